This is an optimization exercise on Yosys and OpenROAD, whose aim is small area, a short achievable clock period and few clock cycles, not a production implementation. Where RTL was checked, it was by simulation tests only, not by an equivalence proof against the original. Order is by start time. A run may have started before the one above it ended, and the first run may already hold edits. Some runs may be left out. An edit can pass the tests and still lose a function that they never use. Only the layout flow was run in runs 3 to 6, 10 and 11; the RTL was not checked for function there. No activity file was given, so power comes from the tool's default toggle rates.

==> design.v <==
module rv32i_core (
  input         clk,
  input         rst_n,
  output [31:0] imem_addr,
  input  [31:0] imem_rdata,
  output reg        dmem_valid,
  output reg        dmem_we,
  output reg [31:0] dmem_addr,
  output reg [31:0] dmem_wdata,
  output reg [3:0]  dmem_wstrb,
  input      [31:0] dmem_rdata,
  output reg        halted
);
  localparam [2:0] ST_RESET  = 3'd0;
  localparam [2:0] ST_FETCH  = 3'd1;
  localparam [2:0] ST_DECODE = 3'd2;
  localparam [2:0] ST_EXEC   = 3'd3;
  localparam [2:0] ST_MEM    = 3'd4;
  localparam [2:0] ST_WB     = 3'd5;
  reg [2:0] state;
  reg [31:0] pc;
  reg [31:0] instr;
  reg [31:0] pc_plus4;
  reg [31:0] regs[0:31];
  reg [6:0]  opcode;
  reg [2:0]  funct3;
  reg [6:0]  funct7;
  reg [4:0]  rd, rs1, rs2;
  reg [31:0] rs1_val, rs2_val;
  reg [31:0] imm_i, imm_s, imm_b, imm_u, imm_j;
  reg [31:0] alu_res;
  reg [31:0] wb_data;
  reg        wb_en;
  reg [4:0]  wb_rd;
  reg [4:0]  shamt;
  reg        branch_take;
  reg [31:0] eff_addr_load;
  reg [1:0]  eff_addr_load_lsb;
  reg [31:0] eff_addr_store;
  reg [1:0]  eff_addr_store_lsb;
  reg [31:0] load_shifted;
  reg [31:0] load_wb_data;
  reg        mem_is_load;
  reg [31:0] mem_addr;
  reg [31:0] mem_store_wdata;
  reg [3:0]  mem_store_wstrb;
  reg [2:0]  mem_funct3;
  reg [1:0]  mem_addr_lsb;
  reg [31:0] mem_load_word;
  integer i;
  function [31:0] signext;
    input [31:0] x;
    input integer bits;
    reg [31:0] mask;
    begin
      mask = 32'h1 << (bits - 1);
      signext = (x ^ mask) - mask;
    end
  endfunction
  always @* begin
    opcode = instr[6:0];
    rd     = instr[11:7];
    funct3 = instr[14:12];
    rs1    = instr[19:15];
    rs2    = instr[24:20];
    funct7 = instr[31:25];
    imm_i = signext({20'b0, instr[31:20]}, 12);
    imm_s = signext({20'b0, instr[31:25], instr[11:7]}, 12);
    imm_b = signext({19'b0, instr[31], instr[7], instr[30:25], instr[11:8], 1'b0}, 13);
    imm_u = {instr[31:12], 12'b0};
    imm_j = signext({11'b0, instr[31], instr[19:12], instr[20], instr[30:21], 1'b0}, 21);
  end
  always @* begin
    rs1_val = (rs1 == 5'd0) ? 32'b0 : regs[rs1];
    rs2_val = (rs2 == 5'd0) ? 32'b0 : regs[rs2];
  end
  always @* begin
    shamt = instr[24:20];
    eff_addr_load = rs1_val + imm_i;
    eff_addr_load_lsb = rs1_val[1:0] + imm_i[1:0];
    eff_addr_store = rs1_val + imm_s;
    eff_addr_store_lsb = rs1_val[1:0] + imm_s[1:0];
    branch_take = 1'b0;
    if (opcode == 7'b1100011) begin
      case (funct3)
        3'b000: branch_take = (rs1_val == rs2_val);  
        3'b001: branch_take = (rs1_val != rs2_val);  
        3'b100: branch_take = ($signed(rs1_val) <  $signed(rs2_val));  
        3'b101: branch_take = ($signed(rs1_val) >= $signed(rs2_val));  
        3'b110: branch_take = (rs1_val <  rs2_val);  
        3'b111: branch_take = (rs1_val >= rs2_val);  
        default: branch_take = 1'b0;
      endcase
    end
    load_shifted = mem_load_word >> (mem_addr_lsb * 8);
    load_wb_data = 32'b0;
    case (mem_funct3)
      3'b000: load_wb_data = signext({24'b0, load_shifted[7:0]}, 8);    
      3'b001: load_wb_data = signext({16'b0, load_shifted[15:0]}, 16);  
      3'b010: load_wb_data = load_shifted;                               
      3'b100: load_wb_data = {24'b0, load_shifted[7:0]};                 
      3'b101: load_wb_data = {16'b0, load_shifted[15:0]};                
      default: load_wb_data = 32'b0;
    endcase
  end
  assign imem_addr = pc;
  always @* begin
    dmem_valid = 1'b0;
    dmem_we    = 1'b0;
    dmem_addr  = 32'b0;
    dmem_wdata = 32'b0;
    dmem_wstrb = 4'b0000;
    if (state == ST_MEM) begin
      dmem_valid = 1'b1;
      dmem_we    = !mem_is_load;
      dmem_addr  = mem_addr;
      dmem_wdata = mem_store_wdata;
      dmem_wstrb = mem_store_wstrb;
    end
  end
  always @(posedge clk or negedge rst_n) begin
    if (!rst_n) begin
      state   <= ST_RESET;
      pc      <= 32'b0;
      instr   <= 32'h00000013;
      pc_plus4 <= 32'b0;
      halted  <= 1'b0;
      wb_en   <= 1'b0;
      wb_rd   <= 5'd0;
      wb_data <= 32'b0;
      mem_is_load <= 1'b1;
      mem_addr <= 32'b0;
      mem_store_wdata <= 32'b0;
      mem_store_wstrb <= 4'b0000;
      mem_funct3 <= 3'b000;
      mem_addr_lsb <= 2'b00;
      mem_load_word <= 32'b0;
      for (i = 0; i < 32; i = i + 1) regs[i] <= 32'b0;
    end else begin
      regs[0] <= 32'b0;
      if (!halted) begin
        wb_en <= 1'b0;
        case (state)
          ST_RESET: begin
            pc <= 32'b0;
            state <= ST_FETCH;
          end
          ST_FETCH: begin
            instr <= imem_rdata;
            pc_plus4 <= pc + 32'd4;
            state <= ST_DECODE;
          end
          ST_DECODE: begin
            state <= ST_EXEC;
          end
          ST_EXEC: begin
            wb_rd <= rd;
            case (opcode)
              7'b0110111: begin  
                wb_en   <= (rd != 5'd0);
                wb_data <= imm_u;
                state   <= ST_WB;
              end
              7'b0010111: begin  
                wb_en   <= (rd != 5'd0);
                wb_data <= pc + imm_u;
                state   <= ST_WB;
              end
              7'b1101111: begin  
                if (rd != 5'd0) regs[rd] <= pc_plus4;
                pc <= pc + imm_j;
                state <= ST_FETCH;
              end
              7'b1100111: begin  
                if (rd != 5'd0) regs[rd] <= pc_plus4;
                pc <= (rs1_val + imm_i) & 32'hFFFF_FFFE;
                state <= ST_FETCH;
              end
              7'b1100011: begin  
                pc <= branch_take ? (pc + imm_b) : pc_plus4;
                state <= ST_FETCH;
              end
              7'b0000011: begin  
                mem_is_load <= 1'b1;
                mem_addr  <= eff_addr_load;
                mem_store_wstrb <= 4'b0000;
                mem_funct3 <= funct3;
                mem_addr_lsb <= eff_addr_load_lsb;
                state <= ST_MEM;
              end
              7'b0100011: begin  
                mem_is_load <= 1'b0;
                mem_addr  <= eff_addr_store;
                mem_store_wdata <= rs2_val << {eff_addr_store_lsb, 3'b000};
                case (funct3)
                  3'b000: mem_store_wstrb <= (4'b0001 << eff_addr_store_lsb);  
                  3'b001: mem_store_wstrb <= eff_addr_store_lsb[1] ? 4'b1100 : 4'b0011;  
                  3'b010: mem_store_wstrb <= 4'b1111;  
                  default: mem_store_wstrb <= 4'b0000;
                endcase
                state <= ST_MEM;
              end
              7'b0010011: begin  
                case (funct3)
                  3'b000: alu_res = rs1_val + imm_i;  
                  3'b010: alu_res = ($signed(rs1_val) < $signed(imm_i)) ? 32'd1 : 32'd0;  
                  3'b011: alu_res = (rs1_val < imm_i) ? 32'd1 : 32'd0;  
                  3'b100: alu_res = rs1_val ^ imm_i;  
                  3'b110: alu_res = rs1_val | imm_i;  
                  3'b111: alu_res = rs1_val & imm_i;  
                  3'b001: alu_res = rs1_val << shamt;  
                  3'b101: begin
                    if (funct7 == 7'b0100000) alu_res = $signed(rs1_val) >>> shamt;  
                    else                      alu_res = rs1_val >> shamt;           
                  end
                  default: alu_res = 32'b0;
                endcase
                wb_en   <= (rd != 5'd0);
                wb_data <= alu_res;
                state   <= ST_WB;
              end
              7'b0110011: begin  
                case (funct3)
                  3'b000: alu_res = (funct7 == 7'b0100000) ? (rs1_val - rs2_val) : (rs1_val + rs2_val);  
                  3'b001: alu_res = rs1_val << rs2_val[4:0];  
                  3'b010: alu_res = ($signed(rs1_val) < $signed(rs2_val)) ? 32'd1 : 32'd0;  
                  3'b011: alu_res = (rs1_val < rs2_val) ? 32'd1 : 32'd0;  
                  3'b100: alu_res = rs1_val ^ rs2_val;  
                  3'b101: begin
                    if (funct7 == 7'b0100000) alu_res = $signed(rs1_val) >>> rs2_val[4:0];  
                    else                      alu_res = rs1_val >> rs2_val[4:0];           
                  end
                  3'b110: alu_res = rs1_val | rs2_val;  
                  3'b111: alu_res = rs1_val & rs2_val;  
                  default: alu_res = 32'b0;
                endcase
                wb_en   <= (rd != 5'd0);
                wb_data <= alu_res;
                state   <= ST_WB;
              end
              7'b1110011: begin
                halted <= 1'b1;
                state  <= ST_FETCH;
              end
              default: begin
                halted <= 1'b1;
                state  <= ST_FETCH;
              end
            endcase
          end
          ST_MEM: begin
            if (mem_is_load) begin
              mem_load_word <= dmem_rdata;
              state <= ST_WB;
            end else begin
              pc <= pc_plus4;
              state <= ST_FETCH;
            end
          end
          ST_WB: begin
            if (opcode == 7'b0000011) begin
              if (wb_rd != 5'd0) regs[wb_rd] <= load_wb_data;
            end else if (wb_en && (wb_rd != 5'd0)) begin
              regs[wb_rd] <= wb_data;
            end
            pc <= pc_plus4;
            state <= ST_FETCH;
          end
          default: begin
            state <= ST_FETCH;
          end
        endcase
      end
    end
  end
endmodule
==> run.sh <==
#!/bin/bash
# synth_recipe.tcl (not shown) runs the flow's synth.tcl, then flattens the netlist and writes it again
# the make line also repeats each setting of config.mk as NAME=value (left out here)
make -C /OpenROAD-flow-scripts/flow DESIGN_CONFIG=/design/flow/config.mk WORK_HOME=/design/flow/orfs CLKGATE_MAP_FILE= SYNTH_SCRIPT=/design/flow/synth_recipe.tcl finish
==> config.mk <==
export PLATFORM = sky130hd
export DESIGN_NAME = rv32i_core
export DESIGN_NICKNAME = rv32i_core
export VERILOG_FILES = /design/flow/design.v
export SDC_FILE = /design/flow/constraint.sdc
export NUM_CORES = 4
export LEC_CHECK = 0
export CAP_MARGIN = 20
export CORE_MARGIN = 2
export CORE_UTILIZATION = 25
export PLACE_DENSITY = 0.4
export SLEW_MARGIN = 20
==> constraint.sdc <==
create_clock -name core_clock -period 10.0 [get_ports {clk}]
set_input_delay 2.0000 -clock core_clock [delete_from_list [all_inputs] [get_ports {clk}]]
set_output_delay 2.0000 -clock core_clock [all_outputs]
set_load 0.01 [all_outputs]
==> impl_metrics.csv, run 1 <==
group,metric,value,unit
place,dp_slack,1.32,ns
sta,slew_viol_final,0,
setup_path,cp_max_fo,56,
clock_network,clkTransAtPathRegs,0.06,ns
setup_path,r2r-end,"pc[5]$_DFFE_PN0P_",
die,rows,215,
die,die_w,591,µm
logic_synthesis,postSynth.asyncResetShare,100,%
logic_synthesis,synth_area,86200,µm²
logic_synthesis,ys_ff_latch,1236,
logic_synthesis,avgSynthCellArea,9.28,µm²
pwr,power.leakage,44.7,nW
route,avgRoutedWirePerCell,45.0,µm
run_status,status,"complete, no violations",
route,vias,90000,
pwr,ir_worst_vdd,0.000165,V
sta,rsz0062_at_grt,"no",
route,route.detailed.drc,0,
sta,worst_slack,0.995,ns
logic_synthesis,synth_edf_count,0,
route,via_per_inst,6.44,
global_route,grt_antenna_before_repair,64,
logic_synthesis,synthTopCellsByArea,"dfrtp_1 (36%), mux2_2 (14%), a21oi_1 (4.0%)",
die,io-pin-count,169,
die,coreArea,343000,µm²
clock_network,cts_buffer_depth,4,
die,die_area,349000,µm²
setup_path,startpoint,"instr[20]$_DFFE_PN0P_",
setup_path,r2r_start,"instr[20]$_DFFE_PN0P_",
global_route,grt.overflow.total,0,
die,fp.dieH,591,µm
final_layout,drive_gt1_share,23.0,%
setup_path,crit_required,10.76,ns
sta,post-route-period-util,90.1,%
setup_path,arrival,9.76,ns
logic_synthesis,synth_top_area_share,35.8,%
route,routed_wl,629,mm
logic_synthesis,ys.flop_type,"dfrtp_1",
setup_path,end_kind,"flip-flop",
clock_network,clock_latency,0.94,ns
global_route,grt_usage,34.8,%
place,place_congestion,1.03,
logic_synthesis,yosysWarnings,2,
sta,fin_tns_setup,0,ns
setup_path,r2r_slack,0.99,ns
global_route,grt_pass1_wl,829,mm
flow_run,maxCapViolations,0,
clock_network,hold_buffers,0,
clock_network,cts_tree,"built",
clock_network,post_cts_buffers,0,
logic_synthesis,synth.yosys.seq_area_share,35.9,%
final_layout,syn2layout_area_growth,16.8,%
route,ant_nets,0,
setup_path,startpoint_type,"flip-flop",
sta,setup_violations,0,
logic_synthesis,syn_nets,9617,
die,start_util,25.1,%
final_layout,nets,9573,
place,dp_hpwl,447,mm
global_route,grt_max_degree,161,
global_route,grt_pass1_vias,85700,
clock_network,cts_root_buf,"clkbuf_16",
place,io_buffers,168,
route,drtPass1Iterations,9,
setup_path,crit_end,"pc[5]$_DFFE_PN0P_",
clock_network,cts_buffers,162,
sta,relSlewSlack,6.49,%
setup_path,worst-r2r-cell-count,23,
logic_synthesis,synth.distinct_cells,99,
clock_network,cts_resized,0,
hold_path,hold_path_class,"reg2reg",
logic_synthesis,netlist_instances,9289,
sta,hold_viol,0,
route,drt-initial-drc-count,13100,
sta,skew,0.100,ns
sta,min_period,9.01,ns
sta,tightest_slew,1.39,ns
clock_network,cts.sinks,1236,
sta,max_clock_freq,0.111,GHz
pwr,p_per_area,302,nW/µm²
clock_network,htreeDepth,4,
logic_synthesis,yosysTopAreaCell,"dfrtp_1",
setup_path,worstSetupPathType,"reg2reg",
-- critical path: stages, from the launching register on --
cell and delay (ns):
dfrtp_4 0.97, nand2b_1 0.81, nor2_4 0.88, buf_4 0.50, a22o_1 0.20, a221oi_1 0.05, nand4_1 0.17, nor3_1 0.13
nor2_1 0.90, inv_1 0.17, ha_1 0.51, a21o_1 0.22, a21oi_1 0.25, o21ai_0 0.11, o21ai_0 0.28, and2_1 0.23
o211ai_1 0.10, a221o_1 0.39, o31ai_4 0.58, buf_12 0.26, buf_4 0.36, nor2_1 0.09, a2111oi_0 0.40, o221ai_1 0.16
-- power by group --
| part | switching [W] | leakage (nW) | total, W | internal, W |
|---|---|---|---|---|
| combinational | 0.0139 | 25.0 | 0.0182 | 0.00421 |
| clock | 0.00261 | 2.64 | 0.00622 | 0.00362 |
| sequential | 0.000855 | 17.1 | 0.00607 | 0.00522 |
-- through the flow --
step	util (%)	total power, W	hold slack (ns)	instance area [µm²]	cells
3_5_place_dp	27.7	0.0234	0.463	95100	13600
3_3_place_gp	27.7	0.0235	0.458	95100	13600
6_report	29.4	0.0305	0.468	101000	14000
5_1_grt	29.3	0.0307	0.495	101000	13900
4_1_cts	29.3	0.0296	0.474	101000	13900
2_1_floorplan	-	0.0138	0.442	86200	9289
-- worst min path at each step --
stage                                   startpoint                        to  cells past startpoint
after global routing      mem_addr[23]$_DFFE_PN0P_  mem_addr[23]$_DFFE_PN0P_                      2
after detailed placement  mem_addr[31]$_DFFE_PN0P_  mem_addr[31]$_DFFE_PN0P_                      2
after floorplan            mem_addr[0]$_DFFE_PN0P_   mem_addr[0]$_DFFE_PN0P_                      2
after CTS                 mem_addr[31]$_DFFE_PN0P_  mem_addr[31]$_DFFE_PN0P_                      2
final                     mem_addr[31]$_DFFE_PN0P_  mem_addr[31]$_DFFE_PN0P_                      2
after global placement    mem_addr[23]$_DFFE_PN0P_  mem_addr[23]$_DFFE_PN0P_                      2
-- area by class of cell --
| class | instances | area [µm²] |
|---|---|---|
| multi-input cells | 6979 | 52000 |
| fillers | 36100 | 242000 |
| inverters | 198 | 744 |
| clock inverters | 65 | 837 |
| flip-flops and latches | 1236 | 31000 |
| diodes | 48 | 120 |
| repair buffers | 668 | 5750 |
| well taps | 4557 | 5700 |
| clock buffers | 221 | 4580 |
-- per-layer routing --
| layer | vias up | global-route usage [%] | routed length (µm) |
|---|---|---|---|
| li1 | 35000 | - | - |
| met1 | 46300 | 43.9 | 249000 |
| met2 | 6611 | 52.2 | 268000 |
| met3 | 1970 | 7.81 | 56900 |
| met4 | 32 | 25.2 | 54900 |
| met5 | - | 0 | 208 |
-- cells in the final DEF, fill, tap and decap left out, types with 38 or more instances in the layout --
master,n
nor2_1,414
clkdlybuf4s50_1,167
buf_4,476
and2_1,88
a22oi_1,268
nor2b_1,38
inv_1,177
o21bai_1,38
a2111oi_0,115
o21ai_0,407
nand2_1,619
a21oi_1,688
diode_2,48
nor3_1,82
mux2i_1,186
a22o_1,153
xnor2_1,120
nor4_1,66
xor2_1,58
a221oi_1,177
dfrtp_1,1218
a211oi_1,86
and3_1,437
nand3_1,301
nor3_2,56
o22ai_1,60
mux2_2,1084
nand2b_1,43
a31oi_1,51
clkbuf_16,164
o221ai_1,40
nand4_1,154
ha_1,254
a21o_1,69
o211ai_1,62
-- sequential cells by signal, summed over array words and instances (netlist names), 5 cells and up --
register	cells
mem_addr	32
pc	32
wb_data	32
mem_store_wdata	32
instr	32
pc_plus4	32
mem_load_word	32
regs	992
wb_rd	5
-- kinds of logic (layout without fill, tap and decap cells) --
family / after synthesis / after routing / share of synthesized area, %
AOI/OAI and AO/OA: 2684 / 2684 / 21.4
and+or+nand+nor: 2560 / 2560 / 15.1
muxes: 1293 / 1293 / 16.9
DFF: 1236 / 1236 / 35.9
buffers and inverters: 1074 / 1152 / 4.98
adders and majority gates: 262 / 262 / 3.87
xor gates and xnor gates: 180 / 180 / 1.83
other: 0 / 48 / 0
-- Yosys cell counts (32+ instances only) --
library cell,count
dfrtp_1,1232
mux2_2,1084
a21oi_1,696
clkbuf_1,690
nand2_1,622
nor2_1,462
o21ai_0,442
and3_1,439
nand3_1,303
a22oi_1,268
ha_1,255
mux2i_1,186
inv_1,182
a221oi_1,178
a22o_1,154
nand4_1,154
nor3_1,141
xnor2_1,122
a2111oi_0,116
buf_2,110
and2_1,89
a211oi_1,88
a21o_1,69
nor4_1,68
o211ai_1,62
o22ai_1,60
xor2_1,58
buf_1,55
a31oi_1,53
nor2b_1,46
nand2b_1,43
o221ai_1,40
o21bai_1,38
nand3b_1,34
o31ai_1,33
a32oi_1,32
Testbench counts, summed over its fixed seeds: cycles 267,373.
==> run 2, diff against run 1 <==
==> design.v (replaced) <==
module rv32i_core (
  input         clk,
  input         rst_n,
  output [31:0] imem_addr,
  input  [31:0] imem_rdata,
  output        dmem_valid,
  output        dmem_we,
  output [31:0] dmem_addr,
  output [31:0] dmem_wdata,
  output [3:0]  dmem_wstrb,
  input  [31:0] dmem_rdata,
  output        halted
);
  reg [31:0] rf [1:31];
  reg        x_v;         
  reg        halt_r;      
  reg [31:0] x_pc;
  reg [31:0] x_a;         
  reg [31:0] x_rs2;
  reg [31:0] x_imm;
  reg [4:0]  x_rd;
  reg        x_wen;       
  reg        x_useimm;    
  reg        x_sub;       
  reg        x_sra;
  reg [2:0]  x_f3;
  reg        x_br, x_jal, x_jalr, x_ld, x_st, x_halt;
  reg        x_rsum, x_rsll, x_rslt, x_rsltu, x_rxor, x_rsr, x_ror, x_rand, x_rld, x_rlink;
  wire [31:0] opb = x_useimm ? x_imm : x_rs2;
  wire [31:0] opb_x = x_sub ? ~opb : opb;
  wire [32:0] sum33 = {1'b0, x_a} + {1'b0, opb_x} + {32'b0, x_sub};
  wire [31:0] sum = sum33[31:0];
  wire        ltu = ~sum33[32];
  wire        lt  = (x_a[31] ^ opb[31]) ? x_a[31] : sum[31];
  wire        eq  = (x_a == x_rs2);
  wire        taken = (x_f3[2] ? (x_f3[1] ? ltu : lt) : eq) ^ x_f3[0];
  wire [4:0]  shamt = opb[4:0];
  reg  [31:0] sh_in, sh_rev;
  integer k;
  always @* begin
    for (k = 0; k < 32; k = k + 1) sh_in[k] = x_rsll ? x_a[31-k] : x_a[k];
  end
  wire        sh_fill = x_sra & x_a[31] & ~x_rsll;
  wire [31:0] sh_r = $signed({sh_fill, sh_in}) >>> shamt;
  always @* begin
    for (k = 0; k < 32; k = k + 1) sh_rev[k] = sh_r[31-k];
  end
  wire [31:0] pc4 = x_pc + 32'd4;
  wire [31:0] pc_tgt = x_pc + x_imm;
  wire [1:0]  ba = sum[1:0];
  wire [31:0] ld_sh = dmem_rdata >> {ba, 3'b000};
  reg  [31:0] ld_val;
  always @* begin
    case (x_f3[1:0])
      2'b00:   ld_val = {{24{ld_sh[7]  & ~x_f3[2]}}, ld_sh[7:0]};
      2'b01:   ld_val = {{16{ld_sh[15] & ~x_f3[2]}}, ld_sh[15:0]};
      default: ld_val = ld_sh;
    endcase
  end
  wire [31:0] wdata =
      ({32{x_rsum}}  & sum)
    | ({32{x_rsll}}  & sh_rev)
    | ({32{x_rslt}}  & {31'b0, lt})
    | ({32{x_rsltu}} & {31'b0, ltu})
    | ({32{x_rxor}}  & (x_a ^ opb))
    | ({32{x_rsr}}   & sh_r)
    | ({32{x_ror}}   & (x_a | opb))
    | ({32{x_rand}}  & (x_a & opb))
    | ({32{x_rld}}   & ld_val)
    | ({32{x_rlink}} & pc4);
  wire        x_we = x_v & x_wen;
  wire        redirect = x_v & (x_jal | x_jalr | (x_br & taken));
  assign imem_addr = redirect ? (x_jalr ? {sum[31:1], 1'b0} : pc_tgt) : pc4;
  assign dmem_valid = x_v & (x_ld | x_st);
  assign dmem_we    = x_st;
  assign dmem_addr  = sum;
  assign dmem_wdata = (x_f3[1:0] == 2'b00) ? {4{x_rs2[7:0]}} :
                      (x_f3[1:0] == 2'b01) ? {2{x_rs2[15:0]}} : x_rs2;
  assign dmem_wstrb = (x_f3[1:0] == 2'b00) ? (4'b0001 << ba) :
                      (x_f3[1:0] == 2'b01) ? (ba[1] ? 4'b1100 : 4'b0011) : 4'b1111;
  wire        halt_now = x_v & x_halt;
  assign halted = halt_r | halt_now;
  wire [31:0] in = imem_rdata;
  wire [6:0]  op = in[6:0];
  wire [2:0]  f3 = in[14:12];
  wire [4:0]  rs1 = in[19:15];
  wire [4:0]  rs2 = in[24:20];
  wire d_lui   = (op == 7'b0110111);
  wire d_auipc = (op == 7'b0010111);
  wire d_jal   = (op == 7'b1101111);
  wire d_jalr  = (op == 7'b1100111);
  wire d_br    = (op == 7'b1100011);
  wire d_ld    = (op == 7'b0000011);
  wire d_st    = (op == 7'b0100011);
  wire d_opi   = (op == 7'b0010011);
  wire d_op    = (op == 7'b0110011);
  wire d_known = d_lui | d_auipc | d_jal | d_jalr | d_br | d_ld | d_st | d_opi | d_op;
  wire d_alu   = d_op | d_opi;
  wire [31:0] imm_i = {{20{in[31]}}, in[31:20]};
  wire [31:0] imm_s = {{20{in[31]}}, in[31:25], in[11:7]};
  wire [31:0] imm_b = {{20{in[31]}}, in[7], in[30:25], in[11:8], 1'b0};
  wire [31:0] imm_u = {in[31:12], 12'b0};
  wire [31:0] imm_j = {{12{in[31]}}, in[19:12], in[20], in[30:21], 1'b0};
  wire [31:0] d_imm = d_st ? imm_s : d_br ? imm_b : (d_lui | d_auipc) ? imm_u : d_jal ? imm_j : imm_i;
  reg [31:0] rd1, rd2;
  integer r;
  always @* begin
    rd1 = 32'b0;
    rd2 = 32'b0;
    for (r = 1; r < 32; r = r + 1) begin
      rd1 = rd1 | ({32{rs1 == r}} & rf[r]);
      rd2 = rd2 | ({32{rs2 == r}} & rf[r]);
    end
  end
  wire fw1 = x_we & (x_rd == rs1);
  wire fw2 = x_we & (x_rd == rs2);
  wire [31:0] v1 = fw1 ? wdata : rd1;
  wire [31:0] v2 = fw2 ? wdata : rd2;
  wire halt_next = halt_r | halt_now;
  always @(posedge clk or negedge rst_n) begin
    if (!rst_n) begin
      x_v    <= 1'b0;
      halt_r <= 1'b0;
      x_pc   <= 32'hFFFF_FFFC;
    end else begin
      x_v    <= ~halt_next;
      halt_r <= halt_next;
      x_pc   <= imem_addr;
    end
  end
  always @(posedge clk) begin
    x_a      <= d_lui ? 32'b0 : d_auipc ? imem_addr : v1;
    x_rs2    <= v2;
    x_imm    <= d_imm;
    x_rd     <= in[11:7];
    x_wen    <= (in[11:7] != 5'd0) & (d_lui | d_auipc | d_jal | d_jalr | d_ld | d_alu);
    x_useimm <= ~(d_op | d_br);
    x_sub    <= d_br | (d_op & (f3 == 3'b000) & in[30]) | (d_alu & (f3[2:1] == 2'b01));
    x_sra    <= in[30];
    x_f3     <= f3;
    x_br     <= d_br;
    x_jal    <= d_jal;
    x_jalr   <= d_jalr;
    x_ld     <= d_ld;
    x_st     <= d_st;
    x_halt   <= ~d_known;
    x_rsum   <= d_lui | d_auipc | (d_alu & (f3 == 3'b000));
    x_rsll   <= d_alu & (f3 == 3'b001);
    x_rslt   <= d_alu & (f3 == 3'b010);
    x_rsltu  <= d_alu & (f3 == 3'b011);
    x_rxor   <= d_alu & (f3 == 3'b100);
    x_rsr    <= d_alu & (f3 == 3'b101);
    x_ror    <= d_alu & (f3 == 3'b110);
    x_rand   <= d_alu & (f3 == 3'b111);
    x_rld    <= d_ld;
    x_rlink  <= d_jal | d_jalr;
  end
  integer w;
  always @(posedge clk) begin
    for (w = 1; w < 32; w = w + 1)
      if (x_we && x_rd == w) rf[w] <= wdata;
  end
endmodule
==> run 2 against run 1 <==
  * Still clean
  * Final cell count fell by 43%
  * Global-route usage fell by 4.3 points
  * Via count decreased by 43%
  * Largest cell class is now sequential cells
  * Largest power group is now sequential cells
==> impl_metrics.csv, run 2 <==
group,metric,value,unit
final_layout,largest_register_ffs,992,
sta,max_clock_freq,0.112,GHz
place,io_buffers,168,
global_route,grt_max_degree,44,
final_layout,instances_no_fill,7978,
route,vias,51600,
global_route,top_usage_layer,"met2",
place,placed_area,64000,µm²
setup_path,cp_max_fo,26,
pwr,p_per_area,189,nW/µm²
clock_network,cts_tree,"built",
pwr,p_comb_share,18.4,%
sta,min_period,8.93,ns
logic_synthesis,syn_nets,4832,
final_layout,largest-register,"rf",
clock_network,clkTransAtPathRegs,0.06,ns
pwr,switchingPower,0.00404,W
global_route,grt.overflow.total,0,
final_layout,layout_common_cells,"edfxtp_1 (992), a22oi_1 (435), a221oi_1 (246)",
pwr,seqPwrFrac,41.8,%
logic_synthesis,synth.most_common_cell,"edfxtp_1",
logic_synthesis,synth.distinct_cells,82,
logic_synthesis,synth.yosys.seq_area_share,57.9,%
logic_synthesis,avgSynthCellArea,12.3,µm²
route,ant_nets,0,
global_route,grt_pass1_vias,48600,
logic_synthesis,synthTopCellsByCount,"edfxtp_1 (992), a22oi_1 (435), clkbuf_1 (271)",
route,via_per_inst,6.47,
sta,slew_viol_final,0,
pwr,internal_power,0.00896,W
sta,setup_violations,0,
die,coreArea,227000,µm²
clock_network,cts.sinks,1149,
route,routed_wl,366,mm
final_layout,syn2layout_area_growth,20.0,%
place,place_congestion,0.960,
setup_path,startpoint_type,"flip-flop",
clock_network,post_cts_buffers,0,
sta,hold_viol,0,
final_layout,drive_gt1_share,14.0,%
sta,skew,0.0501,ns
die,io-pin-count,169,
logic_synthesis,yosysTopAreaCell,"edfxtp_1",
die,fp.dieH,482,µm
die,rows,175,
clock_network,cts_resized,0,
global_route,grtUsageMet3,8.71,%
global_route,grt_pass1_wl,474,mm
clock_network,cts_buffer_depth,3,
sta,relSlewSlack,11.0,%
flow_run,maxCapViolations,0,
logic_synthesis,yosysWarnings,2,
sta,fin_tns_setup,0,ns
logic_synthesis,ys.flop_type,"edfxtp_1",
setup_path,worstSetupPathType,"reg2out",
logic_synthesis,synth_area,57200,µm²
run_status,status,"complete, no violations",
sta,tightest_slew,1.33,ns
die,die_area,233000,µm²
setup_path,end_kind,"output pin",
global_route,grt_util_met1,39.2,%
clock_network,cts_root_buf,"clkbuf_16",
route,drt-initial-drc-count,9914,
place,placed_cells,7710,
sta,post-route-period-util,89.3,%
final_layout,nets,5041,
logic_synthesis,ys_ff_latch,1149,
clock_network,cts_buffers,139,
die,start_util,25.1,%
route,route.detailed.drc,0,
pwr,ir_worst_vdd,0.000189,V
pwr,power.leakage,22.8,nW
pwr,clkPwrFrac,39.8,%
clock_network,hold_buffers,0,
place,dp_hpwl,233,mm
die,die_w,482,µm
final_layout,fill_cells,22800,
logic_synthesis,synthTopCellsByArea,"edfxtp_1 (52%), a22oi_1 (5.7%), dfxtp_1 (4.3%)",
setup_path,arrival,6.93,ns
sta,rsz0062_at_grt,"no",
logic_synthesis,netlist_instances,4637,
global_route,grt_usage,30.4,%
logic_synthesis,synth_top_area_share,52.1,%
logic_synthesis,synth_edf_count,992,
hold_path,hold_path_class,"reg2reg",
final_layout,fin_area,68600,µm²
route,avgRoutedWirePerCell,45.9,µm
setup_path,crit_required,8.00,ns
final_layout,layout_commonest_cell,"edfxtp_1",
global_route,grt_antenna_before_repair,23,
clock_network,htreeDepth,4,
logic_synthesis,postSynth.asyncResetShare,2.96,%
route,drtPass1Iterations,10,
pwr,p_sw_share,31.1,%
global_route,grtUsageMet2,45.8,%
clock_network,clock_latency,0.84,ns
[run 2: cell count changes after synthesis, sizes merged, moves of 323 or more]
| cell | before | now |
|---|---|---|
| dfrtp | 1232 | 4 |
| mux2 | 1085 | 40 |
| edfxtp | 0 | 992 |
| a21oi | 698 | 195 |
| and3 | 439 | 9 |
| nand2 | 622 | 193 |
| clkbuf | 693 | 271 |
| o21ai | 452 | 129 |
[run 2: critical path, stage by stage (launching register included)]
cell	delay, ns
dfxtp_2	0.97
mux2i_4	0.34
buf_4	0.38
xnor2_1	0.11
ha_1	0.38
nor2b_1	0.17
o31a_1	0.30
o41ai_1	0.32
o211ai_1	0.29
a31o_2	0.34
a21oi_1	0.23
nor4_1	0.11
o31ai_4	0.84
buf_4	0.36
mux2i_1	0.34
clkdlybuf4s50_1	0.60
[run 2: cells by family (layout without fill, tap and decap cells)]
| kind of cell | Yosys count | after routing | share of synthesized area, % |
|---|---|---|---|
| AOI/OAI and AO/OA | 1580 | 1580 | 21.0 |
| DFF | 1149 | 1149 | 57.9 |
| and+or+nand+nor | 947 | 947 | 8.02 |
| buffers and inverters | 449 | 774 | 3.07 |
| muxes | 227 | 227 | 4.72 |
| xor gates and xnor gates | 156 | 156 | 2.40 |
| adders and majority gates | 129 | 129 | 2.85 |
| other | 0 | 7 | 0 |
[run 2: worst paths after layout]
check,slack [ns],start,to,cells after the start
min,0.49,halt_r$_DFF_PN0_,halt_r$_DFF_PN0_,1
max reg2reg,3.26,x_useimm$_DFF_P_,x_a[28]$_SDFF_PP0_,14
max,1.07,x_useimm$_DFF_P_,imem_addr[24],15
min in group asynchronous,1.33,rst_n,x_v$_DFF_PN0_,1
min reg2reg,0.49,halt_r$_DFF_PN0_,halt_r$_DFF_PN0_,1
max in group asynchronous,8.09,rst_n,x_pc[1]$_DFF_PN0_,1
[run 2: power groups by stage]
| stage | Combinational (W) | Clock [W] | Sequential (W) |
|---|---|---|---|
| 6_report | 0.00239 | 0.00517 | 0.00544 |
| 3_3_place_gp | 0.00233 | 0 | 0.00553 |
| 5_1_grt | 0.00248 | 0.00538 | 0.00544 |
| 2_1_floorplan | 0.00114 | 0 | 0.00543 |
| 4_1_cts | 0.00232 | 0.00520 | 0.00543 |
| 3_5_place_dp | 0.00231 | 0 | 0.00553 |
[run 2: area by class of cell]
cell class              count  area (µm²)  area share [%]
flip-flops and latches   1149       33100            48.3
clock buffers             173        3730            5.44
clock inverters            84         820            1.19
inverters                 107         404           0.589
diodes                      7        17.5          0.0255
multi-input cells        3039       23200            33.8
well taps                3009        3760            5.49
repair buffers            410        3580            5.21
[run 2: through the flow]
stage	power [W]	utilization [%]	hold WS [ns]	setup WS (ns)
floorplan	0.00657	-	0.499	3.42
global placement	0.00786	28.1	0.475	1.87
detailed placement	0.00784	28.1	0.475	1.92
CTS	0.0130	30.1	0.490	1.05
global route	0.0133	30.2	0.528	0.827
finish	0.0130	30.2	0.495	1.07
[run 2: metal layers]
metal | vias up | share of wire (%)
met1 | 26600 | 39
met2 | 4529 | 43
met4 | 22 | 6.7
li1 | 19400 | -
met3 | 1143 | 12
met5 | - | 0.039
Testbench counts for the RTL of run 2, summed over its fixed seeds: cycles 69,486.
==> run 3, diff against run 2 <==
==> design.v (replaced) <==
module rv32i_core (
  input         clk,
  input         rst_n,
  output [31:0] imem_addr,
  input  [31:0] imem_rdata,
  output        dmem_valid,
  output        dmem_we,
  output [31:0] dmem_addr,
  output [31:0] dmem_wdata,
  output [3:0]  dmem_wstrb,
  input  [31:0] dmem_rdata,
  output        halted
);
  reg [31:0] rf [1:31];
  reg [31:0] fpc;         
  reg        halt_r;      
  reg        x_wen;       
  reg        x_br, x_ld, x_st, x_halt;
  reg [31:0] x_a;         
  reg [31:0] x_b;         
  reg [31:0] x_c;         
  reg        x_cin;       
  reg        x_pred;      
  reg        x_late;      
  reg [4:0]  x_rd;
  reg        x_sra;
  reg [2:0]  x_f3;
  reg        x_rsum, x_rsll, x_rslt, x_rxor, x_rsr, x_ror, x_rand, x_rld, x_rc;
  wire [31:0] sum;
  wire        cout;
  add32 u_alu_add (.a(x_a), .b(x_b), .cin(x_cin), .s(sum), .cout(cout));
  wire        ltu = ~cout;                  
  wire        eq  = &(x_a ^ x_b);                
  wire        taken = (x_f3[2] ? ltu : eq) ^ x_f3[0];
  wire        mispredict = x_br & (taken ^ x_pred);
  wire [4:0]  shamt = x_b[4:0];
  reg  [31:0] sh_in, sh_rev;
  integer k;
  always @* begin
    for (k = 0; k < 32; k = k + 1) sh_in[k] = x_rsll ? x_a[31-k] : x_a[k];
  end
  wire        sh_fill = x_sra & x_a[31] & ~x_rsll;
  wire [31:0] sh_r = $signed({sh_fill, sh_in}) >>> shamt;
  always @* begin
    for (k = 0; k < 32; k = k + 1) sh_rev[k] = sh_r[31-k];
  end
  wire [1:0]  ba = x_a[1:0];
  wire [31:0] ld_sh = dmem_rdata >> {ba, 3'b000};
  reg  [31:0] ld_val;
  always @* begin
    case (x_f3[1:0])
      2'b00:   ld_val = {{24{ld_sh[7]  & ~x_f3[2]}}, ld_sh[7:0]};
      2'b01:   ld_val = {{16{ld_sh[15] & ~x_f3[2]}}, ld_sh[15:0]};
      default: ld_val = ld_sh;
    endcase
  end
  wire [31:0] wdata =
      ({32{x_rsum}}  & sum)
    | ({32{x_rsll}}  & sh_rev)
    | ({32{x_rslt}}  & {31'b0, ltu})
    | ({32{x_rxor}}  & (x_a ^ x_b))
    | ({32{x_rsr}}   & sh_r)
    | ({32{x_ror}}   & (x_a | x_b))
    | ({32{x_rand}}  & (x_a & x_b))
    | ({32{x_rld}}   & ld_val)
    | ({32{x_rc}}    & x_c);
  assign imem_addr  = fpc;
  assign dmem_valid = x_ld | x_st;
  assign dmem_we    = x_st;
  assign dmem_addr  = x_a;
  assign dmem_wdata = (x_f3[1:0] == 2'b00) ? {4{x_c[7:0]}} :
                      (x_f3[1:0] == 2'b01) ? {2{x_c[15:0]}} : x_c;
  assign dmem_wstrb = (x_f3[1:0] == 2'b00) ? (4'b0001 << ba) :
                      (x_f3[1:0] == 2'b01) ? (ba[1] ? 4'b1100 : 4'b0011) : 4'b1111;
  assign halted = halt_r | x_halt;
  wire [31:0] in = imem_rdata;
  wire [6:0]  op = in[6:0];
  wire [2:0]  f3 = in[14:12];
  wire [4:0]  rs1 = in[19:15];
  wire [4:0]  rs2 = in[24:20];
  wire d_lui   = (op == 7'b0110111);
  wire d_auipc = (op == 7'b0010111);
  wire d_jal   = (op == 7'b1101111);
  wire d_jalr  = (op == 7'b1100111);
  wire d_br    = (op == 7'b1100011);
  wire d_ld    = (op == 7'b0000011);
  wire d_st    = (op == 7'b0100011);
  wire d_opi   = (op == 7'b0010011);
  wire d_op    = (op == 7'b0110011);
  wire d_known = d_lui | d_auipc | d_jal | d_jalr | d_br | d_ld | d_st | d_opi | d_op;
  wire d_alu   = d_op | d_opi;
  wire [31:0] imm_i = {{20{in[31]}}, in[31:20]};
  wire [31:0] imm_s = {{20{in[31]}}, in[31:25], in[11:7]};
  wire [31:0] imm_b = {{20{in[31]}}, in[7], in[30:25], in[11:8], 1'b0};
  wire [31:0] imm_u = {in[31:12], 12'b0};
  wire [31:0] imm_j = {{12{in[31]}}, in[19:12], in[20], in[30:21], 1'b0};
  reg [31:0] rd1, rd2;
  integer r;
  always @* begin
    rd1 = 32'b0;
    rd2 = 32'b0;
    for (r = 1; r < 32; r = r + 1) begin
      rd1 = rd1 | ({32{rs1 == r}} & rf[r]);
      rd2 = rd2 | ({32{rs2 == r}} & rf[r]);
    end
  end
  wire hit1 = x_wen & (x_rd == rs1);
  wire hit2 = x_wen & (x_rd == rs2);
  wire [31:0] v1 = hit1 ? wdata : rd1;
  wire [31:0] v2 = hit2 ? wdata : rd2;
  wire [31:0] base = hit1 ? x_c : rd1;
  wire [31:0] addr;
  add32 u_addr_add (.a(base), .b(d_st ? imm_s : imm_i), .cin(1'b0), .s(addr), .cout());
  wire        d_usebase = d_ld | d_st | d_jalr;
  wire        stall = d_usebase & hit1 & x_late;
  wire [31:0] fpc4 = fpc + 32'd4;
  wire [31:0] tgt;
  add32 u_tgt_add (.a(fpc), .b(d_jal ? imm_j : d_br ? imm_b : imm_u), .cin(1'b0), .s(tgt), .cout());
  wire        d_pred = d_br & in[31];            
  wire halt_next = halt_r | x_halt;
  wire go = ~halt_next & ~mispredict & ~stall;
  wire [31:0] fpc_next = mispredict ? x_c :
                         stall      ? fpc :
                         d_jalr     ? {addr[31:1], 1'b0} :
                         (d_jal | d_pred) ? tgt : fpc4;
  wire d_sub  = d_br | (d_op & (f3 == 3'b000) & in[30]) | (d_alu & (f3[2:1] == 2'b01));
  wire d_sgn  = (d_br & ~f3[1]) | (d_alu & (f3 == 3'b010));    
  wire [31:0] a_n = (d_ld | d_st) ? addr : {v1[31] ^ d_sgn, v1[30:0]};
  wire [31:0] b_n = (d_op | d_br) ? v2 : imm_i;
  wire [31:0] b_x = b_n ^ {d_sub ^ d_sgn, {31{d_sub}}};
  wire [31:0] c_n = d_st ? v2 :
                    (d_jal | d_jalr | d_pred) ? fpc4 :
                    d_lui ? imm_u : tgt;
  always @(posedge clk or negedge rst_n) begin
    if (!rst_n) begin
      fpc    <= 32'b0;
      halt_r <= 1'b0;
      x_wen  <= 1'b0;
      x_br   <= 1'b0;
      x_ld   <= 1'b0;
      x_st   <= 1'b0;
      x_halt <= 1'b0;
    end else begin
      fpc    <= fpc_next;
      halt_r <= halt_next;
      x_wen  <= go & (in[11:7] != 5'd0) & (d_lui | d_auipc | d_jal | d_jalr | d_ld | d_alu);
      x_br   <= go & d_br;
      x_ld   <= go & d_ld;
      x_st   <= go & d_st;
      x_halt <= go & ~d_known;
    end
  end
  always @(posedge clk) begin
    x_a      <= a_n;
    x_b      <= b_x;
    x_c      <= c_n;
    x_cin    <= d_sub;
    x_pred   <= d_pred;
    x_late   <= d_alu | d_ld;
    x_rd     <= in[11:7];
    x_sra    <= in[30];
    x_f3     <= f3;
    x_rsum   <= d_alu & (f3 == 3'b000);
    x_rsll   <= d_alu & (f3 == 3'b001);
    x_rslt   <= d_alu & (f3[2:1] == 2'b01);
    x_rxor   <= d_alu & (f3 == 3'b100);
    x_rsr    <= d_alu & (f3 == 3'b101);
    x_ror    <= d_alu & (f3 == 3'b110);
    x_rand   <= d_alu & (f3 == 3'b111);
    x_rld    <= d_ld;
    x_rc     <= d_lui | d_auipc | d_jal | d_jalr;
  end
  integer w;
  always @(posedge clk) begin
    for (w = 1; w < 32; w = w + 1)
      if (x_wen && x_rd == w) rf[w] <= wdata;
  end
endmodule
module add32 (
  input  [31:0] a,
  input  [31:0] b,
  input         cin,
  output [31:0] s,
  output        cout
);
  wire [31:0] p0 = a ^ b;
  wire [31:0] g0 = a & b;
  wire [31:0] g [0:5];
  wire [31:0] p [0:5];
  assign g[0] = {g0[31:1], g0[0] | (p0[0] & cin)};
  assign p[0] = p0;
  genvar l, i;
  generate
    for (l = 0; l < 5; l = l + 1) begin : lvl
      for (i = 0; i < 32; i = i + 1) begin : bt
        if (i >= (1 << l)) begin : op
          assign g[l+1][i] = g[l][i] | (p[l][i] & g[l][i - (1 << l)]);
          assign p[l+1][i] = p[l][i] & p[l][i - (1 << l)];
        end else begin : pass
          assign g[l+1][i] = g[l][i];
          assign p[l+1][i] = p[l][i];
        end
      end
    end
  endgenerate
  wire [32:0] c = {g[5], cin};
  assign s = p0 ^ c[31:0];
  assign cout = c[32];
endmodule
--- a/config.mk
+++ b/config.mk
@@ -9,4 +9,5 @@
 export CORE_MARGIN = 2
 export CORE_UTILIZATION = 25
 export PLACE_DENSITY = 0.4
+export SETUP_SLACK_MARGIN = 5
 export SLEW_MARGIN = 20
==> run 3 against run 2 <==
  * Critical endpoint is now fpc[28]$_DFFE_PN0P_
  * Largest power group unchanged
  * Highest routed layer unchanged
  * Utilization is 2.5 points higher
  * Cell area up 15%
  * Synthesized cell count rose by 17%
==> impl_metrics.csv, run 3 <==
group,metric,value,unit
run_status,status,"complete, no violations",
logic_synthesis,synth.most_common_cell,"edfxtp_1",
die,die_area,246000,µm²
pwr,ir_worst_vdd,0.000126,V
flow_run,maxCapViolations,0,
hold_path,hold_path_class,"reg2reg",
logic_synthesis,synthAdderAreaFrac,2.73,%
logic_synthesis,ys.flop_type,"edfxtp_1",
final_layout,nets,6140,
global_route,grt_pass1_vias,55600,
sta,hold_viol,0,
logic_synthesis,yosysTopAreaCell,"edfxtp_1",
route,route.detailed.drc,0,
route,drtPass1Iterations,10,
die,rows,180,
logic_synthesis,synth_compound_gate_area_share,22.2,%
route,routed_wl,395,mm
setup_path,crit_required,10.69,ns
clock_network,htreeDepth,4,
final_layout,syn2layout_area_growth,29.7,%
sta,post-route-period-util,57.7,%
pwr,power.leakage,27.7,nW
sta,max_clock_freq,0.173,GHz
setup_path,crit_slowest_cell,"a2111o_1",
sta,rsz0062_at_grt,"yes",
die,io-pin-count,169,
die,fp.dieH,496,µm
final_layout,drive_gt1_share,23.4,%
logic_synthesis,netlist_instances,5435,
sta,min_period,5.77,ns
pwr,p_per_area,188,nW/µm²
logic_synthesis,yosys.area_share.xor_xnor,2.04,%
place,dp_hpwl,249,mm
route,vias,59000,
sta,fin_tns_setup,0,ns
global_route,grt_usage,31.0,%
route,top_layer,"met5",
final_layout,layout_commonest_cell,"edfxtp_1",
sta,relSlewSlack,19.6,%
logic_synthesis,yosysWarnings,3,
logic_synthesis,synthTopCellsByCount,"edfxtp_1 (992), a22oi_1 (821), nand2_1 (536)",
sta,tightest_slew,1.21,ns
route,wl_met2,169,mm
route,ant_nets,0,
setup_path,startpoint,"imem_rdata[16]",
logic_synthesis,synthSimpleGateAreaFrac,11.4,%
logic_synthesis,ys_ff_latch,1147,
clock_network,cts_buffer_depth,3,
clock_network,clkTransAtPathRegs,0.06,ns
logic_synthesis,syn_nets,5631,
sta,slew_viol_final,0,
logic_synthesis,synth.yosys.seq_area_share,54.6,%
logic_synthesis,synthTopCellsByArea,"edfxtp_1 (49%), a22oi_1 (10%), dfxtp_1 (3.9%)",
final_layout,largest-register,"rf",
setup_path,max_stage_delay,0.54,ns
global_route,grt_pass1_wl,517,mm
route,met1_length,148,mm
setup_path,r2r_start,"x_rsll$_DFF_P_",
clock_network,clock_latency,0.84,ns
die,start_util,25.2,%
sta,setup_violations,0,
die,coreArea,241000,µm²
clock_network,cts.sinks,1147,
route,met3_length,46.7,mm
place,place_congestion,0.952,
sta,whs,0.470,ns
logic_synthesis,synth.distinct_cells,88,
logic_synthesis,postSynth.asyncResetShare,3.31,%
final_layout,layout_common_cells,"edfxtp_1 (992), a22oi_1 (789), nand2_1 (518)",
die,die_w,496,µm
setup_path,end_kind,"flip-flop",
setup_path,worstSetupPathType,"in2reg",
logic_synthesis,avgSynthCellArea,11.2,µm²
route,drt-initial-drc-count,10800,
place,placed_area,67800,µm²
hold_path,hold_path.startpoint,"halt_r$_DFF_PN0_",
logic_synthesis,synth_top_family_by_area,"compound AO/OA/AOI/OAI gates",
global_route,grt.overflow.total,0,
final_layout,largest_register_ffs,992,
route,avgRoutedWirePerCell,42.7,µm
clock_network,cts_buffers,134,
logic_synthesis,synth_top_area_share,49.1,%
sta,skew,0.0703,ns
clock_network,cts_tree,"built",
setup_path,cp_max_fo,10,
logic_synthesis,muxShareOfSynthArea,3.73,%
global_route,grt_max_degree,64,
final_layout,fill_cells,24000,
route,via_per_inst,6.39,
logic_synthesis,synth_area,60600,µm²
setup_path,arrival,6.46,ns
final_layout,fin_area,78600,µm²
clock_network,cts_root_buf,"clkbuf_16",
global_route,grt_antenna_before_repair,36,
place,io_buffers,168,
setup_path,startpoint_type,"input pin",
logic_synthesis,synth_edf_count,992,
-- run 3: changes by cell type after synthesis, sizes merged, moves of 54 or more --
cell	delta
mux2i	-104
nand2	+343
and3	+69
nand4	-67
a22oi	+386
a22o	-191
o21ai	+114
a221oi	-190
nor4	+54
-- run 3: cell type report --
type / instances / area (µm²) / area share, %
Clock inverter: 71 / 850 / 1.08
Antenna cell: 6 / 15.0 / 0.0191
Inverter: 118 / 447 / 0.568
Timing Repair Buffer: 771 / 7850 / 9.98
Clock buffer: 166 / 3550 / 4.51
Multi-Input combinational cell: 3772 / 28900 / 36.7
Tap cell: 3185 / 3990 / 5.07
Sequential cell: 1147 / 33100 / 42.1
-- run 3: metal layers --
layer	vias to the layer above	track usage, %
li1	22600	-
met3	1413	9.00
met1	29700	39.0
met4	30	18.8
met2	5208	46.7
met5	-	0
-- run 3: repair_timing --
item / 4_1_cts / 5_1_grt
resized for setup: 523 / 216
hold buffers: 0 / 0
gates cloned: 9 / 1
endpoints found under the setup margin: 171 / 198
setup buffers: 270 / 71
pin swaps: 163 / 96
endpoints found under the hold margin: 0 / 0
-- run 3: cell families (layout without fill, tap and decap cells) --
| group | after synthesis | in the layout |
|---|---|---|
| AO/OA/AOI/OAI | 1879 | 1879 |
| AND/OR/NAND/NOR | 1466 | 1469 |
| flip-flops | 1147 | 1147 |
| buffers and inverters | 519 | 1126 |
| multiplexers | 153 | 153 |
| XOR/XNOR | 141 | 141 |
| adder cells (fa/ha/maj) | 130 | 130 |
| other | 0 | 6 |
-- run 3: metrics by stage --
step	total power (W)	setup WS, ns	std cells	utilization, %
after global placement	0.00913	1.73	8640	28.1
after global routing	0.0152	4.18	9231	32.7
after CTS	0.0145	4.39	9157	32.0
after floorplan	0.00738	4.27	5435	-
after detailed placement	0.00911	1.72	8641	28.1
final	0.0148	4.23	9236	32.7
-- run 3: path summary, 6_finish.rpt --
| kind | endpoint | slack (ns) | depth (start not counted) |
|---|---|---|---|
| min in group asynchronous | fpc[0]$_DFFE_PN0P_ | 1.23 | 1 |
| worst min-delay path | halt_r$_DFF_PN0_ | 0.47 | 1 |
| worst max-delay path | fpc[28]$_DFFE_PN0P_ | 4.23 | 25 |
| worst min register to register | halt_r$_DFF_PN0_ | 0.47 | 1 |
| max in group asynchronous | fpc[6]$_DFFE_PN0P_ | 8.32 | 1 |
| worst max register to register | x_b[0]$_DFF_P_ | 4.97 | 10 |
-- run 3: power breakdown --
part | switching [W] | leakage (nW) | total [W] | internal, W
registers | 0.000614 | 10.4 | 0.00594 | 0.00533
clock network | 0.00222 | 2.12 | 0.00503 | 0.00282
logic | 0.00225 | 15.2 | 0.00381 | 0.00156
-- run 3: worst max-delay path: cells and delay by family --
kind / cells / cell delay, ns
and+or+nand+nor: 9 / 1.24
buffers and inverters: 6 / 0.99
adders and majority gates: 2 / 0.43
AOI/OAI and AO/OA: 8 / 1.74
==> run 4, diff against run 3 <==
--- a/design.v
+++ b/design.v
@@ -13,6 +13,10 @@
 );
   reg [31:0] rf [1:31];
   reg [31:0] fpc;         
+  reg        d_v;         
+  reg [31:0] d_ir;
+  reg [31:0] d_pc;
+  reg        d_pred;      
   reg        halt_r;      
   reg        x_wen;       
   reg        x_br, x_ld, x_st, x_halt;
@@ -29,7 +33,7 @@
   wire [31:0] sum;
   wire        cout;
   add32 u_alu_add (.a(x_a), .b(x_b), .cin(x_cin), .s(sum), .cout(cout));
-  wire        ltu = ~cout;                  
+  wire        ltu = ~cout;                       
   wire        eq  = &(x_a ^ x_b);                
   wire        taken = (x_f3[2] ? ltu : eq) ^ x_f3[0];
   wire        mispredict = x_br & (taken ^ x_pred);
@@ -73,7 +77,7 @@
   assign dmem_wstrb = (x_f3[1:0] == 2'b00) ? (4'b0001 << ba) :
                       (x_f3[1:0] == 2'b01) ? (ba[1] ? 4'b1100 : 4'b0011) : 4'b1111;
   assign halted = halt_r | x_halt;
-  wire [31:0] in = imem_rdata;
+  wire [31:0] in = d_ir;
   wire [6:0]  op = in[6:0];
   wire [2:0]  f3 = in[14:12];
   wire [4:0]  rs1 = in[19:15];
@@ -112,28 +116,39 @@
   wire [31:0] addr;
   add32 u_addr_add (.a(base), .b(d_st ? imm_s : imm_i), .cin(1'b0), .s(addr), .cout());
   wire        d_usebase = d_ld | d_st | d_jalr;
-  wire        stall = d_usebase & hit1 & x_late;
-  wire [31:0] fpc4 = fpc + 32'd4;
-  wire [31:0] tgt;
-  add32 u_tgt_add (.a(fpc), .b(d_jal ? imm_j : d_br ? imm_b : imm_u), .cin(1'b0), .s(tgt), .cout());
-  wire        d_pred = d_br & in[31];            
+  wire        stall = d_v & d_usebase & hit1 & x_late;
+  wire [31:0] dpc4 = d_pc + 32'd4;
+  wire [31:0] dtgt;
+  add32 u_tgt_add (.a(d_pc), .b(d_br ? imm_b : imm_u), .cin(1'b0), .s(dtgt), .cout());
   wire halt_next = halt_r | x_halt;
-  wire go = ~halt_next & ~mispredict & ~stall;
-  wire [31:0] fpc_next = mispredict ? x_c :
-                         stall      ? fpc :
-                         d_jalr     ? {addr[31:1], 1'b0} :
-                         (d_jal | d_pred) ? tgt : fpc4;
+  wire go = d_v & ~halt_next & ~mispredict & ~stall;
+  wire redirect_d = go & d_jalr;
   wire d_sub  = d_br | (d_op & (f3 == 3'b000) & in[30]) | (d_alu & (f3[2:1] == 2'b01));
   wire d_sgn  = (d_br & ~f3[1]) | (d_alu & (f3 == 3'b010));    
   wire [31:0] a_n = (d_ld | d_st) ? addr : {v1[31] ^ d_sgn, v1[30:0]};
   wire [31:0] b_n = (d_op | d_br) ? v2 : imm_i;
   wire [31:0] b_x = b_n ^ {d_sub ^ d_sgn, {31{d_sub}}};
   wire [31:0] c_n = d_st ? v2 :
-                    (d_jal | d_jalr | d_pred) ? fpc4 :
-                    d_lui ? imm_u : tgt;
+                    (d_jal | d_jalr | d_pred) ? dpc4 :
+                    d_lui ? imm_u : dtgt;
+  wire [31:0] fin = imem_rdata;
+  wire f_jal  = (fin[6:0] == 7'b1101111);
+  wire f_pred = (fin[6:0] == 7'b1100011) & fin[31];
+  wire [31:0] f_immj = {{12{fin[31]}}, fin[19:12], fin[20], fin[30:21], 1'b0};
+  wire [31:0] f_immb = {{20{fin[31]}}, fin[7], fin[30:25], fin[11:8], 1'b0};
+  wire [31:0] ftgt_j, ftgt_b;
+  add32 u_ftgtj_add (.a(fpc), .b(f_immj), .cin(1'b0), .s(ftgt_j), .cout());
+  add32 u_ftgtb_add (.a(fpc), .b(f_immb), .cin(1'b0), .s(ftgt_b), .cout());
+  wire [31:0] fpc4 = fpc + 32'd4;
+  wire replay = stall & ~mispredict & ~halt_next;
+  wire [31:0] fpc_next = mispredict ? x_c :
+                         replay     ? d_pc :
+                         redirect_d ? {addr[31:1], 1'b0} :
+                         f_jal ? ftgt_j : f_pred ? ftgt_b : fpc4;
   always @(posedge clk or negedge rst_n) begin
     if (!rst_n) begin
       fpc    <= 32'b0;
+      d_v    <= 1'b0;
       halt_r <= 1'b0;
       x_wen  <= 1'b0;
       x_br   <= 1'b0;
@@ -142,6 +157,7 @@
       x_halt <= 1'b0;
     end else begin
       fpc    <= fpc_next;
+      d_v    <= ~(mispredict | replay | redirect_d | halt_next);
       halt_r <= halt_next;
       x_wen  <= go & (in[11:7] != 5'd0) & (d_lui | d_auipc | d_jal | d_jalr | d_ld | d_alu);
       x_br   <= go & d_br;
@@ -149,6 +165,11 @@
       x_st   <= go & d_st;
       x_halt <= go & ~d_known;
     end
+  end
+  always @(posedge clk) begin
+    d_ir   <= fin;
+    d_pc   <= fpc;
+    d_pred <= f_pred;
   end
   always @(posedge clk) begin
     x_a      <= a_n;
==> run 4 against run 3 <==
  * Final cell count grew 5.6%
  * Setup slack improved by 0.57 ns
  * Largest power group unchanged
  * Critical endpoint is now x_b[3]$_DFF_P_
  * Power rose by 1.5%
==> impl_metrics.csv, run 4 <==
group,metric,value,unit
pwr,p_per_area,190,nW/µm²
sta,tightest_slew,1.20,ns
sta,whs,0.405,ns
setup_path,arrival,5.83,ns
sta,max_clock_freq,0.192,GHz
place,dp_hpwl,250,mm
route,via_per_inst,6.30,
run_status,status,"complete, no violations",
clock_network,clkTransAtPathRegs,0.06,ns
global_route,grt_util_met1,37.6,%
global_route,grt_pass1_vias,57500,
place,place_congestion,0.931,
clock_network,cts_buffer_depth,3,
pwr,power.leakage,28.0,nW
setup_path,worstPathCellList,"buf_4, nor3b_1, and2_2, buf_4, a22oi_1, nand2_1, nor4_1, nand3_1, o21ai_1, o21ai_0, xor2_1",
clock_network,cts.sinks,1213,
die,coreArea,260000,µm²
logic_synthesis,ys_ff_latch,1213,
sta,setup_violations,0,
die,io-pin-count,169,
sta,post-route-period-util,52.0,%
final_layout,fill_cells,26500,
clock_network,cts_root_buf,"clkbuf_16",
route,drtPass1Iterations,10,
logic_synthesis,synthTopCellsByArea,"edfxtp_1 (46%), a22oi_1 (9.8%), dfxtp_1 (5.6%)",
logic_synthesis,synth_top_area_share,45.6,%
global_route,grtUsageMet3,7.29,%
sta,hold_viol,0,
flow_run,maxCapViolations,0,
setup_path,path_buf_inv,2,
sta,rsz0062_at_grt,"yes",
final_layout,largest_register_ffs,992,
final_layout,largest-register,"rf",
route,avgRoutedWirePerCell,40.8,µm
die,die_w,515,µm
clock_network,htreeDepth,4,
logic_synthesis,synth_edf_count,992,
setup_path,max_stage_delay,1.00,ns
final_layout,layout_commonest_cell,"edfxtp_1",
route,routed_wl,398,mm
global_route,grt_pass1_wl,524,mm
logic_synthesis,yosysWarnings,3,
die,die_area,265000,µm²
global_route,grt_usage,28.8,%
logic_synthesis,ys.flop_type,"edfxtp_1",
sta,min_period,5.20,ns
logic_synthesis,yosysTopAreaCell,"edfxtp_1",
route,route.detailed.drc,0,
logic_synthesis,syn_nets,6247,
logic_synthesis,synth.most_common_cell,"edfxtp_1",
setup_path,crit_path_frequent_cell,"buf_4",
sta,fin_tns_setup,0,ns
pwr,ir_worst_vdd,0.000202,V
final_layout,syn2layout_area_growth,20.8,%
hold_path,hold_path_class,"reg2reg",
logic_synthesis,avgSynthCellArea,10.9,µm²
place,io_buffers,168,
die,rows,187,
route,vias,61400,
logic_synthesis,netlist_instances,6005,
global_route,grt_antenna_before_repair,32,
setup_path,crit_slowest_cell,"and2_2",
global_route,top_usage_layer,"met2",
final_layout,drive_gt1_share,14.3,%
sta,relSlewSlack,19.5,%
logic_synthesis,synthTopCellsByCount,"edfxtp_1 (992), a22oi_1 (851), nand2_1 (637)",
logic_synthesis,postSynth.asyncResetShare,3.22,%
setup_path,cpLargestDelayFamily,"simple AND/OR/NAND/NOR gates",
global_route,grt.overflow.total,0,
clock_network,cts_tree,"built",
setup_path,worstSetupPathType,"reg2reg",
sta,slew_viol_final,0,
sta,skew,0.0660,ns
final_layout,layout_common_cells,"edfxtp_1 (992), a22oi_1 (845), nand2_1 (636)",
setup_path,cp_max_fo,18,
logic_synthesis,synth.yosys.seq_area_share,52.7,%
global_route,grtUsageMet2,44.0,%
global_route,grt_max_degree,64,
die,start_util,25.1,%
setup_path,end_kind,"flip-flop",
setup_path,startpoint_type,"flip-flop",
logic_synthesis,synth.distinct_cells,92,
route,drt-initial-drc-count,11000,
clock_network,cts_buffers,140,
logic_synthesis,synth_area,65300,µm²
die,fp.dieH,515,µm
setup_path,crit_required,10.63,ns
setup_path,r2r_slack,4.80,ns
final_layout,nets,6477,
clock_network,clock_latency,0.84,ns
route,ant_nets,0,
-- run 4: layer usage --
metal / up-vias / part of all wire, %
met5: - / 0.021
met4: 14 / 6.2
met3: 1180 / 11
met2: 4903 / 43
met1: 31100 / 39
li1: 24200 / -
-- run 4: worst paths after layout --
check	startpoint	endpoint	cells past startpoint
min in group asynchronous	rst_n	x_br$_DFF_PN0_	2
worst min-delay path	d_pred$_DFF_P_	x_pred$_DFF_P_	0
worst max-delay path	d_ir[21]$_DFF_P_	x_b[3]$_DFF_P_	11
max in group asynchronous	rst_n	fpc[22]$_DFF_PN0_	2
worst max register to register	d_ir[21]$_DFF_P_	x_b[3]$_DFF_P_	11
worst min register to register	d_pred$_DFF_P_	x_pred$_DFF_P_	0
-- run 4: what timing repair did --
item | CTS | global route
buffers inserted | 59 | 39
gates resized for setup | 112 | 132
cloned | 3 | 3
endpoints found under the setup margin | 137 | 117
pin swaps | 25 | 30
hold buffers | 0 | 0
-- run 4: report_power, final --
group	total [W]	switching [W]	internal [W]
Sequential	0.00622	0.000624	0.00560
Combinational	0.00344	0.00213	0.00131
Clock	0.00534	0.00234	0.00300
-- run 4: cells by family (layout without fill, tap and decap cells) --
group                      count (synthesis)  count (layout)  synth area share, %
other                                      0              10                    0
muxes                                    159             159                 3.61
DFF                                     1213            1213                 52.7
buffers and inverters                    539             876                 3.26
xor gates and xnor gates                 172             172                 2.31
adders and majority gates                176             176                 3.44
and+or+nand+nor                         1704            1705                 12.2
AOI/OAI and AO/OA                       2042            2042                 22.4
-- run 4: cell type report --
cell class	count	area [µm²]	share of cell area, %
multi-input combinational	4254	30200	38.4
sequential	1213	34400	43.7
clock buffer	176	3740	4.74
clock inverter	74	893	1.13
inverter	128	489	0.620
tap	3402	4260	5.40
antenna	10	25.0	0.0317
timing repair buffer	496	4770	6.04
timing repair inverter	2	12.5	0.0159
-- run 4: through the flow --
stage / area (µm²) / setup slack (ns) / instances / total power (W) / util [%]
2_1_floorplan: 65300 / 5.03 / 6005 / 0.00783 / -
3_3_place_gp: 72100 / 3.50 / 9387 / 0.00955 / 27.8
3_5_place_dp: 72200 / 3.62 / 9391 / 0.00954 / 27.8
4_1_cts: 77800 / 5.00 / 9703 / 0.0149 / 30.0
5_1_grt: 78800 / 4.86 / 9749 / 0.0154 / 30.4
6_report: 78900 / 4.80 / 9755 / 0.0150 / 30.4
==> run 5, diff against run 4 <==
==> flow/run.sh (new file) <==
#!/bin/bash
set -euo pipefail
bash standard.sh SETUP_SLACK_MARGIN=6 finish > standard_flow.log 2>&1
==> standard.sh (new file) <==
#!/bin/bash
# synth_recipe.tcl (not shown) runs the flow's synth.tcl, then flattens the netlist and writes it again
# the make line also repeats each setting of config.mk as NAME=value (left out here)
make -C /OpenROAD-flow-scripts/flow DESIGN_CONFIG=/design/flow/config.mk WORK_HOME=/design/flow/orfs CLKGATE_MAP_FILE= SYNTH_SCRIPT=/design/flow/synth_recipe.tcl "${@:-finish}"
--- a/config.mk
+++ b/config.mk
@@ -9,5 +9,4 @@
 export CORE_MARGIN = 2
 export CORE_UTILIZATION = 25
 export PLACE_DENSITY = 0.4
-export SETUP_SLACK_MARGIN = 5
 export SLEW_MARGIN = 20
removed: run.sh
==> run 5 against run 4 <==
  * Flip-flop and latch count stayed put
  * Sequential share of layout area is 2.9 points lower
  * Cell area is 7.7% higher
  * Non-clock buffer count is 234 higher
  * First-iteration DRC count is 0.57% lower
  * Combinational power is 19% higher
  * Die area stayed put
  * Wire length is 4.2% higher
  * Sequential power hardly changed
  * Global-route usage is 1.2 points higher
  * Area after synthesis stayed put
  * Critical path type unchanged
  * Largest power group unchanged
==> impl_metrics.csv, run 5 <==
group,metric,value,unit
final_layout,layout_common_cells,"edfxtp_1 (992), a22oi_1 (819), nand2_1 (630)",
route,route.detailed.drc,0,
logic_synthesis,ys_ff_latch,1213,
clock_network,cts_buffer_depth,3,
hold_path,hold_path_class,"reg2reg",
setup_path,crit_required,10.70,ns
flow_run,maxCapViolations,0,
logic_synthesis,synth_edf_count,992,
logic_synthesis,yosysWarnings,3,
clock_network,clkTransAtPathRegs,0.06,ns
pwr,ir_worst_vdd,0.000192,V
logic_synthesis,synth_area,65300,µm²
sta,worst_slack,5.26,ns
sta,hold_viol,0,
route,top_layer,"met5",
sta,fin_tns_setup,0,ns
logic_synthesis,synth_compound_gate_area_share,22.4,%
logic_synthesis,synthTopCellsByArea,"edfxtp_1 (46%), a22oi_1 (9.8%), dfxtp_1 (5.6%)",
place,dp_slack,3.73,ns
logic_synthesis,synthAdderAreaFrac,3.44,%
place,dp_hpwl,251,mm
clock_network,cts.sinks,1213,
sta,setup_violations,0,
final_layout,nets,6718,
setup_path,r2r_slack,5.26,ns
pwr,seqPwrFrac,39.6,%
final_layout,largest_register_ffs,992,
sta,slew_viol_final,0,
logic_synthesis,avgSynthCellArea,10.9,µm²
setup_path,worstSetupPathType,"reg2reg",
pwr,power.total,0.0157,W
route,met1_length,158,mm
place,placed_area,72500,µm²
final_layout,fin_area,84900,µm²
sta,max_clock_freq,0.211,GHz
sta,rsz0062_at_grt,"yes",
pwr,internal_power,0.0103,W
route,drtPass1Iterations,10,
pwr,switchingPower,0.00542,W
global_route,grt_usage,30.0,%
clock_network,hold_buffers,0,
logic_synthesis,synthTopCellsByCount,"edfxtp_1 (992), a22oi_1 (851), nand2_1 (637)",
die,die_w,515,µm
sta,tightest_slew,1.24,ns
clock_network,clock_latency,0.84,ns
place,io_buffers,168,
final_layout,layout_commonest_cell,"edfxtp_1",
final_layout,largest-register,"rf",
final_layout,syn2layout_area_growth,30.1,%
setup_path,end_kind,"flip-flop",
die,rows,187,
clock_network,cts_buffers,144,
setup_path,cp_max_fo,13,
route,wl_met2,174,mm
die,fp.dieH,515,µm
die,start_util,25.1,%
logic_synthesis,synth.yosys.seq_area_share,52.7,%
logic_synthesis,synthSimpleGateAreaFrac,12.2,%
route,ant_nets,0,
clock_network,htreeDepth,4,
logic_synthesis,yosysTopAreaCell,"edfxtp_1",
setup_path,startpoint_type,"flip-flop",
logic_synthesis,synth_top_area_share,45.6,%
run_status,status,"complete, no violations",
global_route,grt.overflow.total,0,
die,io-pin-count,169,
route,avgRoutedWirePerCell,41.4,µm
pwr,clkPwrFrac,34.4,%
final_layout,post-route-util,32.7,%
route,drt-initial-drc-count,11000,
global_route,grt_pass1_wl,543,mm
pwr,p_per_area,185,nW/µm²
place,place_congestion,0.958,
global_route,grt_max_degree,62,
die,coreArea,260000,µm²
route,routed_wl,415,mm
logic_synthesis,netlist_instances,6005,
route,vias,63600,
pwr,power.leakage,30.5,nW
logic_synthesis,synth_top_family_by_area,"compound AO/OA/AOI/OAI gates",
logic_synthesis,syn_nets,6247,
route,via_per_inst,6.35,
clock_network,cts_root_buf,"clkbuf_16",
setup_path,arrival,5.44,ns
sta,relSlewSlack,17.3,%
clock_network,cts_tree,"built",
sta,post-route-period-util,47.4,%
global_route,grt_pass1_vias,59100,
logic_synthesis,muxShareOfSynthArea,3.61,%
logic_synthesis,synth.most_common_cell,"edfxtp_1",
die,die_area,265000,µm²
logic_synthesis,yosys.area_share.xor_xnor,2.31,%
logic_synthesis,ys.flop_type,"edfxtp_1",
pwr,p_sw_share,34.5,%
final_layout,drive_gt1_share,23.4,%
sta,skew,0.0666,ns
logic_synthesis,synth.distinct_cells,92,
route,met3_length,51.6,mm
sta,min_period,4.74,ns
global_route,grt_antenna_before_repair,34,
logic_synthesis,postSynth.asyncResetShare,3.22,%
pwr,p_comb_share,26.0,%
[run 5: cells by family (layout without fill, tap and decap cells)]
group           after synthesis  after routing
simple gates               1704           1708
flops                      1213           1213
fa+ha+maj                   176            176
mux                         159            159
other cells                   0             13
buf+inv                     539           1119
compound gates             2042           2044
xor+xnor                    172            172
[run 5: through the flow]
| step | hold WS [ns] | instances |
|---|---|---|
| 3_5_place_dp | 0.420 | 9392 |
| 6_report | 0.412 | 10000 |
| 2_1_floorplan | 0.329 | 6005 |
| 5_1_grt | 0.408 | 9995 |
| 4_1_cts | 0.402 | 9913 |
| 3_3_place_gp | 0.423 | 9386 |
[run 5: final cells by class]
class	count	area [µm²]
tap	3402	4260
inverter	128	503
timing repair buffer	730	8080
clock inverter	75	896
antenna	13	32.5
clock buffer	186	3880
multi-input combinational	4259	32600
fill	26100	175000
sequential	1213	34600
[run 5: critical path, cell delays in order, from the launching register on]
cell and delay [ns]:
dfxtp_4 0.38, buf_6 0.15, or3b_4 0.43, nor2_4 0.21, buf_4 0.42, a22oi_1 0.12, nand2_1 0.09, nor4_1 0.05
and3_4 0.18, nand3_4 0.16, o21a_1 0.19, ha_4 0.22, buf_4 0.13, and4_1 0.18, a21o_1 0.20, o21ai_2 0.19
nand4_1 0.27, a211oi_2 0.24, buf_4 0.17, o31ai_2 0.07, xnor2_1 0.17, and2_1 0.18, o31ai_1 0.20
[run 5: layer usage]
metal	global-route usage, %	vias to the layer above
met5	0	-
met4	17.6	8
met3	9.26	1318
met2	44.4	5214
met1	38.4	32300
li1	-	24700
[run 5: power by group through the flow]
stage | Sequential [W] | Clock [W] | Combinational [W]
finish | 0.00623 | 0.00541 | 0.00408
CTS | 0.00619 | 0.00545 | 0.00375
floorplan | 0.00592 | 0 | 0.00198
global placement | 0.00629 | 0 | 0.00334
global route | 0.00620 | 0.00565 | 0.00429
detailed placement | 0.00628 | 0 | 0.00333
[run 5: worst paths after layout]
kind	startpoint	to	depth (start not counted)
max reg2reg	d_ir[18]$_DFF_P_	fpc[28]$_DFF_PN0_	22
max in group asynchronous	rst_n	fpc[14]$_DFF_PN0_	1
min	d_pred$_DFF_P_	x_pred$_DFF_P_	0
max	d_ir[18]$_DFF_P_	fpc[28]$_DFF_PN0_	22
min reg2reg	d_pred$_DFF_P_	x_pred$_DFF_P_	0
min in group asynchronous	rst_n	d_v$_DFF_PN0_	1
[run 5: what timing repair did]
action,in CTS,in global routing
resized for setup,790,313
gates cloned,26,2
setup buffers,234,78
setup endpoints to repair,904,270
pin swaps,110,130
==> run 6, diff against run 5 <==
--- a/design.v
+++ b/design.v
@@ -13,10 +13,13 @@
 );
   reg [31:0] rf [1:31];
   reg [31:0] fpc;         
+  reg [1:0]  bht [0:15];  
   reg        d_v;         
   reg [31:0] d_ir;
   reg [31:0] d_pc;
   reg        d_pred;      
+  reg [31:1] d_s1;        
+  reg        d_h1, d_h2;  
   reg        halt_r;      
   reg        x_wen;       
   reg        x_br, x_ld, x_st, x_halt;
@@ -25,9 +28,12 @@
   reg [31:0] x_c;         
   reg        x_cin;       
   reg        x_pred;      
+  reg        x_back;      
+  reg [3:0]  x_bi;        
   reg        x_late;      
   reg [4:0]  x_rd;
-  reg        x_sra;
+  reg        x_sra;       
+  reg [4:0]  x_sh;        
   reg [2:0]  x_f3;
   reg        x_rsum, x_rsll, x_rslt, x_rxor, x_rsr, x_ror, x_rand, x_rld, x_rc;
   wire [31:0] sum;
@@ -37,14 +43,10 @@
   wire        eq  = &(x_a ^ x_b);                
   wire        taken = (x_f3[2] ? ltu : eq) ^ x_f3[0];
   wire        mispredict = x_br & (taken ^ x_pred);
-  wire [4:0]  shamt = x_b[4:0];
-  reg  [31:0] sh_in, sh_rev;
+  wire        sh_fill = x_sra & x_a[31];
+  wire [31:0] sh_r = $signed({sh_fill, x_a}) >>> x_sh;
+  reg  [31:0] sh_rev;
   integer k;
-  always @* begin
-    for (k = 0; k < 32; k = k + 1) sh_in[k] = x_rsll ? x_a[31-k] : x_a[k];
-  end
-  wire        sh_fill = x_sra & x_a[31] & ~x_rsll;
-  wire [31:0] sh_r = $signed({sh_fill, sh_in}) >>> shamt;
   always @* begin
     for (k = 0; k < 32; k = k + 1) sh_rev[k] = sh_r[31-k];
   end
@@ -104,12 +106,12 @@
     rd1 = 32'b0;
     rd2 = 32'b0;
     for (r = 1; r < 32; r = r + 1) begin
-      rd1 = rd1 | ({32{rs1 == r}} & rf[r]);
+      rd1 = rd1 | ({32{d_s1[r]}} & rf[r]);
       rd2 = rd2 | ({32{rs2 == r}} & rf[r]);
     end
   end
-  wire hit1 = x_wen & (x_rd == rs1);
-  wire hit2 = x_wen & (x_rd == rs2);
+  wire hit1 = x_wen & d_h1;
+  wire hit2 = x_wen & d_h2;
   wire [31:0] v1 = hit1 ? wdata : rd1;
   wire [31:0] v2 = hit2 ? wdata : rd2;
   wire [31:0] base = hit1 ? x_c : rd1;
@@ -125,7 +127,12 @@
   wire redirect_d = go & d_jalr;
   wire d_sub  = d_br | (d_op & (f3 == 3'b000) & in[30]) | (d_alu & (f3[2:1] == 2'b01));
   wire d_sgn  = (d_br & ~f3[1]) | (d_alu & (f3 == 3'b010));    
-  wire [31:0] a_n = (d_ld | d_st) ? addr : {v1[31] ^ d_sgn, v1[30:0]};
+  reg  [31:0] v1_rev;
+  always @* begin
+    for (r = 0; r < 32; r = r + 1) v1_rev[r] = v1[31-r];
+  end
+  wire d_sll = d_alu & (f3 == 3'b001);
+  wire [31:0] a_n = (d_ld | d_st) ? addr : d_sll ? v1_rev : {v1[31] ^ d_sgn, v1[30:0]};
   wire [31:0] b_n = (d_op | d_br) ? v2 : imm_i;
   wire [31:0] b_x = b_n ^ {d_sub ^ d_sgn, {31{d_sub}}};
   wire [31:0] c_n = d_st ? v2 :
@@ -133,12 +140,19 @@
                     d_lui ? imm_u : dtgt;
   wire [31:0] fin = imem_rdata;
   wire f_jal  = (fin[6:0] == 7'b1101111);
-  wire f_pred = (fin[6:0] == 7'b1100011) & fin[31];
-  wire [31:0] f_immj = {{12{fin[31]}}, fin[19:12], fin[20], fin[30:21], 1'b0};
-  wire [31:0] f_immb = {{20{fin[31]}}, fin[7], fin[30:25], fin[11:8], 1'b0};
-  wire [31:0] ftgt_j, ftgt_b;
-  add32 u_ftgtj_add (.a(fpc), .b(f_immj), .cin(1'b0), .s(ftgt_j), .cout());
-  add32 u_ftgtb_add (.a(fpc), .b(f_immb), .cin(1'b0), .s(ftgt_b), .cout());
+  wire f_agree = bht[fpc[5:2]][1];
+  wire f_pred = (fin[6:0] == 7'b1100011) & (fin[31] ~^ f_agree);
+  wire        f_s = fin[31];
+  wire [12:0] lo_b = {1'b0, fpc[11:0]} + {1'b0, fin[7], fin[30:25], fin[11:8], 1'b0};
+  wire [20:0] lo_j = {1'b0, fpc[19:0]} + {1'b0, fin[19:12], fin[20], fin[30:21], 1'b0};
+  wire [19:0] hb_inc = fpc[31:12] + 20'd1;
+  wire [19:0] hb_dec = fpc[31:12] - 20'd1;
+  wire [11:0] hj_inc = fpc[31:20] + 12'd1;
+  wire [11:0] hj_dec = fpc[31:20] - 12'd1;
+  wire [19:0] hb = (lo_b[12] == f_s) ? fpc[31:12] : lo_b[12] ? hb_inc : hb_dec;
+  wire [11:0] hj = (lo_j[20] == f_s) ? fpc[31:20] : lo_j[20] ? hj_inc : hj_dec;
+  wire [31:0] ftgt_b = {hb, lo_b[11:0]};
+  wire [31:0] ftgt_j = {hj, lo_j[19:0]};
   wire [31:0] fpc4 = fpc + 32'd4;
   wire replay = stall & ~mispredict & ~halt_next;
   wire [31:0] fpc_next = mispredict ? x_c :
@@ -170,6 +184,9 @@
     d_ir   <= fin;
     d_pc   <= fpc;
     d_pred <= f_pred;
+    for (r = 1; r < 32; r = r + 1) d_s1[r] <= (fin[19:15] == r);
+    d_h1   <= (fin[19:15] == in[11:7]);
+    d_h2   <= (fin[24:20] == in[11:7]);
   end
   always @(posedge clk) begin
     x_a      <= a_n;
@@ -177,12 +194,15 @@
     x_c      <= c_n;
     x_cin    <= d_sub;
     x_pred   <= d_pred;
+    x_back   <= in[31];
+    x_bi     <= d_pc[5:2];
     x_late   <= d_alu | d_ld;
     x_rd     <= in[11:7];
-    x_sra    <= in[30];
+    x_sra    <= in[30] & ~d_sll;
+    x_sh     <= d_op ? v2[4:0] : in[24:20];
     x_f3     <= f3;
     x_rsum   <= d_alu & (f3 == 3'b000);
-    x_rsll   <= d_alu & (f3 == 3'b001);
+    x_rsll   <= d_sll;
     x_rslt   <= d_alu & (f3[2:1] == 2'b01);
     x_rxor   <= d_alu & (f3 == 3'b100);
     x_rsr    <= d_alu & (f3 == 3'b101);
@@ -190,6 +210,16 @@
     x_rand   <= d_alu & (f3 == 3'b111);
     x_rld    <= d_ld;
     x_rc     <= d_lui | d_auipc | d_jal | d_jalr;
+  end
+  wire        agreed = taken ~^ x_back;
+  integer e;
+  always @(posedge clk or negedge rst_n) begin
+    if (!rst_n) begin
+      for (e = 0; e < 16; e = e + 1) bht[e] <= 2'b10;
+    end else if (x_br) begin
+      if (agreed) bht[x_bi] <= (bht[x_bi] == 2'b11) ? 2'b11 : bht[x_bi] + 2'b01;
+      else        bht[x_bi] <= (bht[x_bi] == 2'b00) ? 2'b00 : bht[x_bi] - 2'b01;
+    end
   end
   integer w;
   always @(posedge clk) begin
==> run.sh (new file) <==
#!/bin/bash
# synth_recipe.tcl (not shown) runs the flow's synth.tcl, then flattens the netlist and writes it again
# the make line also repeats each setting of config.mk as NAME=value (left out here)
make -C /OpenROAD-flow-scripts/flow DESIGN_CONFIG=/design/flow/config.mk WORK_HOME=/design/flow/orfs CLKGATE_MAP_FILE= SYNTH_SCRIPT=/design/flow/synth_recipe.tcl finish
--- a/config.mk
+++ b/config.mk
@@ -9,4 +9,5 @@
 export CORE_MARGIN = 2
 export CORE_UTILIZATION = 25
 export PLACE_DENSITY = 0.4
+export SETUP_SLACK_MARGIN = 5
 export SLEW_MARGIN = 20
removed: flow/run.sh
removed: standard.sh
==> run 6 against run 5 <==
  * Still clean on timing, DRC and antenna
  * Non-clock buffer count fell by 262
  * Fmax down 7.3%
  * Synthesized cell count shrank 2.1%
  * Flip-flop and latch count rose by 75
  * Via count down 3.9%
  * Worst hold slack better by 0.022 ns
  * Utilization down 2.4 points
  * Highest routed layer unchanged
==> impl_metrics.csv, run 6 <==
group,metric,value,unit
pwr,p_per_area,225,nW/µm²
hold_path,hold_path_class,"reg2reg",
setup_path,crit_required,10.68,ns
die,fp.dieH,522,µm
logic_synthesis,netlist_instances,5878,
route,ant_nets,0,
clock_network,hold_buffers,0,
clock_network,clock_latency,0.84,ns
global_route,grt.overflow.total,0,
route,via_per_inst,6.25,
pwr,power.leakage,28.0,nW
global_route,grt_usage,28.5,%
place,io_buffers,168,
logic_synthesis,avgSynthCellArea,11.4,µm²
setup_path,end_kind,"flip-flop",
setup_path,startpoint_type,"flip-flop",
logic_synthesis,ys.flop_type,"edfxtp_1",
setup_path,worstSetupPathType,"reg2reg",
global_route,grt_max_degree,47,
logic_synthesis,synth_area,67000,µm²
setup_path,r2r-end,"fpc[31]$_DFFE_PN0P_",
logic_synthesis,synth_top_area_share,44.4,%
route,drtPass1Iterations,6,
logic_synthesis,synth_top_family_by_area,"compound AO/OA/AOI/OAI gates",
setup_path,crit_slowest_cell,"dfxtp_2",
final_layout,drive_gt1_share,16.1,%
setup_path,arrival,5.80,ns
sta,setup_violations,0,
route,routed_wl,403,mm
sta,worst_slack,4.88,ns
sta,post-route-period-util,51.2,%
global_route,grt_pass1_wl,532,mm
route,route.detailed.drc,0,
sta,relSlewSlack,18.9,%
clock_network,cts.sinks,1288,
setup_path,cpLargestDelayFamily,"compound AO/OA/AOI/OAI gates",
sta,rsz0062_at_grt,"yes",
global_route,grt_antenna_before_repair,27,
die,io-pin-count,169,
final_layout,largest_register_ffs,992,
die,coreArea,267000,µm²
pwr,power.total,0.0182,W
global_route,grt_pass1_vias,58200,
final_layout,nets,6348,
logic_synthesis,synth.yosys.seq_area_share,53.8,%
logic_synthesis,synth.most_common_cell,"edfxtp_1",
clock_network,cts_buffers,152,
logic_synthesis,yosysTopAreaCell,"edfxtp_1",
clock_network,clkTransAtPathRegs,0.06,ns
logic_synthesis,synth_compound_gate_area_share,23.0,%
sta,slew_viol_final,0,
logic_synthesis,synthTopCellsByArea,"edfxtp_1 (44%), dfxtp_1 (6.7%), a221oi_1 (4.9%)",
sta,skew,0.0596,ns
logic_synthesis,yosysWarnings,4,
logic_synthesis,synth.distinct_cells,103,
sta,tightest_slew,1.22,ns
final_layout,layout_commonest_cell,"edfxtp_1",
setup_path,path_buf_inv,2,
die,start_util,25.1,%
logic_synthesis,synth_edf_count,992,
die,die_area,272000,µm²
final_layout,post-route-util,30.3,%
sta,max_clock_freq,0.195,GHz
logic_synthesis,synthSimpleGateAreaFrac,10.0,%
logic_synthesis,syn_nets,6134,
route,vias,61100,
route,avgRoutedWirePerCell,41.2,µm
die,rows,190,
hold_path,worstHoldEndpoint,"x_pred$_DFF_P_",
place,dp_hpwl,250,mm
flow_run,maxCapViolations,0,
place,place_congestion,0.945,
setup_path,worstPathCellList,"buf_4, a221oi_1, nand3_1, or4_4, o21a_1, ha_1, a21o_1, a21o_1, a2111oi_4, o211ai_1, a21oi_2, nor2_2, a221oi_2, xor2_2, buf_4, o221ai_1, a31oi_1",
logic_synthesis,synthAdderAreaFrac,3.67,%
logic_synthesis,yosys.area_share.xor_xnor,2.68,%
die,die_w,522,µm
final_layout,largest-register,"rf",
sta,min_period,5.12,ns
final_layout,syn2layout_area_growth,20.8,%
clock_network,cts_tree,"built",
route,drt-initial-drc-count,9700,
logic_synthesis,postSynth.asyncResetShare,5.51,%
clock_network,cts_buffer_depth,3,
setup_path,worst-r2r-cell-count,17,
place,dp_slack,3.10,ns
setup_path,max_stage_delay,0.62,ns
run_status,status,"complete, no violations",
hold_path,hold_path.startpoint,"d_pred$_DFF_P_",
clock_network,cts_root_buf,"clkbuf_16",
logic_synthesis,muxShareOfSynthArea,3.41,%
sta,hold_viol,0,
setup_path,r2r_slack,4.88,ns
logic_synthesis,synthTopCellsByCount,"edfxtp_1 (992), nand2_1 (419), a221oi_1 (372)",
logic_synthesis,ys_ff_latch,1288,
clock_network,htreeDepth,4,
final_layout,layout_common_cells,"edfxtp_1 (992), nand2_1 (415), a22oi_1 (369)",
setup_path,cp_max_fo,18,
setup_path,r2r_start,"d_s1[19]$_DFF_P_",
hold_path,worstHoldPathCells,0,
pwr,ir_worst_vdd,0.000218,V
sta,fin_tns_setup,0,ns
run 6: changes by cell type after synthesis, sizes merged, moves of 43 or more:
cell	before	now
nand2	637	420
a22oi	851	370
a222oi	65	0
dfxtp	182	225
a22o	35	311
nand4	63	117
a221oi	60	377
nor4	80	18
run 6: cells by family (layout without fill, tap and decap cells):
group                    after synthesis  after routing
buffers and inverters                545            880
XOR/XNOR                             205            205
adder cells (fa/ha/maj)              192            192
AO/OA/AOI/OAI                       2072           2073
other                                  0              5
AND/OR/NAND/NOR                     1411           1413
multiplexers                         165            165
flip-flops                          1288           1288
run 6: how the worst max path moves through the flow:
| stage | depth (start not counted) | slack, ns | endpoint | startpoint |
|---|---|---|---|---|
| 2_1_floorplan | 17 | 4.45 | fpc[28]$_DFFE_PN0P_ | imem_rdata[25] |
| 3_5_place_dp | 18 | 3.10 | fpc[31]$_DFFE_PN0P_ | imem_rdata[26] |
| 5_1_grt | 20 | 4.77 | fpc[28]$_DFFE_PN0P_ | imem_rdata[26] |
| 3_3_place_gp | 17 | 3.00 | fpc[28]$_DFFE_PN0P_ | imem_rdata[27] |
| 4_1_cts | 17 | 4.92 | fpc[28]$_DFFE_PN0P_ | imem_rdata[28] |
| 6_report | 17 | 4.88 | fpc[31]$_DFFE_PN0P_ | d_s1[19]$_DFF_P_ |
run 6: through the flow:
stage	hold slack [ns]	std cells	area, µm²
6_report	0.434	9773	81000
5_1_grt	0.447	9768	81000
4_1_cts	0.426	9741	80200
3_5_place_dp	0.419	9421	74100
3_3_place_gp	0.414	9421	74100
2_1_floorplan	0.329	5878	67400
run 6: cell type report:
class / instances / area (µm²)
antenna: 5 / 12.5
clock buffer: 191 / 4060
clock inverter: 87 / 1050
fill: 27200 / 186000
inverter: 131 / 526
multi-input combinational: 4048 / 30600
sequential: 1288 / 36200
tap: 3552 / 4440
timing repair buffer: 468 / 4120
timing repair inverter: 3 / 16.3
run 6: per-layer routing:
metal,vias up,GRT usage (%),share of wire (%)
met5,-,0.527,0.080
met4,18,17.5,7.4
met3,1296,7.51,11
met2,4654,43.9,43
met1,31100,35.5,38
li1,24000,-,-
run 6: repair_timing:
action / CTS / global route
setup endpoints to repair: 103 / 129
endpoints found under the hold margin: 0 / 0
gates cloned: 4 / 2
gates resized for setup: 217 / 121
pin swaps: 44 / 38
buffers inserted: 38 / 25
run 6: power breakdown:
part	switching, W	internal, W	leakage [nW]
Clock	0.00249	0.00332	2.48
Sequential	0.000884	0.00597	11.9
Combinational	0.00323	0.00234	13.6
Total	0.00660	0.0116	28.0
==> run 7, diff against run 6 <==
--- a/design.v
+++ b/design.v
@@ -13,11 +13,12 @@
 );
   reg [31:0] rf [1:31];
   reg [31:0] fpc;         
-  reg [1:0]  bht [0:15];  
+  reg [15:0] bht;         
   reg        d_v;         
   reg [31:0] d_ir;
   reg [31:0] d_pc;
   reg        d_pred;      
+  reg        d_fused;     
   reg [31:1] d_s1;        
   reg        d_h1, d_h2;  
   reg        halt_r;      
@@ -124,7 +125,7 @@
   add32 u_tgt_add (.a(d_pc), .b(d_br ? imm_b : imm_u), .cin(1'b0), .s(dtgt), .cout());
   wire halt_next = halt_r | x_halt;
   wire go = d_v & ~halt_next & ~mispredict & ~stall;
-  wire redirect_d = go & d_jalr;
+  wire redirect_d = go & d_jalr & ~d_fused;
   wire d_sub  = d_br | (d_op & (f3 == 3'b000) & in[30]) | (d_alu & (f3[2:1] == 2'b01));
   wire d_sgn  = (d_br & ~f3[1]) | (d_alu & (f3 == 3'b010));    
   reg  [31:0] v1_rev;
@@ -140,7 +141,9 @@
                     d_lui ? imm_u : dtgt;
   wire [31:0] fin = imem_rdata;
   wire f_jal  = (fin[6:0] == 7'b1101111);
-  wire f_agree = bht[fpc[5:2]][1];
+  wire f_agree = bht[fpc[5:2]];
+  wire f_fuse = (fin[6:0] == 7'b1100111) & d_v & d_auipc & (in[11:7] != 5'd0) & (fin[19:15] == in[11:7]);
+  wire [31:0] fjt = dtgt + {{20{fin[31]}}, fin[31:20]};
   wire f_pred = (fin[6:0] == 7'b1100011) & (fin[31] ~^ f_agree);
   wire        f_s = fin[31];
   wire [12:0] lo_b = {1'b0, fpc[11:0]} + {1'b0, fin[7], fin[30:25], fin[11:8], 1'b0};
@@ -158,6 +161,7 @@
   wire [31:0] fpc_next = mispredict ? x_c :
                          replay     ? d_pc :
                          redirect_d ? {addr[31:1], 1'b0} :
+                         f_fuse ? {fjt[31:1], 1'b0} :
                          f_jal ? ftgt_j : f_pred ? ftgt_b : fpc4;
   always @(posedge clk or negedge rst_n) begin
     if (!rst_n) begin
@@ -184,6 +188,7 @@
     d_ir   <= fin;
     d_pc   <= fpc;
     d_pred <= f_pred;
+    d_fused <= f_fuse;
     for (r = 1; r < 32; r = r + 1) d_s1[r] <= (fin[19:15] == r);
     d_h1   <= (fin[19:15] == in[11:7]);
     d_h2   <= (fin[24:20] == in[11:7]);
@@ -212,14 +217,9 @@
     x_rc     <= d_lui | d_auipc | d_jal | d_jalr;
   end
   wire        agreed = taken ~^ x_back;
-  integer e;
   always @(posedge clk or negedge rst_n) begin
-    if (!rst_n) begin
-      for (e = 0; e < 16; e = e + 1) bht[e] <= 2'b10;
-    end else if (x_br) begin
-      if (agreed) bht[x_bi] <= (bht[x_bi] == 2'b11) ? 2'b11 : bht[x_bi] + 2'b01;
-      else        bht[x_bi] <= (bht[x_bi] == 2'b00) ? 2'b00 : bht[x_bi] - 2'b01;
-    end
+    if (!rst_n)    bht <= 16'hFFFF;
+    else if (x_br) bht[x_bi] <= agreed;
   end
   integer w;
   always @(posedge clk) begin
==> run 7 against run 6 <==
  * Still clean on timing, DRC and antenna
  * Sequential share of layout area fell by 1.4 points
  * Fmax fell by 4.8%
  * Wire length rose by 0.88%
  * Power rose by 7.5%
  * Utilization rose by 0.62 points
  * Clock power fell by 2%
  * Non-clock buffer count rose by 52
  * Final cell count rose by 1.7%
  * Combinational power rose by 28%
  * Largest power group is now combinational cells
  * Highest routed layer unchanged
==> impl_metrics.csv, run 7 <==
group,metric,value,unit
setup_path,startpoint,"imem_rdata[27]",
pwr,clkPwrFrac,29.1,%
run_status,status,"complete, no violations",
place,dp_hpwl,257,mm
setup_path,r2r_start,"d_s1[25]$_DFF_P_",
logic_synthesis,synth_edf_count,992,
flow_run,maxCapViolations,0,
global_route,grt_antenna_before_repair,28,
pwr,p_sw_share,38.0,%
logic_synthesis,avgSynthCellArea,11.3,µm²
final_layout,nets,6545,
place,io_buffers,168,
logic_synthesis,yosysWarnings,3,
final_layout,largest_register_ffs,992,
logic_synthesis,synthSimpleGateAreaFrac,9.82,%
logic_synthesis,ys_ff_latch,1273,
clock_network,cts_buffer_depth,3,
sta,min_period,5.38,ns
setup_path,max_stage_delay,0.32,ns
sta,setup_violations,0,
pwr,ir_worst_vdd,0.000134,V
route,vias,61800,
route,via_per_inst,6.22,
sta,hold_viol,0,
hold_path,hold_path_class,"reg2reg",
global_route,grt_pass1_vias,58800,
logic_synthesis,synth.most_common_cell,"edfxtp_1",
die,start_util,25.1,%
setup_path,r2r-end,"fpc[31]$_DFFE_PN0P_",
final_layout,seqCellArea,35800,µm²
setup_path,crit_slowest_cell,"a32o_2",
sta,tightest_slew,1.31,ns
setup_path,cp_max_fo,7,
logic_synthesis,muxShareOfSynthArea,3.00,%
clock_network,cts_root_buf,"clkbuf_16",
setup_path,worst-r2r-cell-count,16,
hold_path,worstHoldPathCells,0,
sta,post-route-period-util,53.8,%
setup_path,worstSetupPathType,"in2reg",
clock_network,htreeDepth,4,
sta,skew,0.0564,ns
logic_synthesis,ys.flop_type,"edfxtp_1",
setup_path,startpoint_type,"input pin",
logic_synthesis,synthTopCellsByCount,"edfxtp_1 (992), nand2_1 (430), a221oi_1 (372)",
logic_synthesis,synth.yosys.seq_area_share,53.0,%
sta,relSlewSlack,12.7,%
sta,rsz0062_at_grt,"yes",
global_route,grt_usage,28.7,%
die,rows,190,
logic_synthesis,synth_compound_gate_area_share,23.6,%
logic_synthesis,synthAdderAreaFrac,4.22,%
logic_synthesis,synthTopCellsByArea,"edfxtp_1 (44%), dfxtp_1 (6.7%), a221oi_1 (4.8%)",
route,avgRoutedWirePerCell,40.9,µm
route,drtPass1Iterations,7,
logic_synthesis,syn_nets,6268,
setup_path,crit_required,10.71,ns
global_route,grt.overflow.total,0,
die,fp.dieH,523,µm
clock_network,cts_buffers,146,
pwr,p_per_area,237,nW/µm²
final_layout,layout_common_cells,"edfxtp_1 (992), nand2_1 (424), a221oi_1 (362)",
final_layout,post-route-util,30.9,%
die,io-pin-count,169,
route,drt-initial-drc-count,9347,
place,place_congestion,0.946,
clock_network,clock_latency,0.84,ns
setup_path,r2r_slack,4.74,ns
setup_path,arrival,6.09,ns
final_layout,multiInputGateArea,32100,µm²
final_layout,fill_cells,27100,
hold_path,hold_path.startpoint,"fpc[0]$_DFFE_PN0P_",
pwr,p_comb_share,36.4,%
clock_network,clkTransAtPathRegs,0.06,ns
final_layout,syn2layout_area_growth,22.8,%
logic_synthesis,yosys.area_share.xor_xnor,3.17,%
sta,max_clock_freq,0.186,GHz
hold_path,worstHoldEndpoint,"d_pc[0]$_DFF_P_",
logic_synthesis,synth_top_family_by_area,"compound AO/OA/AOI/OAI gates",
clock_network,cts.sinks,1273,
die,coreArea,268000,µm²
global_route,grt_max_degree,57,
die,die_area,274000,µm²
route,routed_wl,406,mm
sta,fin_tns_setup,0,ns
global_route,grt_pass1_wl,537,mm
logic_synthesis,postSynth.asyncResetShare,4.32,%
pwr,seqPwrFrac,34.5,%
route,ant_nets,0,
route,route.detailed.drc,0,
setup_path,worstPathCellList,"buf_8, ha_4, a2111oi_4, o21ai_2, a32o_2, a31o_4, a31o_4, a31oi_4, buf_12, ha_4, a211oi_4, o21ai_2, o31a_1, a211o_1, a21o_1, a21oi_2, xnor2_1, xnor2_1, a211oi_1, o21ai_1, a22o_1",
logic_synthesis,synth.distinct_cells,93,
logic_synthesis,synth_top_area_share,44.2,%
logic_synthesis,yosysTopAreaCell,"edfxtp_1",
logic_synthesis,netlist_instances,5980,
pwr,internal_power,0.0122,W
setup_path,end_kind,"flip-flop",
pwr,switchingPower,0.00744,W
final_layout,drive_gt1_share,18.0,%
die,die_w,523,µm
final_layout,largest-register,"rf",
logic_synthesis,synth_area,67400,µm²
clock_network,cts_tree,"built",
pwr,power.leakage,28.8,nW
sta,slew_viol_final,0,
final_layout,layout_commonest_cell,"edfxtp_1",
==> run 7: per-layer routing <==
| layer | vias to the layer above | share of wire [%] | track usage, % |
|---|---|---|---|
| met1 | 31500 | 38 | 35.6 |
| met2 | 4584 | 43 | 44.1 |
| li1 | 24400 | - | - |
| met3 | 1223 | 11 | 8.43 |
| met4 | 26 | 7.3 | 16.9 |
| met5 | - | 0.12 | 0.849 |
==> run 7: worst max path at each step <==
stage,to,slack (ns),depth (start not counted)
floorplan,fpc[31]$_DFFE_PN0P_,3.96,20
global placement,fpc[31]$_DFFE_PN0P_,2.72,20
detailed placement,fpc[31]$_DFFE_PN0P_,2.82,20
CTS,fpc[31]$_DFFE_PN0P_,4.59,21
global route,fpc[31]$_DFFE_PN0P_,4.50,21
finish,fpc[31]$_DFFE_PN0P_,4.62,21
==> run 7: timing repair <==
action | 4_1_cts | 5_1_grt
cloned | 8 | 0
endpoints found under the setup margin | 210 | 155
setup buffers | 87 | 40
hold buffers | 0 | 0
hold endpoints to repair | 0 | 0
pin swaps | 78 | 79
resized for setup | 374 | 184
==> run 7: critical path, delay by kind of cell <==
kind,cells,cell delay [ns]
fa+ha+maj,2,0.45
xor+xnor,2,0.24
buf+inv,2,0.26
compound gates,15,3.15
==> run 7: area by class of cell <==
cell class                 count  share of cell area, %
sequential                  1273                   43.3
multi-input combinational   4158                   38.8
timing repair buffer         520                   5.72
tap                         3552                   5.37
clock buffer                 183                   4.77
clock inverter                84                   1.28
inverter                     152                  0.732
timing repair inverter         6                 0.0438
antenna                       13                 0.0393
==> run 7: power by group through the flow <==
stage / Clock (W) / Sequential, W / Combinational (W)
global route: 0.00594 / 0.00674 / 0.00755
finish: 0.00571 / 0.00676 / 0.00713
floorplan: 0 / 0.00634 / 0.00370
CTS: 0.00576 / 0.00673 / 0.00659
global placement: 0 / 0.00684 / 0.00590
detailed placement: 0 / 0.00683 / 0.00589
==> run 7: through the flow <==
stage	setup slack (ns)	cell area [µm²]	hold WS [ns]	total power (W)	cells
after floorplan	3.96	67600	0.329	0.0100	5980
after global placement	2.72	74400	0.430	0.0127	9523
after detailed placement	2.82	74500	0.417	0.0127	9526
after CTS	4.59	81600	0.426	0.0191	9888
after global routing	4.50	82700	0.432	0.0202	9929
final	4.62	82800	0.437	0.0196	9941
==> run 7: cells by family after synthesis <==
group,after synthesis
AOI/OAI and AO/OA,2167
xor gates and xnor gates,242
adders and majority gates,222
buffers and inverters,551
DFF,1273
muxes,146
and+or+nand+nor,1379
Testbench counts for the RTL of run 7, summed over its fixed seeds: cycles 73,590.
==> run 8, diff against run 7 <==
--- a/config.mk
+++ b/config.mk
@@ -7,7 +7,8 @@
 export LEC_CHECK = 0
 export CAP_MARGIN = 20
 export CORE_MARGIN = 2
-export CORE_UTILIZATION = 25
-export PLACE_DENSITY = 0.4
+export CORE_UTILIZATION = 35
+export CTS_BUF_LIST = sky130_fd_sc_hd__clkbuf_8
+export PLACE_DENSITY = 0.5
 export SETUP_SLACK_MARGIN = 5
 export SLEW_MARGIN = 20
==> run 8 against run 7 <==
  * Sequential share of layout area increased by 1.2 points
  * Register-to-register slack about the same
  * Sequential power barely moved
  * Area after synthesis is the same
  * Non-clock buffer count is 31 lower
  * Worst hold slack improved by 0.017 ns
  * Critical path depth unchanged
  * Setup slack improved by 0.11 ns
  * Synthesized cell count did not move
  * Final cell count decreased by 9.3%
  * Clock-buffer cell count grew 57
  * Critical endpoint unchanged
  * Largest cell class unchanged
==> impl_metrics.csv, run 8 <==
group,metric,value,unit
run_status,status,"complete, no violations",
logic_synthesis,yosysTopAreaCell,"edfxtp_1",
route,drtPass1Iterations,9,
sta,hold_viol,0,
sta,rsz0062_at_grt,"yes",
final_layout,drive_gt1_share,18.3,%
sta,relSlewSlack,12.0,%
setup_path,crit_required,10.91,ns
global_route,grt.overflow.total,0,
logic_synthesis,ys.flop_type,"edfxtp_1",
route,ant_nets,0,
sta,worst_slack,4.73,ns
pwr,ir_worst_vdd,0.000172,V
die,coreArea,192000,µm²
logic_synthesis,postSynth.asyncResetShare,4.32,%
logic_synthesis,synthTopCellsByArea,"edfxtp_1 (44%), dfxtp_1 (6.7%), a221oi_1 (4.8%)",
die,die_w,443,µm
sta,max_clock_freq,0.190,GHz
place,placed_cells,8481,
die,fp.dieH,443,µm
setup_path,worstPathCellList,"buf_6, ha_4, a2111oi_4, o21ai_2, a32o_2, a31o_4, a31o_4, a31oi_4, buf_12, ha_4, a211oi_4, o21ai_2, o31a_1, a211o_1, a21o_1, a21oi_2, xnor2_1, xnor2_1, a211oi_1, o21ai_1, a22o_1",
setup_path,cp_max_fo,5,
place,io_buffers,168,
setup_path,worstSetupPathType,"in2reg",
route,route.detailed.drc,0,
die,rows,161,
route,vias,62800,
final_layout,largest_register_ffs,992,
pwr,p_per_area,231,nW/µm²
logic_synthesis,synth_edf_count,992,
route,avgRoutedWirePerCell,41.5,µm
route,drt-initial-drc-count,11800,
sta,setup_violations,0,
flow_run,maxCapViolations,0,
logic_synthesis,syn_nets,6268,
global_route,grt_usage,36.6,%
die,start_util,35.1,%
clock_network,clkTransAtPathRegs,0.06,ns
final_layout,seqCellArea,35800,µm²
sta,fin_tns_setup,0,ns
logic_synthesis,ys_ff_latch,1273,
hold_path,hold_path_class,"reg2reg",
logic_synthesis,netlist_instances,5980,
clock_network,htreeDepth,4,
route,routed_wl,374,mm
final_layout,fin_area,80600,µm²
die,io-pin-count,169,
sta,skew,0.0830,ns
sta,min_period,5.27,ns
final_layout,nets,6580,
final_layout,instances_no_fill,9019,
final_layout,multiInputGateArea,32000,µm²
clock_network,cts.sinks,1273,
logic_synthesis,synth.most_common_cell,"edfxtp_1",
sta,post-route-period-util,52.7,%
setup_path,end_kind,"flip-flop",
final_layout,layout_commonest_cell,"edfxtp_1",
sta,tightest_slew,1.31,ns
setup_path,cpLargestDelayFamily,"compound AO/OA/AOI/OAI gates",
place,dp_hpwl,234,mm
final_layout,post-route-util,42.0,%
setup_path,arrival,6.18,ns
sta,slew_viol_final,0,
clock_network,cts_buffers,217,
logic_synthesis,synth.yosys.seq_area_share,53.0,%
setup_path,startpoint_type,"input pin",
logic_synthesis,synth_area,67400,µm²
clock_network,cts_buffer_depth,3,
route,via_per_inst,6.97,
setup_path,max_stage_delay,0.34,ns
global_route,grt_max_degree,57,
setup_path,path_buf_inv,2,
place,place_congestion,0.998,
final_layout,largest-register,"rf",
place,dp_slack,2.73,ns
global_route,grt_pass1_wl,497,mm
final_layout,layout_common_cells,"edfxtp_1 (992), nand2_1 (423), a221oi_1 (361)",
clock_network,hold_buffers,0,
logic_synthesis,yosysWarnings,3,
logic_synthesis,avgSynthCellArea,11.3,µm²
global_route,grt_antenna_before_repair,21,
logic_synthesis,synthTopCellsByCount,"edfxtp_1 (992), nand2_1 (430), a221oi_1 (372)",
clock_network,cts_tree,"built",
final_layout,syn2layout_area_growth,19.6,%
logic_synthesis,synth.distinct_cells,93,
clock_network,clock_latency,1.08,ns
clock_network,cts_root_buf,"clkbuf_8",
setup_path,crit_slowest_cell,"a2111oi_4",
die,die_area,196000,µm²
place,placed_area,73000,µm²
final_layout,fill_cells,18100,
pwr,power.leakage,28.8,nW
logic_synthesis,synth_top_area_share,44.2,%
global_route,grt_pass1_vias,58600,
[run 8: cell count changes in the layout (fill, tap and decap cells not counted), sizes merged]
cell / delta
inv: +76
clkbuf: +60
buf: -35
clkinv: +10
clkinvlp: -7
dlymetal6s2s: +6
bufinv: -4
diode: +4
dlygate4sd2: -4
clkdlybuf4s15: -2
and3: -1
bufbuf: +1
[run 8: path summary, 6_finish.rpt]
path / startpoint / cells past startpoint / slack [ns] / to
hold / removal: d_pred$_DFF_P_ / 0 / 0.45 / x_pred$_DFF_P_
min in group asynchronous: rst_n / 2 / 1.15 / x_wen$_DFF_PN0_
setup reg to reg: d_s1[18]$_DFF_P_ / 17 / 4.73 / fpc[25]$_DFFE_PN0P_
setup / recovery: imem_rdata[26] / 21 / 4.73 / fpc[31]$_DFFE_PN0P_
max in group asynchronous: rst_n / 2 / 8.19 / x_ld$_DFF_PN0_
hold reg to reg: d_pred$_DFF_P_ / 0 / 0.45 / x_pred$_DFF_P_
[run 8: final cells by class]
cell class	instances	area share (%)
clock buffer	240	4.10
inverter	152	0.728
timing repair buffer	489	5.54
multi-input combinational	4157	39.7
timing repair inverter	2	0.0109
tap	2526	3.92
sequential	1273	44.5
antenna	17	0.0528
clock inverter	163	1.45
[run 8: through the flow]
step	hold WS [ns]	power [W]
global route	0.448	0.0192
floorplan	0.329	0.0100
finish	0.454	0.0186
detailed placement	0.415	0.0125
CTS	0.431	0.0178
global placement	0.419	0.0125
[run 8: timing repair]
action	CTS	global route
resized for setup	285	241
endpoints found under the setup margin	82	94
pin swaps	81	106
buffers inserted	59	55
gates cloned	4	0
[run 8: cell families after synthesis]
| family | share of synthesized area [%] |
|---|---|
| adders and majority gates | 4.22 |
| xor gates and xnor gates | 3.17 |
| AOI/OAI and AO/OA | 23.6 |
| and+or+nand+nor | 9.82 |
| DFF | 53.0 |
| buffers and inverters | 3.18 |
| muxes | 3.00 |
[run 8: power breakdown]
group	switching, W	leakage, nW	internal (W)
Sequential	0.000818	11.6	0.00591
Combinational	0.00399	14.7	0.00294
Clock	0.00243	2.54	0.00253
Total	0.00724	28.8	0.0114
[run 8: layer usage]
metal	share of wire (%)	vias up	wire, µm	global-route usage, %
li1	-	24600	-	-
met5	0.15	-	562	1.66
met3	14	1673	52400	13.6
met1	36	30800	134000	44.9
met2	41	5749	155000	53.2
met4	8.6	19	32100	25.0
[run 8: worst register-to-register path: cells and delay by family (launching register included)]
kind | cells | cell delay (ns)
compound gates | 6 | 1.63
simple gates | 8 | 1.16
flops | 1 | 0.84
buf+inv | 1 | 0.69
xor+xnor | 1 | 0.45
fa+ha+maj | 1 | 0.33
==> run 9, diff against run 8 <==
==> config.mk (replaced) <==
export PLATFORM = sky130hd
export DESIGN_NAME = rv32i_core
export DESIGN_NICKNAME = rv32i_core
export VERILOG_FILES = /design/flow/design.v
export SDC_FILE = /design/flow/constraint.sdc
export NUM_CORES = 4
export LEC_CHECK = 0
export ABC_AREA = 1
export CAP_MARGIN = 20
export CORE_MARGIN = 2
export CORE_UTILIZATION = 25
export PLACE_DENSITY = 0.4
export SETUP_SLACK_MARGIN = 5
export SLEW_MARGIN = 20
==> run 9 against run 8 <==
  * Via count grew 16%
  * Largest cell class unchanged
  * Clock power grew 22%
  * Critical path depth shrank 5
  * Area after synthesis grew 7.1%
  * Highest routed layer unchanged
  * Setup slack gained 0.022 ns
==> impl_metrics.csv, run 9 <==
group,metric,value,unit
run_status,status,"complete, no violations",
final_layout,layout_commonest_cell,"nand2_1",
logic_synthesis,yosysTopAreaCell,"edfxtp_1",
setup_path,worstPathCellList,"inv_2, nand2_1, nor2_1, nand2_1, buf_4, inv_2, buf_4, nand2_1, o211ai_1, nor4_2, nand4_1, nand2_1, nand2_1, nand2_1, nand2_1, nand2_1",
sta,setup_violations,0,
sta,hold_viol,0,
route,routed_wl,465,mm
sta,rsz0062_at_grt,"yes",
logic_synthesis,synth_area,72100,µm²
sta,relSlewSlack,14.7,%
sta,max_clock_freq,0.191,GHz
setup_path,crit_path_frequent_cell,"nand2_1",
final_layout,largest_register_ffs,992,
logic_synthesis,synthTopCellsByArea,"edfxtp_1 (41%), nand2_1 (13%), dfxtp_1 (6.3%)",
die,die_w,541,µm
route,route.detailed.drc,0,
global_route,grt_pass1_vias,67800,
global_route,grt_usage,30.4,%
global_route,grt.overflow.total,0,
sta,skew,0.106,ns
place,placed_cells,12400,
logic_synthesis,netlist_instances,8497,
clock_network,cts_root_buf,"clkbuf_16",
route,vias,73100,
route,ant_nets,0,
final_layout,fill_cells,30300,
logic_synthesis,synth.most_common_cell,"nand2_1",
global_route,grt_antenna_before_repair,53,
logic_synthesis,postSynth.asyncResetShare,4.32,%
place,place_congestion,0.978,
hold_path,worstHoldEndpoint,"d_pc[0]$_DFF_P_",
setup_path,startpoint_type,"flip-flop",
clock_network,cts.sinks,1273,
clock_network,cts_tree,"built",
logic_synthesis,synth.distinct_cells,70,
sta,min_period,5.24,ns
flow_run,maxCapViolations,0,
clock_network,clock_latency,0.86,ns
sta,post-route-period-util,52.4,%
final_layout,largest-register,"rf",
place,dp_hpwl,324,mm
setup_path,worst-r2r-cell-count,16,
setup_path,path_buf_inv,4,
logic_synthesis,synthTopCellsByCount,"nand2_1 (2,536), edfxtp_1 (992), inv_1 (817)",
logic_synthesis,synth_top_area_share,41.3,%
final_layout,instances_no_fill,12900,
setup_path,crit_required,10.78,ns
route,drtPass1Iterations,10,
die,die_area,293000,µm²
logic_synthesis,synth.yosys.seq_area_share,49.5,%
clock_network,htreeDepth,4,
final_layout,drive_gt1_share,15.4,%
sta,tightest_slew,1.25,ns
final_layout,layout_common_cells,"nand2_1 (2,455), edfxtp_1 (992), inv_1 (775)",
setup_path,worstSetupPathType,"reg2reg",
die,fp.dieH,541,µm
place,io_buffers,168,
pwr,ir_worst_vdd,0.000145,V
setup_path,r2r_slack,4.76,ns
final_layout,nets,9218,
setup_path,cpLargestDelayFamily,"simple AND/OR/NAND/NOR gates",
setup_path,end_kind,"flip-flop",
route,via_per_inst,5.69,
final_layout,post-route-util,31.1,%
die,io-pin-count,169,
logic_synthesis,yosysWarnings,3,
route,drt-initial-drc-count,10800,
logic_synthesis,avgSynthCellArea,8.49,µm²
logic_synthesis,ys.flop_type,"edfxtp_1",
die,rows,197,
hold_path,hold_path.startpoint,"fpc[0]$_DFFE_PN0P_",
sta,fin_tns_setup,0,ns
setup_path,max_stage_delay,0.84,ns
die,coreArea,288000,µm²
clock_network,cts_buffer_depth,4,
pwr,p_per_area,234,nW/µm²
global_route,grt_pass1_wl,609,mm
setup_path,cp_max_fo,14,
global_route,grt_max_degree,70,
logic_synthesis,ys_ff_latch,1273,
logic_synthesis,synth_edf_count,992,
clock_network,clkTransAtPathRegs,0.06,ns
setup_path,r2r-end,"x_b[20]$_DFF_P_",
clock_network,cts_buffers,162,
route,avgRoutedWirePerCell,36.2,µm
logic_synthesis,syn_nets,8785,
pwr,power.leakage,34.8,nW
setup_path,arrival,6.02,ns
setup_path,r2r_start,"d_ir[20]$_DFF_P_",
final_layout,syn2layout_area_growth,24.0,%
die,start_util,25.1,%
sta,slew_viol_final,0,
hold_path,hold_path_class,"reg2reg",
hold_path,worstHoldPathCells,0,
setup_path,crit_slowest_cell,"nand4_1",
## run 9: kinds of logic after synthesis
family / count (synthesis) / share of synthesized area, %
AOI/OAI and AO/OA: 1677 / 14.9
xor gates and xnor gates: 139 / 1.69
adders and majority gates: 222 / 3.94
buffers and inverters: 1203 / 6.63
DFF: 1273 / 49.5
muxes: 13 / 0.180
and+or+nand+nor: 3970 / 23.2
## run 9: worst max path at each step
stage	startpoint	end	slack, ns	depth (start not counted)
4_1_cts	d_s1[23]$_DFF_P_	fpc[31]$_DFFE_PN0P_	4.86	22
3_3_place_gp	imem_rdata[27]	fpc[27]$_DFFE_PN0P_	2.98	26
2_1_floorplan	imem_rdata[30]	fpc[29]$_DFFE_PN0P_	5.01	25
6_report	d_ir[20]$_DFF_P_	x_b[20]$_DFF_P_	4.76	16
5_1_grt	d_ir[5]$_DFF_P_	fpc[24]$_DFFE_PN0P_	4.86	32
3_5_place_dp	imem_rdata[27]	fpc[24]$_DFFE_PN0P_	3.04	25
## run 9: report_power, final
group / internal [W] / total, W / switching [W]
sequential: 0.00591 / 0.00671 / 0.000798
combinational: 0.00286 / 0.00818 / 0.00532
clock: 0.00354 / 0.00603 / 0.00249
## run 9: cell type report
class	instances	area (µm²)	area share, %
Clock inverter	72	807	0.902
Inverter	853	3320	3.71
Sequential cell	1273	35800	40.0
Tap cell	3781	4730	5.29
Antenna cell	22	55.1	0.0615
Timing Repair Buffer	610	5380	6.01
Multi-Input combinational cell	6024	34900	39.0
Timing Repair inverter	6	40.0	0.0447
Clock buffer	214	4450	4.98
## run 9: worst register-to-register path: stages, from the launching register on
cell      delay [ns]
dfxtp_2         0.67
inv_2           0.20
nand2_1         0.27
nor2_1          0.10
nand2_1         0.36
buf_4           0.35
inv_2           0.44
buf_4           0.45
nand2_1         0.14
o211ai_1        0.14
nor4_2          0.61
nand4_1         0.85
nand2_1         0.36
nand2_1         0.10
nand2_1         0.07
nand2_1         0.05
nand2_1         0.08
## run 9: timing repair
item	in CTS	in global routing
pin swaps	56	149
gates cloned	3	7
setup endpoints to repair	95	49
gates resized for setup	402	408
setup buffers	83	94
hold buffers	0	0
## run 9: through the flow
stage               hold slack, ns  cell area (µm²)  total power [W]  setup WS, ns
floorplan                    0.331            72100          0.00999          5.01
global placement             0.422            79300           0.0133          2.98
detailed placement           0.419            79400           0.0132          3.04
CTS                          0.436            87100           0.0200          4.86
global route                 0.415            89400           0.0216          4.86
finish                       0.427            89500           0.0209          4.76
## run 9: metal layers
metal	global-route usage, %	wire length [µm]	vias up
met5	0	169	-
met4	14.9	27200	20
met3	6.79	46600	1055
met2	47.4	204000	4741
met1	39.6	187000	36700
li1	-	-	30600
==> run 10, diff against run 9 <==
--- a/design.v
+++ b/design.v
@@ -18,7 +18,6 @@
   reg [31:0] d_ir;
   reg [31:0] d_pc;
   reg        d_pred;      
-  reg        d_fused;     
   reg [31:1] d_s1;        
   reg        d_h1, d_h2;  
   reg        halt_r;      
@@ -125,7 +124,7 @@
   add32 u_tgt_add (.a(d_pc), .b(d_br ? imm_b : imm_u), .cin(1'b0), .s(dtgt), .cout());
   wire halt_next = halt_r | x_halt;
   wire go = d_v & ~halt_next & ~mispredict & ~stall;
-  wire redirect_d = go & d_jalr & ~d_fused;
+  wire redirect_d = go & d_jalr;
   wire d_sub  = d_br | (d_op & (f3 == 3'b000) & in[30]) | (d_alu & (f3[2:1] == 2'b01));
   wire d_sgn  = (d_br & ~f3[1]) | (d_alu & (f3 == 3'b010));    
   reg  [31:0] v1_rev;
@@ -142,16 +141,16 @@
   wire [31:0] fin = imem_rdata;
   wire f_jal  = (fin[6:0] == 7'b1101111);
   wire f_agree = bht[fpc[5:2]];
-  wire f_fuse = (fin[6:0] == 7'b1100111) & d_v & d_auipc & (in[11:7] != 5'd0) & (fin[19:15] == in[11:7]);
-  wire [31:0] fjt = dtgt + {{20{fin[31]}}, fin[31:20]};
   wire f_pred = (fin[6:0] == 7'b1100011) & (fin[31] ~^ f_agree);
   wire        f_s = fin[31];
-  wire [12:0] lo_b = {1'b0, fpc[11:0]} + {1'b0, fin[7], fin[30:25], fin[11:8], 1'b0};
-  wire [20:0] lo_j = {1'b0, fpc[19:0]} + {1'b0, fin[19:12], fin[20], fin[30:21], 1'b0};
-  wire [19:0] hb_inc = fpc[31:12] + 20'd1;
-  wire [19:0] hb_dec = fpc[31:12] - 20'd1;
-  wire [11:0] hj_inc = fpc[31:20] + 12'd1;
-  wire [11:0] hj_dec = fpc[31:20] - 12'd1;
+  wire [12:0] lo_b;
+  wire [20:0] lo_j;
+  wire [19:0] hb_inc, hb_dec;
+  wire [11:0] hj_inc, hj_dec;
+  addks #(.W(12)) u_lob (.a(fpc[11:0]), .b({fin[7], fin[30:25], fin[11:8], 1'b0}), .s(lo_b[11:0]), .cout(lo_b[12]));
+  addks #(.W(20)) u_loj (.a(fpc[19:0]), .b({fin[19:12], fin[20], fin[30:21], 1'b0}), .s(lo_j[19:0]), .cout(lo_j[20]));
+  incdec #(.W(20)) u_hb (.a(fpc[31:12]), .inc(hb_inc), .dec(hb_dec));
+  incdec #(.W(12)) u_hj (.a(fpc[31:20]), .inc(hj_inc), .dec(hj_dec));
   wire [19:0] hb = (lo_b[12] == f_s) ? fpc[31:12] : lo_b[12] ? hb_inc : hb_dec;
   wire [11:0] hj = (lo_j[20] == f_s) ? fpc[31:20] : lo_j[20] ? hj_inc : hj_dec;
   wire [31:0] ftgt_b = {hb, lo_b[11:0]};
@@ -161,7 +160,6 @@
   wire [31:0] fpc_next = mispredict ? x_c :
                          replay     ? d_pc :
                          redirect_d ? {addr[31:1], 1'b0} :
-                         f_fuse ? {fjt[31:1], 1'b0} :
                          f_jal ? ftgt_j : f_pred ? ftgt_b : fpc4;
   always @(posedge clk or negedge rst_n) begin
     if (!rst_n) begin
@@ -188,7 +186,6 @@
     d_ir   <= fin;
     d_pc   <= fpc;
     d_pred <= f_pred;
-    d_fused <= f_fuse;
     for (r = 1; r < 32; r = r + 1) d_s1[r] <= (fin[19:15] == r);
     d_h1   <= (fin[19:15] == in[11:7]);
     d_h2   <= (fin[24:20] == in[11:7]);
@@ -258,3 +255,50 @@
   assign s = p0 ^ c[31:0];
   assign cout = c[32];
 endmodule
+module addks #(parameter W = 12) (
+  input  [W-1:0] a,
+  input  [W-1:0] b,
+  output [W-1:0] s,
+  output         cout
+);
+  localparam L = $clog2(W);
+  wire [W-1:0] p0 = a ^ b;
+  wire [W-1:0] g [0:L];
+  wire [W-1:0] p [0:L];
+  assign g[0] = a & b;
+  assign p[0] = p0;
+  genvar l, i;
+  generate
+    for (l = 0; l < L; l = l + 1) begin : lvl
+      for (i = 0; i < W; i = i + 1) begin : bt
+        if (i >= (1 << l)) begin : op
+          assign g[l+1][i] = g[l][i] | (p[l][i] & g[l][i - (1 << l)]);
+          assign p[l+1][i] = p[l][i] & p[l][i - (1 << l)];
+        end else begin : pass
+          assign g[l+1][i] = g[l][i];
+          assign p[l+1][i] = p[l][i];
+        end
+      end
+    end
+  endgenerate
+  assign s = p0 ^ {g[L][W-2:0], 1'b0};
+  assign cout = g[L][W-1];
+endmodule
+module incdec #(parameter W = 12) (
+  input  [W-1:0] a,
+  output [W-1:0] inc,
+  output [W-1:0] dec
+);
+  genvar i;
+  generate
+    for (i = 0; i < W; i = i + 1) begin : bt
+      if (i == 0) begin : lsb
+        assign inc[i] = ~a[i];
+        assign dec[i] = ~a[i];
+      end else begin : msb
+        assign inc[i] = a[i] ^ (&a[i-1:0]);
+        assign dec[i] = a[i] ^ ~(|a[i-1:0]);
+      end
+    end
+  endgenerate
+endmodule
==> config.mk (replaced) <==
export PLATFORM = sky130hd
export DESIGN_NAME = rv32i_core
export DESIGN_NICKNAME = rv32i_core
export VERILOG_FILES = /design/flow/design.v
export SDC_FILE = /design/flow/constraint.sdc
export NUM_CORES = 4
export LEC_CHECK = 0
export CAP_MARGIN = 20
export CORE_MARGIN = 2
export CORE_UTILIZATION = 35
export CTS_BUF_LIST = sky130_fd_sc_hd__clkbuf_16
export CTS_CLUSTER_DIAMETER = 120
export CTS_CLUSTER_SIZE = 24
export PLACE_DENSITY = 0.5
export SETUP_SLACK_MARGIN = 5
export SLEW_MARGIN = 20
==> run 10 against run 9 <==
  * Critical path depth decreased by 5
  * Combinational power decreased by 57%
  * Worst hold slack improved by 0.0035 ns
  * Sequential power decreased by 2%
  * Synthesized cell count decreased by 34%
  * Area after synthesis decreased by 10%
  * Cell area decreased by 18%
  * Setup slack improved by 0.20 ns
  * Clock-buffer cell count decreased by 153
  * First-iteration DRC count increased by 5.2%
  * Clock power decreased by 51%
  * Critical endpoint is now x_b[0]$_DFF_P_
  * Largest cell class unchanged
  * Largest power group is now sequential cells
  * Highest routed layer unchanged
==> impl_metrics.csv, run 10 <==
group,metric,value,unit
run_status,status,"complete, no violations",
logic_synthesis,syn_nets,5866,
setup_path,max_stage_delay,0.83,ns
setup_path,worstPathCellList,"clkdlybuf4s50_1, mux2i_1, nand2_1, nand3_1, o2111ai_1, a221oi_1, nand2_1, buf_4, o22ai_1, o21ai_0, xor2_1",
setup_path,startpoint_type,"input pin",
logic_synthesis,synth.yosys.seq_area_share,55.0,%
final_layout,syn2layout_area_growth,13.0,%
hold_path,hold_path_class,"reg2reg",
logic_synthesis,yosysTopAreaCell,"edfxtp_1",
logic_synthesis,ys.flop_type,"edfxtp_1",
setup_path,crit_path_frequent_cell,"nand2_1",
sta,worst_slack,4.96,ns
sta,hold_viol,0,
clock_network,clock_latency,0.79,ns
global_route,grt_pass1_vias,54500,
final_layout,nets,5938,
sta,relSlewSlack,13.8,%
place,place_congestion,0.995,
clock_network,hold_buffers,0,
sta,tightest_slew,1.28,ns
logic_synthesis,synth.most_common_cell,"edfxtp_1",
setup_path,r2r_slack,4.98,ns
route,via_per_inst,7.18,
pwr,clkPwrFrac,22.7,%
final_layout,largest-register,"rf",
setup_path,worstSetupPathType,"in2reg",
sta,slew_viol_final,0,
setup_path,crit_required,10.60,ns
sta,fin_tns_setup,0,ns
final_layout,layout_commonest_cell,"edfxtp_1",
pwr,p_sw_share,36.4,%
setup_path,path_buf_inv,2,
sta,rsz0062_at_grt,"yes",
global_route,grt_usage,35.9,%
sta,setup_violations,0,
sta,min_period,5.04,ns
route,ant_nets,0,
final_layout,layout_common_cells,"edfxtp_1 (992), a221oi_1 (381), nand2_1 (358)",
logic_synthesis,synthTopCellsByCount,"edfxtp_1 (992), a221oi_1 (388), nand2_1 (362)",
clock_network,htreeDepth,2,
pwr,p_comb_share,26.9,%
setup_path,end_kind,"flip-flop",
route,avgRoutedWirePerCell,43.3,µm
setup_path,cpLargestDelayFamily,"compound AO/OA/AOI/OAI gates",
setup_path,cp_max_fo,33,
final_layout,drive_gt1_share,12.0,%
global_route,grt_antenna_before_repair,25,
clock_network,cts_buffers,61,
die,io-pin-count,169,
clock_network,cts_buffer_depth,3,
logic_synthesis,synth_edf_count,992,
route,drtPass1Iterations,11,
final_layout,largest_register_ffs,992,
route,met1_length,127,mm
route,met3_length,51.8,mm
route,routed_wl,357,mm
pwr,p_per_area,178,nW/µm²
final_layout,instances_no_fill,8239,
route,vias,59100,
clock_network,cts_root_buf,"clkbuf_16",
route,top_layer,"met5",
pwr,internal_power,0.00832,W
global_route,grt.overflow.total,0,
place,dp_slack,3.77,ns
final_layout,fill_cells,17600,
sta,max_clock_freq,0.198,GHz
global_route,grt_pass1_wl,473,mm
die,fp.dieH,435,µm
logic_synthesis,yosysWarnings,5,
clock_network,cts.sinks,1272,
die,die_w,435,µm
die,coreArea,185000,µm²
pwr,power.leakage,25.3,nW
setup_path,cp_num_cells,11,
hold_path,worstHoldPathCells,0,
logic_synthesis,synth_top_area_share,45.9,%
clock_network,clkTransAtPathRegs,0.10,ns
pwr,ir_worst_vdd,0.000135,V
setup_path,crit_slowest_cell,"o22ai_1",
route,wl_met2,148,mm
pwr,switchingPower,0.00477,W
place,io_buffers,168,
logic_synthesis,synthTopCellsByArea,"edfxtp_1 (46%), dfxtp_1 (6.9%), a221oi_1 (5.2%)",
logic_synthesis,netlist_instances,5639,
flow_run,maxCapViolations,0,
sta,skew,0.0522,ns
route,route.detailed.drc,0,
logic_synthesis,postSynth.asyncResetShare,4.32,%
logic_synthesis,synth.distinct_cells,94,
pwr,seqPwrFrac,50.3,%
logic_synthesis,synth_area,64900,µm²
place,dp_hpwl,216,mm
setup_path,arrival,5.64,ns
place,placed_cells,8079,
die,rows,158,
route,drt-initial-drc-count,11300,
die,start_util,35.1,%
logic_synthesis,avgSynthCellArea,11.5,µm²
global_route,grt_max_degree,63,
clock_network,cts_tree,"built",
die,die_area,189000,µm²
sta,post-route-period-util,50.4,%
setup_path,worst-r2r-cell-count,17,
logic_synthesis,ys_ff_latch,1272,
==> run 10: layer usage <==
layer | global-route usage (%) | vias to the layer above
li1 | - | 22700
met1 | 44.5 | 29200
met2 | 52.3 | 5669
met3 | 13.5 | 1568
met4 | 23.4 | 28
met5 | 0.454 | -
==> run 10: through the flow <==
stage	area (µm²)	hold WS [ns]	utilization, %	power (W)
after global routing	73400	0.419	39.7	0.0134
final	73400	0.431	39.7	0.0131
after detailed placement	70200	0.408	38.0	0.00992
after CTS	72600	0.427	39.3	0.0129
after floorplan	64900	0.346	-	0.00815
after global placement	70200	0.407	38.0	0.00993
==> run 10: final cells by class <==
class / instances / area, µm² / area share, %
Inverter: 131 / 514 / 0.701
Clock buffer: 61 / 1530 / 2.08
Antenna cell: 11 / 27.5 / 0.0375
Timing Repair inverter: 5 / 30.0 / 0.0409
Timing Repair Buffer: 415 / 3800 / 5.18
Multi-Input combinational cell: 3825 / 28400 / 38.6
Tap cell: 2480 / 3100 / 4.23
Sequential cell: 1272 / 35800 / 48.7
Clock inverter: 39 / 253 / 0.344
==> run 10: cell families (layout without fill, tap and decap cells) <==
family	Yosys count	in the layout	share of synthesized area [%]
adders and majority gates	161	161	3.17
DFF	1272	1272	55.0
muxes	154	154	3.17
AOI/OAI and AO/OA	2058	2060	23.4
xor gates and xnor gates	188	188	2.56
and+or+nand+nor	1262	1262	9.38
other	0	11	0
buffers and inverters	544	651	3.33
==> run 10: final timing paths <==
| kind | startpoint | endpoint |
|---|---|---|
| max | dmem_rdata[24] | x_b[0]$_DFF_P_ |
| max reg2reg | d_s1[25]$_DFF_P_ | fpc[31]$_DFFE_PN0P_ |
| min in group asynchronous | rst_n | fpc[9]$_DFF_PN0_ |
| min | d_pred$_DFF_P_ | x_pred$_DFF_P_ |
| max in group asynchronous | rst_n | x_wen$_DFF_PN0_ |
| min reg2reg | d_pred$_DFF_P_ | x_pred$_DFF_P_ |
==> run 10: what timing repair did <==
action,in CTS,in global routing
pin swaps,6,19
cloned,5,3
gates resized for setup,107,106
endpoints found under the hold margin,0,0
endpoints found under the setup margin,122,129
setup buffers,12,28
==> run 10: power groups by stage <==
stage          logic [W]  clock network [W]  registers (W)
6_report         0.00353            0.00297        0.00659
5_1_grt          0.00368            0.00313        0.00658
4_1_cts          0.00334            0.00296        0.00655
3_5_place_dp     0.00324                  0        0.00667
3_3_place_gp     0.00325                  0        0.00668
2_1_floorplan    0.00192                  0        0.00623
==> run 10: worst reg2reg max path: cells and delay by family, from the launching register on <==
family	cells	cell delay, ns
buffers and inverters	2	0.70
flip-flops	1	0.33
adder cells (fa/ha/maj)	1	0.50
AND/OR/NAND/NOR	6	1.44
XOR/XNOR	1	0.23
AO/OA/AOI/OAI	7	1.72
==> run 11, diff against run 10 <==
--- a/design.v
+++ b/design.v
@@ -25,8 +25,8 @@
   reg        x_br, x_ld, x_st, x_halt;
   reg [31:0] x_a;         
   reg [31:0] x_b;         
+  reg [1:0]  x_ba;        
   reg [31:0] x_c;         
-  reg        x_cin;       
   reg        x_pred;      
   reg        x_back;      
   reg [3:0]  x_bi;        
@@ -35,11 +35,11 @@
   reg        x_sra;       
   reg [4:0]  x_sh;        
   reg [2:0]  x_f3;
-  reg        x_rsum, x_rsll, x_rslt, x_rxor, x_rsr, x_ror, x_rand, x_rld, x_rc;
+  reg        x_rsum, x_rsub, x_rsll, x_rslt, x_rxor, x_rsr, x_ror, x_rand, x_rld, x_rc;
   wire [31:0] sum;
   wire        cout;
-  add32 u_alu_add (.a(x_a), .b(x_b), .cin(x_cin), .s(sum), .cout(cout));
-  wire        ltu = ~cout;                       
+  add32 u_alu_add (.a(x_a), .b(x_b), .cin(1'b0), .s(sum), .cout(cout));
+  wire        ltu = cout;                        
   wire        eq  = &(x_a ^ x_b);                
   wire        taken = (x_f3[2] ? ltu : eq) ^ x_f3[0];
   wire        mispredict = x_br & (taken ^ x_pred);
@@ -50,7 +50,7 @@
   always @* begin
     for (k = 0; k < 32; k = k + 1) sh_rev[k] = sh_r[31-k];
   end
-  wire [1:0]  ba = x_a[1:0];
+  wire [1:0]  ba = x_ba;
   wire [31:0] ld_sh = dmem_rdata >> {ba, 3'b000};
   reg  [31:0] ld_val;
   always @* begin
@@ -62,6 +62,7 @@
   end
   wire [31:0] wdata =
       ({32{x_rsum}}  & sum)
+    | ({32{x_rsub}}  & ~sum)
     | ({32{x_rsll}}  & sh_rev)
     | ({32{x_rslt}}  & {31'b0, ltu})
     | ({32{x_rxor}}  & (x_a ^ x_b))
@@ -132,9 +133,9 @@
     for (r = 0; r < 32; r = r + 1) v1_rev[r] = v1[31-r];
   end
   wire d_sll = d_alu & (f3 == 3'b001);
-  wire [31:0] a_n = (d_ld | d_st) ? addr : d_sll ? v1_rev : {v1[31] ^ d_sgn, v1[30:0]};
+  wire [31:0] a_n = (d_ld | d_st) ? addr : d_sll ? v1_rev : (v1 ^ {d_sub ^ d_sgn, {31{d_sub}}});
   wire [31:0] b_n = (d_op | d_br) ? v2 : imm_i;
-  wire [31:0] b_x = b_n ^ {d_sub ^ d_sgn, {31{d_sub}}};
+  wire [31:0] b_x = {b_n[31] ^ d_sgn, b_n[30:0]};
   wire [31:0] c_n = d_st ? v2 :
                     (d_jal | d_jalr | d_pred) ? dpc4 :
                     d_lui ? imm_u : dtgt;
@@ -192,9 +193,9 @@
   end
   always @(posedge clk) begin
     x_a      <= a_n;
+    x_ba     <= addr[1:0];
     x_b      <= b_x;
     x_c      <= c_n;
-    x_cin    <= d_sub;
     x_pred   <= d_pred;
     x_back   <= in[31];
     x_bi     <= d_pc[5:2];
@@ -203,7 +204,8 @@
     x_sra    <= in[30] & ~d_sll;
     x_sh     <= d_op ? v2[4:0] : in[24:20];
     x_f3     <= f3;
-    x_rsum   <= d_alu & (f3 == 3'b000);
+    x_rsum   <= d_alu & (f3 == 3'b000) & ~d_sub;
+    x_rsub   <= d_alu & (f3 == 3'b000) & d_sub;
     x_rsll   <= d_sll;
     x_rslt   <= d_alu & (f3[2:1] == 2'b01);
     x_rxor   <= d_alu & (f3 == 3'b100);
--- a/config.mk
+++ b/config.mk
@@ -8,9 +8,7 @@
 export CAP_MARGIN = 20
 export CORE_MARGIN = 2
 export CORE_UTILIZATION = 35
-export CTS_BUF_LIST = sky130_fd_sc_hd__clkbuf_16
-export CTS_CLUSTER_DIAMETER = 120
-export CTS_CLUSTER_SIZE = 24
+export CTS_BUF_LIST = sky130_fd_sc_hd__clkbuf_8
 export PLACE_DENSITY = 0.5
 export SETUP_SLACK_MARGIN = 5
 export SLEW_MARGIN = 20
==> run 11 against run 10 <==
  * Worst hold slack worse by 0.0088 ns
  * Non-clock buffer count fell by 9
  * Highest routed layer unchanged
  * Clock-buffer cell count grew 168
  * Die area is 2.0% higher
  * Synthesized cell count rose by 2.9%
  * Power up 19%
  * Critical path depth fell by 8
  * Clock power is 69% higher
  * Fmax rose by 1.4%
  * Utilization increased by 1.4 points
  * Global-route usage is 1.1 points higher
  * Area after synthesis up 2.0%
==> impl_metrics.csv, run 11 <==
group,metric,value,unit
run_status,status,"complete, no violations",
clock_network,hold_buffers,0,
final_layout,drive_gt1_share,14.8,%
global_route,grt_antenna_before_repair,27,
logic_synthesis,synth_edf_count,992,
logic_synthesis,synth.most_common_cell,"edfxtp_1",
logic_synthesis,synthAdderAreaFrac,3.08,%
die,die_area,193000,µm²
setup_path,r2r_slack,5.05,ns
setup_path,cp_num_cells,3,
sta,skew,0.0745,ns
logic_synthesis,synth.yosys.seq_area_share,53.9,%
die,die_w,439,µm
global_route,grt_pass1_wl,493,mm
logic_synthesis,synth_compound_gate_area_share,23.6,%
logic_synthesis,syn_nets,6028,
pwr,power.leakage,26.9,nW
setup_path,cp_max_fo,6,
sta,tightest_slew,1.25,ns
setup_path,startpoint,"x_c[11]$_DFF_P_",
logic_synthesis,yosysWarnings,5,
route,ant_nets,0,
sta,fin_tns_setup,0,ns
setup_path,crit_required,8.00,ns
final_layout,largest_register_ffs,992,
final_layout,multiInputGateArea,29400,µm²
logic_synthesis,synthSimpleGateAreaFrac,10.1,%
die,rows,159,
final_layout,layout_commonest_cell,"edfxtp_1",
sta,post-route-period-util,49.7,%
route,route.detailed.drc,0,
place,dp_hpwl,223,mm
setup_path,worstSetupPathType,"reg2out",
final_layout,seqCellArea,35800,µm²
global_route,grt_usage,37.1,%
place,io_buffers,168,
logic_synthesis,ys_ff_latch,1274,
logic_synthesis,muxShareOfSynthArea,3.68,%
setup_path,startpoint_type,"flip-flop",
setup_path,crit_end,"dmem_wdata[27]",
setup_path,end_kind,"output pin",
pwr,p_per_area,202,nW/µm²
final_layout,post-route-util,41.1,%
logic_synthesis,postSynth.asyncResetShare,4.32,%
route,drtPass1Iterations,13,
route,drt-initial-drc-count,11600,
hold_path,hold_path_class,"reg2reg",
sta,relSlewSlack,16.5,%
logic_synthesis,synth_top_family_by_area,"compound AO/OA/AOI/OAI gates",
clock_network,cts_root_buf,"clkbuf_8",
final_layout,fill_cells,17900,
clock_network,clkTransAtPathRegs,0.07,ns
final_layout,layout_common_cells,"edfxtp_1 (992), a221oi_1 (390), nand2_1 (375)",
setup_path,worst-r2r-cell-count,17,
place,placed_area,71500,µm²
clock_network,cts_tree,"built",
setup_path,cpLargestDelayFamily,"flip-flops",
logic_synthesis,synth_area,66200,µm²
global_route,grt_pass1_vias,57700,
final_layout,fin_area,77200,µm²
setup_path,max_stage_delay,1.00,ns
logic_synthesis,synthTopCellsByCount,"edfxtp_1 (992), a221oi_1 (396), nand2_1 (381)",
sta,setup_violations,0,
logic_synthesis,synthTopCellsByArea,"edfxtp_1 (45%), dfxtp_1 (6.9%), a221oi_1 (5.2%)",
sta,max_clock_freq,0.201,GHz
sta,min_period,4.97,ns
setup_path,r2r-end,"fpc[23]$_DFFE_PN0P_",
setup_path,arrival,2.97,ns
sta,rsz0062_at_grt,"yes",
clock_network,cts.sinks,1274,
pwr,ir_worst_vdd,0.000151,V
logic_synthesis,synth_top_area_share,45.0,%
final_layout,instances_no_fill,8690,
place,place_congestion,0.980,
global_route,grt.overflow.total,0,
setup_path,r2r_start,"d_s1[4]$_DFF_P_",
route,routed_wl,370,mm
setup_path,worstPathCellList,"mux2i_1, o21ai_0, clkdlybuf4s50_1",
logic_synthesis,yosys.area_share.xor_xnor,2.18,%
flow_run,maxCapViolations,0,
logic_synthesis,ys.flop_type,"edfxtp_1",
die,io-pin-count,169,
sta,slew_viol_final,0,
global_route,grt_max_degree,56,
final_layout,syn2layout_area_growth,16.5,%
die,start_util,35.2,%
logic_synthesis,synth.distinct_cells,102,
logic_synthesis,avgSynthCellArea,11.4,µm²
final_layout,largest-register,"rf",
clock_network,cts_buffer_depth,3,
place,placed_cells,8246,
hold_path,hold_path.startpoint,"d_pred$_DFF_P_",
route,avgRoutedWirePerCell,42.6,µm
clock_network,cts_buffers,213,
die,fp.dieH,439,µm
logic_synthesis,yosysTopAreaCell,"edfxtp_1",
clock_network,htreeDepth,4,
setup_path,path_buf_inv,1,
logic_synthesis,netlist_instances,5802,
route,vias,61400,
route,via_per_inst,7.06,
final_layout,nets,6228,
die,coreArea,188000,µm²
setup_path,crit_slowest_cell,"dfxtp_1",
clock_network,clock_latency,1.05,ns
sta,hold_viol,0,
sta,whs,0.422,ns
## run 11: worst min-delay path by stage
stage	cells after the start	slack [ns]	end
2_1_floorplan	0	0.33	x_f3[0]$_DFF_P_
3_3_place_gp	0	0.40	d_pc[0]$_DFF_P_
3_5_place_dp	0	0.41	d_pc[0]$_DFF_P_
4_1_cts	0	0.41	x_pred$_DFF_P_
5_1_grt	0	0.43	x_pred$_DFF_P_
6_report	0	0.42	x_pred$_DFF_P_
## run 11: area by class of cell
class,instances,share of cell area [%]
Antenna cell,13,0.0421
Multi-Input combinational cell,3953,38.1
Tap cell,2495,4.04
Sequential cell,1274,46.4
Timing Repair inverter,2,0.0162
Clock inverter,166,1.70
Inverter,152,0.754
Clock buffer,229,4.08
Timing Repair Buffer,406,4.88
## run 11: stage by stage
stage / setup WS [ns] / power [W]
3_5_place_dp: 3.15 / 0.0103
5_1_grt: 4.99 / 0.0160
3_3_place_gp: 3.14 / 0.0104
4_1_cts: 4.89 / 0.0153
6_report: 5.03 / 0.0156
2_1_floorplan: 5.14 / 0.00844
## run 11: where the power goes
group          internal (W)  leakage [nW]  switching (W)
clock network       0.00261          2.47        0.00241
registers           0.00594          11.6       0.000807
logic               0.00146          12.9        0.00234
total                0.0100          26.9        0.00556
## run 11: timing repair
item / in CTS / in global routing
pin swaps: 7 / 19
setup buffers: 12 / 21
gates resized for setup: 111 / 116
cloned: 2 / 0
endpoints found under the setup margin: 154 / 136
## run 11: per-layer routing
layer  vias up  global-route usage, %  routed length, µm
met3      1580                   13.4              52300
met5         -                   1.09                377
li1      23800                      -                  -
met1     30200                   44.8             130000
met4        18                   25.7              31300
met2      5785                   54.8             156000
## run 11: kinds of logic (layout without fill, tap and decap cells)
family | after synthesis | count (layout)
flops | 1274 | 1274
compound gates | 2088 | 2088
mux | 175 | 175
other cells | 0 | 13
fa+ha+maj | 160 | 160
xor+xnor | 165 | 165
simple gates | 1365 | 1365
buf+inv | 575 | 955
==> run 12, diff against run 11 <==
--- a/design.v
+++ b/design.v
@@ -20,6 +20,7 @@
   reg        d_pred;      
   reg [31:1] d_s1;        
   reg        d_h1, d_h2;  
+  reg        p_ldst, p_st, p_jalr, p_sll, p_sub, p_sgn, p_useb;
   reg        halt_r;      
   reg        x_wen;       
   reg        x_br, x_ld, x_st, x_halt;
@@ -117,15 +118,15 @@
   wire [31:0] v2 = hit2 ? wdata : rd2;
   wire [31:0] base = hit1 ? x_c : rd1;
   wire [31:0] addr;
-  add32 u_addr_add (.a(base), .b(d_st ? imm_s : imm_i), .cin(1'b0), .s(addr), .cout());
-  wire        d_usebase = d_ld | d_st | d_jalr;
+  add32 u_addr_add (.a(base), .b(p_st ? imm_s : imm_i), .cin(1'b0), .s(addr), .cout());
+  wire        d_usebase = p_ldst | p_jalr;
   wire        stall = d_v & d_usebase & hit1 & x_late;
   wire [31:0] dpc4 = d_pc + 32'd4;
   wire [31:0] dtgt;
   add32 u_tgt_add (.a(d_pc), .b(d_br ? imm_b : imm_u), .cin(1'b0), .s(dtgt), .cout());
   wire halt_next = halt_r | x_halt;
   wire go = d_v & ~halt_next & ~mispredict & ~stall;
-  wire redirect_d = go & d_jalr;
+  wire redirect_d = go & p_jalr;
   wire d_sub  = d_br | (d_op & (f3 == 3'b000) & in[30]) | (d_alu & (f3[2:1] == 2'b01));
   wire d_sgn  = (d_br & ~f3[1]) | (d_alu & (f3 == 3'b010));    
   reg  [31:0] v1_rev;
@@ -133,13 +134,20 @@
     for (r = 0; r < 32; r = r + 1) v1_rev[r] = v1[31-r];
   end
   wire d_sll = d_alu & (f3 == 3'b001);
-  wire [31:0] a_n = (d_ld | d_st) ? addr : d_sll ? v1_rev : (v1 ^ {d_sub ^ d_sgn, {31{d_sub}}});
-  wire [31:0] b_n = (d_op | d_br) ? v2 : imm_i;
-  wire [31:0] b_x = {b_n[31] ^ d_sgn, b_n[30:0]};
+  wire [31:0] a_n = p_ldst ? addr : p_sll ? v1_rev : (v1 ^ {p_sub ^ p_sgn, {31{p_sub}}});
+  wire [31:0] b_n = p_useb ? v2 : imm_i;
+  wire [31:0] b_x = {b_n[31] ^ p_sgn, b_n[30:0]};
   wire [31:0] c_n = d_st ? v2 :
                     (d_jal | d_jalr | d_pred) ? dpc4 :
                     d_lui ? imm_u : dtgt;
   wire [31:0] fin = imem_rdata;
+  wire [6:0]  fop = fin[6:0];
+  wire [2:0]  ff3 = fin[14:12];
+  wire f_brop = (fop == 7'b1100011);
+  wire f_ld   = (fop == 7'b0000011);
+  wire f_st   = (fop == 7'b0100011);
+  wire f_op   = (fop == 7'b0110011);
+  wire f_alu  = f_op | (fop == 7'b0010011);
   wire f_jal  = (fin[6:0] == 7'b1101111);
   wire f_agree = bht[fpc[5:2]];
   wire f_pred = (fin[6:0] == 7'b1100011) & (fin[31] ~^ f_agree);
@@ -148,8 +156,8 @@
   wire [20:0] lo_j;
   wire [19:0] hb_inc, hb_dec;
   wire [11:0] hj_inc, hj_dec;
-  addks #(.W(12)) u_lob (.a(fpc[11:0]), .b({fin[7], fin[30:25], fin[11:8], 1'b0}), .s(lo_b[11:0]), .cout(lo_b[12]));
-  addks #(.W(20)) u_loj (.a(fpc[19:0]), .b({fin[19:12], fin[20], fin[30:21], 1'b0}), .s(lo_j[19:0]), .cout(lo_j[20]));
+  addks #(.W(12), .L(4)) u_lob (.a(fpc[11:0]), .b({fin[7], fin[30:25], fin[11:8], 1'b0}), .s(lo_b[11:0]), .cout(lo_b[12]));
+  addks #(.W(20), .L(5)) u_loj (.a(fpc[19:0]), .b({fin[19:12], fin[20], fin[30:21], 1'b0}), .s(lo_j[19:0]), .cout(lo_j[20]));
   incdec #(.W(20)) u_hb (.a(fpc[31:12]), .inc(hb_inc), .dec(hb_dec));
   incdec #(.W(12)) u_hj (.a(fpc[31:20]), .inc(hj_inc), .dec(hj_dec));
   wire [19:0] hb = (lo_b[12] == f_s) ? fpc[31:12] : lo_b[12] ? hb_inc : hb_dec;
@@ -187,6 +195,13 @@
     d_ir   <= fin;
     d_pc   <= fpc;
     d_pred <= f_pred;
+    p_ldst <= f_ld | f_st;
+    p_st   <= f_st;
+    p_jalr <= (fop == 7'b1100111);
+    p_sll  <= f_alu & (ff3 == 3'b001);
+    p_sub  <= f_brop | (f_op & (ff3 == 3'b000) & fin[30]) | (f_alu & (ff3[2:1] == 2'b01));
+    p_sgn  <= (f_brop & ~ff3[1]) | (f_alu & (ff3 == 3'b010));
+    p_useb <= f_op | f_brop;
     for (r = 1; r < 32; r = r + 1) d_s1[r] <= (fin[19:15] == r);
     d_h1   <= (fin[19:15] == in[11:7]);
     d_h2   <= (fin[24:20] == in[11:7]);
@@ -257,13 +272,12 @@
   assign s = p0 ^ c[31:0];
   assign cout = c[32];
 endmodule
-module addks #(parameter W = 12) (
+module addks #(parameter W = 12, parameter L = 4) (
   input  [W-1:0] a,
   input  [W-1:0] b,
   output [W-1:0] s,
   output         cout
 );
-  localparam L = $clog2(W);
   wire [W-1:0] p0 = a ^ b;
   wire [W-1:0] g [0:L];
   wire [W-1:0] p [0:L];
--- a/config.mk
+++ b/config.mk
@@ -8,7 +8,9 @@
 export CAP_MARGIN = 20
 export CORE_MARGIN = 2
 export CORE_UTILIZATION = 35
-export CTS_BUF_LIST = sky130_fd_sc_hd__clkbuf_8
+export CTS_BUF_LIST = sky130_fd_sc_hd__clkbuf_16
+export CTS_CLUSTER_DIAMETER = 120
+export CTS_CLUSTER_SIZE = 24
 export PLACE_DENSITY = 0.5
 export SETUP_SLACK_MARGIN = 5
 export SLEW_MARGIN = 20
==> run 12 against run 11 <==
  * Still clean
  * Clock-buffer cell count is 162 lower
  * Synthesized cell count is 2.7% lower
  * Power is 14% lower
  * Combinational power is 8.2% lower
  * Flip-flop and latch count is 7 higher
  * Via count is 3.7% lower
  * Sequential power is 1% lower
  * First-iteration DRC count is 2.7% higher
  * Sequential share of layout area is 2.4 points higher
  * Area after synthesis is 1.2% lower
  * Clock skew is 0.026 ns lower
  * Critical path type is now reg2reg
==> impl_metrics.csv, run 12 <==
group,metric,value,unit
die,fp.dieH,436,µm
route,avgRoutedWirePerCell,43.5,µm
sta,post-route-period-util,50.2,%
die,start_util,35.3,%
logic_synthesis,synth_top_area_share,45.5,%
route,route.detailed.drc,0,
global_route,grt.overflow.total,0,
sta,hold_viol,0,
place,io_buffers,168,
logic_synthesis,synth.distinct_cells,102,
setup_path,crit_required,10.63,ns
logic_synthesis,netlist_instances,5648,
setup_path,arrival,5.65,ns
setup_path,worstSetupPathType,"reg2reg",
logic_synthesis,synthTopCellsByArea,"edfxtp_1 (46%), dfxtp_1 (7.2%), a221oi_1 (5.2%)",
place,placed_area,70900,µm²
sta,tightest_slew,1.20,ns
logic_synthesis,ys.flop_type,"edfxtp_1",
global_route,grt_pass1_vias,55000,
pwr,power.leakage,25.3,nW
final_layout,fin_area,73700,µm²
global_route,grt_antenna_before_repair,23,
clock_network,cts_buffer_depth,3,
setup_path,worst-r2r-cell-count,11,
logic_synthesis,synth_area,65500,µm²
setup_path,r2r_slack,4.98,ns
clock_network,clock_latency,0.77,ns
global_route,grt_max_degree,61,
die,coreArea,186000,µm²
clock_network,htreeDepth,3,
hold_path,hold_path.startpoint,"fpc[0]$_DFFE_PN0P_",
route,ant_nets,0,
sta,rsz0062_at_grt,"yes",
final_layout,layout_commonest_cell,"edfxtp_1",
logic_synthesis,synthAdderAreaFrac,3.12,%
hold_path,hold_path_class,"reg2reg",
die,rows,158,
run_status,status,"complete, no violations",
sta,fin_tns_setup,0,ns
place,dp_hpwl,223,mm
die,die_w,436,µm
final_layout,largest-register,"rf",
setup_path,r2r-end,"x_b[20]$_DFF_P_",
setup_path,r2r_start,"x_a[11]$_DFF_P_",
logic_synthesis,yosys.area_share.xor_xnor,2.19,%
setup_path,startpoint_type,"flip-flop",
logic_synthesis,synth.yosys.seq_area_share,54.8,%
logic_synthesis,muxShareOfSynthArea,3.73,%
logic_synthesis,ys_ff_latch,1281,
pwr,p_per_area,182,nW/µm²
clock_network,clkTransAtPathRegs,0.12,ns
global_route,grt_usage,36.2,%
sta,relSlewSlack,19.0,%
route,via_per_inst,7.16,
logic_synthesis,syn_nets,5874,
sta,setup_violations,0,
die,die_area,190000,µm²
logic_synthesis,synth_edf_count,992,
route,routed_wl,359,mm
logic_synthesis,postSynth.asyncResetShare,4.29,%
logic_synthesis,synth.most_common_cell,"edfxtp_1",
final_layout,nets,5953,
final_layout,drive_gt1_share,11.6,%
sta,min_period,5.02,ns
setup_path,cp_max_fo,32,
global_route,grt_pass1_wl,479,mm
hold_path,worstHoldEndpoint,"d_pc[0]$_DFF_P_",
route,drt-initial-drc-count,11900,
sta,max_clock_freq,0.199,GHz
logic_synthesis,synthSimpleGateAreaFrac,9.87,%
logic_synthesis,avgSynthCellArea,11.6,µm²
pwr,ir_worst_vdd,0.000159,V
setup_path,end_kind,"flip-flop",
logic_synthesis,yosysTopAreaCell,"edfxtp_1",
logic_synthesis,synthTopCellsByCount,"edfxtp_1 (992), a221oi_1 (388), nand2_1 (379)",
sta,skew,0.0488,ns
clock_network,cts_tree,"built",
final_layout,largest_register_ffs,992,
logic_synthesis,yosysWarnings,5,
flow_run,maxCapViolations,0,
clock_network,cts_buffers,67,
route,vias,59100,
final_layout,syn2layout_area_growth,12.6,%
sta,slew_viol_final,0,
place,place_congestion,1.01,
die,io-pin-count,169,
route,drtPass1Iterations,10,
clock_network,cts_root_buf,"clkbuf_16",
logic_synthesis,synth_compound_gate_area_share,23.0,%
hold_path,worstHoldPathCells,0,
clock_network,cts.sinks,1281,
logic_synthesis,synth_top_family_by_area,"compound AO/OA/AOI/OAI gates",
final_layout,layout_common_cells,"edfxtp_1 (992), a221oi_1 (386), nand2_1 (374)",
## run 12: cell types whose count changed after synthesis, moves of 13 or more
cell      previous run  this run
a21o_1              58        77
a21oi_1            226       204
a222oi_1             1        15
a22oi_1            311       329
clkbuf_1           337       301
mux2_2              28        44
nand2b_1            42        29
nand3_1            187       200
o211ai_1            63        48
o21ai_0            272       221
xnor2_1            112        80
xor2_1              53        84
## run 12: logic make-up after synthesis
family / count (synthesis)
DFF: 1281
muxes: 183
buffers and inverters: 536
and+or+nand+nor: 1323
adders and majority gates: 160
AOI/OAI and AO/OA: 2001
xor gates and xnor gates: 164
## run 12: worst max-delay path, stage by stage, from the launching register on
cell and delay (ns):
dfxtp_1 0.66, inv_1 0.09, ha_1 0.41, a21oi_1 0.38
o21ai_0 0.45, o21ai_0 0.41, nand2_1 0.09, o311ai_0 0.85
mux2i_1 0.22, or2_2 0.58, o22ai_1 0.53, o21ai_0 0.16
## run 12: routing by layer
layer | vias up | track usage (%) | wire, µm
met5 | - | 0.378 | 194
met4 | 20 | 24.3 | 31300
met3 | 1530 | 11.1 | 47900
met2 | 5399 | 54.8 | 154000
met1 | 29300 | 44.4 | 126000
li1 | 22900 | - | -
## run 12: worst max-delay path by stage
stage	from	end	slack (ns)	cells past startpoint
floorplan	imem_rdata[27]	fpc[18]$_DFFE_PN0P_	5.24	13
global placement	dmem_rdata[31]	x_c[28]$_DFF_P_	3.47	9
detailed placement	imem_rdata[15]	fpc[23]$_DFFE_PN0P_	4.04	11
CTS	d_s1[14]$_DFF_P_	fpc[23]$_DFFE_PN0P_	4.97	18
global route	d_ir[5]$_DFF_P_	x_c[26]$_DFF_P_	4.93	15
finish	x_a[11]$_DFF_P_	x_b[20]$_DFF_P_	4.98	11
## run 12: timing repair
item                       in CTS  in global routing
hold buffers                    0                  0
resized for setup              44                 85
setup buffers                   1                 17
setup endpoints to repair      57                 56
gates cloned                    1                  1
pin swaps                       1                  2
## run 12: through the flow
step | cells | setup slack [ns] | power [W] | util, % | hold slack (ns)
final | 8258 | 4.98 | 0.0134 | 39.7 | 0.464
after global routing | 8246 | 4.93 | 0.0137 | 39.7 | 0.489
after CTS | 8225 | 4.97 | 0.0132 | 39.4 | 0.463
after detailed placement | 8115 | 4.04 | 0.0100 | 38.2 | 0.450
after global placement | 8114 | 3.47 | 0.0101 | 38.2 | 0.473
after floorplan | 5648 | 5.24 | 0.00827 | - | 0.380
## run 12: area by class of cell
class | instances | area, µm²
sequential | 1281 | 35900
clock inverter | 41 | 360
antenna | 12 | 30.0
timing repair buffer | 404 | 3680
multi-input combinational | 3832 | 28400
clock buffer | 67 | 1680
tap | 2480 | 3100
timing repair inverter | 1 | 5.00
inverter | 140 | 529
fill | 17700 | 112000
## run 12: power breakdown
group          internal, W  switching [W]  total [W]
registers          0.00591       0.000762    0.00667
logic              0.00136        0.00214    0.00349
clock network      0.00130        0.00196    0.00326
Testbench counts for the RTL of run 12, summed over its fixed seeds: cycles 75,955.
==> run 13, diff against run 12 <==
--- a/config.mk
+++ b/config.mk
@@ -14,3 +14,4 @@
 export PLACE_DENSITY = 0.5
 export SETUP_SLACK_MARGIN = 5
 export SLEW_MARGIN = 20
+export TNS_END_PERCENT = 20
==> run 13 against run 12 <==
  * Still clean
  * Fmax down 3.8%
  * Utilization down 0.093 points
  * Clock-buffer cell count unchanged
  * Setup slack worse by 0.20 ns
  * Die area unchanged
  * Via count up 0.34%
  * Area after synthesis unchanged
  * Worst hold slack better by 0.010 ns
  * Clock power about the same
  * Combinational power about the same
  * Global-route usage about the same
==> impl_metrics.csv, run 13 <==
group,metric,value,unit
run_status,status,"complete, no violations",
setup_path,startpoint,"x_a[11]$_DFF_P_",
setup_path,r2r-end,"x_c[29]$_DFF_P_",
clock_network,cts_buffers,67,
flow_run,maxCapViolations,0,
final_layout,layout_common_cells,"edfxtp_1 (992), a221oi_1 (387), nand2_1 (374)",
logic_synthesis,synth_top_area_share,45.5,%
logic_synthesis,synth_area,65500,µm²
sta,rsz0062_at_grt,"yes",
sta,max_clock_freq,0.192,GHz
die,fp.dieH,436,µm
global_route,grt_antenna_before_repair,22,
logic_synthesis,synthTopCellsByCount,"edfxtp_1 (992), a221oi_1 (388), nand2_1 (379)",
setup_path,cpLargestDelayFamily,"compound AO/OA/AOI/OAI gates",
die,die_w,436,µm
logic_synthesis,syn_nets,5874,
setup_path,crit_path_frequent_cell,"a21oi_1",
clock_network,cts.sinks,1281,
logic_synthesis,synth.yosys.seq_area_share,54.8,%
setup_path,r2r_start,"x_a[11]$_DFF_P_",
setup_path,crit_slowest_cell,"or3_2",
final_layout,drive_gt1_share,11.2,%
final_layout,nets,5948,
logic_synthesis,ys.flop_type,"edfxtp_1",
final_layout,post-route-util,39.6,%
sta,min_period,5.22,ns
setup_path,cp_max_fo,32,
setup_path,worstPathCellList,"inv_1, ha_1, a21oi_1, o211ai_1, a21oi_1, o211ai_1, a2111o_1, and4_1, o31a_1, or3_2, o22ai_4, a21oi_1",
logic_synthesis,yosysWarnings,5,
clock_network,hold_buffers,0,
sta,slew_viol_final,0,
global_route,grt.overflow.total,0,
setup_path,crit_required,10.60,ns
logic_synthesis,synth.most_common_cell,"edfxtp_1",
route,drt-initial-drc-count,11400,
route,avgRoutedWirePerCell,43.5,µm
place,io_buffers,168,
global_route,grt_pass1_wl,479,mm
hold_path,hold_path.startpoint,"fpc[0]$_DFFE_PN0P_",
sta,relSlewSlack,12.2,%
clock_network,clkTransAtPathRegs,0.11,ns
die,die_area,190000,µm²
route,via_per_inst,7.19,
sta,tightest_slew,1.32,ns
final_layout,syn2layout_area_growth,12.3,%
logic_synthesis,avgSynthCellArea,11.6,µm²
clock_network,cts_root_buf,"clkbuf_16",
sta,fin_tns_setup,0,ns
clock_network,cts_tree,"built",
setup_path,crit_end,"x_c[29]$_DFF_P_",
setup_path,worst-r2r-cell-count,12,
final_layout,largest_register_ffs,992,
route,ant_nets,0,
die,io-pin-count,169,
clock_network,htreeDepth,3,
pwr,p_per_area,182,nW/µm²
route,drtPass1Iterations,11,
setup_path,end_kind,"flip-flop",
logic_synthesis,netlist_instances,5648,
sta,skew,0.0590,ns
global_route,grt_pass1_vias,55000,
die,start_util,35.3,%
pwr,ir_worst_vdd,0.000157,V
setup_path,r2r_slack,4.78,ns
route,routed_wl,359,mm
die,coreArea,186000,µm²
die,rows,158,
place,place_congestion,1.01,
logic_synthesis,synthTopCellsByArea,"edfxtp_1 (46%), dfxtp_1 (7.2%), a221oi_1 (5.2%)",
sta,post-route-period-util,52.2,%
route,route.detailed.drc,0,
sta,hold_viol,0,
clock_network,clock_latency,0.77,ns
setup_path,arrival,5.83,ns
pwr,power.total,0.0134,W
hold_path,hold_path_class,"reg2reg",
final_layout,largest-register,"rf",
setup_path,worstSetupPathType,"reg2reg",
setup_path,cp_num_cells,12,
sta,setup_violations,0,
route,vias,59300,
logic_synthesis,ys_ff_latch,1281,
global_route,grt_usage,36.2,%
logic_synthesis,yosysTopAreaCell,"edfxtp_1",
clock_network,cts_buffer_depth,3,
logic_synthesis,synth.distinct_cells,102,
setup_path,path_buf_inv,1,
pwr,power.leakage,25.3,nW
logic_synthesis,synth_edf_count,992,
logic_synthesis,postSynth.asyncResetShare,4.29,%
global_route,grt_max_degree,61,
place,dp_hpwl,223,mm
setup_path,max_stage_delay,0.80,ns
setup_path,startpoint_type,"flip-flop",
final_layout,layout_commonest_cell,"edfxtp_1",
## run 13: cell counts after synthesis
Identical to the previous run, type by type.
## run 13: worst min-delay path by stage
stage | slack [ns] | endpoint | cells after the start
3_3_place_gp | 0.47 | d_pc[0]$_DFF_P_ | 0
3_5_place_dp | 0.45 | d_pc[0]$_DFF_P_ | 0
4_1_cts | 0.46 | d_pc[0]$_DFF_P_ | 0
2_1_floorplan | 0.38 | x_pred$_DFF_P_ | 0
5_1_grt | 0.49 | d_pc[0]$_DFF_P_ | 0
6_report | 0.47 | d_pc[0]$_DFF_P_ | 0
## run 13: final cells by class
class,instances,area (µm²)
Tap cell,2480,3100
Fill cell,17700,112000
Clock buffer,67,1680
Sequential cell,1281,35900
Inverter,140,529
Multi-Input combinational cell,3832,28300
Timing Repair inverter,1,5.00
Clock inverter,41,360
Timing Repair Buffer,399,3600
Antenna cell,12,30.0
## run 13: layer usage
layer,vias to the layer above,routed length [µm],GRT usage (%)
li1,22900,-,-
met1,29500,126000,44.5
met2,5403,154000,55.0
met3,1558,47900,10.8
met4,18,31200,24.1
met5,-,203,0.252
## run 13: worst reg2reg max path: cells and delay by family (launching register included)
kind	cells	cell delay, ns
AO/OA/AOI/OAI	8	2.89
AND/OR/NAND/NOR	2	1.02
flip-flops	1	0.66
adder cells (fa/ha/maj)	1	0.41
buffers and inverters	1	0.10
## run 13: what timing repair did
item | in CTS | in global routing
setup endpoints to repair | 57 | 68
gates resized for setup | 34 | 56
cloned | 1 | 1
pin swaps | 0 | 4
buffers inserted | 0 | 13
## run 13: per-stage QoR
step           hold WS [ns]  cells  instance area [µm²]  setup slack [ns]
6_report              0.475   8253                73500              4.78
5_1_grt               0.489   8241                73500              4.73
4_1_cts               0.463   8224                73100              4.90
3_5_place_dp          0.450   8115                70900              4.04
3_3_place_gp          0.473   8114                70800              3.47
2_1_floorplan         0.380   5648                65500              5.24
## run 13: kinds of logic after synthesis
logic type | synth area share, %
DFF | 54.8
adders and majority gates | 3.12
buffers and inverters | 3.26
xor gates and xnor gates | 2.19
muxes | 3.73
and+or+nand+nor | 9.87
AOI/OAI and AO/OA | 23.0
## run 13: power breakdown
group / internal (W) / switching [W]
clock: 0.00130 / 0.00196
sequential: 0.00591 / 0.000759
combinational: 0.00134 / 0.00213
total: 0.00856 / 0.00484
==> run 14, diff against run 13 <==
==> flow/run.sh (new file) <==
#!/bin/bash
set -euo pipefail
bash standard.sh SETUP_SLACK_MARGIN=5.5 finish > standard_flow.log 2>&1
==> standard.sh (new file) <==
#!/bin/bash
# synth_recipe.tcl (not shown) runs the flow's synth.tcl, then flattens the netlist and writes it again
# the make line also repeats each setting of config.mk as NAME=value (left out here)
make -C /OpenROAD-flow-scripts/flow DESIGN_CONFIG=/design/flow/config.mk WORK_HOME=/design/flow/orfs CLKGATE_MAP_FILE= SYNTH_SCRIPT=/design/flow/synth_recipe.tcl "${@:-finish}"
--- a/config.mk
+++ b/config.mk
@@ -12,6 +12,4 @@
 export CTS_CLUSTER_DIAMETER = 120
 export CTS_CLUSTER_SIZE = 24
 export PLACE_DENSITY = 0.5
-export SETUP_SLACK_MARGIN = 5
 export SLEW_MARGIN = 20
-export TNS_END_PERCENT = 20
removed: run.sh
==> run 14 against run 13 <==
  * Cell area increased by 2.9%
  * Sequential share of layout area is 1.3 points lower
  * Worst hold slack gained 0.012 ns
  * Die area stayed put
  * Highest routed layer unchanged
  * Largest power group unchanged
  * Flip-flop and latch count is the same
  * Final cell count is 0.99% higher
  * Clock skew up 0.0087 ns
==> impl_metrics.csv, run 14 <==
group,metric,value,unit
global_route,grtUsageMet2,53.9,%
final_layout,nets,6026,
setup_path,startpoint_type,"flip-flop",
logic_synthesis,yosys.area_share.xor_xnor,2.19,%
setup_path,r2r-end,"x_b[5]$_DFF_P_",
logic_synthesis,netlist_instances,5648,
logic_synthesis,muxShareOfSynthArea,3.73,%
logic_synthesis,yosysTopAreaCell,"edfxtp_1",
clock_network,cts_buffers,61,
global_route,grt_util_met1,45.1,%
hold_path,worstHoldEndpoint,"d_pc[0]$_DFF_P_",
sta,skew,0.0678,ns
clock_network,htreeDepth,2,
setup_path,end_kind,"flip-flop",
sta,tightest_slew,1.18,ns
logic_synthesis,syn_nets,5874,
logic_synthesis,synth_compound_gate_area_share,23.0,%
global_route,grt_antenna_before_repair,21,
setup_path,arrival,5.19,ns
die,fp.dieH,436,µm
hold_path,hold_path_class,"reg2reg",
final_layout,layout_commonest_cell,"edfxtp_1",
logic_synthesis,yosysWarnings,5,
logic_synthesis,avgSynthCellArea,11.6,µm²
run_status,status,"complete, no violations",
clock_network,cts.sinks,1281,
setup_path,worst-r2r-cell-count,9,
logic_synthesis,synth.yosys.seq_area_share,54.8,%
global_route,top_usage_layer,"met2",
die,io-pin-count,169,
clock_network,cts_buffer_depth,3,
route,drtPass1Iterations,13,
sta,rsz0062_at_grt,"yes",
route,route.detailed.drc,0,
global_route,grt.overflow.total,0,
setup_path,crit_path_frequent_cell,"buf_4",
setup_path,crit_required,10.61,ns
sta,worst_slack,5.42,ns
sta,post-route-period-util,45.9,%
logic_synthesis,synthTopCellsByCount,"edfxtp_1 (992), a221oi_1 (388), nand2_1 (379)",
global_route,grtUsageMet3,13.2,%
final_layout,syn2layout_area_growth,15.6,%
logic_synthesis,ys_ff_latch,1281,
logic_synthesis,synth_area,65500,µm²
place,dp_slack,3.88,ns
final_layout,drive_gt1_share,15.5,%
logic_synthesis,synth.most_common_cell,"edfxtp_1",
sta,relSlewSlack,21.0,%
pwr,power.leakage,26.0,nW
logic_synthesis,synth.distinct_cells,102,
die,coreArea,186000,µm²
place,placed_cells,8114,
route,via_per_inst,7.19,
pwr,p_per_area,178,nW/µm²
logic_synthesis,synthTopCellsByArea,"edfxtp_1 (46%), dfxtp_1 (7.2%), a221oi_1 (5.2%)",
route,ant_nets,0,
global_route,grt_max_degree,61,
sta,setup_violations,0,
final_layout,instances_no_fill,8335,
setup_path,r2r_slack,5.42,ns
logic_synthesis,synth_top_area_share,45.5,%
die,die_area,190000,µm²
route,routed_wl,363,mm
sta,slew_viol_final,0,
sta,max_clock_freq,0.218,GHz
setup_path,cp_max_fo,23,
final_layout,largest-register,"rf",
die,rows,158,
final_layout,layout_common_cells,"edfxtp_1 (992), nand2_1 (374), a221oi_1 (372)",
setup_path,r2r_start,"d_ir[24]$_DFF_P_",
clock_network,clkTransAtPathRegs,0.11,ns
route,drt-initial-drc-count,11700,
logic_synthesis,synth_top_family_by_area,"compound AO/OA/AOI/OAI gates",
clock_network,cts_tree,"built",
setup_path,worstPathCellList,"nand3b_1, nor2_4, buf_4, a22o_1, a221oi_1, nand4_1, o22ai_1, buf_4, o21ai_0",
clock_network,hold_buffers,0,
route,vias,59900,
final_layout,largest_register_ffs,992,
flow_run,maxCapViolations,0,
sta,whs,0.486,ns
place,place_congestion,0.986,
sta,fin_tns_setup,0,ns
clock_network,clock_latency,0.82,ns
sta,min_period,4.59,ns
setup_path,startpoint,"d_ir[24]$_DFF_P_",
hold_path,hold_path.startpoint,"fpc[0]$_DFFE_PN0P_",
setup_path,crit_slowest_cell,"dfxtp_1",
pwr,power.total,0.0135,W
pwr,ir_worst_vdd,0.000148,V
global_route,grt_pass1_wl,482,mm
setup_path,worstSetupPathType,"reg2reg",
logic_synthesis,postSynth.asyncResetShare,4.29,%
die,die_w,436,µm
place,dp_hpwl,229,mm
logic_synthesis,synthAdderAreaFrac,3.12,%
die,start_util,35.3,%
logic_synthesis,ys.flop_type,"edfxtp_1",
logic_synthesis,synth_edf_count,992,
logic_synthesis,synthSimpleGateAreaFrac,9.87,%
setup_path,max_stage_delay,0.97,ns
global_route,grt_usage,36.4,%
clock_network,cts_root_buf,"clkbuf_16",
sta,hold_viol,0,
global_route,grt_pass1_vias,55500,
hold_path,worstHoldPathCells,0,
place,io_buffers,168,
route,avgRoutedWirePerCell,43.6,µm
run 14: through the flow:
stage               util, %  area, µm²
floorplan                 -      65500
global placement       38.2      70900
detailed placement     38.2      71000
CTS                    40.0      74200
global route           40.7      75600
finish                 40.8      75700
run 14: how the worst max path moves through the flow:
stage | endpoint | slack (ns) | cells after the start
after floorplan | fpc[18]$_DFFE_PN0P_ | 5.35 | 13
after global placement | x_c[28]$_DFF_P_ | 3.77 | 10
after detailed placement | x_c[29]$_DFF_P_ | 3.88 | 11
after CTS | fpc[23]$_DFFE_PN0P_ | 5.43 | 17
after global routing | fpc[26]$_DFFE_PN0P_ | 5.40 | 13
final | x_b[5]$_DFF_P_ | 5.42 | 9
run 14: what timing repair did:
item	4_1_cts	5_1_grt
gates resized for setup	283	199
pin swaps	30	55
setup endpoints to repair	240	141
setup buffers	41	56
gates cloned	2	4
run 14: per-layer routing:
| metal | part of all wire, % | vias up |
|---|---|---|
| met4 | 8.2 | 26 |
| met3 | 14 | 1590 |
| li1 | - | 23000 |
| met5 | 0.11 | - |
| met2 | 42 | 5609 |
| met1 | 36 | 29700 |
run 14: final cells by class:
class | count | area (µm²)
diodes | 18 | 45.0
clock buffers | 62 | 1550
clock inverters | 38 | 239
fillers | 17600 | 110000
inverters | 140 | 544
multi-input cells | 3831 | 29300
flip-flops and latches | 1281 | 36000
well taps | 2480 | 3100
repair buffers | 483 | 4820
repair inverters | 2 | 12.5
run 14: logic make-up (layout without fill, tap and decap cells):
logic type                 after synthesis  count (layout)
AOI/OAI and AO/OA                     2001            2001
xor gates and xnor gates               164             164
adders and majority gates              160             160
buffers and inverters                  536             725
DFF                                   1281            1281
muxes                                  183             183
other                                    0              18
and+or+nand+nor                       1323            1323
run 14: critical path, delay by kind of cell (launching register included):
family | cells | cell delay, ns
buffers and inverters | 2 | 0.89
DFF | 1 | 0.97
AOI/OAI and AO/OA | 4 | 1.08
and+or+nand+nor | 3 | 1.41
run 14: report_power, final:
| part | switching [W] | total (W) | internal (W) |
|---|---|---|---|
| Sequential | 0.000712 | 0.00663 | 0.00592 |
| Clock | 0.00187 | 0.00301 | 0.00114 |
| Combinational | 0.00232 | 0.00382 | 0.00150 |
| Total | 0.00490 | 0.0135 | 0.00856 |
==> run 15, diff against run 14 <==
==> flow/run.sh (replaced) <==
#!/bin/bash
set -euo pipefail
bash standard.sh SETUP_SLACK_MARGIN=6 finish > standard_flow.log 2>&1
==> run 15 against run 14 <==
  * First-iteration DRC count rose by 7.9%
  * Non-clock buffer count rose by 320
  * Clock power rose by 6.6%
  * Critical path type unchanged
  * Critical endpoint is now fpc[30]$_DFFE_PN0P_
  * Largest power group unchanged
==> impl_metrics.csv, run 15 <==
group,metric,value,unit
run_status,status,"complete, no violations",
final_layout,layout_common_cells,"edfxtp_1 (992), buf_4 (466), nand2_1 (357)",
sta,setup_violations,0,
route,avgRoutedWirePerCell,45.9,µm
global_route,top_usage_layer,"met2",
logic_synthesis,synth.distinct_cells,102,
pwr,power.leakage,28.7,nW
route,drt-initial-drc-count,12600,
logic_synthesis,syn_nets,5874,
logic_synthesis,synth.yosys.seq_area_share,54.8,%
final_layout,layout_commonest_cell,"edfxtp_1",
clock_network,cts.sinks,1281,
global_route,grtUsageMet3,18.1,%
setup_path,worstSetupPathType,"reg2reg",
final_layout,syn2layout_area_growth,26.0,%
sta,slew_viol_final,0,
final_layout,nets,6367,
global_route,grt_util_met1,47.5,%
final_layout,drive_gt1_share,26.5,%
pwr,ir_worst_vdd,0.000122,V
route,drtPass1Iterations,14,
global_route,grt_pass1_vias,58300,
place,place_congestion,0.989,
pwr,clkPwrFrac,22.2,%
route,routed_wl,398,mm
die,start_util,35.3,%
global_route,grt_pass1_wl,522,mm
logic_synthesis,ys.flop_type,"edfxtp_1",
clock_network,clkTransAtPathRegs,0.11,ns
clock_network,cts_buffer_depth,3,
die,fp.dieH,436,µm
final_layout,seqCellArea,36200,µm²
logic_synthesis,synthTopCellsByArea,"edfxtp_1 (46%), dfxtp_1 (7.2%), a221oi_1 (5.2%)",
clock_network,clock_latency,0.80,ns
global_route,grtUsageMet2,56.2,%
setup_path,end_kind,"flip-flop",
setup_path,arrival,4.98,ns
logic_synthesis,synthTopCellsByCount,"edfxtp_1 (992), a221oi_1 (388), nand2_1 (379)",
sta,max_clock_freq,0.230,GHz
global_route,grt_antenna_before_repair,33,
pwr,power.total,0.0145,W
sta,hold_viol,0,
clock_network,cts_root_buf,"clkbuf_16",
die,io-pin-count,169,
pwr,p_per_area,176,nW/µm²
logic_synthesis,synth_edf_count,992,
route,via_per_inst,7.32,
clock_network,cts_buffers,66,
final_layout,multiInputGateArea,32300,µm²
pwr,internal_power,0.00914,W
sta,rsz0062_at_grt,"yes",
sta,skew,0.0746,ns
sta,min_period,4.35,ns
clock_network,htreeDepth,3,
sta,fin_tns_setup,0,ns
route,ant_nets,0,
setup_path,max_stage_delay,0.55,ns
logic_synthesis,netlist_instances,5648,
setup_path,startpoint_type,"flip-flop",
route,route.detailed.drc,0,
final_layout,fill_cells,17000,
setup_path,worstPathCellList,"and2_4, buf_12, buf_4, a21oi_1, nand3_1, or4_4, o21a_1, ha_4, nand2_1, nand2_1, a21o_1, a21oi_2, nand3b_1, a211o_4, a211oi_4, buf_4, o21ai_0, nand3b_1, a31oi_1",
sta,relSlewSlack,16.3,%
setup_path,crit_required,10.63,ns
logic_synthesis,avgSynthCellArea,11.6,µm²
sta,post-route-period-util,43.5,%
logic_synthesis,yosysWarnings,5,
pwr,p_sw_share,37.0,%
die,die_w,436,µm
logic_synthesis,postSynth.asyncResetShare,4.29,%
setup_path,cp_max_fo,7,
setup_path,cpLargestDelayFamily,"simple AND/OR/NAND/NOR gates",
logic_synthesis,synth_area,65500,µm²
pwr,p_comb_share,31.9,%
die,coreArea,186000,µm²
final_layout,largest-register,"rf",
sta,whs,0.458,ns
logic_synthesis,synth_top_area_share,45.5,%
final_layout,largest_register_ffs,992,
setup_path,crit_slowest_cell,"or4_4",
global_route,grt_max_degree,61,
route,vias,63500,
clock_network,cts_tree,"built",
sta,tightest_slew,1.26,ns
setup_path,path_buf_inv,3,
place,io_buffers,168,
logic_synthesis,synth.most_common_cell,"edfxtp_1",
global_route,grt_usage,39.9,%
logic_synthesis,ys_ff_latch,1281,
hold_path,hold_path_class,"reg2reg",
global_route,grt.overflow.total,0,
place,dp_hpwl,222,mm
die,die_area,190000,µm²
pwr,seqPwrFrac,45.9,%
flow_run,maxCapViolations,0,
logic_synthesis,yosysTopAreaCell,"edfxtp_1",
pwr,switchingPower,0.00536,W
die,rows,158,
## run 15: logic make-up after synthesis
logic type      count (synthesis)  share of synthesized area, %
compound gates               2001                          23.0
simple gates                 1323                          9.87
fa+ha+maj                     160                          3.12
mux                           183                          3.73
flops                        1281                          54.8
buf+inv                       536                          3.26
xor+xnor                      164                          2.19
## run 15: metal layers
metal	share of wire (%)	wire, µm
met1	34	136000
met2	40	160000
met3	16	63400
met4	9.6	38100
met5	0.24	945
## run 15: area by class of cell
cell class	count	share of cell area, %
Antenna cell	26	0.0789
Clock buffer	67	2.03
Clock inverter	34	0.329
Tap cell	2480	3.76
Inverter	140	0.674
Multi-Input combinational cell	3847	39.1
Sequential cell	1281	43.9
Timing Repair inverter	2	0.0152
Timing Repair Buffer	803	10.1
## run 15: path summary, 6_finish.rpt
path / start / end / slack (ns) / depth (start not counted)
min in group asynchronous: rst_n / x_br$_DFF_PN0_ / 1.44 / 2
hold / removal: fpc[0]$_DFFE_PN0P_ / d_pc[0]$_DFF_P_ / 0.46 / 0
setup reg to reg: x_wen$_DFF_PN0_ / fpc[30]$_DFFE_PN0P_ / 5.65 / 19
hold reg to reg: fpc[0]$_DFFE_PN0P_ / d_pc[0]$_DFF_P_ / 0.46 / 0
setup / recovery: x_wen$_DFF_PN0_ / fpc[30]$_DFFE_PN0P_ / 5.65 / 19
max in group asynchronous: rst_n / fpc[4]$_DFF_PN0_ / 7.93 / 2
## run 15: what timing repair did
action,CTS,global route
cloned,38,3
setup buffers,316,105
resized for setup,954,316
hold buffers,0,0
setup endpoints to repair,908,274
pin swaps,216,189
## run 15: through the flow
step           setup WS (ns)  std cells  util [%]  cell area (µm²)
6_report                5.65       8680      44.4            82500
3_5_place_dp            3.94       8089      38.2            70900
3_3_place_gp            3.62       8085      38.2            70800
4_1_cts                 5.79       8544      43.2            80200
5_1_grt                 5.60       8658      44.4            82400
2_1_floorplan           5.35       5648         -            65800
## run 15: power by group through the flow
| stage | Combinational, W | Clock [W] | Sequential, W |
|---|---|---|---|
| 2_1_floorplan | 0.00203 | 0 | 0.00628 |
| 4_1_cts | 0.00414 | 0.00319 | 0.00661 |
| 3_3_place_gp | 0.00334 | 0 | 0.00675 |
| 3_5_place_dp | 0.00335 | 0 | 0.00674 |
| 5_1_grt | 0.00477 | 0.00335 | 0.00664 |
| 6_report | 0.00463 | 0.00321 | 0.00666 |
==> run 16, diff against run 15 <==
==> flow/run.sh (replaced) <==
#!/bin/bash
set -euo pipefail
bash standard.sh SETUP_SLACK_MARGIN=7 finish > standard_flow.log 2>&1
==> run 16 against run 15 <==
  * Die area unchanged
  * Worst hold slack improved by 0.0051 ns
  * Wire length grew 4.8%
  * Fmax decreased by 0.86%
  * Critical endpoint is now x_a[31]$_DFF_P_
  * Clock skew fell by 0.015 ns
==> impl_metrics.csv, run 16 <==
group,metric,value,unit
run_status,status,"complete, no violations",
logic_synthesis,yosysWarnings,5,
setup_path,crit_end,"x_a[31]$_DFF_P_",
sta,whs,0.463,ns
global_route,grt_pass1_wl,543,mm
die,die_area,190000,µm²
pwr,seqPwrFrac,41.4,%
global_route,grt_util_met1,49.4,%
global_route,grt_max_degree,56,
logic_synthesis,ys.flop_type,"edfxtp_1",
route,avgRoutedWirePerCell,45.5,µm
sta,slew_viol_final,0,
final_layout,layout_commonest_cell,"edfxtp_1",
final_layout,largest-register,"rf",
setup_path,arrival,5.00,ns
logic_synthesis,synthTopCellsByArea,"edfxtp_1 (46%), dfxtp_1 (7.2%), a221oi_1 (5.2%)",
place,place_congestion,1.01,
sta,relSlewSlack,13.1,%
die,die_w,436,µm
sta,max_clock_freq,0.228,GHz
clock_network,cts_buffers,67,
pwr,internal_power,0.00987,W
setup_path,startpoint,"x_wen$_DFF_PN0_",
logic_synthesis,syn_nets,5874,
logic_synthesis,synth.yosys.seq_area_share,54.8,%
setup_path,crit_slowest_cell,"or4_4",
route,ant_nets,0,
final_layout,layout_common_cells,"edfxtp_1 (992), buf_4 (583), buf_6 (352)",
die,start_util,35.3,%
clock_network,htreeDepth,3,
setup_path,cp_max_fo,7,
clock_network,clock_latency,0.78,ns
pwr,switchingPower,0.00585,W
flow_run,maxCapViolations,0,
sta,min_period,4.39,ns
pwr,p_comb_share,38.2,%
setup_path,r2r_slack,5.61,ns
pwr,p_sw_share,37.2,%
place,dp_slack,4.01,ns
pwr,power.leakage,33.0,nW
sta,rsz0062_at_grt,"yes",
logic_synthesis,avgSynthCellArea,11.6,µm²
sta,post-route-period-util,43.9,%
clock_network,cts_tree,"built",
pwr,clkPwrFrac,20.4,%
route,routed_wl,417,mm
die,rows,158,
pwr,p_per_area,171,nW/µm²
clock_network,cts_buffer_depth,3,
hold_path,worstHoldPathCells,2,
global_route,grt_usage,41.6,%
global_route,grtUsageMet2,57.9,%
setup_path,r2r_start,"x_wen$_DFF_PN0_",
die,coreArea,186000,µm²
die,fp.dieH,436,µm
global_route,top_usage_layer,"met2",
die,io-pin-count,169,
sta,skew,0.0601,ns
logic_synthesis,synth.distinct_cells,102,
setup_path,r2r-end,"x_a[31]$_DFF_P_",
final_layout,largest_register_ffs,992,
logic_synthesis,ys_ff_latch,1281,
global_route,grtUsageMet3,20.7,%
sta,hold_viol,0,
route,route.detailed.drc,0,
setup_path,cpLargestDelayFamily,"compound AO/OA/AOI/OAI gates",
place,io_buffers,168,
setup_path,startpoint_type,"flip-flop",
logic_synthesis,postSynth.asyncResetShare,4.29,%
setup_path,path_buf_inv,2,
final_layout,drive_gt1_share,38.4,%
sta,setup_violations,0,
place,dp_hpwl,222,mm
route,via_per_inst,7.30,
sta,worst_slack,5.61,ns
sta,fin_tns_setup,0,ns
sta,tightest_slew,1.30,ns
setup_path,worstPathCellList,"and2_4, buf_12, buf_12, a21oi_4, nand3_1, or4_4, o21a_1, ha_4, a211oi_2, o21ai_1, and3_4, o21ai_4, a21oi_4, o2111ai_4, nand3_2, a31oi_4, xnor2_2, a221oi_2",
setup_path,cp_num_cells,18,
hold_path,hold_path_class,"reg2reg",
clock_network,clkTransAtPathRegs,0.11,ns
logic_synthesis,synth_top_area_share,45.5,%
logic_synthesis,netlist_instances,5648,
setup_path,max_stage_delay,0.64,ns
global_route,grt.overflow.total,0,
final_layout,syn2layout_area_growth,40.8,%
logic_synthesis,yosysTopAreaCell,"edfxtp_1",
global_route,grt_pass1_vias,61100,
global_route,grt_antenna_before_repair,25,
clock_network,cts.sinks,1281,
setup_path,worst-r2r-cell-count,18,
route,drt-initial-drc-count,13700,
setup_path,worstSetupPathType,"reg2reg",
pwr,ir_worst_vdd,0.000131,V
setup_path,crit_required,10.61,ns
logic_synthesis,synthTopCellsByCount,"edfxtp_1 (992), a221oi_1 (388), nand2_1 (379)",
clock_network,cts_root_buf,"clkbuf_16",
logic_synthesis,synth.most_common_cell,"edfxtp_1",
final_layout,fill_cells,16000,
logic_synthesis,synth_edf_count,992,
setup_path,end_kind,"flip-flop",
logic_synthesis,synth_area,65500,µm²
route,drtPass1Iterations,8,
route,vias,67000,
final_layout,nets,6885,
-- run 16: cell counts after synthesis --
Identical to the previous run, type by type.
-- run 16: per-layer routing --
metal | vias to the layer above | share of wire (%)
li1 | 24900 | -
met1 | 33100 | 34
met2 | 6858 | 40
met3 | 2097 | 17
met4 | 28 | 9.5
met5 | - | 0.26
-- run 16: per-stage QoR --
| step | instances | power [W] | instance area (µm²) | utilization [%] |
|---|---|---|---|---|
| 3_3_place_gp | 8092 | 0.0103 | 72100 | 38.9 |
| 2_1_floorplan | 5648 | 0.00848 | 67300 | - |
| 4_1_cts | 8963 | 0.0149 | 88100 | 47.5 |
| 5_1_grt | 9167 | 0.0160 | 92100 | 49.6 |
| 6_report | 9179 | 0.0157 | 92200 | 49.6 |
| 3_5_place_dp | 8092 | 0.0103 | 72100 | 38.9 |
-- run 16: area by class of cell --
class	instances	area, µm²	share of cell area [%]
diodes	16	40.0	0.0434
clock buffers	67	1680	1.82
clock inverters	26	246	0.267
inverters	140	583	0.633
multi-input cells	3881	35400	38.4
flip-flops and latches	1281	36300	39.4
well taps	2480	3100	3.37
repair buffers	1284	14800	16.0
repair inverters	4	30.0	0.0326
-- run 16: timing repair --
item,CTS,global route
hold buffers,0,0
endpoints found under the setup margin,1275,1253
pin swaps,346,274
buffers inserted,679,179
resized for setup,2093,464
gates cloned,99,20
endpoints found under the hold margin,0,0
-- run 16: worst min path at each step --
stage                                from             end  slack, ns
final                     d_pc[0]$_DFF_P_  x_c[0]$_DFF_P_       0.46
after global routing      d_pc[0]$_DFF_P_  x_c[0]$_DFF_P_       0.47
after CTS                 d_pc[0]$_DFF_P_  x_c[0]$_DFF_P_       0.46
after detailed placement  d_pc[0]$_DFF_P_  x_c[0]$_DFF_P_       0.46
after global placement    d_pc[0]$_DFF_P_  x_c[0]$_DFF_P_       0.45
after floorplan            d_pred$_DFF_P_  x_pred$_DFF_P_       0.38
-- run 16: logic make-up after synthesis --
| family | after synthesis | synth area share [%] |
|---|---|---|
| DFF | 1281 | 54.8 |
| buffers and inverters | 536 | 3.26 |
| and+or+nand+nor | 1323 | 9.87 |
| muxes | 183 | 3.73 |
| adders and majority gates | 160 | 3.12 |
| AOI/OAI and AO/OA | 2001 | 23.0 |
| xor gates and xnor gates | 164 | 2.19 |
-- run 16: worst register-to-register path: stages (launching register included) --
cell and delay (ns):
dfrtp_2 0.42, and2_4 0.21, buf_12 0.19, buf_12 0.16, a21oi_4 0.11, nand3_1 0.10, or4_4 0.64, o21a_1 0.19
ha_4 0.18, a211oi_2 0.26, o21ai_1 0.14, and3_4 0.24, o21ai_4 0.17, a21oi_4 0.09, o2111ai_4 0.27, nand3_2 0.14
a31oi_4 0.26, xnor2_2 0.12, a221oi_2 0.35
-- run 16: power by group through the flow --
stage	logic (W)	clock network [W]	registers, W
final	0.00601	0.00320	0.00651
after global routing	0.00615	0.00334	0.00649
after CTS	0.00529	0.00317	0.00646
after detailed placement	0.00352	0	0.00673
after global placement	0.00351	0	0.00674
after floorplan	0.00218	0	0.00630
==> run 17, diff against run 16 <==
==> flow/run.sh (replaced) <==
#!/bin/bash
set -euo pipefail
bash standard.sh SETUP_SLACK_MARGIN=5.5 finish > standard_flow.log 2>&1
--- a/config.mk
+++ b/config.mk
@@ -7,9 +7,9 @@
 export LEC_CHECK = 0
 export CAP_MARGIN = 20
 export CORE_MARGIN = 2
-export CORE_UTILIZATION = 35
+export CORE_UTILIZATION = 40
 export CTS_BUF_LIST = sky130_fd_sc_hd__clkbuf_16
 export CTS_CLUSTER_DIAMETER = 120
 export CTS_CLUSTER_SIZE = 24
-export PLACE_DENSITY = 0.5
+export PLACE_DENSITY = 0.55
 export SLEW_MARGIN = 20
==> run 17 against run 16 <==
  * Wire length down 16%
  * Cell area down 18%
  * Power down 15%
  * Still clean
  * Non-clock buffer count down 800
  * Largest power group unchanged
  * Worst hold slack better by 0.023 ns
  * Flip-flop and latch count unchanged
==> impl_metrics.csv, run 17 <==
group,metric,value,unit
clock_network,cts_root_buf,"clkbuf_16",
global_route,grt_pass1_wl,466,mm
setup_path,crit_path_frequent_cell,"buf_4",
global_route,grt_usage,40.1,%
final_layout,nets,6029,
setup_path,cpLargestDelayFamily,"simple AND/OR/NAND/NOR gates",
logic_synthesis,postSynth.asyncResetShare,4.29,%
logic_synthesis,synthTopCellsByArea,"edfxtp_1 (46%), dfxtp_1 (7.2%), a221oi_1 (5.2%)",
die,fp.dieH,409,µm
setup_path,worstPathCellList,"nand2b_1, nor2_4, buf_4, a221oi_1, nand4_1, o22ai_1, buf_4, o21ai_0",
sta,rsz0062_at_grt,"yes",
pwr,internal_power,0.00858,W
setup_path,end_kind,"flip-flop",
route,vias,60300,
clock_network,clock_latency,0.84,ns
logic_synthesis,ys.flop_type,"edfxtp_1",
pwr,p_sw_share,35.9,%
clock_network,cts_tree,"built",
setup_path,r2r-end,"x_sh[4]$_DFF_P_",
setup_path,cp_max_fo,22,
setup_path,path_buf_inv,2,
die,coreArea,163000,µm²
flow_run,maxCapViolations,0,
final_layout,layout_commonest_cell,"edfxtp_1",
run_status,status,"complete, no violations",
setup_path,startpoint_type,"flip-flop",
clock_network,htreeDepth,2,
final_layout,largest-register,"rf",
logic_synthesis,ys_ff_latch,1281,
die,die_w,409,µm
setup_path,crit_required,10.58,ns
setup_path,arrival,5.30,ns
place,io_buffers,168,
setup_path,worstSetupPathType,"reg2reg",
route,via_per_inst,7.52,
die,io-pin-count,169,
clock_network,clkTransAtPathRegs,0.11,ns
sta,hold_viol,0,
sta,relSlewSlack,20.3,%
logic_synthesis,yosysTopAreaCell,"edfxtp_1",
pwr,p_per_area,178,nW/µm²
route,drtPass1Iterations,10,
setup_path,r2r_slack,5.28,ns
global_route,grt.overflow.total,0,
global_route,grt_antenna_before_repair,30,
pwr,power.leakage,26.0,nW
place,place_congestion,1.04,
setup_path,max_stage_delay,0.92,ns
pwr,p_comb_share,28.0,%
logic_synthesis,synthTopCellsByCount,"edfxtp_1 (992), a221oi_1 (388), nand2_1 (379)",
global_route,grt_pass1_vias,55100,
sta,min_period,4.72,ns
global_route,grt_max_degree,66,
clock_network,cts_buffers,61,
hold_path,hold_path.startpoint,"d_pc[0]$_DFF_P_",
logic_synthesis,avgSynthCellArea,11.6,µm²
sta,skew,0.119,ns
logic_synthesis,synth.distinct_cells,102,
pwr,switchingPower,0.00481,W
hold_path,hold_path_class,"reg2reg",
pwr,ir_worst_vdd,0.000174,V
sta,slew_viol_final,0,
sta,max_clock_freq,0.212,GHz
die,die_area,167000,µm²
clock_network,cts.sinks,1281,
logic_synthesis,syn_nets,5874,
final_layout,fill_cells,14900,
logic_synthesis,synth_top_area_share,45.5,%
logic_synthesis,synth_area,65500,µm²
place,dp_hpwl,215,mm
setup_path,r2r_start,"d_ir[21]$_DFF_P_",
route,avgRoutedWirePerCell,43.9,µm
final_layout,drive_gt1_share,15.5,%
route,drt-initial-drc-count,12200,
logic_synthesis,netlist_instances,5648,
final_layout,layout_common_cells,"edfxtp_1 (992), nand2_1 (373), a221oi_1 (369)",
hold_path,worstHoldEndpoint,"x_c[0]$_DFF_P_",
logic_synthesis,synth.most_common_cell,"edfxtp_1",
final_layout,syn2layout_area_growth,14.8,%
logic_synthesis,synth_edf_count,992,
route,routed_wl,352,mm
die,rows,148,
setup_path,worst-r2r-cell-count,8,
pwr,clkPwrFrac,22.5,%
place,dp_slack,3.98,ns
pwr,seqPwrFrac,49.6,%
clock_network,cts_buffer_depth,3,
sta,fin_tns_setup,0,ns
die,start_util,40.3,%
sta,tightest_slew,1.18,ns
hold_path,worstHoldPathCells,2,
route,route.detailed.drc,0,
sta,post-route-period-util,47.2,%
route,ant_nets,0,
final_layout,largest_register_ffs,992,
logic_synthesis,synth.yosys.seq_area_share,54.8,%
sta,setup_violations,0,
setup_path,crit_slowest_cell,"o21ai_0",
logic_synthesis,yosysWarnings,5,
sta,worst_slack,5.28,ns
run 17: routing by layer:
| metal | track usage, % | part of all wire (%) | up-vias |
|---|---|---|---|
| met5 | 1.44 | 0.14 | - |
| met4 | 28.1 | 9.6 | 24 |
| met3 | 14.0 | 15 | 1730 |
| met2 | 58.2 | 41 | 5989 |
| met1 | 49.6 | 35 | 29600 |
| li1 | - | - | 23000 |
run 17: per-stage QoR:
step	hold slack (ns)	utilization, %	instance area, µm²	std cells	power (W)
final	0.487	46.2	75200	8028	0.0134
after global routing	0.508	46.2	75100	8016	0.0137
after CTS	0.480	45.3	73700	7953	0.0130
after detailed placement	0.457	43.4	70600	7806	0.0100
after global placement	0.459	43.3	70400	7797	0.0100
after floorplan	0.380	-	65500	5648	0.00829
run 17: cell families (layout without fill, tap and decap cells):
logic type      count (synthesis)  in the layout  share of synthesized area, %
compound gates               2001           2002                          23.0
xor+xnor                      164            164                          2.19
fa+ha+maj                     160            160                          3.12
buf+inv                       536            723                          3.26
flops                        1281           1281                          54.8
mux                           183            183                          3.73
other cells                     0             16                             0
simple gates                 1323           1324                          9.87
run 17: area by class of cell:
type | count | area (µm²) | area share, %
antenna | 16 | 40.0 | 0.0533
timing repair inverter | 2 | 10.0 | 0.0133
clock buffer | 61 | 1530 | 2.03
sequential | 1281 | 36000 | 47.9
multi-input combinational | 3833 | 29300 | 39.0
timing repair buffer | 484 | 4720 | 6.29
inverter | 140 | 543 | 0.723
clock inverter | 36 | 288 | 0.383
tap | 2175 | 2720 | 3.62
run 17: worst max-delay path by stage:
| stage | startpoint | end | slack, ns | cells after the start |
|---|---|---|---|---|
| floorplan | imem_rdata[27] | fpc[18]$_DFFE_PN0P_ | 5.35 | 13 |
| global placement | dmem_rdata[8] | x_b[0]$_DFF_P_ | 2.49 | 8 |
| detailed placement | imem_rdata[15] | fpc[23]$_DFFE_PN0P_ | 3.98 | 11 |
| CTS | d_s1[18]$_DFF_P_ | fpc[31]$_DFFE_PN0P_ | 5.49 | 18 |
| global route | d_s1[14]$_DFF_P_ | x_a[30]$_DFF_P_ | 5.37 | 17 |
| finish | d_ir[21]$_DFF_P_ | x_sh[4]$_DFF_P_ | 5.28 | 8 |
run 17: what timing repair did:
item | 4_1_cts | 5_1_grt
hold buffers | 0 | 0
buffers inserted | 48 | 51
gates cloned | 2 | 7
pin swaps | 28 | 42
setup endpoints to repair | 235 | 139
gates resized for setup | 247 | 200
run 17: power groups by stage:
stage | Clock, W | Sequential (W) | Combinational [W]
after floorplan | 0 | 0.00628 | 0.00201
after global placement | 0 | 0.00672 | 0.00330
after detailed placement | 0 | 0.00671 | 0.00331
after CTS | 0.00298 | 0.00659 | 0.00346
after global routing | 0.00315 | 0.00662 | 0.00391
final | 0.00301 | 0.00664 | 0.00375
run 17: worst register-to-register path, delay by kind of cell (launching register included):
family / cells / cell delay [ns]
AND/OR/NAND/NOR: 3 / 1.67
AO/OA/AOI/OAI: 3 / 1.24
buffers and inverters: 2 / 0.94
flip-flops: 1 / 0.73

-- separate check: timing with driven ports --
How much do the figures lean on ideal ports? The routed layouts below were timed once more, with nothing changed but the port constraints. Step 1 sets driving cells, clkbuf_16 on the clock port and buf_2 on the other inputs (assumed; they add their load-dependent delay and slew). Step 2 also shifts input and output timing later by t, the mid clock arrival at the registers, as if the neighbouring blocks saw the same clock. a / b / c = no drivers / after step 1 / after step 2; a / b = the first two.
run | shift t [ns] | setup WS [ns] | hold WS [ns] | worst slew at a driven data input, ns | cell pins on the clock port's net
run 1 | 0.997 | 0.995 / 0.995 / 0.995 | 0.468 / 0.468 / 0.468 | 0.08 | 1
run 2 | 0.907 | 1.072 / 0.978 / 1.885 | 0.495 / 0.495 / 0.495 | 0.09 | 1
run 3 | 0.889 | 4.229 / 4.265 / 3.376 | 0.470 / 0.470 / 0.470 | 0.08 | 1
run 4 | 0.904 | 4.798 / 4.798 / 4.067 | 0.405 / 0.405 / 0.405 | 0.05 | 1
run 5 | 0.901 | 5.257 / 5.257 / 4.550 | 0.412 / 0.412 / 0.412 | 0.06 | 1
run 6 | 0.928 | 4.882 / 4.882 / 4.039 | 0.434 / 0.434 / 0.434 | 0.09 | 1
run 7 | 0.910 | 4.622 / 4.676 / 3.766 | 0.437 / 0.437 / 0.437 | 0.08 | 1
run 8 | 1.134 | 4.735 / 4.735 / 3.648 | 0.454 / 0.454 / 0.454 | 0.08 | 1
run 9 | 0.905 | 4.757 / 4.757 / 4.223 | 0.427 / 0.427 / 0.427 | 0.08 | 1
run 10 | 0.850 | 4.960 / 4.978 / 4.165 | 0.431 / 0.431 / 0.431 | 0.05 | 1
run 11 | 1.103 | 5.032 / 4.940 / 4.033 | 0.422 / 0.422 / 0.422 | 0.05 | 1
run 12 | 0.861 | 4.977 / 4.977 / 4.302 | 0.464 / 0.464 / 0.464 | 0.06 | 1
run 13 | 0.823 | 4.779 / 4.779 / 4.128 | 0.475 / 0.475 / 0.475 | 0.06 | 1
run 14 | 0.889 | 5.415 / 5.415 / 4.666 | 0.486 / 0.486 / 0.486 | 0.06 | 1
run 15 | 0.845 | 5.652 / 5.652 / 4.940 | 0.458 / 0.458 / 0.458 | 0.06 | 1
run 16 | 0.840 | 5.615 / 5.615 / 4.971 | 0.463 / 0.463 / 0.463 | 0.12 | 1
run 17 | 0.873 | 5.282 / 5.282 / 4.612 | 0.487 / 0.487 / 0.487 | 0.05 | 1
After both steps every run listed still meets setup and hold. For run 8, which loses most, drivers alone change the setup slack by 0.000 ns; drivers and shift together by -1.087 ns.
